Source: an optimization exercise on an open RTL-to-GDS flow (aim: small area). Production flows keep margins and buffers that such runs may drop.
Only simulation tests tie the RTL to the original design; equivalence was not proved.
Runs are listed by start time; runs that overlapped did not see each other's results, and the first one shown may already differ from the original design.
Some runs may be left out. An edit can pass the tests and still lose a function that they never use.
The flow treats the clock pin as an ideal source, which a real chip does not have.
Power and IR drop assume default switching activity.

$ cat flow/design.v
`timescale 1 ns / 1 ps
module FDRE #
(
  parameter [0:0] INIT = 1'b0
)
(
  output reg Q,
  input  wire C,
  input  wire CE,
  input  wire R,
  input  wire D
);
  always @(posedge C)
  begin
    if(R)
      Q <= 1'b0;
    else if(CE)
      Q <= D;
  end
endmodule
`timescale 1 ns / 1 ps
module axi_cfg_register #
(
  parameter integer CFG_DATA_WIDTH = 1024,
  parameter integer AXI_DATA_WIDTH = 32,
  parameter integer AXI_ADDR_WIDTH = 32,
  parameter [CFG_DATA_WIDTH/AXI_DATA_WIDTH-1:0] NON_REG_MASK = 'h0
)
(
  input  wire                        aclk,
  input  wire                        aresetn,
  output wire [CFG_DATA_WIDTH-1:0]   cfg_data,
  input  wire [AXI_ADDR_WIDTH-1:0]   s_axi_awaddr,   
  input  wire                        s_axi_awvalid,  
  output wire                        s_axi_awready,  
  input  wire [AXI_DATA_WIDTH-1:0]   s_axi_wdata,    
  input  wire [AXI_DATA_WIDTH/8-1:0] s_axi_wstrb,    
  input  wire                        s_axi_wvalid,   
  output wire                        s_axi_wready,   
  output wire [1:0]                  s_axi_bresp,    
  output wire                        s_axi_bvalid,   
  input  wire                        s_axi_bready,   
  input  wire [AXI_ADDR_WIDTH-1:0]   s_axi_araddr,   
  input  wire                        s_axi_arvalid,  
  output wire                        s_axi_arready,  
  output wire [AXI_DATA_WIDTH-1:0]   s_axi_rdata,    
  output wire [1:0]                  s_axi_rresp,    
  output wire                        s_axi_rvalid,   
  input  wire                        s_axi_rready    
);
  function integer clogb2 (input integer value);
    for(clogb2 = 0; value > 0; clogb2 = clogb2 + 1) value = value >> 1;
  endfunction
  localparam integer ADDR_LSB = clogb2(AXI_DATA_WIDTH/8 - 1);
  localparam integer CFG_SIZE = CFG_DATA_WIDTH/AXI_DATA_WIDTH;
  localparam integer CFG_WIDTH = CFG_SIZE > 1 ? clogb2(CFG_SIZE-1) : 1;
  reg int_bvalid_reg, int_bvalid_next;
  reg int_rvalid_reg, int_rvalid_next;
  reg [AXI_DATA_WIDTH-1:0] int_rdata_reg, int_rdata_next;
  wire [AXI_DATA_WIDTH-1:0] int_data_mux [CFG_SIZE-1:0];
  wire [CFG_DATA_WIDTH-1:0] int_data_wire;
  wire [CFG_SIZE-1:0] int_ce_wire;
  wire int_wvalid_wire;
  genvar j, k;
  assign int_wvalid_wire = s_axi_awvalid & s_axi_wvalid;
  generate
    for(j = 0; j < CFG_SIZE; j = j + 1)
    begin : WORDS
      assign int_data_mux[j] = int_data_wire[j*AXI_DATA_WIDTH+AXI_DATA_WIDTH-1:j*AXI_DATA_WIDTH];
      assign int_ce_wire[j] = int_wvalid_wire & (s_axi_awaddr[ADDR_LSB+CFG_WIDTH-1:ADDR_LSB] == j);
	  if (NON_REG_MASK[j] == 1'b0)
		  for(k = 0; k < AXI_DATA_WIDTH; k = k + 1)
		  begin : BITS
			FDRE #(
			  .INIT(1'b0)
			) FDRE_inst (
			  .CE(int_ce_wire[j] & s_axi_wstrb[k/8]),
			  .C(aclk),
			  .R(~aresetn),
			  .D(s_axi_wdata[k]),
			  .Q(int_data_wire[j*AXI_DATA_WIDTH + k])
			);
		  end
	  else
	  	for (k=0; k < AXI_DATA_WIDTH; k = k + 1)
		begin
			assign int_data_wire[j*AXI_DATA_WIDTH + k] = (int_ce_wire[j] & s_axi_wstrb[k/8]) ? s_axi_wdata[k] : 1'b0;
		end
    end
  endgenerate
  always @(posedge aclk)
  begin
    if(~aresetn)
    begin
      int_bvalid_reg <= 1'b0;
      int_rvalid_reg <= 1'b0;
      int_rdata_reg <= {(AXI_DATA_WIDTH){1'b0}};
    end
    else
    begin
      int_bvalid_reg <= int_bvalid_next;
      int_rvalid_reg <= int_rvalid_next;
      int_rdata_reg <= int_rdata_next;
    end
  end
  always @*
  begin
    int_bvalid_next = int_bvalid_reg;
    if(int_wvalid_wire)
    begin
      int_bvalid_next = 1'b1;
    end
    if(s_axi_bready & int_bvalid_reg)
    begin
      int_bvalid_next = 1'b0;
    end
  end
  always @*
  begin
    int_rvalid_next = int_rvalid_reg;
    int_rdata_next = int_rdata_reg;
    if(s_axi_arvalid)
    begin
      int_rvalid_next = 1'b1;
      int_rdata_next = int_data_mux[s_axi_araddr[ADDR_LSB+CFG_WIDTH-1:ADDR_LSB]];
    end
    if(s_axi_rready & int_rvalid_reg)
    begin
      int_rvalid_next = 1'b0;
    end
  end
  assign cfg_data = int_data_wire;
  assign s_axi_bresp = 2'd0;
  assign s_axi_rresp = 2'd0;
  assign s_axi_awready = int_wvalid_wire;
  assign s_axi_wready = int_wvalid_wire;
  assign s_axi_bvalid = int_bvalid_reg;
  assign s_axi_arready = 1'b1;
  assign s_axi_rdata = int_rdata_reg;
  assign s_axi_rvalid = int_rvalid_reg;
endmodule
$ cat flow/run.sh
#!/bin/bash
# synth_recipe.tcl (not shown) runs the flow's synth.tcl, then flattens the netlist and writes it again
# the make line also repeats each setting of config.mk as NAME=value (left out here)
make -C /OpenROAD-flow-scripts/flow DESIGN_CONFIG=/design/flow/config.mk WORK_HOME=/design/flow/orfs CLKGATE_MAP_FILE= SYNTH_SCRIPT=/design/flow/synth_recipe.tcl finish
$ cat flow/config.mk
export PLATFORM = sky130hd
export DESIGN_NAME = axi_cfg_register
export DESIGN_NICKNAME = axi_cfg_register
export VERILOG_FILES = /design/flow/design.v
export SDC_FILE = /design/flow/constraint.sdc
export NUM_CORES = 4
export LEC_CHECK = 0
export CAP_MARGIN = 20
export CORE_MARGIN = 2
export CORE_UTILIZATION = 40
export SLEW_MARGIN = 20
$ cat flow/constraint.sdc
create_clock -name core_clock -period 8.0 [get_ports {aclk}]
set_input_delay 1.6000 -clock core_clock [delete_from_list [all_inputs] [get_ports {aclk}]]
set_output_delay 1.6000 -clock core_clock [all_outputs]
set_load 0.01 [all_outputs]
==> metrics.md, run 1 <==
| Metric | Value |
|---|---|
| Outcome | `no timing/DRC/antenna violations` |
| Post-CTS Hold Fix Bufs | `0` |
| Sequential share of the synthesized area | `between 30% and 40%` |
| DP HPWL | `~280 mm` |
| Area Growth Syn to Fin | `15.5%` |
| FP Rows | `between 100 and 150` |
| Synthesized area | `55500 um^2` |
| Worst min path class | `reg2reg` |
| Max reg flops | `slightly above 1000` |
| Cell count after placement | `between 8000 and 9000` |
| Final Slew Violations | `0` |
| RSZ-0062 raised after global routing | `no` |
| Syn_area_per_cell | `~8.0 um^2` |
| MaxCap Viol Count | `0` |
| Sw Pwr | `between 3 and 4 mW` |
| RR Startpoint | `WORDS[9].genblk1.BITS[13].FDRE_inst.Q$_SDFFE_PN0P_` |
| Cts repair resizes | `0` |
| Vias in the first global route | `around 50000` |
| Area of the core | `approximately 140000 um^2` |
| Post-synthesis register bit count | `1058` |
| Worst ir drop on vdd | `~0.22 mV` |
| Pint | `about 8.7 mW` |
| Fin. Hold Viols | `0` |
| Critical Path Source Type | `primary input` |
| Pwr Density | `between 150 and 200 nW/um^2` |
| Mapped Cells | `just under 7000` |
| Die area | `around 140000 um^2` |
| Clock power frac | `48.3%` |
| CTS clock-pin slew for the worst setup and hold paths | `approximately 0.060 ns` |
| Commonest non-fill, non-tap cells in the layout | `nand2_1 (1281), clkdlybuf4s50_1 (1078), dfxtp_1 (1058)` |
| Final GP Congestion | `between 1 and 1.5` |
| CP Data Arrival Time | `~5.9 ns` |
| Final period util | `65.7%` |
| Final setup vio count | `0` |
| Fin Setup TNS | `0 ns` |
| Setup WS post-layout | `around 2.7 ns` |
| Measured slew at the worst slew-check pin | `1.26 ns` |
| CTS tree | `built` |
| Min Tclk post-route | `5.26 ns` |
| Non-Filler Instances | `between 8000 and 9000` |
| DP Worst Slack | `2.31 ns` |
| Initial antenna violation count | `38` |
| Crit path required time | `just under 9 ns` |
| Leak Pwr | `between 20 and 25 nW` |
| IO Count | `1172` |
| Top_reg_cell synth | `dfxtp_1` |
| Register share of total power | `roughly 45%` |
| Setup CP Type | `in2reg` |
| Die W | `roughly 380 um` |
| Overflow after GRT | `0` |
| Asr flop ratio synth | `0%` |
| Slew margin rel. | `between 10% and 20%` |
| Wirelength, routed | `about 370 mm` |
| Clk Latency, worst-skew pair | `about 0.8 ns` |
| IO Port Bufs | `approximately 1100` |
| Combinational power share | `between 6 and 7%` |
| CP Max Fanout | `21` |
| Final Skew | `0.0347 ns` |
| FMAX | `approximately 190 MHz` |
| Total track usage | `between 50% and 60%` |
| Worst hold start | `int_rdata_reg[19]$_SDFFE_PN0P_` |
| Largest net degree at the start of global routing | `approximately 270` |
| Clk buf depth | `3` |
| Cts bufs inserted | `~120` |
| Netlist cell types | `76` |
| Die H | `376 um` |
| Final nets | `about 6800` |
| Avg Vias per Cell | `6.57` |
| First-pass GRT wire length | `roughly 480 mm` |
| Htree depth | `3` |
| Worst Setup SP | `s_axi_araddr[2]` |
| Routed Antenna Nets | `0` |
| WHS | `between 0.4 and 0.5 ns` |
| Via Count | `roughly 57000` |
| Most common cell after layout, fill and taps aside | `nand2_1` |
| Avg WL per Cell | `around 43 um` |
| Critical Path Sink Type | `register` |
| TritonRoute pass-1 iters | `12` |
| Drt first-iter violations | `about 11000` |
| Fin util | `46.6%` |
| Residual DRC | `0` |
| Starting Density | `about two fifths` |
| Synthesis Warnings | `2` |
| Share of layout cells above drive strength 1 | `6.62%` |
| Clock sink total | `roughly 1100` |
| CTS root buffer | `clkbuf_16` |
| Reg2Reg Setup Slack | `5.19 ns` |
| Sw Ratio | `about a quarter` |
| Post-CTS setup buffers | `0` |
| EDFF count, synth | `0` |
logic make-up (layout without fill, tap and decap cells):
logic type      after synthesis  count (layout)  synth area share, %
compound gates             1575            1575                 21.3
simple gates               2662            2662                 21.8
buf+inv                    1591            1462                 18.3
other cells                   2              25               0.0135
flops                      1058            1058                 38.2
mux                          25              25                0.463
worst max-delay path: stages:
cell and delay, ns:
buf_2 0.57, nand2b_1 0.98, nor2_4 0.34, buf_4 0.42, a22oi_1 0.67, nand4_1 0.17
nor4_1 0.94, o21ai_1 0.15
cells in the mapped netlist (5+ instances only):
cell type	n	area (um^2)
a2111oi_2	10	150
a21boi_0	1024	7690
a21oi_1	50	250
a221oi_1	8	70.1
a22o_1	16	140
a22oi_1	384	2880
and3_1	52	325
buf_2	83	415
buf_4	1049	7880
buf_6	15	169
clkbuf_1	440	1650
dfxtp_1	1058	21200
mux2_2	5	56.3
mux2i_1	20	200
nand2_1	1282	4810
nand2b_1	6	37.5
nand3_1	1046	5240
nand4_1	61	382
nor2_1	80	300
nor2_2	10	62.6
nor2_4	11	124
nor2b_1	12	75.1
nor3_1	34	170
nor3b_1	5	37.5
nor4_1	22	138
o211ai_1	17	128
o21ai_0	19	95.1
o21ai_1	9	45.0
cell type report:
cell class	count	area, um^2
well taps	1794	2240
clock buffers	183	3520
flip-flops and latches	1058	21200
fillers	13600	73500
diodes	20	50.0
inverters	3	11.3
clock inverters	35	410
repair buffers	1241	12100
multi-input cells	4267	24500
stage by stage:
step,cell area [um^2],total power [mW]
CTS,64000,11.7
finish,64000,11.8
detailed placement,60000,6.15
global route,64000,11.9
global placement,60000,6.15
floorplan,55500,5.81
worst paths after layout:
| path | depth (start not counted) | end |
|---|---|---|
| hold / removal | 2 | int_rdata_reg[19]$_SDFFE_PN0P_ |
| hold reg to reg | 2 | int_rdata_reg[19]$_SDFFE_PN0P_ |
| setup / recovery | 8 | int_rdata_reg[16]$_SDFFE_PN0P_ |
| setup reg to reg | 5 | int_rdata_reg[13]$_SDFFE_PN0P_ |
power by group through the flow:
| stage | Combinational, mW | Clock [mW] | Sequential (mW) |
|---|---|---|---|
| 6_report | 0.770 | 5.70 | 5.32 |
| 5_1_grt | 0.755 | 5.86 | 5.31 |
| 4_1_cts | 0.721 | 5.65 | 5.32 |
| 3_5_place_dp | 0.721 | 0 | 5.43 |
| 3_3_place_gp | 0.720 | 0 | 5.43 |
| 2_1_floorplan | 0.399 | 0 | 5.41 |
routing by layer:
| metal | global-route usage [%] | part of all wire (%) | vias to the layer above |
|---|---|---|---|
| li1 | - | - | 22500 |
| met1 | 68.2 | 39 | 28200 |
| met2 | 66.1 | 38 | 5044 |
| met3 | 22.5 | 16 | 716 |
| met4 | 23.4 | 5.8 | 28 |
| met5 | 0 | 0.11 | - |
==> run 2: changes to the inputs <==
==> flow/design.v (replaced) <==
`timescale 1 ns / 1 ps
module FDRE #
(
  parameter [0:0] INIT = 1'b0
)
(
  output reg Q,
  input  wire C,
  input  wire CE,
  input  wire R,
  input  wire D
);
  always @(posedge C)
  begin
    if(R)
      Q <= 1'b0;
    else if(CE)
      Q <= D;
  end
endmodule
`timescale 1 ns / 1 ps
module axi_cfg_register #
(
  parameter integer CFG_DATA_WIDTH = 1024,
  parameter integer AXI_DATA_WIDTH = 32,
  parameter integer AXI_ADDR_WIDTH = 32,
  parameter [CFG_DATA_WIDTH/AXI_DATA_WIDTH-1:0] NON_REG_MASK = 'h0
)
(
  input  wire                        aclk,
  input  wire                        aresetn,
  output wire [CFG_DATA_WIDTH-1:0]   cfg_data,
  input  wire [AXI_ADDR_WIDTH-1:0]   s_axi_awaddr,   
  input  wire                        s_axi_awvalid,  
  output wire                        s_axi_awready,  
  input  wire [AXI_DATA_WIDTH-1:0]   s_axi_wdata,    
  input  wire [AXI_DATA_WIDTH/8-1:0] s_axi_wstrb,    
  input  wire                        s_axi_wvalid,   
  output wire                        s_axi_wready,   
  output wire [1:0]                  s_axi_bresp,    
  output wire                        s_axi_bvalid,   
  input  wire                        s_axi_bready,   
  input  wire [AXI_ADDR_WIDTH-1:0]   s_axi_araddr,   
  input  wire                        s_axi_arvalid,  
  output wire                        s_axi_arready,  
  output wire [AXI_DATA_WIDTH-1:0]   s_axi_rdata,    
  output wire [1:0]                  s_axi_rresp,    
  output wire                        s_axi_rvalid,   
  input  wire                        s_axi_rready    
);
  localparam integer NW = CFG_DATA_WIDTH/AXI_DATA_WIDTH;
  wire       wvalid = s_axi_awvalid & s_axi_wvalid;
  wire [4:0] widx   = s_axi_awaddr[6:2];
  wire [4:0] ridx   = s_axi_araddr[6:2];
  reg  [CFG_DATA_WIDTH-1:0] cfg_reg;
  wire [CFG_DATA_WIDTH-1:0] cfg_next;
  reg  [NW*4-1:0]           ld, hd;
  reg                       bvalid_reg, rvalid_reg;
  reg  [AXI_DATA_WIDTH-1:0] rdata_reg;
  wire [AXI_DATA_WIDTH-1:0] rdata_next;
  reg  [NW:0]               rsel;
  wire [(NW+1)*AXI_DATA_WIDTH-1:0] rsrc;
  wire [11*AXI_DATA_WIDTH-1:0]     rterm;
  integer j, b;
  genvar g, k;
  always @*
  begin
    for(j = 0; j < NW; j = j + 1)
      for(b = 0; b < 4; b = b + 1)
      begin
        ld[j*4+b] = aresetn & wvalid & (widx == j) & s_axi_wstrb[b];
        hd[j*4+b] = aresetn & ~(wvalid & (widx == j) & s_axi_wstrb[b]);
      end
    for(j = 0; j < NW; j = j + 1)
      rsel[j] = aresetn & s_axi_arvalid & (ridx == j);
    rsel[NW] = aresetn & ~s_axi_arvalid;
  end
  generate
    for(g = 0; g < CFG_DATA_WIDTH; g = g + 1)
    begin : BITS
      cfg_bit_mux u_mux (
        .ld(ld[g/8]), .hd(hd[g/8]), .w(s_axi_wdata[g%32]), .q(cfg_reg[g]), .d(cfg_next[g])
      );
    end
    assign rsrc = {rdata_reg, cfg_reg};
    for(k = 0; k < AXI_DATA_WIDTH; k = k + 1)
    begin : RBITS
      for(g = 0; g < 11; g = g + 1)
      begin : TERMS
        rd_aoi3 u_aoi (
          .s0(rsel[3*g]),   .d0(rsrc[(3*g)*32+k]),
          .s1(rsel[3*g+1]), .d1(rsrc[(3*g+1)*32+k]),
          .s2(rsel[3*g+2]), .d2(rsrc[(3*g+2)*32+k]),
          .y(rterm[k*11+g])
        );
      end
      rd_or11 u_or (.n(rterm[k*11+10:k*11]), .y(rdata_next[k]));
    end
  endgenerate
  always @(posedge aclk)
  begin
    cfg_reg   <= cfg_next;
    rdata_reg <= rdata_next;
    bvalid_reg <= aresetn & ~(s_axi_bready & bvalid_reg) & (wvalid | bvalid_reg);
    rvalid_reg <= aresetn & ~(s_axi_rready & rvalid_reg) & (s_axi_arvalid | rvalid_reg);
  end
  assign cfg_data = cfg_reg;
  assign s_axi_bresp = 2'd0;
  assign s_axi_rresp = 2'd0;
  assign s_axi_awready = wvalid;
  assign s_axi_wready = wvalid;
  assign s_axi_bvalid = bvalid_reg;
  assign s_axi_arready = 1'b1;
  assign s_axi_rdata = rdata_reg;
  assign s_axi_rvalid = rvalid_reg;
endmodule
module cfg_bit_mux (
  input  wire ld,
  input  wire hd,
  input  wire w,
  input  wire q,
  output wire d
);
  assign d = (ld & w) | (hd & q);
endmodule
module rd_or11 (
  input  wire [10:0] n,
  output wire        y
);
  wire a, b, c;
  rd_nand4 u_a (.i(n[3:0]), .y(a));
  rd_nand4 u_b (.i(n[7:4]), .y(b));
  rd_nand3 u_c (.i(n[10:8]), .y(c));
  rd_or3   u_y (.i({a, b, c}), .y(y));
endmodule
module rd_nand3 (
  input  wire [2:0] i,
  output wire       y
);
  assign y = ~&i;
endmodule
module rd_or3 (
  input  wire [2:0] i,
  output wire       y
);
  assign y = |i;
endmodule
module rd_nand4 (
  input  wire [3:0] i,
  output wire       y
);
  assign y = ~&i;
endmodule
module rd_aoi3 (
  input  wire s0, d0,
  input  wire s1, d1,
  input  wire s2, d2,
  output wire y
);
  assign y = ~((s0 & d0) | (s1 & d1) | (s2 & d2));
endmodule
--- a/flow/config.mk
+++ b/flow/config.mk
@@ -7,5 +7,8 @@
 export LEC_CHECK = 0
 export CAP_MARGIN = 20
 export CORE_MARGIN = 2
-export CORE_UTILIZATION = 40
+export CORE_UTILIZATION = 60
+export PLACE_DENSITY = 0.72
 export SLEW_MARGIN = 20
+export SYNTH_HIERARCHICAL = 1
+export SYNTH_MINIMUM_KEEP_SIZE = 0
==> run 2 against run 1 <==
  * The run now fails in I/O pin placement (3_2_place_iop)
  * Area after synthesis shrank 32%
  * Synthesized cell count shrank 56%
==> metrics.md, run 2 <==
| Metric | Value |
|---|---|
| Outcome | `aborted with a tool error` |
| Failed at | `I/O pin placement (3_2_place_iop)` |
| First error | `[ERROR PPL-0024] Number of IO pins (1172) exceeds maximum number of available positions (920). Increase the die perimeter from 1020.74um to 1593.92um.` |
| Syn_area_per_cell | `12.5 um^2 (+55%)` |
| Die W | `255 um (-32%)` |
| Mapped Cells | `3035 (-56%)` |
| Top_reg_cell synth | `dfxtp_1` |
| Most frequent cell after synthesis | `dfxtp_1` |
| FP Rows | `92 (-32%)` |
| Leading area contributor after synthesis | `dfxtp_1` |
| Die H | `255 um (-32%)` |
| Synthesis Warnings | `7 (+5)` |
| Post-synth top cells | `dfxtp_1 (1058), a22o_1 (1024), a222oi_1 (352)` |
| Post-synthesis register bit count | `1058 (unchanged)` |
| Asr flop ratio synth | `0% (unchanged)` |
| Yosys top cell area share | `55.9% (+18 points)` |
| EDFF count, synth | `0 (unchanged)` |
| Netlist cell types | `42 (-45%)` |
| Sequential share of the synthesized area | `55.9% (+18 points)` |
| Synthesized area | `37900 um^2 (-32%)` |
| Synth top area cells | `dfxtp_1 (56%), a22o_1 (24%), a222oi_1 (9.3%), nor3_1 (2.1%), a21boi_0 (1.8%)` |
| Starting Density | `60.3% (+20 points)` |
[run 2: changes by cell type after synthesis, moves of 350 or more]
cell,change
clkbuf_1,-416
nand3_1,-1014
a21boi_0,-935
a22oi_1,-384
buf_4,-1036
a22o_1,+1008
nand2_1,-1279
a222oi_1,+350
[run 2: Yosys stat by module (local to each module, per instance), a selection]
module | flops+latches | cell area (um^2) | copies in the design | cells inside
rd_nand3 | 0 | 5.00 | 32 | 1
rd_aoi3 | 0 | 10.0 | 352 | 1
rd_or3 | 0 | 6.26 | 32 | 1
axi_cfg_register | 1058 | 24600 | 1 | 1531
rd_nand4 | 0 | 6.26 | 64 | 1
cfg_bit_mux | 0 | 8.76 | 1024 | 1
[run 2: logic make-up after synthesis]
kind of cell           Yosys count  share of synthesized area [%]
other                            2                         0.0198
buffers and inverters           91                           1.56
and+or+nand+nor                378                           6.89
AOI/OAI and AO/OA             1506                           35.6
DFF                           1058                           55.9
==> run 3: changes to the inputs <==
--- a/flow/config.mk
+++ b/flow/config.mk
@@ -7,8 +7,9 @@
 export LEC_CHECK = 0
 export CAP_MARGIN = 20
 export CORE_MARGIN = 2
-export CORE_UTILIZATION = 60
-export PLACE_DENSITY = 0.72
+export CORE_UTILIZATION = 70
+export CTS_BUF_LIST = sky130_fd_sc_hd__clkbuf_4 sky130_fd_sc_hd__clkbuf_8
+export PLACE_DENSITY = 0.8
 export SLEW_MARGIN = 20
 export SYNTH_HIERARCHICAL = 1
 export SYNTH_MINIMUM_KEEP_SIZE = 0
==> run 3 against run 2 <==
  * The run again fails in I/O pin placement (3_2_place_iop)
  * Area after synthesis unchanged
  * Synthesized cell count did not move
==> metrics.md, run 3 <==
| Metric | Value |
|---|---|
| Post-synthesis register bit count | `1058 (unchanged)` |
| Most frequent cell after synthesis | `dfxtp_1` |
| Top_reg_cell synth | `dfxtp_1` |
| Syn_area_per_cell | `12.5 um^2 (unchanged)` |
| Outcome | `aborted with a tool error` |
| Die W | `237 um (-7.3%)` |
| FP Rows | `85 (-7.6%)` |
| Synth top area cells | `dfxtp_1 (56%), a22o_1 (24%), a222oi_1 (9.3%), nor3_1 (2.1%), a21boi_0 (1.8%)` |
| Starting Density | `70.6% (+10 points)` |
| Synthesis Warnings | `7 (unchanged)` |
| Netlist cell types | `42 (unchanged)` |
| Yosys top cell area share | `55.9% (unchanged)` |
| Leading area contributor after synthesis | `dfxtp_1` |
| Asr flop ratio synth | `0% (unchanged)` |
| EDFF count, synth | `0 (unchanged)` |
| Synthesized area | `37900 um^2 (unchanged)` |
| Sequential share of the synthesized area | `55.9% (unchanged)` |
| Mapped Cells | `3035 (unchanged)` |
| Failed at | `I/O pin placement (3_2_place_iop)` |
| Post-synth top cells | `dfxtp_1 (1058), a22o_1 (1024), a222oi_1 (352)` |
| First error | `[ERROR PPL-0024] Number of IO pins (1172) exceeds maximum number of available positions (850). Increase the die perimeter from 946.20um to 1593.92um.` |
| Die H | `237 um (-7.3%)` |
-- run 3: cell counts after synthesis --
No cell type changed its count.
-- run 3: cell families after synthesis --
kind of cell           synth area share (%)
AOI/OAI and AO/OA                      35.6
buffers and inverters                  1.56
DFF                                    55.9
other                                0.0198
and+or+nand+nor                        6.89
-- run 3: Yosys stat by module (local to each module, per instance), excerpt --
module,area (um^2),cells,times used
axi_cfg_register,24600,1531,1
cfg_bit_mux,8.76,1,1024
rd_aoi3,10.0,1,352
rd_nand3,5.00,1,32
rd_nand4,6.26,1,64
rd_or3,6.26,1,32
==> run 4: changes to the inputs <==
--- a/flow/design.v
+++ b/flow/design.v
@@ -54,27 +54,45 @@
   wire [4:0] ridx   = s_axi_araddr[6:2];
   reg  [CFG_DATA_WIDTH-1:0] cfg_reg;
   wire [CFG_DATA_WIDTH-1:0] cfg_next;
-  reg  [NW*4-1:0]           ld, hd;
+  wire [NW*4-1:0]           ld, hd;
   reg                       bvalid_reg, rvalid_reg;
   reg  [AXI_DATA_WIDTH-1:0] rdata_reg;
   wire [AXI_DATA_WIDTH-1:0] rdata_next;
-  reg  [NW:0]               rsel;
+  wire [NW:0]               rsel;
   wire [(NW+1)*AXI_DATA_WIDTH-1:0] rsrc;
   wire [11*AXI_DATA_WIDTH-1:0]     rterm;
-  integer j, b;
+  integer j;
   genvar g, k;
+  wire       rst = ~aresetn;
+  reg  [7:0] nwh, nrh;
+  reg  [3:0] nwl, nrl, nwp;
+  wire       nrp = ~(aresetn & s_axi_arvalid);
   always @*
   begin
-    for(j = 0; j < NW; j = j + 1)
-      for(b = 0; b < 4; b = b + 1)
-      begin
-        ld[j*4+b] = aresetn & wvalid & (widx == j) & s_axi_wstrb[b];
-        hd[j*4+b] = aresetn & ~(wvalid & (widx == j) & s_axi_wstrb[b]);
-      end
-    for(j = 0; j < NW; j = j + 1)
-      rsel[j] = aresetn & s_axi_arvalid & (ridx == j);
-    rsel[NW] = aresetn & ~s_axi_arvalid;
+    for(j = 0; j < 8; j = j + 1)
+    begin
+      nwh[j] = ~(widx[4:2] == j);
+      nrh[j] = ~(ridx[4:2] == j);
+    end
+    for(j = 0; j < 4; j = j + 1)
+    begin
+      nwl[j] = ~(widx[1:0] == j);
+      nrl[j] = ~(ridx[1:0] == j);
+      nwp[j] = ~(aresetn & wvalid & s_axi_wstrb[j]);
+    end
   end
+  generate
+    for(g = 0; g < NW*4; g = g + 1)
+    begin : BYTES
+      dec_nor3 u_ld (.a(nwh[g/16]), .b(nwl[(g/4)%4]), .c(nwp[g%4]), .y(ld[g]));
+      dec_nor2 u_hd (.a(rst), .b(ld[g]), .y(hd[g]));
+    end
+    for(g = 0; g < NW; g = g + 1)
+    begin : RSEL
+      dec_nor3 u_rs (.a(nrh[g/4]), .b(nrl[g%4]), .c(nrp), .y(rsel[g]));
+    end
+  endgenerate
+  assign rsel[NW] = aresetn & ~s_axi_arvalid;
   generate
     for(g = 0; g < CFG_DATA_WIDTH; g = g + 1)
     begin : BITS
@@ -113,6 +131,18 @@
   assign s_axi_arready = 1'b1;
   assign s_axi_rdata = rdata_reg;
   assign s_axi_rvalid = rvalid_reg;
+endmodule
+module dec_nor3 (
+  input  wire a, b, c,
+  output wire y
+);
+  assign y = ~(a | b | c);
+endmodule
+module dec_nor2 (
+  input  wire a, b,
+  output wire y
+);
+  assign y = ~(a | b);
 endmodule
 module cfg_bit_mux (
   input  wire ld,
==> flow/flow/run.sh (new file) <==
#!/bin/bash
# The standard layout (standard.sh, unchanged synthesis, floorplan, power grid and
# tap cells), with one change: the buffers that global placement puts on every
# input and output port are the smallest plain buffer, buf_1, rather than the
# cell OpenROAD picks by default. Repair may still resize them later.
set -euo pipefail
export BUFFER_PORTS_ARGS="-buffer_cell sky130_fd_sc_hd__buf_1"
bash standard.sh > standard.log 2>&1
==> flow/standard.sh (new file) <==
#!/bin/bash
# synth_recipe.tcl (not shown) runs the flow's synth.tcl, then flattens the netlist and writes it again
# the make line also repeats each setting of config.mk as NAME=value (left out here)
make -C /OpenROAD-flow-scripts/flow DESIGN_CONFIG=/design/flow/config.mk WORK_HOME=/design/flow/orfs CLKGATE_MAP_FILE= SYNTH_SCRIPT=/design/flow/synth_recipe.tcl "${@:-finish}"
==> flow/config.mk (replaced) <==
export PLATFORM = sky130hd
export DESIGN_NAME = axi_cfg_register
export DESIGN_NICKNAME = axi_cfg_register
export VERILOG_FILES = /design/flow/design.v
export SDC_FILE = /design/flow/constraint.sdc
export NUM_CORES = 4
export LEC_CHECK = 0
export CAP_MARGIN = 20
export CORE_AREA = 10 10 420 420
export DIE_AREA = 0 0 430 430
export SLEW_MARGIN = 20
export SYNTH_HIERARCHICAL = 1
export SYNTH_MINIMUM_KEEP_SIZE = 0
removed: flow/run.sh
==> run 4 against run 3 <==
  * The run now finishes clean
  * Area after synthesis decreased by 2.8%
  * Synthesized cell count decreased by 4.4%
==> metrics.md, run 4 <==
| Metric | Value |
|---|---|
| Netlist cell types | `19 (-55%)` |
| Area Growth Syn to Fin | `32.7%` |
| Post-CTS Hold Fix Bufs | `0` |
| Starting Density | `22.0% (-49 points)` |
| Worst path slowest cell | `a222oi_1` |
| Hold Path Cell Cnt | `2` |
| DP HPWL | `191 mm` |
| Die W | `430 um (+82%)` |
| Worst min path class | `reg2reg` |
| Power Total | `between 10 and 15 mW` |
| Share of layout cells above drive strength 1 | `approximately 11%` |
| Die area | `185000 um^2` |
| Avg WL per Cell | `approximately 38 um` |
| IO Port Bufs | `about 1100` |
| Die H | `430 um (+82%)` |
| CTS root buffer | `clkbuf_16` |
| Post-synthesis register bit count | `1058 (unchanged)` |
| Final setup vio count | `0` |
| CTS clock-pin slew for the worst setup and hold paths | `approximately 0.060 ns` |
| Final Slew Violations | `0` |
| Yosys top cell area share | `57.5% (+1.6 points)` |
| Area of the core | `~170000 um^2` |
| Syn_area_per_cell | `12.7 um^2 (+1.7%)` |
| Clock sink total | `1058` |
| Fin util | `approximately 30%` |
| Slew margin rel. | `around 17%` |
| First-pass GRT wire length | `between 300 and 400 mm` |
| Worst Setup SP | `s_axi_arvalid` |
| Leak Pwr | `17.4 nW` |
| Fin. Hold Viols | `0` |
| Top_reg_cell synth | `dfxtp_1` |
| Worst reg2reg path endpoint | `rdata_reg[0]$_DFF_P_` |
| Crit path required time | `about 8.6 ns` |
| CTS tree | `built` |
| TritonRoute pass-1 iters | `13` |
| Final Skew | `roughly 0.033 ns` |
| RR Startpoint | `cfg_reg[480]$_DFF_P_` |
| Pwr Density | `approximately 240 nW/um^2` |
| Synthesis Warnings | `7 (unchanged)` |
| Fin Setup TNS | `0 ns` |
| Area occupied by multi-input gates | `around 16000 um^2` |
| Top delay family on crit path | `simple AND/OR/NAND/NOR gates` |
| Final nets | `between 4000 and 5000` |
| IO Count | `roughly 1200` |
| Cts bufs inserted | `between 100 and 150` |
| Routed Antenna Nets | `0` |
| CP Max Fanout | `32` |
| Most frequent cell after synthesis | `dfxtp_1` |
| Measured slew at the worst slew-check pin | `between 1 and 1.5 ns` |
| Worst ir drop on vdd | `between 0.15 and 0.2 mV` |
| Post-CTS setup buffers | `0` |
| R2R depth | `3` |
| Setup WS post-layout | `around 3.7 ns` |
| Most common cell after layout, fill and taps aside | `buf_1` |
| Initial antenna violation count | `23` |
| Cell count after placement | `around 6300` |
| Leading area contributor after synthesis | `dfxtp_1` |
| Critical Path Source Type | `primary input` |
| Final non-filler cell area | `48900 um^2` |
| Post-synth top cells | `dfxtp_1 (1058), a22o_1 (1024), a222oi_1 (352)` |
| Reg area | `21200 um^2` |
| Commonest non-fill, non-tap cells in the layout | `buf_1 (1081), dfxtp_1 (1058), a22o_1 (1024)` |
| Sequential share of the synthesized area | `57.5% (+1.6 points)` |
| Drt first-iter violations | `6713` |
| Final period util | `between 50% and 60%` |
| Wirelength, routed | `~250 mm` |
| Htree depth | `3` |
| Avg Vias per Cell | `roughly 5.9` |
| Filler Cell Count | `about 17000` |
| Area of placed instances | `roughly 45000 um^2` |
| Via Count | `between 30000 and 40000` |
| Non-Filler Instances | `around 6500` |
| Cts repair resizes | `0` |
| Setup crit end | `rdata_reg[0]$_DFF_P_` |
| Asr flop ratio synth | `0% (unchanged)` |
| Residual DRC | `0` |
| FP Rows | `150 (+76%)` |
| WP buf/inv | `3` |
| Slowest cell delay on critical path | `approximately 0.80 ns` |
| FMAX | `between 200 and 250 MHz` |
| EDFF count, synth | `0 (unchanged)` |
| WHS | `0.485 ns` |
| Min Tclk post-route | `roughly 4.3 ns` |
| Clk Latency, worst-skew pair | `0.78 ns` |
| Overflow after GRT | `0` |
| Max reg flops | `between 1000 and 1500` |
| CP Data Arrival Time | `4.92 ns` |
| CP Depth | `8` |
| Mapped Cells | `2900 (-4.4%)` |
| Critical Path Sink Type | `register` |
| Outcome | `no timing/DRC/antenna violations` |
| Cell Chain, Critical Path | `buf_1 -> nand2_4 -> nor3_4 -> buf_16 -> buf_4 -> a222oi_1 -> nand4_1 -> or3_1` |
| Vias in the first global route | `approximately 36000` |
| Total track usage | `between 20% and 30%` |
| Synth top area cells | `dfxtp_1 (58%), a22o_1 (24%), a222oi_1 (9.6%), nor3_2 (4.4%), nor2_1 (1.3%)` |
| Setup CP Type | `in2reg` |
| Synthesized area | `36800 um^2 (-2.8%)` |
| Reg2Reg Setup Slack | `between 5 and 6 ns` |
| RSZ-0062 raised after global routing | `no` |
| MaxCap Viol Count | `0` |
| DP Worst Slack | `between 2 and 3 ns` |
| Final GP Congestion | `0.982` |
| Largest net degree at the start of global routing | `51` |
| Clk buf depth | `3` |
[run 4: worst min path at each step]
stage	slack (ns)	from	end
finish	0.49	rvalid_reg$_DFF_P_	rvalid_reg$_DFF_P_
global route	0.51	cfg_reg[226]$_DFF_P_	cfg_reg[226]$_DFF_P_
CTS	0.48	rvalid_reg$_DFF_P_	rvalid_reg$_DFF_P_
detailed placement	0.47	rvalid_reg$_DFF_P_	rvalid_reg$_DFF_P_
global placement	0.48	cfg_reg[8]$_DFF_P_	cfg_reg[8]$_DFF_P_
floorplan	0.50	bvalid_reg$_DFF_P_	bvalid_reg$_DFF_P_
[run 4: where the power goes]
| part | total [mW] | switching (mW) | internal, mW |
|---|---|---|---|
| sequential | 5.29 | 0.0140 | 5.28 |
| combinational | 0.444 | 0.393 | 0.0507 |
| clock | 5.84 | 2.41 | 3.43 |
[run 4: modules after synthesis, one instance, submodules excluded, a selection]
module,area (um^2),copies in the design,cells,flops+latches
dec_nor3,10.0,160,1,0
rd_nand4,6.26,64,1,0
rd_or3,6.26,32,1,0
rd_nand3,5.00,32,1,0
rd_aoi3,10.0,352,1,0
dec_nor2,3.75,128,1,0
axi_cfg_register,21500,1,1108,1058
cfg_bit_mux,8.76,1024,1,0
[run 4: worst reg2reg max path, stage by stage, from the launching register on]
cell and delay (ns):
dfxtp_1 0.34, a222oi_1 0.75, nand4_1 0.37, or3_1 0.47
[run 4: cell families (layout without fill, tap and decap cells)]
kind of cell / count (synthesis) / in the layout / share of synthesized area (%)
other cells: 2 / 12 / 0.0204
simple gates: 455 / 455 / 8.33
flops: 1058 / 1058 / 57.5
buf+inv: 7 / 1408 / 0.133
compound gates: 1378 / 1378 / 34.0
[run 4: cell type report]
class                   count  share of cell area, %
diodes                      7                 0.0359
clock buffers             169                   7.00
clock inverters            49                   1.47
inverters                   1                 0.0179
multi-input cells        1838                   32.4
flip-flops and latches   1058                   43.4
well taps                2204                   5.64
repair buffers           1189                   10.0
[run 4: per-layer routing]
layer  up-vias  share of wire (%)  track usage (%)
met5         -              0.022                0
met4        10                7.2             14.8
met2      3038                 45             40.5
li1      15500                  -                -
met3       633                 11             7.74
met1     19200                 37             29.8
==> run 5: changes to the inputs <==
--- a/flow/config.mk
+++ b/flow/config.mk
@@ -7,6 +7,7 @@
 export LEC_CHECK = 0
 export CAP_MARGIN = 20
 export CORE_AREA = 10 10 420 420
+export CTS_BUF_LIST = sky130_fd_sc_hd__clkbuf_4 sky130_fd_sc_hd__clkbuf_8
 export DIE_AREA = 0 0 430 430
 export SLEW_MARGIN = 20
 export SYNTH_HIERARCHICAL = 1
==> run 5 against run 4 <==
  * Still clean on timing, DRC and antenna
  * Final cell count rose by 1.7%
  * Register-to-register slack got worse by 0.11 ns
  * Setup slack improved by 0.059 ns
  * Cell area fell by 0.32%
  * Synthesized cell count did not move
  * First-iteration DRC count rose by 5.2%
  * Area after synthesis did not move
  * Hold slack improved by 0.00076 ns
  * Combinational power barely moved
  * Wire length rose by 0.36%
  * Clock-buffer cell count rose by 117
  * Sequential power barely moved
  * Largest cell class unchanged
==> metrics.md, run 5 <==
| Metric | Value |
|---|---|
| Outcome | `no timing/DRC/antenna violations` |
| Reg2Reg Setup Slack | `5.82 ns (-0.11 ns)` |
| Measured slew at the worst slew-check pin | `1.24 ns (+0.00124 ns)` |
| Synth Area in XOR/XNOR | `0% (unchanged)` |
| RSZ-0062 raised after global routing | `no` |
| Fin Setup TNS | `0 ns (unchanged)` |
| RR Startpoint | `cfg_reg[480]$_DFF_P_` |
| Post-synthesis register bit count | `1058 (unchanged)` |
| Combinational family with the most area after synthesis | `compound AO/OA/AOI/OAI gates` |
| MaxCap Viol Count | `0 (unchanged)` |
| Worst min path class | `reg2reg` |
| Sequential share of the synthesized area | `57.5% (unchanged)` |
| Clock sink total | `1058 (unchanged)` |
| CP Max Fanout | `32 (unchanged)` |
| IO Count | `1172 (unchanged)` |
| Max reg flops | `1024 (unchanged)` |
| Commonest non-fill, non-tap cells in the layout | `buf_1 (1081), dfxtp_1 (1058), a22o_1 (1024)` |
| Critical Path Source Type | `primary input` |
| IO Port Bufs | `1112 (unchanged)` |
| R2R depth | `3 (unchanged)` |
| Critical Path Sink Type | `register` |
| DP Worst Slack | `2.95 ns (unchanged)` |
| Slew margin rel. | `17.2% (-0.083 points)` |
| EDFF count, synth | `0 (unchanged)` |
| CTS tree | `built` |
| Worst Setup SP | `s_axi_arvalid` |
| CTS root buffer | `clkbuf_8` |
| First-pass GRT wire length | `333 mm (+0.42%)` |
| Syn_area_per_cell | `12.7 um^2 (unchanged)` |
| Clk Latency, worst-skew pair | `0.95 ns (+0.17 ns)` |
| Leak Pwr | `17.5 nW (+0.24%)` |
| Starting Density | `22.0% (unchanged)` |
| Total track usage | `25.4% (+0.12 points)` |
| Final period util | `52.9% (-0.74 points)` |
| Pwr Density | `229 nW/um^2 (-3.3%)` |
| Final setup vio count | `0 (unchanged)` |
| Final Slew Violations | `0 (unchanged)` |
| Cts repair resizes | `0 (unchanged)` |
| Avg WL per Cell | `37.9 um (-1.3%)` |
| Share of layout cells above drive strength 1 | `13.7% (+2.5 points)` |
| Final Skew | `0.0499 ns (+0.0168 ns)` |
| Min Tclk post-route | `4.23 ns (-0.0592 ns)` |
| Clk buf depth | `3 (unchanged)` |
| Via Count | `38900 (+1.4%)` |
| TritonRoute pass-1 iters | `13 (unchanged)` |
| Post-synthesis compound-gate area fraction | `34.0% (unchanged)` |
| Residual DRC | `0 (unchanged)` |
| Post-synthesis mux area share | `0% (unchanged)` |
| Setup CP Type | `in2reg` |
| Setup WS post-layout | `3.77 ns (+0.0592 ns)` |
| Wirelength, routed | `251 mm (+0.36%)` |
| Setup crit end | `rdata_reg[0]$_DFF_P_` |
| FP Rows | `150 (unchanged)` |
| Vias in the first global route | `36600 (+2.0%)` |
| Final GP Congestion | `0.982 (unchanged)` |
| Die H | `430 um (unchanged)` |
| CP Data Arrival Time | `5.01 ns (+0.09 ns)` |
| Die area | `185000 um^2 (unchanged)` |
| Die W | `430 um (unchanged)` |
| Fin. Hold Viols | `0 (unchanged)` |
| Post-CTS Hold Fix Bufs | `0 (unchanged)` |
| CTS clock-pin slew for the worst setup and hold paths | `0.06 ns (about the same)` |
| Cts bufs inserted | `181 (+57%)` |
| Synthesis Warnings | `7 (unchanged)` |
| Largest net degree at the start of global routing | `51 (unchanged)` |
| Netlist cell types | `19 (unchanged)` |
| Synthesized area | `36800 um^2 (unchanged)` |
| Filler Cell Count | `17600 (+0.51%)` |
| DP HPWL | `191 mm (unchanged)` |
| Yosys top cell area share | `57.5% (unchanged)` |
| Fin util | `29.1% (-0.092 points)` |
| Asr flop ratio synth | `0% (unchanged)` |
| Overflow after GRT | `0 (unchanged)` |
| Most common cell after layout, fill and taps aside | `buf_1` |
| Post-CTS setup buffers | `0 (unchanged)` |
| Adder-cell share of the synthesized area | `0% (unchanged)` |
| Mapped Cells | `2900 (unchanged)` |
| Post-Synth Simple-Gate Area | `8.33% (unchanged)` |
| Post-synth top cells | `dfxtp_1 (1058), a22o_1 (1024), a222oi_1 (352)` |
| Leading area contributor after synthesis | `dfxtp_1` |
| Htree depth | `4 (+1)` |
| Initial antenna violation count | `22 (-4.3%)` |
| Avg Vias per Cell | `5.88 (-0.27%)` |
| Synth top area cells | `dfxtp_1 (58%), a22o_1 (24%), a222oi_1 (9.6%), nor3_2 (4.4%), nor2_1 (1.3%)` |
| Top_reg_cell synth | `dfxtp_1` |
| Worst reg2reg path endpoint | `rdata_reg[0]$_DFF_P_` |
| Final nets | `4376 (+1.5%)` |
| Area of the core | `167000 um^2 (unchanged)` |
| Area Growth Syn to Fin | `32.3%` |
| FMAX | `236 MHz (+1.4%)` |
| Worst ir drop on vdd | `0.162 mV (-19%)` |
| Routed Antenna Nets | `0 (unchanged)` |
| Most frequent cell after synthesis | `dfxtp_1` |
| Drt first-iter violations | `7061 (+5.2%)` |
| Crit path required time | `8.78 ns (+0.15 ns)` |
==> run 5: cell counts after synthesis <==
Identical to the previous run, type by type.
==> run 5: how the worst min path moves through the flow <==
stage	startpoint	end	slack (ns)	depth (start not counted)
final	rvalid_reg$_DFF_P_	rvalid_reg$_DFF_P_	0.49	2
after detailed placement	rvalid_reg$_DFF_P_	rvalid_reg$_DFF_P_	0.47	2
after global placement	cfg_reg[8]$_DFF_P_	cfg_reg[8]$_DFF_P_	0.48	1
after floorplan	bvalid_reg$_DFF_P_	bvalid_reg$_DFF_P_	0.50	2
after global routing	cfg_reg[226]$_DFF_P_	cfg_reg[226]$_DFF_P_	0.51	1
after CTS	rvalid_reg$_DFF_P_	rvalid_reg$_DFF_P_	0.48	2
==> run 5: cells by family after synthesis <==
kind of cell    count (synthesis)
other cells                     2
buf+inv                         7
compound gates               1378
simple gates                  455
flops                        1058
==> run 5: Yosys stat by module (local to each module, per instance), excerpt <==
| module | area [um^2] | flip-flops and latches | times used | cells inside |
|---|---|---|---|---|
| axi_cfg_register | 21500 | 1058 | 1 | 1108 |
| dec_nor3 | 10.0 | 0 | 160 | 1 |
| rd_aoi3 | 10.0 | 0 | 352 | 1 |
| cfg_bit_mux | 8.76 | 0 | 1024 | 1 |
| rd_nand4 | 6.26 | 0 | 64 | 1 |
| rd_or3 | 6.26 | 0 | 32 | 1 |
| rd_nand3 | 5.00 | 0 | 32 | 1 |
| dec_nor2 | 3.75 | 0 | 128 | 1 |
==> run 5: area by class of cell <==
cell class	count	area (um^2)	area share, %
Clock inverter	31	368	0.755
Antenna cell	17	42.5	0.0874
Inverter	1	8.76	0.0180
Multi-Input combinational cell	1838	15800	32.5
Sequential cell	1058	21200	43.5
Tap cell	2204	2760	5.66
Clock buffer	286	3590	7.38
Timing Repair Buffer	1189	4900	10.1
==> run 5: where the power goes <==
| part | switching [mW] | internal, mW | total, mW |
|---|---|---|---|
| Sequential | 0.0140 | 5.28 | 5.30 |
| Clock | 2.42 | 2.99 | 5.42 |
| Combinational | 0.393 | 0.0507 | 0.443 |
==> run 5: through the flow <==
step	power, mW	area, um^2	hold slack (ns)	cells
2_1_floorplan	5.55	36800	0.496	2903
3_3_place_gp	5.84	44500	0.477	6281
3_5_place_dp	5.84	44600	0.472	6286
4_1_cts	11.2	48600	0.481	6603
5_1_grt	11.4	48700	0.509	6613
6_report	11.2	48700	0.486	6624
==> run 5: worst max-delay path, cell delays in order <==
cell	delay [ns]
buf_1	0.18
nand2_4	0.70
nor3_4	0.24
buf_16	0.24
buf_4	0.23
a222oi_1	0.86
nand4_1	0.39
or3_1	0.47
==> run 5: metal layers <==
metal | share of wire, % | routed length, um | global-route usage [%] | vias to the layer above
met5 | 0.019 | 47 | 0 | -
met4 | 6.8 | 17000 | 14.8 | 8
met3 | 11 | 28600 | 8.35 | 670
met2 | 46 | 115000 | 40.8 | 3247
met1 | 36 | 90300 | 29.5 | 19400
li1 | - | - | - | 15600
==> run 6: changes to the inputs <==
==> flow/flow/run.sh (replaced) <==
#!/bin/bash
# The standard layout (standard.sh: unchanged synthesis, floorplan, power grid and
# tap cells), with two changes:
# - the buffers that global placement puts on every input and output port are
#   the smallest plain buffer, buf_1, rather than the cell OpenROAD picks;
# - clock tree synthesis uses set leaf clusters (size and diameter below) and
#   inserts no dummy loads.
set -euo pipefail
export BUFFER_PORTS_ARGS="-buffer_cell sky130_fd_sc_hd__buf_1"
export CTS_ARGS="-sink_clustering_enable -repair_clock_nets -dont_use_dummy_load -buf_list {sky130_fd_sc_hd__clkbuf_8} -sink_clustering_size 16 -sink_clustering_max_diameter 50"
bash standard.sh > standard.log 2>&1
--- a/flow/config.mk
+++ b/flow/config.mk
@@ -6,9 +6,9 @@
 export NUM_CORES = 4
 export LEC_CHECK = 0
 export CAP_MARGIN = 20
-export CORE_AREA = 10 10 420 420
-export CTS_BUF_LIST = sky130_fd_sc_hd__clkbuf_4 sky130_fd_sc_hd__clkbuf_8
+export CORE_AREA = 75 75 355 355
 export DIE_AREA = 0 0 430 430
+export PLACE_DENSITY = 0.65
 export SLEW_MARGIN = 20
 export SYNTH_HIERARCHICAL = 1
 export SYNTH_MINIMUM_KEEP_SIZE = 0
==> run 6 against run 5 <==
  * Clock skew increased by 0.074 ns
  * Wire length increased by 17%
  * Area after synthesis unchanged
  * Die area unchanged
  * Non-clock buffer count decreased by 19
  * Critical path depth unchanged
  * Fmax increased by 1.1%
  * Hold slack got worse by 0.00072 ns
  * Synthesized cell count unchanged
  * Flip-flop and latch count unchanged
  * Global-route usage increased by 1.4 points
  * Largest cell class unchanged
  * Largest power group is now registers
  * Highest routed layer unchanged
==> metrics.md, run 6 <==
| Metric | Value |
|---|---|
| TritonRoute pass-1 iters | `21 (+8)` |
| Cts bufs inserted | `109 (-40%)` |
| Final nets | `4285 (-2.1%)` |
| Leak Pwr | `16.0 nW (-8.5%)` |
| MaxCap Viol Count | `0 (unchanged)` |
| Residual DRC | `0 (unchanged)` |
| Area of the core | `77500 um^2 (-54%)` |
| Worst reg2reg path endpoint | `rdata_reg[30]$_DFF_P_` |
| Die W | `430 um (unchanged)` |
| Pwr Density | `196 nW/um^2 (-14%)` |
| Measured slew at the worst slew-check pin | `1.19 ns (-0.0516 ns)` |
| WHS | `0.485 ns (-0.000718 ns)` |
| Netlist cell types | `19 (unchanged)` |
| CTS tree | `built` |
| CTS clock-pin slew for the worst setup and hold paths | `0.09 ns (+0.03 ns)` |
| Vias in the first global route | `34700 (-5.2%)` |
| Critical Path Sink Type | `register` |
| Critical Path Source Type | `primary input` |
| Max reg flops | `1024 (unchanged)` |
| Clock sink total | `1058 (unchanged)` |
| CP Max Fanout | `23 (-28%)` |
| Yosys top cell area share | `57.5% (unchanged)` |
| Avg Vias per Cell | `7.42 (+26%)` |
| Fin Setup TNS | `0 ns (unchanged)` |
| Top_reg_cell synth | `dfxtp_1` |
| Overflow after GRT | `0 (unchanged)` |
| Final setup vio count | `0 (unchanged)` |
| CTS root buffer | `clkbuf_8` |
| Setup WS post-layout | `3.82 ns (+0.0461 ns)` |
| Outcome | `no timing/DRC/antenna violations` |
| Syn_area_per_cell | `12.7 um^2 (unchanged)` |
| Cell count after placement | `5106 (-19%)` |
| Synthesis Warnings | `7 (unchanged)` |
| CP Data Arrival Time | `4.81 ns (-0.20 ns)` |
| Crit path required time | `8.62 ns (-0.16 ns)` |
| Share of layout cells above drive strength 1 | `8.69% (-5.0 points)` |
| FP Rows | `102 (-32%)` |
| Post-CTS Hold Fix Bufs | `0 (unchanged)` |
| Final Slew Violations | `0 (unchanged)` |
| IO Port Bufs | `1112 (unchanged)` |
| Mapped Cells | `2900 (unchanged)` |
| Worst min path class | `reg2reg` |
| Avg WL per Cell | `55.9 um (+48%)` |
| IO Count | `1172 (unchanged)` |
| Min Tclk post-route | `4.18 ns (-0.0461 ns)` |
| Final non-filler cell area | `44500 um^2 (-8.6%)` |
| Post-synthesis register bit count | `1058 (unchanged)` |
| Final period util | `52.3% (-0.58 points)` |
| Area Growth Syn to Fin | `20.9%` |
| Slew margin rel. | `20.7% (+3.4 points)` |
| Synthesized area | `36800 um^2 (unchanged)` |
| Hold EP | `bvalid_reg$_DFF_P_` |
| Total track usage | `26.8% (+1.4 points)` |
| Leading area contributor after synthesis | `dfxtp_1` |
| Htree depth | `3 (-1)` |
| EDFF count, synth | `0 (unchanged)` |
| Die H | `430 um (unchanged)` |
| Hold Path Cell Cnt | `2 (unchanged)` |
| RR Startpoint | `cfg_reg[414]$_DFF_P_` |
| Fin util | `57.5% (+28 points)` |
| Initial antenna violation count | `32 (+45%)` |
| Clk buf depth | `3 (unchanged)` |
| Clk Latency, worst-skew pair | `0.78 ns (-0.17 ns)` |
| Fin. Hold Viols | `0 (unchanged)` |
| FMAX | `239 MHz (+1.1%)` |
| Worst ir drop on vdd | `0.144 mV (-11%)` |
| Final Skew | `0.124 ns (+0.0743 ns)` |
| Post-synth top cells | `dfxtp_1 (1058), a22o_1 (1024), a222oi_1 (352)` |
| Die area | `185000 um^2 (unchanged)` |
| Starting Density | `47.5% (+26 points)` |
| Via Count | `38800 (-0.34%)` |
| R2R depth | `3 (unchanged)` |
| Area of placed instances | `42900 um^2 (-3.8%)` |
| Reg2Reg Setup Slack | `6.16 ns (+0.34 ns)` |
| DP Worst Slack | `3.16 ns (+0.205 ns)` |
| Filler Cell Count | `6953 (-60%)` |
| Post-CTS setup buffers | `0 (unchanged)` |
| Most frequent cell after synthesis | `dfxtp_1` |
| Drt first-iter violations | `7748 (+9.7%)` |
| Cts repair resizes | `0 (unchanged)` |
| RSZ-0062 raised after global routing | `no` |
| Wirelength, routed | `292 mm (+17%)` |
| Setup CP Type | `in2reg` |
| Power Total | `8.74 mW (-22%)` |
| Asr flop ratio synth | `0% (unchanged)` |
| Routed Antenna Nets | `0 (unchanged)` |
| Commonest non-fill, non-tap cells in the layout | `buf_1 (1092), dfxtp_1 (1058), a22o_1 (1024)` |
| Non-Filler Instances | `5230 (-21%)` |
| Largest net degree at the start of global routing | `77 (+51%)` |
| First-pass GRT wire length | `369 mm (+11%)` |
| Worst hold start | `bvalid_reg$_DFF_P_` |
| Sequential share of the synthesized area | `57.5% (unchanged)` |
| Final GP Congestion | `0.976 (-0.61%)` |
| Synth top area cells | `dfxtp_1 (58%), a22o_1 (24%), a222oi_1 (9.6%), nor3_2 (4.4%), nor2_1 (1.3%)` |
| DP HPWL | `236 mm (+23%)` |
| Most common cell after layout, fill and taps aside | `buf_1` |
-- run 6: metal layers --
layer | vias up | part of all wire [%] | global-route usage [%]
met3 | 835 | 16 | 15.0
li1 | 15300 | - | -
met4 | 34 | 11 | 22.2
met1 | 19100 | 28 | 24.2
met2 | 3526 | 45 | 43.0
met5 | - | 0.074 | 0
-- run 6: power breakdown --
group | total [mW] | switching, mW | internal [mW] | leakage (nW)
Sequential | 5.29 | 0.0121 | 5.28 | 8.52
Combinational | 0.420 | 0.370 | 0.0502 | 6.70
Clock | 3.03 | 1.83 | 1.20 | 0.784
Total | 8.74 | 2.21 | 6.53 | 16.0
-- run 6: how the worst max path moves through the flow --
stage	start	end	slack [ns]
2_1_floorplan	aresetn	rdata_reg[0]$_DFF_P_	2.47
3_3_place_gp	s_axi_arvalid	rdata_reg[13]$_DFF_P_	3.18
3_5_place_dp	s_axi_arvalid	rdata_reg[13]$_DFF_P_	3.16
4_1_cts	s_axi_arvalid	rdata_reg[13]$_DFF_P_	3.94
5_1_grt	aresetn	rdata_reg[8]$_DFF_P_	3.88
6_report	s_axi_arvalid	rdata_reg[11]$_DFF_P_	3.82
-- run 6: layout make-up --
class / instances / area, um^2 / share of cell area (%)
Antenna cell: 14 / 35.0 / 0.0787
Clock buffer: 109 / 1500 / 3.37
Inverter: 1 / 8.76 / 0.0197
Multi-Input combinational cell: 1838 / 15800 / 35.6
Sequential cell: 1058 / 21200 / 47.6
Tap cell: 1040 / 1300 / 2.92
Timing Repair Buffer: 1170 / 4650 / 10.5
-- run 6: per-module statistics from Yosys (local to each module, per instance), excerpt --
module	area (um^2)	flops+latches	copies in the design
axi_cfg_register	21500	1058	1
cfg_bit_mux	8.76	0	1024
dec_nor2	3.75	0	128
dec_nor3	10.0	0	160
rd_aoi3	10.0	0	352
rd_nand3	5.00	0	32
rd_nand4	6.26	0	64
rd_or3	6.26	0	32
-- run 6: logic make-up after synthesis --
| group | share of synthesized area [%] |
|---|---|
| AND/OR/NAND/NOR | 8.33 |
| AO/OA/AOI/OAI | 34.0 |
| flip-flops | 57.5 |
| buffers and inverters | 0.133 |
| other | 0.0204 |
-- run 6: worst max-delay path, stage by stage --
cell	delay, ns
buf_1	0.18
nand2_2	0.44
buf_4	0.62
nor3_4	0.27
buf_4	0.32
a222oi_1	0.76
nand4_1	0.23
or3_1	0.36
==> run 7: changes to the inputs <==
--- a/flow/flow/run.sh
+++ b/flow/flow/run.sh
@@ -7,5 +7,5 @@
 #   inserts no dummy loads.
 set -euo pipefail
 export BUFFER_PORTS_ARGS="-buffer_cell sky130_fd_sc_hd__buf_1"
-export CTS_ARGS="-sink_clustering_enable -repair_clock_nets -dont_use_dummy_load -buf_list {sky130_fd_sc_hd__clkbuf_8} -sink_clustering_size 16 -sink_clustering_max_diameter 50"
+export CTS_ARGS="-sink_clustering_enable -repair_clock_nets -dont_use_dummy_load -buf_list {sky130_fd_sc_hd__clkbuf_16} -sink_clustering_size 32 -sink_clustering_max_diameter 60"
 bash standard.sh > standard.log 2>&1
==> run 7 against run 6 <==
  * Sequential share of layout area decreased by 0.30 points
  * Cell area increased by 0.63%
  * Critical endpoint is now rdata_reg[29]$_DFF_P_
  * First-iteration DRC count increased by 6.2%
==> metrics.md, run 7 <==
| Metric | Value |
|---|---|
| Syn_area_per_cell | `12.7 um^2 (unchanged)` |
| Starting Density | `47.5% (unchanged)` |
| Top_reg_cell synth | `dfxtp_1` |
| Filler Cell Count | `6891 (-0.89%)` |
| Post-CTS Hold Fix Bufs | `0 (unchanged)` |
| Routed Antenna Nets | `0 (unchanged)` |
| TritonRoute pass-1 iters | `10 (-52%)` |
| CP Data Arrival Time | `4.82 ns (about the same)` |
| IO Count | `1172 (unchanged)` |
| CP Max Fanout | `23 (unchanged)` |
| Die H | `430 um (unchanged)` |
| Worst Setup SP | `s_axi_arvalid` |
| Avg WL per Cell | `56.2 um (+0.53%)` |
| Worst hold start | `bvalid_reg$_DFF_P_` |
| Drt first-iter violations | `8228 (+6.2%)` |
| Slew margin rel. | `22.3% (+1.6 points)` |
| Sequential share of the synthesized area | `57.5% (unchanged)` |
| Max reg flops | `1024 (unchanged)` |
| Synthesis Warnings | `7 (unchanged)` |
| Fin. Hold Viols | `0 (unchanged)` |
| Largest net degree at the start of global routing | `77 (unchanged)` |
| Final GP Congestion | `0.976 (unchanged)` |
| RSZ-0062 raised after global routing | `no` |
| Most common cell after layout, fill and taps aside | `buf_1` |
| Mapped Cells | `2900 (unchanged)` |
| Initial antenna violation count | `34 (+6.3%)` |
| Die area | `185000 um^2 (unchanged)` |
| DP Worst Slack | `3.16 ns (unchanged)` |
| CTS root buffer | `clkbuf_16` |
| Vias in the first global route | `34300 (-1.1%)` |
| Final Slew Violations | `0 (unchanged)` |
| CP most frequent cell | `buf_4` |
| MaxCap Viol Count | `0 (unchanged)` |
| Residual DRC | `0 (unchanged)` |
| RR Startpoint | `cfg_reg[221]$_DFF_P_` |
| Post-CTS setup buffers | `0 (unchanged)` |
| Cts bufs inserted | `71 (-35%)` |
| Fin Setup TNS | `0 ns (unchanged)` |
| Via Count | `38500 (-0.81%)` |
| Share of layout cells above drive strength 1 | `7.85% (-0.84 points)` |
| EDFF count, synth | `0 (unchanged)` |
| Avg Vias per Cell | `7.41 (-0.10%)` |
| Clk buf depth | `3 (unchanged)` |
| Worst ir drop on vdd | `0.162 mV (+13%)` |
| Cts repair resizes | `0 (unchanged)` |
| Final Skew | `0.0801 ns (-0.0440 ns)` |
| Final setup vio count | `0 (unchanged)` |
| Worst min path class | `reg2reg` |
| Measured slew at the worst slew-check pin | `1.16 ns (-0.0280 ns)` |
| Post-synth top cells | `dfxtp_1 (1058), a22o_1 (1024), a222oi_1 (352)` |
| Min Tclk post-route | `4.33 ns (+0.143 ns)` |
| CTS clock-pin slew for the worst setup and hold paths | `0.08 ns (about the same)` |
| Overflow after GRT | `0 (unchanged)` |
| Wirelength, routed | `292 mm (-0.19%)` |
| Netlist cell types | `19 (unchanged)` |
| Commonest non-fill, non-tap cells in the layout | `buf_1 (1092), dfxtp_1 (1058), a22o_1 (1024)` |
| Pwr Density | `203 nW/um^2 (+3.4%)` |
| Total track usage | `26.8% (-0.036 points)` |
| Final period util | `54.1% (+1.8 points)` |
| Yosys top cell area share | `57.5% (unchanged)` |
| Worst path slowest cell | `buf_4` |
| Synth top area cells | `dfxtp_1 (58%), a22o_1 (24%), a222oi_1 (9.6%), nor3_2 (4.4%), nor2_1 (1.3%)` |
| Setup WS post-layout | `3.67 ns (-0.143 ns)` |
| Area of the core | `77500 um^2 (unchanged)` |
| FP Rows | `102 (unchanged)` |
| Clock sink total | `1058 (unchanged)` |
| Area Growth Syn to Fin | `21.7%` |
| Htree depth | `3 (unchanged)` |
| Crit path required time | `8.49 ns (-0.13 ns)` |
| Most frequent cell after synthesis | `dfxtp_1` |
| Slowest cell delay on critical path | `0.62 ns (-0.14 ns)` |
| Clk Latency, worst-skew pair | `0.64 ns (-0.14 ns)` |
| Post-synthesis register bit count | `1058 (unchanged)` |
| Synthesized area | `36800 um^2 (unchanged)` |
| Outcome | `no timing/DRC/antenna violations` |
| Critical Path Sink Type | `register` |
| Cell Chain, Critical Path | `buf_1 -> nand2_2 -> buf_4 -> nor3_4 -> buf_4 -> a222oi_1 -> nand4_1 -> or3_1` |
| Die W | `430 um (unchanged)` |
| Leading area contributor after synthesis | `dfxtp_1` |
| Final nets | `4247 (-0.89%)` |
| Asr flop ratio synth | `0% (unchanged)` |
| Setup CP Type | `in2reg` |
| CTS tree | `built` |
| First-pass GRT wire length | `368 mm (-0.26%)` |
| Leak Pwr | `16.1 nW (+0.57%)` |
| Critical Path Source Type | `primary input` |
| DP HPWL | `236 mm (unchanged)` |
| IO Port Bufs | `1112 (unchanged)` |
| FMAX | `231 MHz (-3.3%)` |
run 7: changes by cell type in the layout (fill, tap and decap cells not counted):
cell       delta
diode_2       +1
clkbuf_16    +71
clkbuf_8    -109
run 7: per-layer routing:
metal  track usage, %  share of wire, %  vias to the layer above  wire [um]
li1                 -                 -                    15300          -
met1             24.5                28                    18900      82500
met2             43.2                46                     3500     133000
met3             14.5                16                      785      45300
met4             21.5                11                       36      30800
met5                0             0.079                        -        230
run 7: power breakdown:
group / internal [mW] / switching (mW) / total, mW / leakage (nW)
combinational: 0.0502 / 0.370 / 0.420 / 6.70
sequential: 5.27 / 0.0122 / 5.29 / 8.52
clock: 1.58 / 1.81 / 3.39 / 0.875
run 7: layout make-up:
cell class	instances	area, um^2	share of cell area (%)
Antenna cell	15	37.5	0.0838
Multi-Input combinational cell	1838	15800	35.3
Tap cell	1040	1300	2.91
Sequential cell	1058	21200	47.3
Inverter	1	8.76	0.0196
Timing Repair Buffer	1170	4650	10.4
Clock buffer	71	1780	3.97
run 7: path summary, 6_finish.rpt:
path | to | slack (ns) | depth (start not counted)
worst max-delay path | rdata_reg[29]$_DFF_P_ | 3.67 | 8
worst min-delay path | bvalid_reg$_DFF_P_ | 0.49 | 2
worst max register to register | rdata_reg[29]$_DFF_P_ | 6.12 | 3
worst min register to register | bvalid_reg$_DFF_P_ | 0.49 | 2
run 7: logic make-up after synthesis:
| kind of cell | after synthesis | share of synthesized area [%] |
|---|---|---|
| AOI/OAI and AO/OA | 1378 | 34.0 |
| DFF | 1058 | 57.5 |
| and+or+nand+nor | 455 | 8.33 |
| buffers and inverters | 7 | 0.133 |
| other | 2 | 0.0204 |
run 7: stage by stage:
step	util, %	total power, mW	instance area (um^2)	instances	hold WS [ns]
after floorplan	-	5.55	36800	2903	0.496
after global placement	55.4	5.81	42900	5106	0.468
after detailed placement	55.4	5.81	42900	5106	0.475
after CTS	57.7	9.04	44700	5177	0.486
after global routing	57.8	9.25	44800	5181	0.500
final	57.8	9.10	44800	5193	0.488
run 7: per-module statistics from Yosys, one instance, submodules excluded, a selection:
module / cell area, um^2 / flops+latches / cells / copies in the design
cfg_bit_mux: 8.76 / 0 / 1 / 1024
rd_nand4: 6.26 / 0 / 1 / 64
axi_cfg_register: 21500 / 1058 / 1108 / 1
dec_nor3: 10.0 / 0 / 1 / 160
rd_aoi3: 10.0 / 0 / 1 / 352
dec_nor2: 3.75 / 0 / 1 / 128
rd_nand3: 5.00 / 0 / 1 / 32
rd_or3: 6.26 / 0 / 1 / 32
run 7: worst max-delay path, delay by kind of cell:
| kind | cells | cell delay [ns] |
|---|---|---|
| buffers and inverters | 3 | 1.10 |
| and+or+nand+nor | 4 | 1.51 |
| AOI/OAI and AO/OA | 1 | 0.56 |
==> run 8: changes to the inputs <==
--- a/flow/design.v
+++ b/flow/design.v
@@ -58,41 +58,39 @@
   reg                       bvalid_reg, rvalid_reg;
   reg  [AXI_DATA_WIDTH-1:0] rdata_reg;
   wire [AXI_DATA_WIDTH-1:0] rdata_next;
-  wire [NW:0]               rsel;
+  wire [NW:0]               rsel_lo, rsel_hi;
   wire [(NW+1)*AXI_DATA_WIDTH-1:0] rsrc;
   wire [11*AXI_DATA_WIDTH-1:0]     rterm;
   integer j;
   genvar g, k;
   wire       rst = ~aresetn;
-  reg  [7:0] nwh, nrh;
-  reg  [3:0] nwl, nrl, nwp;
-  wire       nrp = ~(aresetn & s_axi_arvalid);
+  reg  [NW-1:0] nws;
+  reg  [7:0]    nra;
+  reg  [3:0]    nrl;
+  wire [3:0]    nstb = ~s_axi_wstrb;
   always @*
   begin
+    for(j = 0; j < NW; j = j + 1)
+      nws[j] = ~(aresetn & wvalid & (widx == j));
     for(j = 0; j < 8; j = j + 1)
-    begin
-      nwh[j] = ~(widx[4:2] == j);
-      nrh[j] = ~(ridx[4:2] == j);
-    end
+      nra[j] = ~(aresetn & s_axi_arvalid & (ridx[4:2] == j));
     for(j = 0; j < 4; j = j + 1)
-    begin
-      nwl[j] = ~(widx[1:0] == j);
       nrl[j] = ~(ridx[1:0] == j);
-      nwp[j] = ~(aresetn & wvalid & s_axi_wstrb[j]);
-    end
   end
   generate
     for(g = 0; g < NW*4; g = g + 1)
     begin : BYTES
-      dec_nor3 u_ld (.a(nwh[g/16]), .b(nwl[(g/4)%4]), .c(nwp[g%4]), .y(ld[g]));
+      dec_nor2 u_ld (.a(nws[g/4]), .b(nstb[g%4]), .y(ld[g]));
       dec_nor2 u_hd (.a(rst), .b(ld[g]), .y(hd[g]));
     end
     for(g = 0; g < NW; g = g + 1)
     begin : RSEL
-      dec_nor3 u_rs (.a(nrh[g/4]), .b(nrl[g%4]), .c(nrp), .y(rsel[g]));
+      dec_nor2 u_lo (.a(nra[g/4]), .b(nrl[g%4]), .y(rsel_lo[g]));
+      dec_nor2 u_hi (.a(nra[g/4]), .b(nrl[g%4]), .y(rsel_hi[g]));
     end
   endgenerate
-  assign rsel[NW] = aresetn & ~s_axi_arvalid;
+  dec_nor2 u_hold_lo (.a(rst), .b(s_axi_arvalid), .y(rsel_lo[NW]));
+  dec_nor2 u_hold_hi (.a(rst), .b(s_axi_arvalid), .y(rsel_hi[NW]));
   generate
     for(g = 0; g < CFG_DATA_WIDTH; g = g + 1)
     begin : BITS
@@ -106,9 +104,9 @@
       for(g = 0; g < 11; g = g + 1)
       begin : TERMS
         rd_aoi3 u_aoi (
-          .s0(rsel[3*g]),   .d0(rsrc[(3*g)*32+k]),
-          .s1(rsel[3*g+1]), .d1(rsrc[(3*g+1)*32+k]),
-          .s2(rsel[3*g+2]), .d2(rsrc[(3*g+2)*32+k]),
+          .s0(k < 16 ? rsel_lo[3*g]   : rsel_hi[3*g]),   .d0(rsrc[(3*g)*32+k]),
+          .s1(k < 16 ? rsel_lo[3*g+1] : rsel_hi[3*g+1]), .d1(rsrc[(3*g+1)*32+k]),
+          .s2(k < 16 ? rsel_lo[3*g+2] : rsel_hi[3*g+2]), .d2(rsrc[(3*g+2)*32+k]),
           .y(rterm[k*11+g])
         );
       end
--- a/flow/flow/run.sh
+++ b/flow/flow/run.sh
@@ -7,5 +7,5 @@
 #   inserts no dummy loads.
 set -euo pipefail
 export BUFFER_PORTS_ARGS="-buffer_cell sky130_fd_sc_hd__buf_1"
-export CTS_ARGS="-sink_clustering_enable -repair_clock_nets -dont_use_dummy_load -buf_list {sky130_fd_sc_hd__clkbuf_16} -sink_clustering_size 32 -sink_clustering_max_diameter 60"
+export CTS_ARGS="-sink_clustering_enable -repair_clock_nets -dont_use_dummy_load -buf_list {sky130_fd_sc_hd__clkbuf_8} -sink_clustering_size 16 -sink_clustering_max_diameter 50"
 bash standard.sh > standard.log 2>&1
==> run 8 against run 7 <==
  * Sequential power about the same
  * Via count about the same
  * Area after synthesis decreased by 1.8%
  * Critical endpoint is now s_axi_awready
  * Synthesized cell count increased by 2.4%
==> metrics.md, run 8 <==
| Metric | Value |
|---|---|
| Worst ir drop on vdd | `0.146 mV (-9.9%)` |
| Cts bufs inserted | `111 (+56%)` |
| Critical Path Source Type | `primary input` |
| Area of the core | `77500 um^2 (unchanged)` |
| FP Rows | `102 (unchanged)` |
| CP Data Arrival Time | `2.53 ns (-2.29 ns)` |
| Post-CTS Hold Fix Bufs | `0 (unchanged)` |
| Die area | `185000 um^2 (unchanged)` |
| Avg Vias per Cell | `7.28 (-1.8%)` |
| Total track usage | `27.2% (+0.40 points)` |
| Fin Setup TNS | `0 ns (unchanged)` |
| Critical Path Sink Type | `output port` |
| Cell count after placement | `5167 (+1.2%)` |
| Filler Cell Count | `7194 (+4.4%)` |
| Setup WS post-layout | `3.87 ns (+0.195 ns)` |
| Worst Setup SP | `s_axi_wvalid` |
| DP Worst Slack | `3.49 ns (+0.334 ns)` |
| DP HPWL | `247 mm (+4.3%)` |
| Largest net degree at the start of global routing | `73 (-5.2%)` |
| Mapped Cells | `2969 (+2.4%)` |
| Overflow after GRT | `0 (unchanged)` |
| CTS clock-pin slew for the worst setup and hold paths | `0.07 ns (about the same)` |
| Residual DRC | `0 (unchanged)` |
| Pwr Density | `200 nW/um^2 (-1.4%)` |
| Measured slew at the worst slew-check pin | `1.25 ns (+0.0853 ns)` |
| Final Slew Violations | `0 (unchanged)` |
| Die H | `430 um (unchanged)` |
| Worst reg2reg path endpoint | `rdata_reg[21]$_DFF_P_` |
| RR Startpoint | `cfg_reg[405]$_DFF_P_` |
| Leading area contributor after synthesis | `dfxtp_1` |
| Die W | `430 um (unchanged)` |
| Cts repair resizes | `0 (unchanged)` |
| First-pass GRT wire length | `372 mm (+0.89%)` |
| Max reg flops | `1024 (unchanged)` |
| Fin. Hold Viols | `0 (unchanged)` |
| Post-synth top cells | `dfxtp_1 (1058), a22o_1 (1024), a222oi_1 (352)` |
| Final nets | `4347 (+2.4%)` |
| RSZ-0062 raised after global routing | `no` |
| Clock sink total | `1058 (unchanged)` |
| Most common cell after layout, fill and taps aside | `buf_1` |
| IO Port Bufs | `1112 (unchanged)` |
| Outcome | `no timing/DRC/antenna violations` |
| Wirelength, routed | `296 mm (+1.3%)` |
| Commonest non-fill, non-tap cells in the layout | `buf_1 (1080), dfxtp_1 (1058), a22o_1 (1024)` |
| Most frequent cell after synthesis | `dfxtp_1` |
| Final Skew | `0.115 ns (+0.0347 ns)` |
| Slew margin rel. | `16.8% (-5.4 points)` |
| Starting Density | `46.6% (-0.88 points)` |
| Leak Pwr | `16.1 nW (about the same)` |
| EDFF count, synth | `0 (unchanged)` |
| IO Count | `1172 (unchanged)` |
| Post-synthesis register bit count | `1058 (unchanged)` |
| Final period util | `51.7% (-2.4 points)` |
| Worst min path class | `reg2reg` |
| Via Count | `38500 (-0.029%)` |
| Asr flop ratio synth | `0% (unchanged)` |
| Reg2Reg Setup Slack | `5.90 ns (-0.22 ns)` |
| Avg WL per Cell | `55.9 um (-0.43%)` |
| Clk Latency, worst-skew pair | `0.76 ns (+0.12 ns)` |
| TritonRoute pass-1 iters | `15 (+5)` |
| Netlist cell types | `25 (+6)` |
| Top_reg_cell synth | `dfxtp_1` |
| Final setup vio count | `0 (unchanged)` |
| Clk buf depth | `3 (unchanged)` |
| Syn_area_per_cell | `12.2 um^2 (-4.1%)` |
| Yosys top cell area share | `58.6% (+1.1 points)` |
| Routed Antenna Nets | `0 (unchanged)` |
| Final non-filler cell area | `43600 um^2 (-2.7%)` |
| FMAX | `242 MHz (+4.7%)` |
| Synthesized area | `36100 um^2 (-1.8%)` |
| Synthesis Warnings | `7 (unchanged)` |
| Setup CP Type | `in2out` |
| CTS root buffer | `clkbuf_8` |
| Synth top area cells | `dfxtp_1 (59%), a22o_1 (25%), a222oi_1 (9.8%), nor2_1 (3.4%), nand4_1 (1.1%)` |
| Initial antenna violation count | `38 (+12%)` |
| CTS tree | `built` |
| Area Growth Syn to Fin | `20.7%` |
| Sequential share of the synthesized area | `58.6% (+1.1 points)` |
| CP Max Fanout | `6 (-74%)` |
| Min Tclk post-route | `4.13 ns (-0.195 ns)` |
| Share of layout cells above drive strength 1 | `5.19% (-2.7 points)` |
| Post-CTS setup buffers | `0 (unchanged)` |
| Crit path required time | `6.40 ns (-2.09 ns)` |
| Final GP Congestion | `1.01 (+3.3%)` |
| WHS | `0.483 ns (-0.00493 ns)` |
| MaxCap Viol Count | `0 (unchanged)` |
| R2R depth | `3 (unchanged)` |
| Setup crit end | `s_axi_awready` |
| Vias in the first global route | `34200 (-0.29%)` |
| Non-Filler Instances | `5285 (+1.8%)` |
| Htree depth | `3 (unchanged)` |
| Drt first-iter violations | `8646 (+5.1%)` |
| Area of placed instances | `42000 um^2 (-2.2%)` |
[run 8: cell types whose count changed after synthesis, sizes merged, moves of 2 or more]
cell | before | now
nor2 | 132 | 323
nor3 | 160 | 0
and4bb | 0 | 4
nand2 | 10 | 39
and4 | 0 | 2
nand3b | 7 | 1
buf | 6 | 10
or3b | 3 | 0
nand2b | 7 | 5
or3 | 34 | 32
nor2b | 0 | 2
and4b | 0 | 5
inv | 1 | 5
[run 8: final cells by class]
cell class / count / area, um^2 / share of cell area [%]
Sequential cell: 1058 / 21200 / 48.6
Multi-Input combinational cell: 1899 / 14900 / 34.2
Timing Repair Buffer: 1165 / 4610 / 10.6
Clock buffer: 111 / 1530 / 3.51
Tap cell: 1040 / 1300 / 2.99
Inverter: 5 / 23.8 / 0.0545
Antenna cell: 7 / 17.5 / 0.0402
[run 8: logic make-up after synthesis]
| logic type | Yosys count | synth area share [%] |
|---|---|---|
| compound gates | 1378 | 34.6 |
| flops | 1058 | 58.6 |
| simple gates | 516 | 6.50 |
| other cells | 2 | 0.0208 |
| buf+inv | 15 | 0.232 |
[run 8: power breakdown]
group / internal, mW / leakage, nW / switching [mW]
clock network: 1.22 / 0.798 / 1.84
logic: 0.0435 / 6.79 / 0.330
registers: 5.28 / 8.52 / 0.0120
total: 6.54 / 16.1 / 2.18
[run 8: per-layer routing]
layer	GRT usage [%]	vias to the layer above	part of all wire [%]
met4	20.3	54	9.7
met1	24.7	18900	28
met2	43.5	3470	46
li1	-	15300	-
met5	0	-	0.12
met3	16.6	741	16
[run 8: worst min-delay path by stage]
stage,cells after the start,start,end
3_3_place_gp,2,bvalid_reg$_DFF_P_,bvalid_reg$_DFF_P_
4_1_cts,2,bvalid_reg$_DFF_P_,bvalid_reg$_DFF_P_
3_5_place_dp,1,cfg_reg[868]$_DFF_P_,cfg_reg[868]$_DFF_P_
5_1_grt,1,cfg_reg[277]$_DFF_P_,cfg_reg[277]$_DFF_P_
6_report,2,bvalid_reg$_DFF_P_,bvalid_reg$_DFF_P_
2_1_floorplan,2,bvalid_reg$_DFF_P_,bvalid_reg$_DFF_P_
[run 8: critical path, stage by stage]
cell and delay, ns:
buf_1 0.44, and2_1 0.23, buf_1 0.25
[run 8: per-module statistics from Yosys (local to each module, per instance), excerpt]
module | times used | cells inside
axi_cfg_register | 1 | 1143
cfg_bit_mux | 1024 | 1
dec_nor2 | 322 | 1
rd_aoi3 | 352 | 1
rd_nand3 | 32 | 1
rd_nand4 | 64 | 1
rd_or3 | 32 | 1
[run 8: metrics by stage]
stage	utilization [%]	total power, mW
finish	56.3	8.72
global route	56.2	8.88
CTS	56.2	8.65
detailed placement	54.2	5.76
global placement	54.2	5.76
floorplan	-	5.53
==> run 9: changes to the inputs <==
--- a/flow/config.mk
+++ b/flow/config.mk
@@ -6,9 +6,9 @@
 export NUM_CORES = 4
 export LEC_CHECK = 0
 export CAP_MARGIN = 20
-export CORE_AREA = 75 75 355 355
+export CORE_AREA = 90 90 340 340
 export DIE_AREA = 0 0 430 430
-export PLACE_DENSITY = 0.65
+export PLACE_DENSITY = 0.75
 export SLEW_MARGIN = 20
 export SYNTH_HIERARCHICAL = 1
 export SYNTH_MINIMUM_KEEP_SIZE = 0
==> run 9 against run 8 <==
  * Still clean
  * Largest power group unchanged
  * Critical path type is now in2reg
  * Clock-buffer cell count fell by 19
  * Cell area fell by 1.5%
  * Sequential share of layout area rose by 0.76 points
  * Power fell by 3.4%
==> metrics.md, run 9 <==
| Metric | Value |
|---|---|
| Outcome | `no timing/DRC/antenna violations` |
| Hold Path Cell Cnt | `2 (unchanged)` |
| RSZ-0062 raised after global routing | `no` |
| Slowest cell delay on critical path | `0.94 ns (+0.50 ns)` |
| Overflow after GRT | `0 (unchanged)` |
| Avg Vias per Cell | `7.70 (+5.7%)` |
| Clock sink total | `1058 (unchanged)` |
| Leak Pwr | `15.8 nW (-1.8%)` |
| Post-CTS Hold Fix Bufs | `0 (unchanged)` |
| Clk buf depth | `3 (unchanged)` |
| Cts repair resizes | `0 (unchanged)` |
| Leading area contributor after synthesis | `dfxtp_1` |
| Final period util | `53.2% (+1.5 points)` |
| Crit path required time | `8.62 ns (+2.22 ns)` |
| Worst min path class | `reg2reg` |
| First-pass GRT wire length | `386 mm (+3.7%)` |
| IO Port Bufs | `1112 (unchanged)` |
| Fin. Hold Viols | `0 (unchanged)` |
| Die area | `185000 um^2 (unchanged)` |
| Measured slew at the worst slew-check pin | `1.28 ns (+0.0302 ns)` |
| Pwr Density | `196 nW/um^2 (-1.9%)` |
| Non-Filler Instances | `5034 (-4.7%)` |
| Synthesized area | `36100 um^2 (unchanged)` |
| Synthesis Warnings | `7 (unchanged)` |
| Htree depth | `3 (unchanged)` |
| Worst hold start | `bvalid_reg$_DFF_P_` |
| WP buf/inv | `1 (-1)` |
| Area of the core | `61800 um^2 (-20%)` |
| Critical Path Source Type | `primary input` |
| CTS root buffer | `clkbuf_8` |
| Synth top area cells | `dfxtp_1 (59%), a22o_1 (25%), a222oi_1 (9.8%), nor2_1 (3.4%), nand4_1 (1.1%)` |
| Setup CP Type | `in2reg` |
| Top_reg_cell synth | `dfxtp_1` |
| Cell Chain, Critical Path | `buf_1 -> nand2_1 -> nor2_1 -> a222oi_1 -> nand4_1 -> or3_1` |
| WHS | `0.496 ns (+0.0133 ns)` |
| Post-synth top cells | `dfxtp_1 (1058), a22o_1 (1024), a222oi_1 (352)` |
| MaxCap Viol Count | `0 (unchanged)` |
| Vias in the first global route | `33900 (-1.1%)` |
| Adder-cell share of the synthesized area | `0% (unchanged)` |
| Commonest non-fill, non-tap cells in the layout | `buf_1 (1082), dfxtp_1 (1058), a22o_1 (1024)` |
| Starting Density | `58.4% (+12 points)` |
| Final Skew | `0.0722 ns (-0.0426 ns)` |
| Asr flop ratio synth | `0% (unchanged)` |
| Area Growth Syn to Fin | `18.8%` |
| Initial antenna violation count | `32 (-16%)` |
| Residual DRC | `0 (unchanged)` |
| Setup WS post-layout | `3.75 ns (-0.123 ns)` |
| Largest net degree at the start of global routing | `84 (+15%)` |
| FP Rows | `91 (-11%)` |
| EDFF count, synth | `0 (unchanged)` |
| Final Slew Violations | `0 (unchanged)` |
| Routed Antenna Nets | `0 (unchanged)` |
| Worst ir drop on vdd | `0.148 mV (+1.1%)` |
| Worst reg2reg path endpoint | `rdata_reg[4]$_DFF_P_` |
| Post-CTS setup buffers | `0 (unchanged)` |
| DP Worst Slack | `3.47 ns (-0.0239 ns)` |
| Min Tclk post-route | `4.25 ns (+0.123 ns)` |
| TritonRoute pass-1 iters | `14 (-1)` |
| Slew margin rel. | `14.6% (-2.2 points)` |
| Final setup vio count | `0 (unchanged)` |
| Mapped Cells | `2969 (unchanged)` |
| Final non-filler cell area | `42900 um^2 (-1.5%)` |
| Final nets | `4303 (-1.0%)` |
| Most frequent cell after synthesis | `dfxtp_1` |
| Post-Synth Simple-Gate Area | `6.50% (unchanged)` |
| Yosys top cell area share | `58.6% (unchanged)` |
| FMAX | `235 MHz (-2.9%)` |
| Cts bufs inserted | `92 (-17%)` |
| Die W | `430 um (unchanged)` |
| Critical Path Sink Type | `register` |
| DP HPWL | `263 mm (+6.6%)` |
| Final GP Congestion | `1.07 (+6.4%)` |
| Top delay family on crit path | `simple AND/OR/NAND/NOR gates` |
| Share of layout cells above drive strength 1 | `4.55% (-0.64 points)` |
| Total track usage | `28.2% (+1.0 points)` |
| Avg WL per Cell | `61.7 um (+10%)` |
| Synth Area in XOR/XNOR | `0% (unchanged)` |
| Sequential share of the synthesized area | `58.6% (unchanged)` |
| Netlist cell types | `25 (unchanged)` |
| Clk Latency, worst-skew pair | `0.77 ns (about the same)` |
| Via Count | `38700 (+0.72%)` |
| CTS tree | `built` |
| Syn_area_per_cell | `12.2 um^2 (unchanged)` |
| R2R depth | `3 (unchanged)` |
| Wirelength, routed | `311 mm (+5.1%)` |
| Fin util | `69.4% (+13 points)` |
| Power Total | `8.43 mW (-3.4%)` |
| IO Count | `1172 (unchanged)` |
| Max reg flops | `1024 (unchanged)` |
| RR Startpoint | `cfg_reg[388]$_DFF_P_` |
| Fin Setup TNS | `0 ns (unchanged)` |
| Die H | `430 um (unchanged)` |
| CP Max Fanout | `16 (+10)` |
| Post-synthesis register bit count | `1058 (unchanged)` |
| Area of placed instances | `41500 um^2 (-1.1%)` |
| Reg2Reg Setup Slack | `6.01 ns (+0.11 ns)` |
| Drt first-iter violations | `8373 (-3.2%)` |
| CP Data Arrival Time | `4.88 ns (+2.35 ns)` |
| Cell count after placement | `4937 (-4.5%)` |
| Hold EP | `bvalid_reg$_DFF_P_` |
| Most common cell after layout, fill and taps aside | `buf_1` |
| Worst path slowest cell | `nand2_1` |
| Combinational family with the most area after synthesis | `compound AO/OA/AOI/OAI gates` |
| Post-synthesis mux area share | `0% (unchanged)` |
| CTS clock-pin slew for the worst setup and hold paths | `0.10 ns (+0.03 ns)` |
| Post-synthesis compound-gate area fraction | `34.6% (unchanged)` |
==> run 9: cell counts after synthesis <==
Identical to the previous run, type by type.
==> run 9: layout make-up <==
type | count | area, um^2
Antenna cell | 3 | 7.51
Clock buffer | 92 | 1270
Fill cell | 5085 | 18900
Inverter | 5 | 23.8
Multi-Input combinational cell | 1899 | 15000
Sequential cell | 1058 | 21200
Tap cell | 837 | 1050
Timing Repair Buffer | 1140 | 4420
==> run 9: worst register-to-register path, cell delays in order (launching register included) <==
cell and delay [ns]:
dfxtp_1 0.35, a222oi_1 0.61, nand4_1 0.43, or3_1 0.46
==> run 9: cell families (layout without fill, tap and decap cells) <==
group                  after synthesis  in the layout
other                                2              8
flip-flops                        1058           1058
AND/OR/NAND/NOR                    516            516
buffers and inverters               15           1237
AO/OA/AOI/OAI                     1378           1378
==> run 9: worst max-delay path by stage <==
stage | from | to | cells past startpoint
after CTS | s_axi_awvalid | s_axi_awready | 3
after detailed placement | s_axi_araddr[2] | rdata_reg[16]$_DFF_P_ | 6
after global placement | s_axi_araddr[3] | rdata_reg[16]$_DFF_P_ | 6
final | s_axi_araddr[2] | rdata_reg[21]$_DFF_P_ | 6
after global routing | s_axi_awvalid | s_axi_awready | 3
after floorplan | aresetn | rdata_reg[0]$_DFF_P_ | 5
==> run 9: per-layer routing <==
layer,vias to the layer above,share of wire [%],global-route usage [%]
met1,18600,26,23.8
li1,15200,-,-
met5,-,0.11,0
met4,54,10,22.4
met2,4028,45,44.8
met3,893,19,20.0
==> run 9: per-module statistics from Yosys (local to each module, per instance), a selection <==
module,cells,flops+latches
axi_cfg_register,1143,1058
rd_aoi3,1,0
cfg_bit_mux,1,0
rd_nand4,1,0
rd_or3,1,0
rd_nand3,1,0
dec_nor2,1,0
==> run 9: power by group <==
part / total, mW / leakage (nW) / switching (mW) / internal [mW]
clock network: 2.78 / 0.661 / 1.75 / 1.03
registers: 5.29 / 8.52 / 0.0122 / 5.28
logic: 0.367 / 6.65 / 0.324 / 0.0429
total: 8.43 / 15.8 / 2.09 / 6.34
==> run 10: changes to the inputs <==
==> flow/flow/run.sh (replaced) <==
#!/bin/bash
# The standard layout (standard.sh: unchanged synthesis, floorplan, power grid and
# tap cells), with these changes:
# - the buffers that global placement puts on every input and output port are
#   the smallest plain buffer, buf_1, rather than the cell OpenROAD picks;
# - clock tree synthesis uses small clkbuf_4 leaf clusters and inserts no dummy
#   loads; after it, clk_upsize.tcl upsizes each leaf buffer whose flip-flops see
#   too slow a clock edge, and legalizes the placement again.
set -euo pipefail
here=$(cd "$(dirname "$0")" && pwd)
export BUFFER_PORTS_ARGS="-buffer_cell sky130_fd_sc_hd__buf_1"
export CTS_ARGS="-sink_clustering_enable -repair_clock_nets -dont_use_dummy_load -buf_list {sky130_fd_sc_hd__clkbuf_4} -sink_clustering_size 12 -sink_clustering_max_diameter 60"
export POST_CTS_TCL="$here/clk_upsize.tcl"
export CLK_SLEW_TARGET_PS=95
bash standard.sh > standard.log 2>&1
==> flow/flow/clk_upsize.tcl (new file) <==
# After clock tree synthesis: any clock buffer whose flip-flop clock pins see a
# slew above the target is swapped for the next larger clock buffer, then the
# placement is legalized again. Only the clock buffers' drive strengths change.
set clk_slew_target_ps [expr {[info exists ::env(CLK_SLEW_TARGET_PS)] ? $::env(CLK_SLEW_TARGET_PS) : 95}]
set clk_next {sky130_fd_sc_hd__clkbuf_1 sky130_fd_sc_hd__clkbuf_2 sky130_fd_sc_hd__clkbuf_4 sky130_fd_sc_hd__clkbuf_8 sky130_fd_sc_hd__clkbuf_16}
proc clk_pin_slew_ps {pin} {
  set worst 0
  foreach e {rise fall} { foreach a {min max} {
    set s [get_property $pin slew_${a}_$e]
    set ps [expr {[sta::time_ui_sta $s]*1e12}]
    if {$ps > $worst} {set worst $ps}
  }}
  return $worst
}
for {set pass 0} {$pass < 4} {incr pass} {
  estimate_parasitics -placement
  set swapped 0
  foreach inst [get_cells -filter "ref_name =~ sky130_fd_sc_hd__clkbuf_*"] {
    set master [get_property $inst ref_name]
    set worst 0
    set out [get_pins -of_objects $inst -filter "direction == output"]
    set net [get_nets -of_objects $out]
    foreach pin [get_pins -of_objects $net -filter "direction == input"] {
      if {[get_property $pin name] ne "CLK"} continue
      set s [clk_pin_slew_ps $pin]
      if {$s > $worst} {set worst $s}
    }
    if {$worst > $clk_slew_target_ps} {
      set i [lsearch -exact $clk_next $master]
      if {$i >= 0} {
        set bigger [lindex $clk_next [expr {$i + 1}]]
        replace_cell $inst $bigger
        incr swapped
      }
    }
  }
  puts "clk_upsize pass $pass: $swapped clock buffers upsized"
  if {$swapped == 0} break
}
detailed_placement
check_placement -verbose
estimate_parasitics -placement
==> run 10 against run 9 <==
  * Power rose by 0.53%
  * Die area did not move
  * Clock power increased by 1%
  * Via count rose by 0.63%
  * Flip-flop and latch count unchanged
  * Highest routed layer unchanged
  * Still clean on timing, DRC and antenna
  * Clock skew down 0.0048 ns
  * Register-to-register slack better by 0.08 ns
  * Critical path depth down 3
  * Global-route usage is 0.11 points higher
  * Critical path type is now in2out
  * Fmax increased by 4.5%
  * First-iteration DRC count rose by 0.70%
==> metrics.md, run 10 <==
| Metric | Value |
|---|---|
| Non-Filler Instances | `5042 (+0.16%)` |
| TritonRoute pass-1 iters | `13 (-1)` |
| Sw Ratio | `25.2% (+0.47 points)` |
| EDFF count, synth | `0 (unchanged)` |
| Die H | `430 um (unchanged)` |
| GR Layer Usage met1 | `23.4% (-0.40 points)` |
| M3 GR Usage | `20.9% (+0.90 points)` |
| Overflow after GRT | `0 (unchanged)` |
| Mapped Cells | `2969 (unchanged)` |
| Most frequent cell after synthesis | `dfxtp_1` |
| Netlist cell types | `25 (unchanged)` |
| Post-synth top cells | `dfxtp_1 (1058), a22o_1 (1024), a222oi_1 (352)` |
| GRT met2 Usage | `43.9% (-0.84 points)` |
| Worst Setup SP | `s_axi_awvalid` |
| CP Data Arrival Time | `2.47 ns (-2.41 ns)` |
| Commonest non-fill, non-tap cells in the layout | `buf_1 (1082), dfxtp_1 (1058), a22o_1 (1024)` |
| Routed Antenna Nets | `0 (unchanged)` |
| Vias in the first global route | `34000 (+0.51%)` |
| Outcome | `no timing/DRC/antenna violations` |
| Worst min path class | `reg2reg` |
| Fin util | `69.4% (about the same)` |
| Crit path required time | `6.40 ns (-2.22 ns)` |
| Synthesis Warnings | `7 (unchanged)` |
| Yosys top cell area share | `58.6% (unchanged)` |
| Leak Pwr | `15.8 nW (about the same)` |
| Clock power frac | `33.3% (+0.4 points)` |
| Asr flop ratio synth | `0% (unchanged)` |
| Synth top area cells | `dfxtp_1 (59%), a22o_1 (25%), a222oi_1 (9.8%), nor2_1 (3.4%), nand4_1 (1.1%)` |
| Post-synthesis register bit count | `1058 (unchanged)` |
| Pwr Density | `197 nW/um^2 (+0.48%)` |
| Pint | `6.34 mW (-0.10%)` |
| Critical Path Sink Type | `output port` |
| Worst ir drop on vdd | `0.163 mV (+10%)` |
| Initial antenna violation count | `34 (+6.3%)` |
| Fin Setup TNS | `0 ns (unchanged)` |
| Wirelength, routed | `312 mm (+0.35%)` |
| Share of layout cells above drive strength 1 | `4.69% (+0.14 points)` |
| Area of the core | `61800 um^2 (unchanged)` |
| Busiest grt layer | `met2` |
| Most common cell after layout, fill and taps aside | `buf_1` |
| CTS tree | `built` |
| Area of placed instances | `41500 um^2 (unchanged)` |
| Final Slew Violations | `0 (unchanged)` |
| WHS | `0.495 ns (-0.000795 ns)` |
| FP Rows | `91 (unchanged)` |
| Cell count after placement | `4937 (unchanged)` |
| FMAX | `246 MHz (+4.5%)` |
| Die W | `430 um (unchanged)` |
| Slew margin rel. | `15.4% (+0.77 points)` |
| Largest net degree at the start of global routing | `84 (unchanged)` |
| DP Worst Slack | `3.47 ns (unchanged)` |
| Final GP Congestion | `1.07 (unchanged)` |
| IO Port Bufs | `1112 (unchanged)` |
| Final non-filler cell area | `42900 um^2 (about the same)` |
| Combinational power share | `4.3% (about the same)` |
| Clock sink total | `1058 (unchanged)` |
| First-pass GRT wire length | `387 mm (+0.47%)` |
| Syn_area_per_cell | `12.2 um^2 (unchanged)` |
| Final Skew | `0.0675 ns (-0.00476 ns)` |
| Via Count | `39000 (+0.63%)` |
| Power Total | `8.47 mW (+0.53%)` |
| Drt first-iter violations | `8432 (+0.70%)` |
| R2R depth | `3 (unchanged)` |
| Total track usage | `28.3% (+0.11 points)` |
| DP HPWL | `263 mm (unchanged)` |
| Synthesized area | `36100 um^2 (unchanged)` |
| Min Tclk post-route | `4.07 ns (-0.183 ns)` |
| RR Startpoint | `cfg_reg[16]$_DFF_P_` |
| Avg Vias per Cell | `7.73 (+0.47%)` |
| Sequential share of the synthesized area | `58.6% (unchanged)` |
| Starting Density | `58.4% (unchanged)` |
| Measured slew at the worst slew-check pin | `1.26 ns (-0.0132 ns)` |
| Clk Latency, worst-skew pair | `0.99 ns (+0.22 ns)` |
| Top_reg_cell synth | `dfxtp_1` |
| Residual DRC | `0 (unchanged)` |
| Leading area contributor after synthesis | `dfxtp_1` |
| Final setup vio count | `0 (unchanged)` |
| Critical Path Source Type | `primary input` |
| Reg2Reg Setup Slack | `6.09 ns (+0.08 ns)` |
| Avg WL per Cell | `61.8 um (+0.19%)` |
| CP Max Fanout | `10 (-6)` |
| Fin. Hold Viols | `0 (unchanged)` |
| Register share of total power | `62.4% (-0.3 points)` |
| Max reg flops | `1024 (unchanged)` |
| RSZ-0062 raised after global routing | `no` |
| Area Growth Syn to Fin | `18.8% (about the same)` |
| CTS clock-pin slew for the worst setup and hold paths | `0.08 ns (-0.02 ns)` |
| IO Count | `1172 (unchanged)` |
| Worst reg2reg path endpoint | `rdata_reg[16]$_DFF_P_` |
| Setup CP Type | `in2out` |
| Die area | `185000 um^2 (unchanged)` |
| Final nets | `4308 (+0.12%)` |
| Setup crit end | `s_axi_awready` |
| Setup WS post-layout | `3.93 ns (+0.183 ns)` |
| MaxCap Viol Count | `0 (unchanged)` |
| Final period util | `50.9% (-2.3 points)` |
| Sw Pwr | `2.14 mW (+2.5%)` |
-- run 10: cell counts after synthesis --
No cell type changed its count.
-- run 10: cell families (layout without fill, tap and decap cells) --
group | after synthesis | count (layout) | synth area share, %
AO/OA/AOI/OAI | 1378 | 1378 | 34.6
flip-flops | 1058 | 1058 | 58.6
AND/OR/NAND/NOR | 516 | 516 | 6.50
buffers and inverters | 15 | 1242 | 0.232
other | 2 | 11 | 0.0208
-- run 10: critical path: stages --
cell	delay [ns]
buf_1	0.38
and2_1	0.22
buf_1	0.27
-- run 10: layout make-up --
type	instances	area (um^2)
inverters	5	23.8
well taps	837	1050
flip-flops and latches	1058	21200
diodes	6	15.0
multi-input cells	1899	15000
repair buffers	1139	4410
clock buffers	98	1290
fillers	5071	18900
-- run 10: how the worst min path moves through the flow --
stage | from | endpoint | slack [ns] | depth (start not counted)
floorplan | bvalid_reg$_DFF_P_ | bvalid_reg$_DFF_P_ | 0.50 | 2
global placement | bvalid_reg$_DFF_P_ | bvalid_reg$_DFF_P_ | 0.46 | 2
detailed placement | cfg_reg[782]$_DFF_P_ | cfg_reg[782]$_DFF_P_ | 0.48 | 1
global route | cfg_reg[456]$_DFF_P_ | cfg_reg[456]$_DFF_P_ | 0.52 | 1
finish | bvalid_reg$_DFF_P_ | bvalid_reg$_DFF_P_ | 0.50 | 2
-- run 10: Yosys stat by module (local to each module, per instance), a selection --
module	copies in the design	area, um^2	flip-flops and latches	cells inside
axi_cfg_register	1	21700	1058	1143
rd_nand4	64	6.26	0	1
cfg_bit_mux	1024	8.76	0	1
rd_nand3	32	5.00	0	1
dec_nor2	322	3.75	0	1
rd_or3	32	6.26	0	1
rd_aoi3	352	10.0	0	1
-- run 10: power by group through the flow --
stage	Sequential, mW	Clock (mW)	Combinational [mW]
after floorplan	5.41	0	0.116
after global placement	5.41	0	0.336
after detailed placement	5.41	0	0.340
after global routing	5.29	2.94	0.366
final	5.28	2.82	0.368
-- run 10: layer usage --
metal	wire (um)	vias up
met4	34900	58
li1	-	15200
met2	137000	4088
met1	79000	18700
met5	566	-
met3	59900	979
==> run 11: changes to the inputs <==
--- a/flow/design.v
+++ b/flow/design.v
@@ -58,7 +58,7 @@
   reg                       bvalid_reg, rvalid_reg;
   reg  [AXI_DATA_WIDTH-1:0] rdata_reg;
   wire [AXI_DATA_WIDTH-1:0] rdata_next;
-  wire [NW:0]               rsel_lo, rsel_hi;
+  wire [NW:0]               rsel_q [0:3];
   wire [(NW+1)*AXI_DATA_WIDTH-1:0] rsrc;
   wire [11*AXI_DATA_WIDTH-1:0]     rterm;
   integer j;
@@ -85,12 +85,16 @@
     end
     for(g = 0; g < NW; g = g + 1)
     begin : RSEL
-      dec_nor2 u_lo (.a(nra[g/4]), .b(nrl[g%4]), .y(rsel_lo[g]));
-      dec_nor2 u_hi (.a(nra[g/4]), .b(nrl[g%4]), .y(rsel_hi[g]));
+      dec_nor2 u_q0 (.a(nra[g/4]), .b(nrl[g%4]), .y(rsel_q[0][g]));
+      dec_nor2 u_q1 (.a(nra[g/4]), .b(nrl[g%4]), .y(rsel_q[1][g]));
+      dec_nor2 u_q2 (.a(nra[g/4]), .b(nrl[g%4]), .y(rsel_q[2][g]));
+      dec_nor2 u_q3 (.a(nra[g/4]), .b(nrl[g%4]), .y(rsel_q[3][g]));
     end
   endgenerate
-  dec_nor2 u_hold_lo (.a(rst), .b(s_axi_arvalid), .y(rsel_lo[NW]));
-  dec_nor2 u_hold_hi (.a(rst), .b(s_axi_arvalid), .y(rsel_hi[NW]));
+  dec_nor2 u_hold_q0 (.a(rst), .b(s_axi_arvalid), .y(rsel_q[0][NW]));
+  dec_nor2 u_hold_q1 (.a(rst), .b(s_axi_arvalid), .y(rsel_q[1][NW]));
+  dec_nor2 u_hold_q2 (.a(rst), .b(s_axi_arvalid), .y(rsel_q[2][NW]));
+  dec_nor2 u_hold_q3 (.a(rst), .b(s_axi_arvalid), .y(rsel_q[3][NW]));
   generate
     for(g = 0; g < CFG_DATA_WIDTH; g = g + 1)
     begin : BITS
@@ -104,9 +108,9 @@
       for(g = 0; g < 11; g = g + 1)
       begin : TERMS
         rd_aoi3 u_aoi (
-          .s0(k < 16 ? rsel_lo[3*g]   : rsel_hi[3*g]),   .d0(rsrc[(3*g)*32+k]),
-          .s1(k < 16 ? rsel_lo[3*g+1] : rsel_hi[3*g+1]), .d1(rsrc[(3*g+1)*32+k]),
-          .s2(k < 16 ? rsel_lo[3*g+2] : rsel_hi[3*g+2]), .d2(rsrc[(3*g+2)*32+k]),
+          .s0(rsel_q[k/8][3*g]),   .d0(rsrc[(3*g)*32+k]),
+          .s1(rsel_q[k/8][3*g+1]), .d1(rsrc[(3*g+1)*32+k]),
+          .s2(rsel_q[k/8][3*g+2]), .d2(rsrc[(3*g+2)*32+k]),
           .y(rterm[k*11+g])
         );
       end
==> flow/flow/run.sh (replaced) <==
#!/bin/bash
# The standard layout (standard.sh: unchanged synthesis, floorplan, power grid and
# tap cells), with two changes:
# - the buffers that global placement puts on every input and output port are
#   the smallest plain buffer, buf_1, rather than the cell OpenROAD picks;
# - clock tree synthesis uses set leaf clusters (size and diameter below) and
#   inserts no dummy loads.
set -euo pipefail
export BUFFER_PORTS_ARGS="-buffer_cell sky130_fd_sc_hd__buf_1"
export CTS_ARGS="-sink_clustering_enable -repair_clock_nets -dont_use_dummy_load -buf_list {sky130_fd_sc_hd__clkbuf_8} -sink_clustering_size 16 -sink_clustering_max_diameter 50"
bash standard.sh > standard.log 2>&1
removed: flow/flow/clk_upsize.tcl
==> run 11 against run 10 <==
  * Area after synthesis is 0.69% higher
  * Wire length is 0.71% higher
  * Sequential power hardly changed
  * Fmax is 11% lower
  * Synthesized cell count is 2.2% higher
  * Sequential share of layout area is 0.23 points lower
  * Setup slack worse by 0.50 ns
  * Clock skew hardly changed
  * Register-to-register slack better by 0.04 ns
  * Non-clock buffer count is 3 higher
  * Global-route usage is 0.16 points higher
  * Highest routed layer unchanged
  * Hold slack worse by 0.0044 ns
==> metrics.md, run 11 <==
| Metric | Value |
|---|---|
| Synthesized area | `36400 um^2 (+0.69%)` |
| Fin util | `69.8% (+0.32 points)` |
| CP Data Arrival Time | `2.97 ns (+0.50 ns)` |
| Post-CTS Hold Fix Bufs | `0` |
| Critical Path Source Type | `primary input` |
| Final Skew | `0.0680 ns (+0.000498 ns)` |
| Residual DRC | `0 (unchanged)` |
| Area of the core | `61800 um^2 (unchanged)` |
| Mapped Cells | `3035 (+2.2%)` |
| CTS tree | `built` |
| Synthesis Warnings | `7 (unchanged)` |
| DP HPWL | `259 mm (-1.4%)` |
| IO Count | `1172 (unchanged)` |
| Worst ir drop on vdd | `0.164 mV (+0.60%)` |
| TritonRoute pass-1 iters | `15 (+2)` |
| Commonest non-fill, non-tap cells in the layout | `buf_1 (1095), dfxtp_1 (1058), a22o_1 (1024)` |
| Yosys top cell area share | `58.2% (-0.40 points)` |
| Htree depth | `3` |
| Total track usage | `28.5% (+0.16 points)` |
| Clk Latency, worst-skew pair | `0.76 ns (-0.23 ns)` |
| Netlist cell types | `25 (unchanged)` |
| Top_reg_cell synth | `dfxtp_1` |
| Worst reg2reg path endpoint | `rdata_reg[9]$_DFF_P_` |
| First-pass GRT wire length | `390 mm (+0.58%)` |
| Vias in the first global route | `34400 (+1.1%)` |
| Overflow after GRT | `0 (unchanged)` |
| EDFF count, synth | `0 (unchanged)` |
| Final setup vio count | `0 (unchanged)` |
| Avg WL per Cell | `61.4 um (-0.67%)` |
| Setup CP Type | `in2out` |
| CTS clock-pin slew for the worst setup and hold paths | `0.10 ns (+0.02 ns)` |
| Die H | `430 um (unchanged)` |
| Cts repair resizes | `0` |
| Measured slew at the worst slew-check pin | `1.26 ns (-0.00359 ns)` |
| Largest net degree at the start of global routing | `56 (-33%)` |
| Cts bufs inserted | `95` |
| Asr flop ratio synth | `0% (unchanged)` |
| CP Max Fanout | `10 (unchanged)` |
| Reg2Reg Setup Slack | `6.13 ns (+0.04 ns)` |
| Outcome | `no timing/DRC/antenna violations` |
| Hold EP | `bvalid_reg$_DFF_P_` |
| Final period util | `57.1% (+6.2 points)` |
| Clock sink total | `1058 (unchanged)` |
| Most frequent cell after synthesis | `dfxtp_1` |
| Hold Path Cell Cnt | `2 (unchanged)` |
| Area Growth Syn to Fin | `18.6%` |
| Die W | `430 um (unchanged)` |
| Most common cell after layout, fill and taps aside | `buf_1` |
| Via Count | `39500 (+1.2%)` |
| Avg Vias per Cell | `7.72 (-0.15%)` |
| Post-synth top cells | `dfxtp_1 (1058), a22o_1 (1024), nor2_1 (389)` |
| RSZ-0062 raised after global routing | `no` |
| Crit path required time | `6.40 ns (about the same)` |
| Leak Pwr | `15.9 nW (+0.39%)` |
| RR Startpoint | `cfg_reg[297]$_DFF_P_` |
| R2R depth | `3 (unchanged)` |
| MaxCap Viol Count | `0 (unchanged)` |
| Post-synthesis register bit count | `1058 (unchanged)` |
| Die area | `185000 um^2 (unchanged)` |
| Fin Setup TNS | `0 ns (unchanged)` |
| Pwr Density | `197 nW/um^2 (about the same)` |
| FP Rows | `91 (unchanged)` |
| Final Slew Violations | `0 (unchanged)` |
| Filler Cell Count | `4992 (-1.6%)` |
| Syn_area_per_cell | `12.0 um^2 (-1.5%)` |
| Leading area contributor after synthesis | `dfxtp_1` |
| Synth top area cells | `dfxtp_1 (58%), a22o_1 (25%), a222oi_1 (9.7%), nor2_1 (4.0%), nand4_1 (1.1%)` |
| Power Total | `8.51 mW (+0.43%)` |
| Share of layout cells above drive strength 1 | `3.52% (-1.2 points)` |
| Starting Density | `58.8% (+0.40 points)` |
| Sequential share of the synthesized area | `58.2% (-0.40 points)` |
| Final nets | `4374 (+1.5%)` |
| Wirelength, routed | `314 mm (+0.71%)` |
| Drt first-iter violations | `9599 (+14%)` |
| Min Tclk post-route | `4.57 ns (+0.496 ns)` |
| Fin. Hold Viols | `0 (unchanged)` |
| CTS root buffer | `clkbuf_8` |
| Worst hold start | `bvalid_reg$_DFF_P_` |
| Final GP Congestion | `1.06 (-1.2%)` |
| Routed Antenna Nets | `0 (unchanged)` |
| FMAX | `219 MHz (-11%)` |
| Post-CTS setup buffers | `0` |
| IO Port Bufs | `1112 (unchanged)` |
| Slew margin rel. | `15.7% (+0.35 points)` |
| Clk buf depth | `3` |
| Critical Path Sink Type | `output port` |
| Initial antenna violation count | `31 (-8.8%)` |
| Worst min path class | `reg2reg` |
| Max reg flops | `1024 (unchanged)` |
==> run 11: cell types whose count changed in the layout (fill, tap and decap cells not counted), moves of 3 or more <==
cell      previous run  this run
clkbuf_8            88        95
nor2_2              38         0
diode_2              6        10
clkbuf_4            10         0
buf_4               27        30
clkbuf_2            30        17
nor2_1             285       389
buf_1             1082      1095
==> run 11: cell type report <==
| class | instances | area, um^2 | share of cell area, % |
|---|---|---|---|
| Antenna cell | 10 | 25.0 | 0.0580 |
| Clock buffer | 95 | 1310 | 3.03 |
| Inverter | 5 | 21.3 | 0.0493 |
| Multi-Input combinational cell | 1965 | 15100 | 35.1 |
| Sequential cell | 1058 | 21200 | 49.1 |
| Tap cell | 837 | 1050 | 2.43 |
| Timing Repair Buffer | 1142 | 4420 | 10.2 |
==> run 11: cell families after synthesis <==
kind of cell    after synthesis  synth area share, %
compound gates             1378                 34.4
buf+inv                      15                0.230
flops                      1058                 58.2
other cells                   2               0.0206
simple gates                582                 7.14
==> run 11: how the worst max path moves through the flow <==
stage	start	to	depth (start not counted)
final	s_axi_awvalid	s_axi_awready	3
after global routing	s_axi_awvalid	s_axi_awready	3
after CTS	s_axi_awvalid	s_axi_awready	3
after detailed placement	aresetn	rdata_reg[24]$_DFF_P_	7
after global placement	aresetn	rdata_reg[28]$_DFF_P_	7
after floorplan	aresetn	rdata_reg[0]$_DFF_P_	5
==> run 11: modules after synthesis (local to each module, per instance), excerpt <==
module,flip-flops and latches,copies in the design,cells
rd_aoi3,0,352,1
axi_cfg_register,1058,1,1143
rd_nand4,0,64,1
rd_nand3,0,32,1
rd_or3,0,32,1
dec_nor2,0,388,1
cfg_bit_mux,0,1024,1
==> run 11: where the power goes <==
group          switching, mW  internal [mW]  total (mW)
Clock                   1.77           1.06        2.83
Combinational          0.346         0.0474       0.393
Sequential            0.0132           5.28        5.29
Total                   2.13           6.38        8.51
==> run 11: critical path, cell delays in order <==
cell and delay, ns:
buf_1 0.51, and2_1 0.30, buf_1 0.55
==> run 11: layer usage <==
| layer | GRT usage, % | up-vias | share of wire [%] |
|---|---|---|---|
| met5 | 0.207 | - | 0.15 |
| met4 | 21.5 | 46 | 10 |
| met3 | 20.3 | 1015 | 19 |
| met2 | 46.3 | 4296 | 46 |
| met1 | 23.6 | 18700 | 25 |
| li1 | - | 15400 | - |
==> run 11: metrics by stage <==
step,instance area (um^2),worst slack (ns),cells,hold slack [ns]
floorplan,36400,3.09,3038,0.496
global placement,41800,3.36,5007,0.465
detailed placement,41800,3.33,5007,0.470
CTS,43100,3.52,5102,0.489
global route,43100,3.40,5109,0.502
finish,43100,3.43,5112,0.491
==> run 12: changes to the inputs <==
--- a/flow/design.v
+++ b/flow/design.v
@@ -58,7 +58,7 @@
   reg                       bvalid_reg, rvalid_reg;
   reg  [AXI_DATA_WIDTH-1:0] rdata_reg;
   wire [AXI_DATA_WIDTH-1:0] rdata_next;
-  wire [NW:0]               rsel_q [0:3];
+  wire [NW:0]               rsel_lo, rsel_hi;
   wire [(NW+1)*AXI_DATA_WIDTH-1:0] rsrc;
   wire [11*AXI_DATA_WIDTH-1:0]     rterm;
   integer j;
@@ -85,16 +85,12 @@
     end
     for(g = 0; g < NW; g = g + 1)
     begin : RSEL
-      dec_nor2 u_q0 (.a(nra[g/4]), .b(nrl[g%4]), .y(rsel_q[0][g]));
-      dec_nor2 u_q1 (.a(nra[g/4]), .b(nrl[g%4]), .y(rsel_q[1][g]));
-      dec_nor2 u_q2 (.a(nra[g/4]), .b(nrl[g%4]), .y(rsel_q[2][g]));
-      dec_nor2 u_q3 (.a(nra[g/4]), .b(nrl[g%4]), .y(rsel_q[3][g]));
+      dec_nor2 u_lo (.a(nra[g/4]), .b(nrl[g%4]), .y(rsel_lo[g]));
+      dec_nor2 u_hi (.a(nra[g/4]), .b(nrl[g%4]), .y(rsel_hi[g]));
     end
   endgenerate
-  dec_nor2 u_hold_q0 (.a(rst), .b(s_axi_arvalid), .y(rsel_q[0][NW]));
-  dec_nor2 u_hold_q1 (.a(rst), .b(s_axi_arvalid), .y(rsel_q[1][NW]));
-  dec_nor2 u_hold_q2 (.a(rst), .b(s_axi_arvalid), .y(rsel_q[2][NW]));
-  dec_nor2 u_hold_q3 (.a(rst), .b(s_axi_arvalid), .y(rsel_q[3][NW]));
+  dec_nor2 u_hold_lo (.a(rst), .b(s_axi_arvalid), .y(rsel_lo[NW]));
+  dec_nor2 u_hold_hi (.a(rst), .b(s_axi_arvalid), .y(rsel_hi[NW]));
   generate
     for(g = 0; g < CFG_DATA_WIDTH; g = g + 1)
     begin : BITS
@@ -108,9 +104,9 @@
       for(g = 0; g < 11; g = g + 1)
       begin : TERMS
         rd_aoi3 u_aoi (
-          .s0(rsel_q[k/8][3*g]),   .d0(rsrc[(3*g)*32+k]),
-          .s1(rsel_q[k/8][3*g+1]), .d1(rsrc[(3*g+1)*32+k]),
-          .s2(rsel_q[k/8][3*g+2]), .d2(rsrc[(3*g+2)*32+k]),
+          .s0(k < 16 ? rsel_lo[3*g]   : rsel_hi[3*g]),   .d0(rsrc[(3*g)*32+k]),
+          .s1(k < 16 ? rsel_lo[3*g+1] : rsel_hi[3*g+1]), .d1(rsrc[(3*g+1)*32+k]),
+          .s2(k < 16 ? rsel_lo[3*g+2] : rsel_hi[3*g+2]), .d2(rsrc[(3*g+2)*32+k]),
           .y(rterm[k*11+g])
         );
       end
@@ -134,12 +130,6 @@
   assign s_axi_rdata = rdata_reg;
   assign s_axi_rvalid = rvalid_reg;
 endmodule
-module dec_nor3 (
-  input  wire a, b, c,
-  output wire y
-);
-  assign y = ~(a | b | c);
-endmodule
 module dec_nor2 (
   input  wire a, b,
   output wire y
@@ -159,23 +149,11 @@
   input  wire [10:0] n,
   output wire        y
 );
-  wire a, b, c;
+  wire a, b, e;
   rd_nand4 u_a (.i(n[3:0]), .y(a));
   rd_nand4 u_b (.i(n[7:4]), .y(b));
-  rd_nand3 u_c (.i(n[10:8]), .y(c));
-  rd_or3   u_y (.i({a, b, c}), .y(y));
-endmodule
-module rd_nand3 (
-  input  wire [2:0] i,
-  output wire       y
-);
-  assign y = ~&i;
-endmodule
-module rd_or3 (
-  input  wire [2:0] i,
-  output wire       y
-);
-  assign y = |i;
+  dec_nor2 u_e (.a(a), .b(b), .y(e));
+  rd_nand4 u_y (.i({e, n[10:8]}), .y(y));
 endmodule
 module rd_nand4 (
   input  wire [3:0] i,
==> run 12 against run 11 <==
  * Still clean on timing, DRC and antenna
  * Sequential share of layout area up 0.18 points
  * Hold slack worse by 0.0018 ns
  * Clock power is essentially flat
  * First-iteration DRC count down 6.6%
  * Sequential power is essentially flat
  * Final cell count down 1.1%
  * Power barely moved
  * Non-clock buffer count up 6
  * Area after synthesis fell by 0.79%
  * Combinational power fell by 4%
  * Largest cell class unchanged
==> metrics.md, run 12 <==
| Metric | Value |
|---|---|
| Outcome | `no timing/DRC/antenna violations` |
| Residual DRC | `0 (unchanged)` |
| Worst min path class | `reg2reg` |
| Largest net degree at the start of global routing | `83 (+48%)` |
| Clock power frac | `33.5% (+0.3 points)` |
| Leading area contributor after synthesis | `dfxtp_1` |
| DP HPWL | `261 mm (+0.92%)` |
| Synthesis Warnings | `7 (unchanged)` |
| Die area | `185000 um^2 (unchanged)` |
| Post-CTS Hold Fix Bufs | `0 (unchanged)` |
| Sw Pwr | `2.13 mW (-0.16%)` |
| Synthesized area | `36100 um^2 (-0.79%)` |
| IO Count | `1172 (unchanged)` |
| Critical Path Sink Type | `output port` |
| Final Skew | `0.0832 ns (+0.0152 ns)` |
| Synth top area cells | `dfxtp_1 (59%), a22o_1 (25%), a222oi_1 (9.8%), nor2_1 (3.7%), nand4_1 (1.7%)` |
| Routed Antenna Nets | `0 (unchanged)` |
| CTS root buffer | `clkbuf_8` |
| EDFF count, synth | `0 (unchanged)` |
| Final GP Congestion | `1.08 (+2.0%)` |
| Overflow after GRT | `0 (unchanged)` |
| Most frequent cell after synthesis | `dfxtp_1` |
| Drt first-iter violations | `8963 (-6.6%)` |
| Mapped Cells | `2969 (-2.2%)` |
| Htree depth | `3 (unchanged)` |
| Via Count | `38900 (-1.4%)` |
| Area Growth Syn to Fin | `19.1%` |
| Asr flop ratio synth | `0% (unchanged)` |
| Measured slew at the worst slew-check pin | `1.27 ns (+0.0116 ns)` |
| Vias in the first global route | `33900 (-1.4%)` |
| Netlist cell types | `24 (-4.0%)` |
| Share of layout cells above drive strength 1 | `4.56% (+1.0 points)` |
| Final nets | `4315 (-1.3%)` |
| Post-synth top cells | `dfxtp_1 (1058), a22o_1 (1024), nor2_1 (355)` |
| Die W | `430 um (unchanged)` |
| Critical Path Source Type | `primary input` |
| TritonRoute pass-1 iters | `17 (+2)` |
| Starting Density | `58.4% (-0.47 points)` |
| Setup CP Type | `in2out` |
| Fin Setup TNS | `0 ns (unchanged)` |
| Commonest non-fill, non-tap cells in the layout | `buf_1 (1080), dfxtp_1 (1058), a22o_1 (1024)` |
| Post-synthesis register bit count | `1058 (unchanged)` |
| Total track usage | `28.5% (about the same)` |
| Slew margin rel. | `15.2% (-0.57 points)` |
| Top_reg_cell synth | `dfxtp_1` |
| Initial antenna violation count | `29 (-6.5%)` |
| Yosys top cell area share | `58.7% (+0.46 points)` |
| Clk buf depth | `3 (unchanged)` |
| Cts repair resizes | `0 (unchanged)` |
| FP Rows | `91 (unchanged)` |
| First-pass GRT wire length | `388 mm (-0.28%)` |
| CP Data Arrival Time | `2.75 ns (-0.22 ns)` |
| Final Slew Violations | `0 (unchanged)` |
| Fin. Hold Viols | `0 (unchanged)` |
| Fin util | `69.5% (-0.25 points)` |
| Avg WL per Cell | `62.1 um (+1.2%)` |
| CTS tree | `built` |
| Clk Latency, worst-skew pair | `0.80 ns (+0.04 ns)` |
| Cts bufs inserted | `96 (+1.1%)` |
| Clock sink total | `1058 (unchanged)` |
| Pwr Density | `198 nW/um^2 (+0.41%)` |
| CTS clock-pin slew for the worst setup and hold paths | `0.10 ns (about the same)` |
| Pint | `6.39 mW (+0.11%)` |
| Most common cell after layout, fill and taps aside | `buf_1` |
| Worst ir drop on vdd | `0.149 mV (-9.0%)` |
| Die H | `430 um (unchanged)` |
| Final setup vio count | `0 (unchanged)` |
| RSZ-0062 raised after global routing | `no` |
| CP Max Fanout | `10 (unchanged)` |
| Avg Vias per Cell | `7.70 (-0.26%)` |
| Register share of total power | `62.1% (about the same)` |
| FMAX | `230 MHz (+5.0%)` |
| IO Port Bufs | `1112 (unchanged)` |
| Crit path required time | `6.40 ns (about the same)` |
| Sequential share of the synthesized area | `58.7% (+0.46 points)` |
| Syn_area_per_cell | `12.2 um^2 (+1.4%)` |
| Min Tclk post-route | `4.35 ns (-0.219 ns)` |
| Filler Cell Count | `5038 (+0.92%)` |
| Area of the core | `61800 um^2 (unchanged)` |
| WHS | `0.489 ns (-0.00176 ns)` |
| Final period util | `54.4% (-2.7 points)` |
| MaxCap Viol Count | `0 (unchanged)` |
| Post-CTS setup buffers | `0 (unchanged)` |
| Sw Ratio | `25.0% (-0.050 points)` |
| Combinational power share | `4.4% (-0.2 points)` |
| Wirelength, routed | `314 mm (about the same)` |
| Leak Pwr | `15.7 nW (-1.3%)` |
| Max reg flops | `1024 (unchanged)` |
[run 12: cell type report]
class | instances | area (um^2) | share of cell area (%)
sequential | 1058 | 21200 | 49.3
multi-input combinational | 1899 | 14900 | 34.6
timing repair buffer | 1148 | 4480 | 10.4
clock buffer | 96 | 1320 | 3.07
tap | 837 | 1050 | 2.44
antenna | 11 | 27.5 | 0.0641
inverter | 5 | 23.8 | 0.0553
[run 12: kinds of logic after synthesis]
| logic type | Yosys count | share of synthesized area (%) |
|---|---|---|
| compound gates | 1378 | 34.6 |
| flops | 1058 | 58.7 |
| simple gates | 516 | 6.40 |
| buf+inv | 15 | 0.232 |
| other cells | 2 | 0.0208 |
[run 12: per-module statistics from Yosys (local to each module, per instance), a selection]
module | times used | flops+latches
cfg_bit_mux | 1024 | 0
rd_nand4 | 96 | 0
rd_aoi3 | 352 | 0
axi_cfg_register | 1 | 1058
dec_nor2 | 354 | 0
[run 12: final timing paths]
path / startpoint / end / slack, ns / cells after the start
max: s_axi_awvalid / s_axi_wready / 3.65 / 3
min: rvalid_reg$_DFF_P_ / rvalid_reg$_DFF_P_ / 0.49 / 2
max reg2reg: cfg_reg[681]$_DFF_P_ / rdata_reg[9]$_DFF_P_ / 5.71 / 4
min reg2reg: rvalid_reg$_DFF_P_ / rvalid_reg$_DFF_P_ / 0.49 / 2
[run 12: metrics by stage]
stage	instances	cell area, um^2	setup WS [ns]	power [mW]
after floorplan	2972	36100	3.14	5.53
after global placement	4942	41500	3.56	5.76
after detailed placement	4942	41500	3.43	5.76
after CTS	5038	42900	3.65	8.39
after global routing	5050	43000	3.62	8.63
final	5054	43000	3.65	8.51
[run 12: per-layer routing]
| layer | routed length [um] | global-route usage (%) | part of all wire [%] |
|---|---|---|---|
| met1 | 79600 | 23.3 | 25 |
| met2 | 142000 | 45.5 | 45 |
| met3 | 58200 | 20.4 | 19 |
| met5 | 210 | 0.129 | 0.067 |
| met4 | 34400 | 23.6 | 11 |
[run 12: critical path: stages]
cell and delay (ns):
buf_1 0.48, and2_1 0.24, buf_1 0.42
[run 12: power by group through the flow]
stage	Combinational (mW)	Clock [mW]	Sequential (mW)
after floorplan	0.116	0	5.41
after global placement	0.347	0	5.41
after detailed placement	0.350	0	5.41
after CTS	0.351	2.75	5.29
after global routing	0.373	2.97	5.29
final	0.376	2.85	5.29
==> run 13: changes to the inputs <==
--- a/flow/config.mk
+++ b/flow/config.mk
@@ -8,6 +8,7 @@
 export CAP_MARGIN = 20
 export CORE_AREA = 90 90 340 340
 export DIE_AREA = 0 0 430 430
+export GPL_TIMING_DRIVEN = 0
 export PLACE_DENSITY = 0.75
 export SLEW_MARGIN = 20
 export SYNTH_HIERARCHICAL = 1
==> run 13 against run 12 <==
  * Fmax decreased by 3.8%
  * Clock power about the same
  * Area after synthesis unchanged
  * Critical endpoint is now rdata_reg[9]$_DFF_P_
==> metrics.md, run 13 <==
| Metric | Value |
|---|---|
| Commonest non-fill, non-tap cells in the layout | `buf_1 (1080), dfxtp_1 (1058), a22o_1 (1024)` |
| Cts repair resizes | `0 (unchanged)` |
| Measured slew at the worst slew-check pin | `1.21 ns (-0.0630 ns)` |
| Setup WS post-layout | `3.48 ns (-0.173 ns)` |
| First-pass GRT wire length | `392 mm (+0.98%)` |
| Worst min path class | `reg2reg` |
| CTS root buffer | `clkbuf_8` |
| Slew margin rel. | `19.1% (+3.9 points)` |
| Avg Vias per Cell | `7.72 (+0.24%)` |
| CP Data Arrival Time | `5.15 ns (+2.40 ns)` |
| Die W | `430 um (unchanged)` |
| Htree depth | `3 (unchanged)` |
| Crit path required time | `8.63 ns (+2.23 ns)` |
| IO Port Bufs | `1112 (unchanged)` |
| Final period util | `56.5% (+2.2 points)` |
| Cell count after placement | `4954 (+0.24%)` |
| Fin. Hold Viols | `0 (unchanged)` |
| Pwr Density | `196 nW/um^2 (-0.90%)` |
| Final Slew Violations | `0 (unchanged)` |
| Yosys top cell area share | `58.7% (unchanged)` |
| Final setup vio count | `0 (unchanged)` |
| RSZ-0062 raised after global routing | `no` |
| Clk Latency, worst-skew pair | `0.78 ns (-0.02 ns)` |
| MaxCap Viol Count | `0 (unchanged)` |
| Mapped Cells | `2969 (unchanged)` |
| FP Rows | `91 (unchanged)` |
| Outcome | `no timing/DRC/antenna violations` |
| Non-Filler Instances | `5065 (+0.22%)` |
| Routed Antenna Nets | `0 (unchanged)` |
| Top_reg_cell synth | `dfxtp_1` |
| Clk buf depth | `3 (unchanged)` |
| CTS tree | `built` |
| Most frequent cell after synthesis | `dfxtp_1` |
| Final GP Congestion | `1.07 (-0.63%)` |
| Area Growth Syn to Fin | `21.0%` |
| Hold Path Cell Cnt | `2 (unchanged)` |
| Netlist cell types | `24 (unchanged)` |
| Power Total | `8.57 mW (+0.65%)` |
| Drt first-iter violations | `8798 (-1.8%)` |
| Syn_area_per_cell | `12.2 um^2 (unchanged)` |
| DP HPWL | `266 mm (+1.8%)` |
| Synthesized area | `36100 um^2 (unchanged)` |
| Max reg flops | `1024 (unchanged)` |
| Critical Path Sink Type | `register` |
| Area of the core | `61800 um^2 (unchanged)` |
| CTS clock-pin slew for the worst setup and hold paths | `0.09 ns (about the same)` |
| Final Skew | `0.103 ns (+0.0200 ns)` |
| Total track usage | `28.7% (+0.23 points)` |
| Post-synth top cells | `dfxtp_1 (1058), a22o_1 (1024), nor2_1 (355)` |
| Overflow after GRT | `0 (unchanged)` |
| Residual DRC | `0 (unchanged)` |
| Avg WL per Cell | `62.3 um (+0.30%)` |
| Most common cell after layout, fill and taps aside | `buf_1` |
| Clock sink total | `1058 (unchanged)` |
| TritonRoute pass-1 iters | `13 (-4)` |
| Final non-filler cell area | `43600 um^2 (+1.6%)` |
| Leak Pwr | `15.9 nW (+1.4%)` |
| R2R depth | `4 (unchanged)` |
| Vias in the first global route | `34200 (+0.87%)` |
| Critical Path Source Type | `primary input` |
| Setup CP Type | `in2reg` |
| CP Max Fanout | `16 (+6)` |
| Cts bufs inserted | `96 (unchanged)` |
| Synth top area cells | `dfxtp_1 (59%), a22o_1 (25%), a222oi_1 (9.8%), nor2_1 (3.7%), nand4_1 (1.7%)` |
| Area of placed instances | `42200 um^2 (+1.6%)` |
| Final nets | `4323 (+0.19%)` |
| Share of layout cells above drive strength 1 | `5.60% (+1.0 points)` |
| EDFF count, synth | `0 (unchanged)` |
| Worst ir drop on vdd | `0.168 mV (+12%)` |
| Synthesis Warnings | `7 (unchanged)` |
| Die area | `185000 um^2 (unchanged)` |
| Initial antenna violation count | `44 (+52%)` |
| Post-CTS Hold Fix Bufs | `0 (unchanged)` |
| Asr flop ratio synth | `0% (unchanged)` |
| Fin Setup TNS | `0 ns (unchanged)` |
| FMAX | `221 MHz (-3.8%)` |
| Starting Density | `58.4% (unchanged)` |
| Largest net degree at the start of global routing | `69 (-17%)` |
| Wirelength, routed | `316 mm (+0.52%)` |
| Leading area contributor after synthesis | `dfxtp_1` |
| Post-synthesis register bit count | `1058 (unchanged)` |
| Via Count | `39100 (+0.46%)` |
| Min Tclk post-route | `4.52 ns (+0.173 ns)` |
| IO Count | `1172 (unchanged)` |
| Sequential share of the synthesized area | `58.7% (unchanged)` |
| DP Worst Slack | `3.17 ns (-0.262 ns)` |
| Post-CTS setup buffers | `0 (unchanged)` |
| Die H | `430 um (unchanged)` |
-- run 13: cell count changes in the layout (fill, tap and decap cells not counted), moves of 17 or more --
cell / previous run / this run
nor2_2: 24 / 53
nor2_1: 331 / 302
buf_4: 36 / 7
buf_2: 0 / 36
clkbuf_2: 32 / 0
buf_12: 0 / 17
-- run 13: cell families after synthesis --
logic type      count (synthesis)  synth area share, %
compound gates               1378                 34.6
other cells                     2               0.0208
buf+inv                        15                0.232
simple gates                  516                 6.40
flops                        1058                 58.7
-- run 13: metal layers --
metal	track usage, %	wire, um
met2	45.3	140000
met3	21.1	60000
met4	25.1	36200
met1	23.2	78800
met5	0.388	333
-- run 13: area by class of cell --
cell class                 count  area (um^2)
tap                          837         1050
fill                        4945        18200
buffer                        10         65.1
timing repair buffer        1146         5000
inverter                       5         26.3
antenna                       14         35.0
clock buffer                  96         1320
multi-input combinational   1899        15000
sequential                  1058        21200
-- run 13: path summary, 6_finish.rpt --
path / startpoint / endpoint / slack, ns
worst min-delay path: bvalid_reg$_DFF_P_ / bvalid_reg$_DFF_P_ / 0.49
worst max-delay path: s_axi_arvalid / rdata_reg[9]$_DFF_P_ / 3.48
worst min register to register: bvalid_reg$_DFF_P_ / bvalid_reg$_DFF_P_ / 0.49
worst max register to register: cfg_reg[681]$_DFF_P_ / rdata_reg[9]$_DFF_P_ / 5.61
-- run 13: metrics by stage --
stage	hold slack (ns)	util (%)
after floorplan	0.496	-
after global placement	0.467	66.8
after detailed placement	0.471	68.2
after CTS	0.486	70.4
after global routing	0.510	70.6
final	0.490	70.6
-- run 13: per-module statistics from Yosys (local to each module, per instance), a selection --
module | cells | times used | flip-flops and latches | area [um^2]
rd_aoi3 | 1 | 352 | 0 | 10.0
cfg_bit_mux | 1 | 1024 | 0 | 8.76
axi_cfg_register | 1143 | 1 | 1058 | 21700
dec_nor2 | 1 | 354 | 0 | 3.75
rd_nand4 | 1 | 96 | 0 | 6.26
-- run 13: critical path: stages --
cell	delay, ns
buf_1	0.27
and3_1	0.32
nand2_1	0.58
nor2_2	0.33
a222oi_1	0.65
nand4_1	0.72
nor2_1	0.53
nand4_1	0.13
-- run 13: report_power, final --
| part | internal (mW) | switching [mW] | total (mW) |
|---|---|---|---|
| logic | 0.0805 | 0.348 | 0.428 |
| registers | 5.28 | 0.0123 | 5.29 |
| clock network | 1.07 | 1.79 | 2.85 |
==> run 14: changes to the inputs <==
--- a/flow/design.v
+++ b/flow/design.v
@@ -130,6 +130,12 @@
   assign s_axi_rdata = rdata_reg;
   assign s_axi_rvalid = rvalid_reg;
 endmodule
+module dec_nor3 (
+  input  wire a, b, c,
+  output wire y
+);
+  assign y = ~(a | b | c);
+endmodule
 module dec_nor2 (
   input  wire a, b,
   output wire y
@@ -149,11 +155,23 @@
   input  wire [10:0] n,
   output wire        y
 );
-  wire a, b, e;
+  wire a, b, c;
   rd_nand4 u_a (.i(n[3:0]), .y(a));
   rd_nand4 u_b (.i(n[7:4]), .y(b));
-  dec_nor2 u_e (.a(a), .b(b), .y(e));
-  rd_nand4 u_y (.i({e, n[10:8]}), .y(y));
+  rd_nand3 u_c (.i(n[10:8]), .y(c));
+  rd_or3   u_y (.i({a, b, c}), .y(y));
+endmodule
+module rd_nand3 (
+  input  wire [2:0] i,
+  output wire       y
+);
+  assign y = ~&i;
+endmodule
+module rd_or3 (
+  input  wire [2:0] i,
+  output wire       y
+);
+  assign y = |i;
 endmodule
 module rd_nand4 (
   input  wire [3:0] i,
--- a/flow/config.mk
+++ b/flow/config.mk
@@ -6,10 +6,9 @@
 export NUM_CORES = 4
 export LEC_CHECK = 0
 export CAP_MARGIN = 20
-export CORE_AREA = 90 90 340 340
+export CORE_AREA = 97 97 333 333
 export DIE_AREA = 0 0 430 430
-export GPL_TIMING_DRIVEN = 0
-export PLACE_DENSITY = 0.75
+export PLACE_DENSITY = 0.8
 export SLEW_MARGIN = 20
 export SYNTH_HIERARCHICAL = 1
 export SYNTH_MINIMUM_KEEP_SIZE = 0
==> run 14 against run 13 <==
  * Still clean
  * Wire length grew 1.9%
  * Power shrank 3.0%
  * Cell area fell by 2.1%
  * Setup slack improved by 0.37 ns
  * Clock skew fell by 0.050 ns
  * Sequential share of layout area rose by 1.0 points
  * Flip-flop and latch count unchanged
  * Hold slack improved by 0.010 ns
  * Die area unchanged
  * Clock-buffer cell count shrank 13
  * Largest power group unchanged
==> metrics.md, run 14 <==
| Metric | Value |
|---|---|
| Worst min path class | `reg2reg` |
| Area Growth Syn to Fin | `18.3%` |
| Die area | `185000 um^2 (unchanged)` |
| Measured slew at the worst slew-check pin | `1.26 ns (+0.0545 ns)` |
| Fin util | `77.6% (+7.0 points)` |
| CTS root buffer | `clkbuf_8` |
| Htree depth | `3 (unchanged)` |
| Synthesis Warnings | `7 (unchanged)` |
| Final setup vio count | `0 (unchanged)` |
| CP Depth | `3 (-5)` |
| CTS tree | `built` |
| RSZ-0062 raised after global routing | `no` |
| Outcome | `no timing/DRC/antenna violations` |
| Largest net degree at the start of global routing | `62 (-10%)` |
| MaxCap Viol Count | `0 (unchanged)` |
| R2R depth | `3 (-1)` |
| Final Skew | `0.0536 ns (-0.0495 ns)` |
| Drt first-iter violations | `9798 (+11%)` |
| Clock sink total | `1058 (unchanged)` |
| FP Rows | `86 (-5.5%)` |
| CTS clock-pin slew for the worst setup and hold paths | `0.07 ns (-0.02 ns)` |
| Post-CTS setup buffers | `0 (unchanged)` |
| Cts repair resizes | `0 (unchanged)` |
| Area of the core | `55100 um^2 (-11%)` |
| Wirelength, routed | `322 mm (+1.9%)` |
| Avg Vias per Cell | `8.01 (+3.7%)` |
| WHS | `0.501 ns (+0.0105 ns)` |
| Via Count | `39600 (+1.3%)` |
| EDFF count, synth | `0 (unchanged)` |
| Post-CTS Hold Fix Bufs | `0 (unchanged)` |
| Power Total | `8.31 mW (-3.0%)` |
| Post-synth top cells | `dfxtp_1 (1058), a22o_1 (1024), a222oi_1 (352)` |
| Filler Cell Count | `3810 (-23%)` |
| Worst ir drop on vdd | `0.163 mV (-2.9%)` |
| Share of layout cells above drive strength 1 | `4.27% (-1.3 points)` |
| Fin Setup TNS | `0 ns (unchanged)` |
| Worst path slowest cell | `buf_1` |
| Cts bufs inserted | `83 (-14%)` |
| Min Tclk post-route | `4.15 ns (-0.369 ns)` |
| Final GP Congestion | `1.09 (+1.9%)` |
| Clk buf depth | `3 (unchanged)` |
| Worst reg2reg path endpoint | `rdata_reg[29]$_DFF_P_` |
| Synthesized area | `36100 um^2 (+0.11%)` |
| Leading area contributor after synthesis | `dfxtp_1` |
| Residual DRC | `0 (unchanged)` |
| Most frequent cell after synthesis | `dfxtp_1` |
| Slowest cell delay on critical path | `0.41 ns (-0.31 ns)` |
| Fin. Hold Viols | `0 (unchanged)` |
| Synth top area cells | `dfxtp_1 (59%), a22o_1 (25%), a222oi_1 (9.8%), nor2_1 (3.4%), nand4_1 (1.1%)` |
| Yosys top cell area share | `58.6% (-0.065 points)` |
| Avg WL per Cell | `65.0 um (+4.3%)` |
| Pwr Density | `195 nW/um^2 (-0.91%)` |
| Slew margin rel. | `15.5% (-3.5 points)` |
| CP most frequent cell | `buf_1` |
| Vias in the first global route | `34700 (+1.5%)` |
| Die W | `430 um (unchanged)` |
| CP Data Arrival Time | `2.55 ns (-2.60 ns)` |
| IO Count | `1172 (unchanged)` |
| Total track usage | `29.1% (+0.42 points)` |
| Cell Chain, Critical Path | `buf_1 -> and2_1 -> buf_1` |
| TritonRoute pass-1 iters | `14 (+1)` |
| Most common cell after layout, fill and taps aside | `buf_1` |
| DP HPWL | `273 mm (+2.5%)` |
| Final period util | `51.9% (-4.6 points)` |
| Reg2Reg Setup Slack | `5.93 ns (+0.32 ns)` |
| Post-synthesis register bit count | `1058 (unchanged)` |
| Setup crit end | `s_axi_awready` |
| First-pass GRT wire length | `398 mm (+1.4%)` |
| IO Port Bufs | `1112 (unchanged)` |
| Overflow after GRT | `0 (unchanged)` |
| Worst Setup SP | `s_axi_awvalid` |
| Clk Latency, worst-skew pair | `0.75 ns (-0.03 ns)` |
| Sequential share of the synthesized area | `58.6% (-0.065 points)` |
| Crit path required time | `6.40 ns (-2.23 ns)` |
| Die H | `430 um (unchanged)` |
| Critical Path Sink Type | `output port` |
| Syn_area_per_cell | `12.2 um^2 (+0.11%)` |
| Leak Pwr | `15.8 nW (-0.96%)` |
| Mapped Cells | `2969 (unchanged)` |
| FMAX | `241 MHz (+8.9%)` |
| Top_reg_cell synth | `dfxtp_1` |
| Commonest non-fill, non-tap cells in the layout | `buf_1 (1093), dfxtp_1 (1058), a22o_1 (1024)` |
| Critical Path Source Type | `primary input` |
| Netlist cell types | `25 (+4.2%)` |
| Max reg flops | `1024 (unchanged)` |
| Setup CP Type | `in2out` |
| RR Startpoint | `cfg_reg[29]$_DFF_P_` |
| CP Max Fanout | `10 (-6)` |
| Final nets | `4301 (-0.51%)` |
| Initial antenna violation count | `49 (+11%)` |
| Routed Antenna Nets | `0 (unchanged)` |
| Asr flop ratio synth | `0% (unchanged)` |
| Top delay family on crit path | `buffers and inverters` |
| Final Slew Violations | `0 (unchanged)` |
| WP buf/inv | `2 (+1)` |
| Starting Density | `65.6% (+7.2 points)` |
## run 14: changes by cell type after synthesis
cell,previous run,this run
nand3_1,2,34
nand4_1,96,64
nor2_1,355,323
or3_1,0,32
## run 14: where the power goes
group	switching, mW	internal [mW]	total [mW]
clock	1.72	0.930	2.65
sequential	0.0124	5.27	5.29
combinational	0.325	0.0458	0.371
## run 14: how the worst min path moves through the flow
stage	depth (start not counted)	to	from
final	1	cfg_reg[820]$_DFF_P_	cfg_reg[820]$_DFF_P_
after global routing	2	bvalid_reg$_DFF_P_	bvalid_reg$_DFF_P_
after CTS	1	cfg_reg[820]$_DFF_P_	cfg_reg[820]$_DFF_P_
after detailed placement	1	cfg_reg[625]$_DFF_P_	cfg_reg[625]$_DFF_P_
after global placement	2	rvalid_reg$_DFF_P_	rvalid_reg$_DFF_P_
after floorplan	2	bvalid_reg$_DFF_P_	bvalid_reg$_DFF_P_
## run 14: cell families (layout without fill, tap and decap cells)
| group | after synthesis | in the layout | synth area share, % |
|---|---|---|---|
| simple gates | 516 | 516 | 6.50 |
| flops | 1058 | 1058 | 58.6 |
| buf+inv | 15 | 1235 | 0.232 |
| compound gates | 1378 | 1378 | 34.6 |
| other cells | 2 | 13 | 0.0208 |
## run 14: cell type report
type | count | area [um^2] | area share [%]
inverter | 5 | 21.3 | 0.0498
timing repair buffer | 1147 | 4460 | 10.4
multi-input combinational | 1899 | 15000 | 35.0
sequential | 1058 | 21200 | 49.6
clock buffer | 83 | 1140 | 2.67
antenna | 8 | 20.0 | 0.0469
tap | 748 | 936 | 2.19
## run 14: per-stage QoR
step	cell area (um^2)	std cells	setup WS, ns
final	42700	4948	3.85
after global routing	42700	4943	3.83
after CTS	42600	4939	3.91
after detailed placement	41500	4856	3.34
after global placement	41400	4854	3.37
after floorplan	36100	2972	2.83
## run 14: modules after synthesis (local to each module, per instance), excerpt
module / cells / cell area (um^2) / copies in the design / flops+latches
dec_nor2: 1 / 3.75 / 322 / 0
rd_or3: 1 / 6.26 / 32 / 0
rd_nand4: 1 / 6.26 / 64 / 0
axi_cfg_register: 1143 / 21700 / 1 / 1058
rd_aoi3: 1 / 10.0 / 352 / 0
cfg_bit_mux: 1 / 8.76 / 1024 / 0
rd_nand3: 1 / 5.00 / 32 / 0
## run 14: per-layer routing
metal,wire length (um),track usage [%],vias up
met5,839,1.38,-
met4,35700,25.3,76
met3,65400,23.2,1117
met2,142000,45.5,4703
met1,78000,22.9,18500
li1,-,-,15200
## run 14: worst reg2reg max path, cell delays in order (launching register included)
cell and delay [ns]:
dfxtp_1 0.35, a222oi_1 0.69, nand4_1 0.48, or3_1 0.43
==> run 15: changes to the inputs <==
--- a/flow/config.mk
+++ b/flow/config.mk
@@ -6,9 +6,9 @@
 export NUM_CORES = 4
 export LEC_CHECK = 0
 export CAP_MARGIN = 20
-export CORE_AREA = 97 97 333 333
-export DIE_AREA = 0 0 430 430
-export PLACE_DENSITY = 0.8
+export CORE_AREA = 77.5 77.5 327.5 327.5
+export DIE_AREA = 0 0 405 405
+export PLACE_DENSITY = 0.75
 export SLEW_MARGIN = 20
 export SYNTH_HIERARCHICAL = 1
 export SYNTH_MINIMUM_KEEP_SIZE = 0
==> run 15 against run 14 <==
  * Clock-buffer cell count is 13 higher
  * Combinational power is 1% higher
  * Clock skew is 0.033 ns higher
  * Power is 2.3% higher
  * Critical endpoint is now rdata_reg[17]$_DFF_P_
  * Area after synthesis stayed put
  * Critical path depth is 3 higher
  * Via count is 0.99% lower
  * Flip-flop and latch count stayed put
  * Largest cell class unchanged
==> metrics.md, run 15 <==
| Metric | Value |
|---|---|
| DP Worst Slack | `3.44 ns (+0.0943 ns)` |
| Pwr Density | `197 nW/um^2 (+1.3%)` |
| Outcome | `no timing/DRC/antenna violations` |
| CP Max Fanout | `16 (+6)` |
| Non-Filler Instances | `5072 (+2.5%)` |
| Final GP Congestion | `1.04 (-4.5%)` |
| Final Skew | `0.0871 ns (+0.0335 ns)` |
| Critical Path Sink Type | `register` |
| Residual DRC | `0 (unchanged)` |
| Worst path slowest cell | `nand2_1` |
| Mapped Cells | `2969 (unchanged)` |
| Worst min path class | `reg2reg` |
| Via Count | `39200 (-0.99%)` |
| Overflow after GRT | `0 (unchanged)` |
| Routed Antenna Nets | `0 (unchanged)` |
| Final Slew Violations | `0 (unchanged)` |
| Sw Pwr | `2.12 mW (+2.7%)` |
| Die H | `405 um (-5.8%)` |
| CTS tree | `built` |
| Initial antenna violation count | `22 (-55%)` |
| Synth top area cells | `dfxtp_1 (59%), a22o_1 (25%), a222oi_1 (9.8%), nor2_1 (3.4%), nand4_1 (1.1%)` |
| Cell Chain, Critical Path | `buf_1 -> nand2_1 -> nor2_1 -> a222oi_1 -> nand4_1 -> or3_1` |
| Post-synthesis mux area share | `0% (unchanged)` |
| Slowest cell delay on critical path | `0.86 ns (+0.45 ns)` |
| WHS | `0.497 ns (-0.00420 ns)` |
| Combinational power share | `4.4% (about the same)` |
| Final setup vio count | `0 (unchanged)` |
| CP Data Arrival Time | `4.75 ns (+2.20 ns)` |
| RR Startpoint | `cfg_reg[788]$_DFF_P_` |
| Total track usage | `30.8% (+1.7 points)` |
| DP HPWL | `247 mm (-9.3%)` |
| Final period util | `51.6% (-0.31 points)` |
| Post-synthesis compound-gate area fraction | `34.6% (unchanged)` |
| Area of the core | `61700 um^2 (+12%)` |
| Critical Path Source Type | `primary input` |
| Synthesized area | `36100 um^2 (unchanged)` |
| Measured slew at the worst slew-check pin | `1.26 ns (-0.00722 ns)` |
| Drt first-iter violations | `9793 (-0.051%)` |
| Top delay family on crit path | `simple AND/OR/NAND/NOR gates` |
| Yosys top cell area share | `58.6% (unchanged)` |
| Post-synth top cells | `dfxtp_1 (1058), a22o_1 (1024), a222oi_1 (352)` |
| Min Tclk post-route | `4.13 ns (-0.0251 ns)` |
| Area Growth Syn to Fin | `19.4%` |
| Clock power frac | `33.4% (+1.5 points)` |
| Combinational family with the most area after synthesis | `compound AO/OA/AOI/OAI gates` |
| Post-CTS Hold Fix Bufs | `0 (unchanged)` |
| Worst hold start | `rvalid_reg$_DFF_P_` |
| Pint | `6.39 mW (+2.2%)` |
| Fin Setup TNS | `0 ns (unchanged)` |
| Clk buf depth | `3 (unchanged)` |
| Largest net degree at the start of global routing | `71 (+15%)` |
| Final nets | `4332 (+0.72%)` |
| Cts repair resizes | `0 (unchanged)` |
| Top_reg_cell synth | `dfxtp_1` |
| FP Rows | `91 (+5.8%)` |
| IO Port Bufs | `1112 (unchanged)` |
| Syn_area_per_cell | `12.2 um^2 (unchanged)` |
| Cell count after placement | `4962 (+2.2%)` |
| Netlist cell types | `25 (unchanged)` |
| Clk Latency, worst-skew pair | `0.75 ns (about the same)` |
| Cts bufs inserted | `96 (+16%)` |
| Post-CTS setup buffers | `0 (unchanged)` |
| Setup WS post-layout | `3.87 ns (+0.0251 ns)` |
| Clock sink total | `1058 (unchanged)` |
| Worst Setup SP | `s_axi_araddr[3]` |
| CTS clock-pin slew for the worst setup and hold paths | `0.10 ns (+0.03 ns)` |
| Htree depth | `3 (unchanged)` |
| Commonest non-fill, non-tap cells in the layout | `buf_1 (1086), dfxtp_1 (1058), a22o_1 (1024)` |
| Synth Area in XOR/XNOR | `0% (unchanged)` |
| Post-synthesis register bit count | `1058 (unchanged)` |
| Max reg flops | `1024 (unchanged)` |
| Worst ir drop on vdd | `0.169 mV (+3.7%)` |
| MaxCap Viol Count | `0 (unchanged)` |
| Die area | `164000 um^2 (-11%)` |
| Adder-cell share of the synthesized area | `0% (unchanged)` |
| Crit path required time | `8.62 ns (+2.22 ns)` |
| Most common cell after layout, fill and taps aside | `buf_1` |
| Setup CP Type | `in2reg` |
| WP buf/inv | `1 (-1)` |
| EDFF count, synth | `0 (unchanged)` |
| Die W | `405 um (-5.8%)` |
| FMAX | `242 MHz (+0.61%)` |
| Share of layout cells above drive strength 1 | `4.90% (+0.63 points)` |
| Filler Cell Count | `5035 (+32%)` |
| IO Count | `1172 (unchanged)` |
| CTS root buffer | `clkbuf_8` |
| Sw Ratio | `24.9% (+0.089 points)` |
| Most frequent cell after synthesis | `dfxtp_1` |
| Avg WL per Cell | `58.5 um (-10%)` |
| Wirelength, routed | `297 mm (-7.7%)` |
| Fin. Hold Viols | `0 (unchanged)` |
| Post-Synth Simple-Gate Area | `6.50% (unchanged)` |
| Slew margin rel. | `16.2% (+0.69 points)` |
| RSZ-0062 raised after global routing | `no` |
| Asr flop ratio synth | `0% (unchanged)` |
| Leading area contributor after synthesis | `dfxtp_1` |
| First-pass GRT wire length | `372 mm (-6.6%)` |
| Avg Vias per Cell | `7.73 (-3.4%)` |
| Synthesis Warnings | `7 (unchanged)` |
| Leak Pwr | `16.0 nW (+1.3%)` |
| Starting Density | `58.5% (-7.0 points)` |
| Register share of total power | `62.2% (-1.4 points)` |
| TritonRoute pass-1 iters | `14 (unchanged)` |
| Vias in the first global route | `34100 (-1.7%)` |
| Sequential share of the synthesized area | `58.6% (unchanged)` |
## run 15: tightest hold or removal path, delay by kind of cell, from the launching register on
kind | cells | cell delay [ns]
compound gates | 1 | 0.05
flops | 1 | 0.34
simple gates | 1 | 0.07
## run 15: path summary, 6_finish.rpt
kind	cells past startpoint	to	slack [ns]
worst min-delay path	2	rvalid_reg$_DFF_P_	0.50
worst max-delay path	6	rdata_reg[17]$_DFF_P_	3.87
worst min register to register	2	rvalid_reg$_DFF_P_	0.50
worst max register to register	3	rdata_reg[20]$_DFF_P_	5.89
## run 15: logic make-up (layout without fill, tap and decap cells)
group | count (synthesis) | in the layout
AO/OA/AOI/OAI | 1378 | 1378
flip-flops | 1058 | 1058
AND/OR/NAND/NOR | 516 | 516
buffers and inverters | 15 | 1266
other | 2 | 17
## run 15: per-layer routing
layer,part of all wire [%],up-vias,global-route usage (%),wire [um]
met2,45,4211,48.0,132000
met5,0.064,-,0.523,191
met4,9.8,12,24.0,29000
met1,25,18800,26.2,75000
met3,20,944,23.1,60400
li1,-,15300,-,-
## run 15: layout make-up
cell class / count / area, um^2 / share of cell area (%)
diodes: 12 / 30.0 / 0.0696
flip-flops and latches: 1058 / 21200 / 49.1
inverters: 5 / 21.3 / 0.0493
well taps: 837 / 1050 / 2.43
multi-input cells: 1899 / 14900 / 34.6
clock buffers: 96 / 1320 / 3.06
repair buffers: 1165 / 4610 / 10.7
## run 15: through the flow
stage                     cell area (um^2)  total power, mW  utilization (%)
after floorplan                      36100             5.53                -
after global placement               41700             5.75             67.6
after detailed placement             41700             5.76             67.6
after CTS                            43100             8.40             69.8
after global routing                 43100             8.63             69.9
final                                43100             8.51             69.9
## run 15: power groups by stage
stage | sequential [mW] | clock, mW | combinational, mW
floorplan | 5.41 | 0 | 0.116
global route | 5.29 | 2.97 | 0.374
global placement | 5.41 | 0 | 0.345
CTS | 5.29 | 2.77 | 0.350
finish | 5.29 | 2.84 | 0.375
detailed placement | 5.41 | 0 | 0.349
## run 15: modules after synthesis, one instance, submodules excluded, excerpt
module            area [um^2]  times used  cells inside  flops+latches
axi_cfg_register        21700           1          1143           1058
rd_aoi3                  10.0         352             1              0
cfg_bit_mux              8.76        1024             1              0
rd_nand4                 6.26          64             1              0
rd_or3                   6.26          32             1              0
rd_nand3                 5.00          32             1              0
dec_nor2                 3.75         322             1              0
==> run 16: changes to the inputs <==
--- a/flow/config.mk
+++ b/flow/config.mk
@@ -6,9 +6,9 @@
 export NUM_CORES = 4
 export LEC_CHECK = 0
 export CAP_MARGIN = 20
-export CORE_AREA = 77.5 77.5 327.5 327.5
-export DIE_AREA = 0 0 405 405
-export PLACE_DENSITY = 0.75
+export CORE_AREA = 102.5 102.5 327.5 327.5
+export DIE_AREA = 0 0 430 430
+export PLACE_DENSITY = 0.85
 export SLEW_MARGIN = 20
 export SYNTH_HIERARCHICAL = 1
 export SYNTH_MINIMUM_KEEP_SIZE = 0
==> run 16 against run 15 <==
  * Area after synthesis is the same
  * Critical endpoint is now rdata_reg[3]$_DFF_P_
  * Sequential share of layout area grew 0.59 points
  * Still clean on timing, DRC and antenna
  * Combinational power is essentially flat
  * Clock power shrank 7.7%
==> metrics.md, run 16 <==
| Metric | Value |
|---|---|
| GR Layer Usage met1 | `21.9% (-4.3 points)` |
| Yosys top cell area share | `58.6% (unchanged)` |
| Wirelength, routed | `328 mm (+11%)` |
| WP buf/inv | `1 (unchanged)` |
| CP Data Arrival Time | `4.77 ns (+0.02 ns)` |
| CTS tree | `built` |
| Fin. Hold Viols | `0 (unchanged)` |
| FMAX | `242 MHz (-0.23%)` |
| Crit path required time | `8.63 ns (about the same)` |
| Post-CTS Hold Fix Bufs | `0 (unchanged)` |
| Busiest grt layer | `met2` |
| Drt first-iter violations | `11600 (+19%)` |
| Die area | `185000 um^2 (+13%)` |
| Cell Chain, Critical Path | `buf_1 -> and3b_1 -> nand2_1 -> nor2_1 -> a222oi_1 -> nand4_1 -> or3_1` |
| Avg WL per Cell | `67.3 um (+15%)` |
| Htree depth | `3 (unchanged)` |
| Critical Path Source Type | `primary input` |
| TritonRoute pass-1 iters | `15 (+1)` |
| Die W | `430 um (+6.2%)` |
| Cell count after placement | `4780 (-3.7%)` |
| Slowest cell delay on critical path | `0.68 ns (-0.18 ns)` |
| Top delay family on crit path | `simple AND/OR/NAND/NOR gates` |
| Most common cell after layout, fill and taps aside | `buf_1` |
| Area of the core | `50100 um^2 (-19%)` |
| Commonest non-fill, non-tap cells in the layout | `buf_1 (1090), dfxtp_1 (1058), a22o_1 (1024)` |
| IO Port Bufs | `1112 (unchanged)` |
| CP Max Fanout | `16 (unchanged)` |
| Total track usage | `29.4% (-1.4 points)` |
| Worst min path class | `reg2reg` |
| Clk Latency, worst-skew pair | `0.77 ns (+0.02 ns)` |
| Final GP Congestion | `1.11 (+6.7%)` |
| Final setup vio count | `0 (unchanged)` |
| Cts bufs inserted | `81 (-16%)` |
| RSZ-0062 raised after global routing | `no` |
| Area Growth Syn to Fin | `18.0%` |
| Asr flop ratio synth | `0% (unchanged)` |
| Syn_area_per_cell | `12.2 um^2 (unchanged)` |
| Largest net degree at the start of global routing | `69 (-2.8%)` |
| MaxCap Viol Count | `0 (unchanged)` |
| Avg Vias per Cell | `8.35 (+8.0%)` |
| FP Rows | `82 (-9.9%)` |
| Post-synthesis register bit count | `1058 (unchanged)` |
| Residual DRC | `0 (unchanged)` |
| IO Count | `1172 (unchanged)` |
| Setup WS post-layout | `3.86 ns (-0.00964 ns)` |
| Top_reg_cell synth | `dfxtp_1` |
| Min Tclk post-route | `4.14 ns (+0.00964 ns)` |
| Fin Setup TNS | `0 ns (unchanged)` |
| Critical Path Sink Type | `register` |
| Mapped Cells | `2969 (unchanged)` |
| Worst ir drop on vdd | `0.174 mV (+3.3%)` |
| Synthesis Warnings | `7 (unchanged)` |
| EDFF count, synth | `0 (unchanged)` |
| Slew margin rel. | `13.3% (-3.0 points)` |
| Final nets | `4298 (-0.78%)` |
| Outcome | `no timing/DRC/antenna violations` |
| Via Count | `40700 (+3.9%)` |
| Non-Filler Instances | `4877 (-3.8%)` |
| First-pass GRT wire length | `405 mm (+8.9%)` |
| Clk buf depth | `3 (unchanged)` |
| Synthesized area | `36100 um^2 (unchanged)` |
| Pwr Density | `194 nW/um^2 (-1.4%)` |
| Cts repair resizes | `0 (unchanged)` |
| Sequential share of the synthesized area | `58.6% (unchanged)` |
| Final Skew | `0.0476 ns (-0.0395 ns)` |
| Netlist cell types | `25 (unchanged)` |
| CTS root buffer | `clkbuf_8` |
| GRT met2 Usage | `45.4% (-2.6 points)` |
| Initial antenna violation count | `53 (+140%)` |
| CTS clock-pin slew for the worst setup and hold paths | `0.09 ns (about the same)` |
| Post-synth top cells | `dfxtp_1 (1058), a22o_1 (1024), a222oi_1 (352)` |
| Setup CP Type | `in2reg` |
| Final period util | `51.7% (+0.12 points)` |
| Final Slew Violations | `0 (unchanged)` |
| Leak Pwr | `15.8 nW (-1.4%)` |
| M3 GR Usage | `26.4% (+3.3 points)` |
| Leading area contributor after synthesis | `dfxtp_1` |
| Max reg flops | `1024 (unchanged)` |
| Share of layout cells above drive strength 1 | `4.30% (-0.60 points)` |
| Most frequent cell after synthesis | `dfxtp_1` |
| Clock sink total | `1058 (unchanged)` |
| DP HPWL | `275 mm (+11%)` |
| Fin util | `85.1% (+15 points)` |
| DP Worst Slack | `3.19 ns (-0.245 ns)` |
| Synth top area cells | `dfxtp_1 (59%), a22o_1 (25%), a222oi_1 (9.8%), nor2_1 (3.4%), nand4_1 (1.1%)` |
| Measured slew at the worst slew-check pin | `1.30 ns (+0.0443 ns)` |
| Die H | `430 um (+6.2%)` |
| Routed Antenna Nets | `0 (unchanged)` |
| Starting Density | `72.1% (+14 points)` |
| Post-CTS setup buffers | `0 (unchanged)` |
| Vias in the first global route | `35000 (+2.4%)` |
| Overflow after GRT | `0 (unchanged)` |
| Worst path slowest cell | `a222oi_1` |
| Filler Cell Count | `2866 (-43%)` |
## run 16: cells by family after synthesis
kind of cell | count (synthesis) | synth area share [%]
AOI/OAI and AO/OA | 1378 | 34.6
buffers and inverters | 15 | 0.232
DFF | 1058 | 58.6
other | 2 | 0.0208
and+or+nand+nor | 516 | 6.50
## run 16: cell type report
cell class	instances	area, um^2	share of cell area (%)
Multi-Input combinational cell	1899	15000	35.1
Tap cell	672	841	1.97
Antenna cell	16	40.0	0.0939
Inverter	5	23.8	0.0558
Timing Repair Buffer	1146	4460	10.5
Clock buffer	81	1110	2.61
Sequential cell	1058	21200	49.7
## run 16: path summary, 6_finish.rpt
check	cells past startpoint	slack (ns)	end	startpoint
worst max-delay path	7	3.86	rdata_reg[3]$_DFF_P_	s_axi_arvalid
worst min register to register	1	0.50	cfg_reg[244]$_DFF_P_	cfg_reg[244]$_DFF_P_
worst max register to register	3	5.92	rdata_reg[23]$_DFF_P_	cfg_reg[87]$_DFF_P_
worst min-delay path	1	0.50	cfg_reg[244]$_DFF_P_	cfg_reg[244]$_DFF_P_
## run 16: where the power goes
part / internal [mW] / switching, mW
registers: 5.28 / 0.0126
logic: 0.0449 / 0.334
clock network: 0.910 / 1.71
## run 16: metrics by stage
| step | hold WS (ns) | cell area (um^2) | total power [mW] |
|---|---|---|---|
| global placement | 0.463 | 41300 | 5.74 |
| CTS | 0.500 | 42500 | 8.12 |
| detailed placement | 0.478 | 41400 | 5.75 |
| global route | 0.514 | 42600 | 8.36 |
| finish | 0.503 | 42600 | 8.28 |
| floorplan | 0.496 | 36100 | 5.53 |
## run 16: routing by layer
metal / routed length (um) / vias up
met5: 888 / -
met2: 142000 / 5260
li1: - / 15200
met3: 73100 / 1513
met1: 73000 / 18700
met4: 39200 / 78
## run 16: worst reg2reg max path, stage by stage, from the launching register on
cell and delay [ns]:
dfxtp_1 0.37, a222oi_1 0.59, nand4_1 0.53, or3_1 0.47
## run 16: per-module statistics from Yosys, one instance, submodules excluded, excerpt
| module | cell area (um^2) | times used | cells |
|---|---|---|---|
| axi_cfg_register | 21700 | 1 | 1143 |
| rd_aoi3 | 10.0 | 352 | 1 |
| cfg_bit_mux | 8.76 | 1024 | 1 |
| rd_nand4 | 6.26 | 64 | 1 |
| rd_or3 | 6.26 | 32 | 1 |
| rd_nand3 | 5.00 | 32 | 1 |
| dec_nor2 | 3.75 | 322 | 1 |
==> run 17: changes to the inputs <==
--- a/flow/design.v
+++ b/flow/design.v
@@ -130,12 +130,6 @@
   assign s_axi_rdata = rdata_reg;
   assign s_axi_rvalid = rvalid_reg;
 endmodule
-module dec_nor3 (
-  input  wire a, b, c,
-  output wire y
-);
-  assign y = ~(a | b | c);
-endmodule
 module dec_nor2 (
   input  wire a, b,
   output wire y
@@ -155,23 +149,11 @@
   input  wire [10:0] n,
   output wire        y
 );
-  wire a, b, c;
+  wire a, b, e;
   rd_nand4 u_a (.i(n[3:0]), .y(a));
   rd_nand4 u_b (.i(n[7:4]), .y(b));
-  rd_nand3 u_c (.i(n[10:8]), .y(c));
-  rd_or3   u_y (.i({a, b, c}), .y(y));
-endmodule
-module rd_nand3 (
-  input  wire [2:0] i,
-  output wire       y
-);
-  assign y = ~&i;
-endmodule
-module rd_or3 (
-  input  wire [2:0] i,
-  output wire       y
-);
-  assign y = |i;
+  dec_nor2 u_e (.a(a), .b(b), .y(e));
+  rd_nand4 u_y (.i({e, n[10:8]}), .y(y));
 endmodule
 module rd_nand4 (
   input  wire [3:0] i,
--- a/flow/config.mk
+++ b/flow/config.mk
@@ -6,9 +6,9 @@
 export NUM_CORES = 4
 export LEC_CHECK = 0
 export CAP_MARGIN = 20
-export CORE_AREA = 102.5 102.5 327.5 327.5
+export CORE_AREA = 97 97 333 333
 export DIE_AREA = 0 0 430 430
-export PLACE_DENSITY = 0.85
+export PLACE_DENSITY = 0.8
 export SLEW_MARGIN = 20
 export SYNTH_HIERARCHICAL = 1
 export SYNTH_MINIMUM_KEEP_SIZE = 0
==> run 17 against run 16 <==
  * Fmax fell by 8.9%
  * Register-to-register slack got worse by 0.12 ns
  * Clock power rose by 5%
  * Flip-flop and latch count did not move
  * Core utilization fell by 7.5 points
  * Largest power group unchanged
  * Still clean
  * Via count fell by 1.4%
  * Global-route usage rose by 0.13 points
  * Critical path type is now in2out
  * Final cell count rose by 1.6%
  * First-iteration DRC count fell by 15%
  * Wire length fell by 0.65%
  * Combinational power rose by 2%
  * Non-clock buffer count rose by 1
==> metrics.md, run 17 <==
| Metric | Value |
|---|---|
| DP HPWL | `271 mm (-1.6%)` |
| Clock power frac | `32.7% (+1.1 points)` |
| Mapped Cells | `2969 (unchanged)` |
| Top_reg_cell synth | `dfxtp_1` |
| Area Growth Syn to Fin | `18.6%` |
| Slowest cell delay on critical path | `0.55 ns (-0.13 ns)` |
| Leading area contributor after synthesis | `dfxtp_1` |
| CP most frequent cell | `buf_1` |
| Die H | `430 um (unchanged)` |
| Post-synth top cells | `dfxtp_1 (1058), a22o_1 (1024), nor2_1 (355)` |
| CTS tree | `built` |
| Die area | `185000 um^2 (unchanged)` |
| Final GP Congestion | `1.11 (-0.57%)` |
| CP Depth | `3 (-4)` |
| Yosys top cell area share | `58.7% (+0.065 points)` |
| Met1 wire length | `79.7 mm (+9.0%)` |
| IO Port Bufs | `1112 (unchanged)` |
| Outcome | `no timing/DRC/antenna violations` |
| Crit path required time | `6.40 ns (-2.23 ns)` |
| R2R depth | `4 (+1)` |
| Post-CTS setup buffers | `0 (unchanged)` |
| Power Total | `8.43 mW (+1.8%)` |
| Measured slew at the worst slew-check pin | `1.30 ns (-0.00460 ns)` |
| Routed Antenna Nets | `0 (unchanged)` |
| Overflow after GRT | `0 (unchanged)` |
| Largest net degree at the start of global routing | `78 (+13%)` |
| Fin. Hold Viols | `0 (unchanged)` |
| Top delay family on crit path | `buffers and inverters` |
| Worst ir drop on vdd | `0.162 mV (-7.1%)` |
| Cts repair resizes | `0 (unchanged)` |
| Post-synthesis register bit count | `1058 (unchanged)` |
| Pwr Density | `197 nW/um^2 (+1.5%)` |
| IO Count | `1172 (unchanged)` |
| CP Max Fanout | `10 (-6)` |
| Htree depth | `3 (unchanged)` |
| CTS clock-pin slew for the worst setup and hold paths | `0.09 ns (about the same)` |
| Drt first-iter violations | `9878 (-15%)` |
| Sw Pwr | `2.12 mW (+3.2%)` |
| Leak Pwr | `15.7 nW (-0.65%)` |
| Synthesis Warnings | `7 (unchanged)` |
| Residual DRC | `0 (unchanged)` |
| MaxCap Viol Count | `0 (unchanged)` |
| Setup WS post-layout | `3.46 ns (-0.404 ns)` |
| Most frequent cell after synthesis | `dfxtp_1` |
| Met3 WL | `64.8 mm (-11%)` |
| Clock sink total | `1058 (unchanged)` |
| Combinational power share | `4.5% (about the same)` |
| Min Tclk post-route | `4.54 ns (+0.404 ns)` |
| Slew margin rel. | `13.6% (+0.31 points)` |
| Cell count after placement | `4853 (+1.5%)` |
| Critical Path Sink Type | `output port` |
| Commonest non-fill, non-tap cells in the layout | `buf_1 (1080), dfxtp_1 (1058), a22o_1 (1024)` |
| Worst path slowest cell | `buf_1` |
| Avg Vias per Cell | `8.11 (-2.9%)` |
| Wirelength, routed | `326 mm (-0.65%)` |
| Sequential share of the synthesized area | `58.7% (+0.065 points)` |
| Final Slew Violations | `0 (unchanged)` |
| Most common cell after layout, fill and taps aside | `buf_1` |
| Setup CP Type | `in2out` |
| Vias in the first global route | `34900 (-0.22%)` |
| TritonRoute pass-1 iters | `14 (-1)` |
| Cell Chain, Critical Path | `buf_1 -> and2_1 -> buf_1` |
| Critical Path Source Type | `primary input` |
| WP buf/inv | `2 (+1)` |
| Fin Setup TNS | `0 ns (unchanged)` |
| DP Worst Slack | `3.37 ns (+0.174 ns)` |
| Clk buf depth | `3 (unchanged)` |
| EDFF count, synth | `0 (unchanged)` |
| Synthesized area | `36100 um^2 (-0.11%)` |
| Register share of total power | `62.7% (-1.1 points)` |
| Share of layout cells above drive strength 1 | `4.38% (+0.086 points)` |
| Asr flop ratio synth | `0% (unchanged)` |
| CTS root buffer | `clkbuf_8` |
| Final period util | `56.8% (+5.1 points)` |
| First-pass GRT wire length | `403 mm (-0.45%)` |
| Cts bufs inserted | `89 (+9.9%)` |
| Pint | `6.31 mW (+1.3%)` |
| RSZ-0062 raised after global routing | `no` |
| Via Count | `40200 (-1.4%)` |
| Netlist cell types | `24 (-4.0%)` |
| Total track usage | `29.5% (+0.13 points)` |
| Post-CTS Hold Fix Bufs | `0 (unchanged)` |
| Met2 Wirelength | `141 mm (-0.36%)` |
| Clk Latency, worst-skew pair | `0.76 ns (about the same)` |
| Final nets | `4307 (+0.21%)` |
| Synth top area cells | `dfxtp_1 (59%), a22o_1 (25%), a222oi_1 (9.8%), nor2_1 (3.7%), nand4_1 (1.7%)` |
| Avg WL per Cell | `65.8 um (-2.3%)` |
| Final Skew | `0.0553 ns (+0.00765 ns)` |
| FP Rows | `86 (+4.9%)` |
| CP Data Arrival Time | `2.94 ns (-1.83 ns)` |
| Final setup vio count | `0 (unchanged)` |
| Non-Filler Instances | `4957 (+1.6%)` |
| Syn_area_per_cell | `12.2 um^2 (-0.11%)` |
| Initial antenna violation count | `37 (-30%)` |
| Top sig layer | `met5` |
| Worst min path class | `reg2reg` |
| Die W | `430 um (unchanged)` |
| Max reg flops | `1024 (unchanged)` |
| Sw Ratio | `25.1% (+0.35 points)` |
| Area of the core | `55100 um^2 (+10%)` |
| Starting Density | `65.5% (-6.7 points)` |
| Reg2Reg Setup Slack | `5.80 ns (-0.12 ns)` |
| Hold Path Cell Cnt | `2 (+1)` |
| FMAX | `220 MHz (-8.9%)` |
[run 17: changes by cell type after synthesis, sizes merged]
cell,previous run,this run
nand3,34,2
nand4,64,96
nor2,323,355
or3,32,0
[run 17: path summary, 6_finish.rpt]
kind | from | to
hold / removal | rvalid_reg$_DFF_P_ | rvalid_reg$_DFF_P_
hold reg to reg | rvalid_reg$_DFF_P_ | rvalid_reg$_DFF_P_
setup / recovery | s_axi_awvalid | s_axi_awready
setup reg to reg | cfg_reg[674]$_DFF_P_ | rdata_reg[2]$_DFF_P_
[run 17: per-stage QoR]
step                hold WS [ns]  utilization (%)  instance area (um^2)
CTS                        0.485             77.4                 42600
finish                     0.490             77.7                 42800
global placement           0.470             75.2                 41400
floorplan                  0.496                -                 36100
detailed placement         0.471             75.2                 41400
global route               0.510             77.6                 42800
[run 17: power by group through the flow]
stage,logic (mW),clock network (mW),registers (mW)
after global routing,0.375,2.87,5.29
after floorplan,0.116,0,5.41
after global placement,0.342,0,5.41
after detailed placement,0.347,0,5.41
final,0.384,2.76,5.29
after CTS,0.348,2.64,5.29
[run 17: worst reg2reg max path: stages, from the launching register on]
cell	delay [ns]
dfxtp_1	0.36
a222oi_1	0.61
nand4_1	0.55
nor2_1	0.39
nand4_1	0.13
[run 17: final cells by class]
cell class / instances / area, um^2
timing repair buffer: 1147 / 4500
fill: 3769 / 12300
antenna: 11 / 27.5
inverter: 5 / 23.8
multi-input combinational: 1899 / 14900
sequential: 1058 / 21200
tap: 748 / 936
clock buffer: 89 / 1220
[run 17: logic make-up after synthesis]
group	synth area share, %
other	0.0208
AOI/OAI and AO/OA	34.6
DFF	58.7
and+or+nand+nor	6.40
buffers and inverters	0.232
[run 17: layer usage]
metal / global-route usage (%) / up-vias
li1: - / 15200
met1: 23.5 / 18800
met2: 45.7 / 4807
met3: 22.5 / 1294
met4: 27.1 / 54
met5: 1.38 / -
[run 17: per-module statistics from Yosys (local to each module, per instance), excerpt]
| module | area [um^2] | cells inside | times used |
|---|---|---|---|
| rd_aoi3 | 10.0 | 1 | 352 |
| dec_nor2 | 3.75 | 1 | 354 |
| rd_nand4 | 6.26 | 1 | 96 |
| axi_cfg_register | 21700 | 1143 | 1 |
| cfg_bit_mux | 8.76 | 1 | 1024 |

## what the ideal ports hide
In the flow no input, the clock included, has a driving cell. The finished layouts below were timed again as built, in two steps.
Step 1, drivers: a clkbuf_16 drives aclk and a buf_2 each remaining input, both assumed.
Step 2 also shifts input and output timing later by t, the mid clock arrival at the registers, as if the neighbouring blocks saw the same clock.
Three values: ideal ports, drivers, drivers and shift; two values: the first two.
run | shift t [ns] | slack for setup (ns) | latest minus earliest clock arrival (ns)
run 1 | 0.862 | 2.741 / 2.739 / 1.877 | 0.036 / 0.036
run 4 | 0.841 | 3.711 / 3.761 / 2.921 | 0.039 / 0.039
run 5 | 0.996 | 3.770 / 3.804 / 2.808 | 0.056 / 0.056
run 6 | 0.781 | 3.816 / 3.818 / 3.037 | 0.131 / 0.131
run 7 | 0.672 | 3.673 / 3.676 / 3.004 | 0.118 / 0.118
run 8 | 0.798 | 3.868 / 3.778 / 3.280 | 0.150 / 0.149
run 9 | 0.809 | 3.745 / 3.748 / 2.938 | 0.090 / 0.089
run 10 | 1.038 | 3.928 / 3.819 / 2.980 | 0.072 / 0.071
run 11 | 0.816 | 3.432 / 3.277 / 2.736 | 0.075 / 0.076
run 12 | 0.841 | 3.651 / 3.501 / 2.962 | 0.110 / 0.110
run 13 | 0.827 | 3.477 / 3.380 / 2.679 | 0.114 / 0.114
run 14 | 0.818 | 3.847 / 3.752 / 3.045 | 0.068 / 0.068
run 15 | 0.797 | 3.872 / 3.806 / 3.039 | 0.107 / 0.107
run 16 | 0.831 | 3.862 / 3.823 / 3.038 | 0.067 / 0.067
run 17 | 0.832 | 3.458 / 3.302 / 2.866 | 0.061 / 0.062
After both steps every run listed still meets setup and hold. For run 5, which loses most, drivers alone change the setup slack by +0.034 ns; drivers and shift together by -0.962 ns.
